Context: an optimization exercise on an open-source flow, tuned for small area. The choices shown serve that exercise and are no tape-out recipe.
At most, simulation tests tie the RTL to the original design; equivalence was not proved.
Order is by start time. A run may have started before the one above it ended, and the first run may already hold edits.
Not every run is shown, and edits may drop behaviour that the tests do not exercise.
For runs 1 to 3 and 9, only the layout was checked, not whether the RTL still works.
The clock cells of runs 7 to 13 come from the design's own scripts or RTL, not from TritonCTS.
The clock input has no modelled driver; a real chip could not lean on it and would need a root buffer or a full tree.
Power and IR drop assume default switching activity.

==> design/flow/design.v <==
module cpu (
  input  logic     rst_n,
  input  logic     boot_mode,
  input  logic     clk,
  input  logic [23:0]  counter,
  output logic [7:0]   col,
  output logic [7:0]   row,
  input  logic [15:0]  dout,
  output logic [10:0]  pc_out
);
  logic [4:0] op;
  logic [2:0] sss;
  assign op  = dout[7:3];
  assign sss = dout[2:0];
  wire  [ 2:0] i = counter[15:13];
  logic        c_flag;
  logic [ 7:0] regs               [8];
  logic [11:0] pc;
  assign row = { regs[i][0], regs[i][1], regs[i][2], regs[i][3], regs[i][4],
                    regs[i][5], regs[i][6], regs[i][7] };
  assign col ={i!=0,i!=1,i!=2,i!=3,i!=4,i!=5,i!=6,i!=7};
  always_ff @(posedge clk or negedge rst_n) begin
    if (!rst_n) begin
      {regs[0], regs[1], regs[2], regs[3], regs[4], regs[5], regs[6], regs[7]} <= 8'd0;
      pc    <= 11'd0;
      c_flag  <= 1'b0;
      pc_out <= 11'd0;
    end else begin
      casez (op)
        5'b00zzz: regs[op[2:0]] <= regs[sss];
        5'b01000: begin
          regs[0] <= regs[0] + regs[sss];
          c_flag  <= ({1'b0, regs[0]} + {1'b0, regs[sss]}) > 9'h0FF ? 1'b1 : 1'b0;
        end
        5'b01001: regs[0] <= regs[0] | regs[sss];
        5'b01010: regs[0] <= regs[0] & regs[sss];
        5'b01011: regs[0] <= regs[0] ^ regs[sss];
        5'b01100: begin
          regs[sss] <= (regs[sss] + 1) & 8'hFF;
          c_flag  <= ((regs[sss] + 1) > 8'hFF) ? 1'b1 : 1'b0;
        end
        5'b01101: regs[sss] <= ~regs[sss];
        5'b01110: regs[sss] <= (regs[sss] >> 1) | ((regs[sss] << 7) & 8'b10000000);
        5'b01111: regs[sss] <= (regs[sss] << 1) | ((regs[sss] >> 7) & 8'b00000001);
        5'b1000z: begin
          pc <= (c_flag) ? (pc + 2) & 11'b111_1111_1111 : {op[0], sss};
          c_flag  <= 1'b0;
        end
        5'b1001z:
        pc <= {
          7'b0000000, op[0], sss
        };
        5'b1010z: regs[0] <= {4'b0000, op[0], sss};
        default: ;   
      endcase
      if (op[4:1] != 4'b1000 && op[4:1] != 4'b1001) begin
        pc <= (pc + 2) & 11'b111_1111_1111;
      end
      pc_out <= pc;
    end
  end
endmodule
==> design/flow/run.sh <==
#!/bin/bash
# synth_recipe.tcl (not shown) runs the flow's synth.tcl, then flattens the netlist and writes it again
# the make line also repeats each setting of config.mk as NAME=value (left out here)
make -C /OpenROAD-flow-scripts/flow DESIGN_CONFIG=/design/flow/config.mk WORK_HOME=/design/flow/orfs CLKGATE_MAP_FILE= SYNTH_SCRIPT=/design/flow/synth_recipe.tcl finish
==> design/flow/config.mk <==
export PLATFORM = sky130hd
export DESIGN_NAME = cpu
export DESIGN_NICKNAME = cpu
export VERILOG_FILES = /design/flow/design.v
export SDC_FILE = /design/flow/constraint.sdc
export NUM_CORES = 4
export LEC_CHECK = 0
export CAP_MARGIN = 20
export CORE_MARGIN = 2
export CORE_UTILIZATION = 40
export SLEW_MARGIN = 20
==> design/flow/constraint.sdc <==
create_clock -name core_clock -period 4.5 [get_ports {clk}]
set_input_delay 0.9000 -clock core_clock [delete_from_list [all_inputs] [get_ports {clk}]]
set_output_delay 0.9000 -clock core_clock [all_outputs]
set_load 0.01 [all_outputs]
==> results of run 1 <==
-- power groups by stage --
stage | sequential, mW | combinational, mW | clock, mW
4_1_cts | 1.22 | 1.27 | 0.772
5_1_grt | 1.26 | 1.41 | 0.803
2_1_floorplan | 1.17 | 0.829 | 0
3_5_place_dp | 1.24 | 1.26 | 0
3_3_place_gp | 1.22 | 1.23 | 0
6_report | 1.23 | 1.28 | 0.760
-- cells in the mapped netlist (16+ instances only) --
master,instances
dfrtp_1,87
o22ai_1,19
o31ai_1,19
nand2_1,74
nor3_1,16
a31oi_1,18
ha_1,19
nand3_1,16
mux2i_1,26
o21ai_0,29
nor2_1,68
inv_1,29
a21oi_1,52
clkbuf_1,35
mux2_2,21
-- sequential cells by signal (all words and copies together), names as in the netlist --
signal / cells
pc: 11
pc_out: 11
regs: 64
c_flag: 1
-- area by class of cell --
| cell class | count | area (um2) |
|---|---|---|
| Fill cell | 1388 | 7440 |
| Inverter | 37 | 144 |
| Clock buffer | 9 | 225 |
| Multi-Input combinational cell | 528 | 3500 |
| Sequential cell | 87 | 2180 |
| Clock inverter | 7 | 80.1 |
| Timing Repair Buffer | 95 | 846 |
| Tap cell | 184 | 230 |
-- worst max-delay path by stage --
stage                     start                     end  depth (start not counted)
finish              counter[14]                  row[2]                          9
floorplan               dout[1]      c_flag$_DFFE_PN0P_                         14
CTS                 counter[14]                  row[2]                          9
global placement        dout[0]  regs[0][6]$_DFFE_PN0P_                         16
detailed placement      dout[0]  regs[0][6]$_DFFE_PN0P_                         16
global route        counter[14]                  row[2]                          9
-- stage by stage --
stage | power [mW] | instances | cell area [um2] | hold slack (ns) | worst slack (ns)
after floorplan | 2.00 | 698 | 6040 | 0.350 | 0.796
after global placement | 2.46 | 931 | 6900 | 0.359 | 0.133
after detailed placement | 2.50 | 931 | 6900 | 0.366 | 0.134
after CTS | 3.26 | 947 | 7210 | 0.383 | 0.240
after global routing | 3.47 | 947 | 7210 | 0.405 | 0.141
final | 3.27 | 947 | 7210 | 0.387 | 0.185
-- routing by layer --
| metal | global-route usage (%) | routed length, um |
|---|---|---|
| met3 | 5.44 | 1690 |
| met2 | 39.1 | 8880 |
| met5 | 0 | 0 |
| met4 | 9.05 | 464 |
| met1 | 34.4 | 8610 |
-- cells by family (layout without fill, tap and decap cells) --
| family | count (synthesis) | after routing | share of synthesized area, % |
|---|---|---|---|
| AOI/OAI and AO/OA | 223 | 223 | 25.4 |
| xor gates and xnor gates | 13 | 13 | 1.89 |
| adders and majority gates | 20 | 20 | 4.27 |
| buffers and inverters | 83 | 148 | 5.97 |
| DFF | 87 | 87 | 36.1 |
| muxes | 50 | 50 | 9.35 |
| and+or+nand+nor | 222 | 222 | 17.1 |
-- critical path, delay by kind of cell --
| kind | cells | cell delay (ns) |
|---|---|---|
| buf+inv | 5 | 1.73 |
| simple gates | 2 | 0.49 |
| compound gates | 2 | 0.29 |
==> notes.md, run 1 <==
status timing/DRC/antenna clean; Synth area leaders dfrtp_1 36%, nand2_1 4.6%, a21oi_1 4.3%, mux2i_1 4.3%, nor2_1 4.2%; slew margin rel. 36.4%; reg2reg path depth 15; H-tree levels 3; Synth Instances 698; part of the cycle the worst path needs 95.9%; switching pwr 1.27 mW; post-synth design cell area 6040 um2; switching share of total power 38.8%; number of distinct library cells after synthesis 77; final hold violation count 0; WS Path Type input port to output port; Post-CTS Repair Setup Buffers 0; Routed WL per cell 20.7 um; Num CTS Buffers 9; I/O pins 70; Reg2Reg Launch Point regs[5][0]$_DFFE_PN0P_; crit start category input port; die width 127 um; Routed Antenna Nets 0; fmax 232 MHz; hold depth 0; Detail Placement HPWL 14.3 mm; largest net degree at the start of global routing 59; clock power share 23.3%; final net count 821; most frequent cells in the layout 87 x dfrtp_1, 74 x nand2_1, 68 x nor2_1, 54 x buf_4, 52 x a21oi_1; Seq/Total Area, Yosys 36.1%; clock skew 0.00600 ns; Synth Register Bits 87; CTS-repair resized insts 0; Setup violations, final 0; vias in the first global route 5790; Final Max Tran Viols 0; commonest non-fill, non-tap cell in the layout dfrtp_1; Min-Delay Path Class register to register; hold endpoint pc_out[0]$_DFF_PN0_; Leak 3.11 nW; die area 16100 um2; Inserted Diodes 0; cell taking the most area after synthesis dfrtp_1; area grow syn2layout 19.4%; # clock sinks 87; iteration-0 DRC count of the detailed router 490; first-pass GRT wire length 31.4 mm; power density over the cells 454 nW/um2; Tmin final 4.32 ns; layout cells sized above 1 15.9%; Async SR Flop Fraction 100%; Hold Buf Count CTS 0; Least-Margin Pin Slew 0.947 ns; TNS Setup 0 ns; GRT overflow 0; CP Max Fanout 9; Cell Chain, Critical Path clkdlybuf4s50_1 -> clkinv_1 -> buf_4 -> nand2_1 -> nor2_1 -> buf_4 -> a22oi_1 -> a31oi_1 -> clkdlybuf4s50_1; Post-Route WL 19.6 mm; hold path start pc[0]$_DFFE_PN0P_; Clock Latency Late Sink 0.36 ns; die height 127 um; Starting Density 41.2%; RSZ-0062 raised after global routing no; main flop type after synthesis dfrtp_1; Setup crit end kind output port; number of synthesized flops with an enable pin 0; reg2reg end regs[0][6]$_DFFE_PN0P_; final core area utilization 49.2%; max-capacitance violation count 0; CP required 3.60 ns; vias per cell 6.18; site row count 44; Vias 5854; Data arrival, critical path 3.42 ns; Worst path slowest cell clkdlybuf4s50_1; TritonCTS clock tree yes; Clock Tree Root clkbuf_16; VDD IR-drop max 0.238 mV; Max clock buf depth 2; cell-internal power 2.00 mW; max incr delay on CP 0.61 ns; Synth warnings 2; placer's final routability congestion estimate 0.920; total core area 14600 um2; Clock Pin Slew Worst Setup and Hold Paths 0.07 ns; Flop pwr share 37.6%; Post-Syn Area per Cell 8.65 um2; TritonRoute pass-1 iters 5; reg2reg setup slack 1.34 ns; Post-route DRC 0; initial antenna violation count 0; Yosys top cell area share 36.1%; GRT Resource Usage Total 25.1%; I/O Buffers 39; combinational fraction of design power 39.1%
==> run 2, diff against run 1 <==
==> design/flow/design.v (replaced) <==
module cpu_dec3 (
  input  logic [2:0] a,
  output logic [7:0] y
);
  always_comb
    for (int k = 0; k < 8; k++) y[k] = (a == k);
endmodule
module cpu_mux8 (
  input  logic [7:0] sel,
  input  logic [7:0] d,
  output logic       y
);
  assign y = |(sel & d);
endmodule
module cpu_wmux (
  input  logic       we,
  input  logic [7:0] w,
  input  logic [7:0] q,
  output logic [7:0] d
);
  assign d = we ? w : q;
endmodule
module cpu (
  input  logic        rst_n,
  input  logic        boot_mode,
  input  logic        clk,
  input  logic [23:0] counter,
  output logic [7:0]  col,
  output logic [7:0]  row,
  input  logic [15:0] dout,
  output logic [10:0] pc_out
);
  logic [4:0] op;
  logic [2:0] sss;
  assign op  = dout[7:3];
  assign sss = dout[2:0];
  wire [2:0] i = counter[15:13];
  logic [7:0] regs [8];
  logic       c_flag;
  logic       seq;
  logic [3:0] tgt;
  logic [7:0] isel;
  cpu_dec3 u_idec (.a(i), .y(isel));
  assign col = ~{isel[0], isel[1], isel[2], isel[3], isel[4], isel[5], isel[6], isel[7]};
  logic [7:0] ssel;
  cpu_dec3 u_sdec (.a(sss), .y(ssel));
  logic [7:0] rs;
  for (genvar b = 0; b < 8; b++) begin : g_bit
    logic [7:0] colb;
    for (genvar k = 0; k < 8; k++) begin : g_k
      assign colb[k] = regs[k][b];
    end
    cpu_mux8 u_rmux (.sel(ssel), .d(colb), .y(rs[b]));
    cpu_mux8 u_lmux (.sel(isel), .d(colb), .y(row[7-b]));
  end
  wire [10:0] pc = seq ? pc_out + 11'd2 : {7'd0, tgt};
  wire [7:0] r0 = regs[0];
  wire is_mov = (op[4:3] == 2'b00);
  wire is_add = (op == 5'b01000);
  wire is_or  = (op == 5'b01001);
  wire is_and = (op == 5'b01010);
  wire is_xor = (op == 5'b01011);
  wire is_inc = (op == 5'b01100);
  wire is_not = (op == 5'b01101);
  wire is_rr  = (op == 5'b01110);
  wire is_rl  = (op == 5'b01111);
  wire is_jnc = (op[4:1] == 4'b1000);
  wire is_jmp = (op[4:1] == 4'b1001);
  wire is_mvi = (op[4:1] == 4'b1010);
  wire [8:0] sum = {1'b0, rs} + (is_add ? {1'b0, r0} : 9'd0) + {8'd0, is_inc};
  logic [7:0] w;
  always_comb begin
    case (1'b1)
      is_add, is_inc: w = sum[7:0];
      is_or:  w = r0 | rs;
      is_and: w = r0 & rs;
      is_xor: w = r0 ^ rs;
      is_not: w = ~rs;
      is_rr:  w = {rs[0], rs[7:1]};
      is_rl:  w = {rs[6:0], rs[7]};
      is_mvi: w = {4'd0, op[0], sss};
      default: w = rs;
    endcase
  end
  wire wr_r0  = is_add | is_or | is_and | is_xor | is_mvi;
  wire wr_sss = op[4:2] == 3'b011;
  wire [2:0] wa = is_mov ? op[2:0] : wr_sss ? sss : 3'd0;
  wire we = is_mov | wr_r0 | wr_sss;
  logic [7:0] wsel;
  cpu_dec3 u_wdec (.a(wa), .y(wsel));
  logic [7:0] rnext [8];
  for (genvar k = 0; k < 8; k++) begin : g_w
    cpu_wmux u_wmux (.we(we & wsel[k]), .w(w), .q(regs[k]), .d(rnext[k]));
  end
  wire taken = is_jmp | (is_jnc & ~c_flag);
  always_ff @(posedge clk or negedge rst_n) begin
    if (!rst_n) begin
      for (int k = 0; k < 8; k++) regs[k] <= 8'd0;
      c_flag <= 1'b0;
      seq    <= 1'b0;
      tgt    <= 4'd0;
      pc_out <= 11'd0;
    end else begin
      for (int k = 0; k < 8; k++) regs[k] <= rnext[k];
      if (is_add | is_inc) c_flag <= sum[8];
      else if (is_jnc)     c_flag <= 1'b0;
      seq    <= ~taken;
      tgt    <= {op[0], sss};
      pc_out <= pc;
    end
  end
endmodule
--- a/design/flow/config.mk
+++ b/design/flow/config.mk
@@ -9,3 +9,4 @@
 export CORE_MARGIN = 2
 export CORE_UTILIZATION = 40
 export SLEW_MARGIN = 20
+export SYNTH_HIERARCHICAL = 1
==> run 2 against run 1 <==
Flip-flop and latch count shrank 6. Via count is 15% lower. Worst setup slack gained 0.0031 ns. Clock power grew 11%. Fmax about the same. Sequential power decreased by 9.8%. Core utilization down 0.51 points. Critical endpoint is now regs[3][6]$_DFF_PN0_. Largest power group is now sequential cells.
==> notes.md, run 2 <==
status timing/DRC/antenna clean; iteration-0 DRC count of the detailed router 508 (+3.7%); crit start category input port; Clock Pin Slew Worst Setup and Hold Paths 0.06 ns (about the same); area taken by multi-input logic gates 3550 um2 (+1.4%); Min-Delay Path Class register to register; max-capacitance violation count 0 (unchanged); final instance area 7050 um2 (-2.2%); Post-Route WL 17.1 mm (-13%); largest registers regs x64, pc_out x11, tgt x4; die height 126 um (-1.0%); Post-Syn Area per Cell 10.4 um2 (+20%); Storage cell area 2030 um2 (-6.9%); WS Path Type input port to register; VDD IR-drop max 0.204 mV (-14%); # fillers 1290 (-7.1%); hold endpoint pc_out[2]$_DFF_PN0_; power density over the cells 420 nW/um2 (-7.4%); Setup crit end kind register; max FFs per register 64 (unchanged); Routed WL per cell 20.5 um (-1.3%); I/O pins 70 (unchanged); commonest non-fill, non-tap cell in the layout dfrtp_1; placer's final routability congestion estimate 0.857 (-6.8%); Seq/Total Area, Yosys 34.3% (-1.8 points); Yosys top cell area share 34.3% (-1.8 points); post-synth design cell area 5910 um2 (-2.1%); hold path start tgt[2]$_DFF_PN0_; TritonCTS clock tree yes; layout cells sized above 1 25.5% (+9.6 points); H-tree levels 3 (unchanged); CP Max Fanout 8 (-1); RSZ-0062 raised after global routing no; Final WS setup 0.188 ns (+0.00315 ns); number of synthesized flops with an enable pin 0 (unchanged); Post-CTS Repair Setup Buffers 0 (unchanged); first-pass GRT wire length 27.0 mm (-14%); Cell Area, Placed 6690 um2 (-3.0%); most frequent cells after synthesis 81 x dfrtp_1, 65 x a22oi_1, 64 x mux2_4; Post-route DRC 0 (unchanged); TritonRoute pass-1 iters 5 (unchanged); fmax 232 MHz (about the same); slew margin rel. 42.3% (+5.9 points); vias in the first global route 4843 (-16%); reg2reg path depth 12 (-3); Vias 4987 (-15%); final net count 715 (-13%); TNS Setup 0 ns (unchanged); I/O Buffers 39 (unchanged); Synth Instances 568 (-19%); Async SR Flop Fraction 100% (unchanged); Synth Register Bits 81 (-6.9%); GRT Resource Usage Total 21.8% (-3.3 points); most flop-heavy register regs; Routed Antenna Nets 0 (unchanged); CP required 4.74 ns (+1.14 ns); Cells after DPL 818 (-12%); Data arrival, critical path 4.55 ns (+1.13 ns); hold depth 1 (+1); Clock Tree Root clkbuf_16; number of distinct library cells after synthesis 64 (-17%); die width 126 um (-1.0%); Overall Power 2.96 mW (-9.4%); reg2reg end regs[3][6]$_DFF_PN0_; Tmin final 4.31 ns (-0.00315 ns); most common cell in the netlist dfrtp_1; area grow syn2layout 19.3% (about the same); Inserted Diodes 0 (unchanged); Least-Margin Pin Slew 0.861 ns (-0.0860 ns); clock skew 0.00936 ns (+0.00336 ns); Final Max Tran Viols 0 (unchanged); final core area utilization 48.7% (-0.51 points); GRT overflow 0 (unchanged); Worst path slowest cell clkdlybuf4s50_1; Most common cell on crit path fa_1; Clock Latency Late Sink 0.35 ns (about the same); reg2reg setup slack 1.40 ns (+0.06 ns); # clock sinks 81 (-6.9%); Leak 3.09 nW (-0.83%); main flop type after synthesis dfrtp_1; total core area 14500 um2 (-1.1%); max incr delay on CP 0.60 ns (about the same); most frequent cells in the layout 81 x dfrtp_1, 64 x a22oi_1, 64 x mux2_4, 53 x buf_4, 38 x clkdlybuf4s50_1; vias per cell 5.97 (-3.4%); site row count 44 (unchanged); die area 15800 um2 (-2.0%); initial antenna violation count 0 (unchanged); Hold WS 0.477 ns (+0.0900 ns); Synth area leaders dfrtp_1 34%, mux2_4 16%, a22oi_1 8.3%, ha_1 5.1%, a21oi_1 3.2%; Detail Placement HPWL 12.1 mm (-15%); Max clock buf depth 2 (unchanged); final std cells w/o fill 835 (-12%); Synth warnings 11 (+9); Starting Density 40.8% (-0.41 points); final hold violation count 0 (unchanged); Reg2Reg Launch Point regs[0][0]$_DFF_PN0_; part of the cycle the worst path needs 95.8% (about the same); Post-Place Setup Slack -0.262 ns (-0.396 ns); Num CTS Buffers 9 (unchanged); Setup violations, final 0 (unchanged); cell taking the most area after synthesis dfrtp_1; Cell Chain, Critical Path clkdlybuf4s50_1 -> buf_4 -> and3b_2 -> a22oi_1 -> nand4_1 -> inv_1 -> fa_1 -> fa_1 -> nor2b_1 -> o31a_1 -> o21ai_1 -> nand2b_1 -> xor2_1 -> a22o_1 -> mux2_4; largest net degree at the start of global routing 82 (+39%)
-- run 2: cell types whose count changed in the layout (fill, tap and decap cells not counted), sizes merged, moves of 12 or more --
cell / delta
nand4: +17
nor2: -49
o22ai: -14
a22oi: +59
a221oi: -12
o21ai: -14
o31ai: -20
a31oi: -17
mux2i: -24
nand2: -45
mux2: +45
a21oi: -16
-- run 2: cell families after synthesis --
family	count (synthesis)	synth area share, %
multiplexers	68	17.0
AO/OA/AOI/OAI	161	18.5
adder cells (fa/ha/maj)	26	5.76
AND/OR/NAND/NOR	165	16.9
flip-flops	81	34.3
XOR/XNOR	12	1.78
buffers and inverters	55	5.80
-- run 2: modules after synthesis (local to each module, per instance) --
module / cells inside / area, um2
cpu: 392 / 4080
cpu_dec3: 8 / 65.1
cpu_mux8: 5 / 36.3
cpu_wmux: 9 / 131
-- run 2: worst max-delay path by stage --
stage                            to  cells past startpoint  startpoint
6_report       regs[3][6]$_DFF_PN0_                     15     dout[2]
3_5_place_dp   regs[2][4]$_DFF_PN0_                     13     dout[1]
5_1_grt        regs[7][6]$_DFF_PN0_                     14     dout[1]
4_1_cts        regs[5][4]$_DFF_PN0_                     13     dout[1]
2_1_floorplan  regs[0][6]$_DFF_PN0_                     13     dout[2]
3_3_place_gp   regs[5][1]$_DFF_PN0_                      9     dout[2]
-- run 2: final cells by class --
type	instances	area share, %
clock buffers	10	3.39
clock inverters	6	1.38
inverters	28	1.49
multi-input cells	432	50.4
flip-flops and latches	81	28.7
well taps	184	3.27
repair buffers	94	11.3
-- run 2: what timing repair did --
item	4_1_cts	5_1_grt
gates resized for setup	0	3
hold buffers	0	0
endpoints found under the setup margin	0	24
-- run 2: power by group --
part	internal (mW)	total, mW	switching (mW)
combinational	0.554	1.01	0.457
sequential	0.912	1.11	0.197
clock	0.510	0.843	0.333
total	1.98	2.96	0.987
-- run 2: worst max-delay path, delay by kind of cell --
family,cells,cell delay (ns)
simple gates,4,0.77
mux,1,0.30
fa+ha+maj,2,0.92
buf+inv,3,0.95
xor+xnor,1,0.08
compound gates,4,0.63
-- run 2: metal layers --
layer / share of wire [%] / wire, um / vias up / track usage (%)
met5: 0 / 0 / - / 0
met4: 3.4 / 581 / 0 / 9.80
met3: 5.2 / 883 / 36 / 3.08
met2: 46 / 7880 / 203 / 34.1
met1: 45 / 7760 / 2456 / 30.0
li1: - / - / 2292 / -
==> run 3, diff against run 2 <==
==> design/flow/design.v (replaced) <==
module cpu_a22o (input logic a1, a2, b1, b2, output logic x);
  assign x = (a1 & a2) | (b1 & b2);
endmodule
module cpu_a222oi (input logic a1, a2, b1, b2, c1, c2, output logic y);
  assign y = ~((a1 & a2) | (b1 & b2) | (c1 & c2));
endmodule
module cpu_a22oi (input logic a1, a2, b1, b2, output logic y);
  assign y = ~((a1 & a2) | (b1 & b2));
endmodule
module cpu_nand3 (input logic a, b, c, output logic y);
  assign y = ~(a & b & c);
endmodule
module cpu_a21o (input logic a1, a2, b1, output logic x);
  assign x = (a1 & a2) | b1;
endmodule
module cpu_a21oi (input logic a1, a2, b1, output logic y);
  assign y = ~((a1 & a2) | b1);
endmodule
module cpu_o21ai (input logic a1, a2, b1, output logic y);
  assign y = ~((a1 | a2) & b1);
endmodule
module cpu_xor2 (input logic a, b, output logic x);
  assign x = a ^ b;
endmodule
module cpu_ha (input logic a, b, output logic s, c);
  assign s = a ^ b;
  assign c = a & b;
endmodule
module cpu_xnor2 (input logic a, b, output logic y);
  assign y = ~(a ^ b);
endmodule
module cpu_nand2 (input logic a, b, output logic y);
  assign y = ~(a & b);
endmodule
module cpu_dec3 (
  input  logic [2:0] a,
  output logic [7:0] y
);
  always_comb
    for (int k = 0; k < 8; k++) y[k] = (a == k);
endmodule
module cpu_scan (
  input  logic [2:0] i,
  output logic [7:0] sel,
  output logic [7:0] col
);
  always_comb
    for (int k = 0; k < 8; k++) begin
      sel[k]     = (i == k);
      col[7 - k] = (i != k);
    end
endmodule
module cpu_mux8 (
  input  logic [7:0] sel,
  input  logic [7:0] d,
  output logic       y
);
  logic y0, y1, y2;
  cpu_a222oi u0 (.a1(sel[0]), .a2(d[0]), .b1(sel[1]), .b2(d[1]), .c1(sel[2]), .c2(d[2]), .y(y0));
  cpu_a222oi u1 (.a1(sel[3]), .a2(d[3]), .b1(sel[4]), .b2(d[4]), .c1(sel[5]), .c2(d[5]), .y(y1));
  cpu_a22oi  u2 (.a1(sel[6]), .a2(d[6]), .b1(sel[7]), .b2(d[7]), .y(y2));
  cpu_nand3  u3 (.a(y0), .b(y1), .c(y2), .y(y));
endmodule
module cpu_ctrl (
  input  logic [4:0] op,
  input  logic [3:0] imm,
  input  logic [7:0] ssel,
  input  logic       c_flag,
  input  logic       cout,
  output logic       l,       
  output logic       inv,     
  output logic       cin,     
  output logic       ar,      
  output logic       px,      
  output logic       ha,      
  output logic       rr,      
  output logic       rl,      
  output logic [3:0] im,      
  output logic [7:0] we,      
  output logic [7:0] wen,     
  output logic       c_next,
  output logic       seq_next
);
  wire is_mov = (op[4:3] == 2'b00);
  wire is_add = (op == 5'b01000);
  wire is_or  = (op == 5'b01001);
  wire is_and = (op == 5'b01010);
  wire is_xor = (op == 5'b01011);
  wire is_inc = (op == 5'b01100);
  wire is_not = (op == 5'b01101);
  wire is_jnc = (op[4:1] == 4'b1000);
  wire is_jmp = (op[4:1] == 4'b1001);
  wire is_mvi = (op[4:1] == 4'b1010);
  wire wr_r0  = (op[4:2] == 3'b010) | is_mvi;
  wire wr_sss = (op[4:2] == 3'b011);
  assign l   = (op[4:2] == 3'b010);
  assign inv = is_not;
  assign cin = is_inc;
  assign ar  = is_add | is_inc;
  assign px  = is_xor | is_not | is_mov | is_or;
  assign ha  = is_or | is_and;
  assign rr  = (op == 5'b01110);
  assign rl  = (op == 5'b01111);
  assign im  = is_mvi ? imm : 4'd0;
  always_comb
    for (int k = 0; k < 8; k++) begin
      we[k]  = (is_mov & (op[2:0] == k)) | (wr_sss & ssel[k]) | ((k == 0) & wr_r0);
      wen[k] = ~we[k];
    end
  assign c_next   = ar ? cout : (c_flag & ~is_jnc);
  assign seq_next = ~(is_jmp | (is_jnc & ~c_flag));
endmodule
module cpu_wsel (
  input  logic s, p, g, rsp, rsm, im,
  input  logic ar, px, ha, rr, rl,
  output logic w
);
  assign w = (s & ar) | (p & px) | (g & ha) | (rsp & rr) | (rsm & rl) | im;
endmodule
module cpu_alu_even (
  input  logic rs, r0, rsp, rsm, im, c,
  input  logic l, inv, ar, px, ha, rr, rl,
  output logic w, cn_out
);
  logic xa, p, g, s;
  cpu_a21o  u_xa (.a1(r0), .a2(l), .b1(inv), .x(xa));
  cpu_ha    u_pg (.a(rs), .b(xa), .s(p), .c(g));
  cpu_a21oi u_c  (.a1(p), .a2(c), .b1(g), .y(cn_out));
  cpu_xor2  u_s  (.a(p), .b(c), .x(s));
  cpu_wsel  u_w  (.s(s), .p(p), .g(g), .rsp(rsp), .rsm(rsm), .im(im),
                  .ar(ar), .px(px), .ha(ha), .rr(rr), .rl(rl), .w(w));
endmodule
module cpu_alu_odd (
  input  logic rs, r0, rsp, rsm, im, cn,
  input  logic l, inv, ar, px, ha, rr, rl,
  output logic w, c_out
);
  logic xa, pn, gn, s;
  cpu_a21o  u_xa (.a1(r0), .a2(l), .b1(inv), .x(xa));
  cpu_xnor2 u_p  (.a(rs), .b(xa), .y(pn));
  cpu_nand2 u_g  (.a(rs), .b(xa), .y(gn));
  cpu_o21ai u_c  (.a1(pn), .a2(cn), .b1(gn), .y(c_out));
  cpu_xor2  u_s  (.a(pn), .b(cn), .x(s));
  cpu_wsel  u_w  (.s(s), .p(~pn), .g(~gn), .rsp(rsp), .rsm(rsm), .im(im),
                  .ar(ar), .px(px), .ha(ha), .rr(rr), .rl(rl), .w(w));
endmodule
module cpu_pc (
  input  logic        seq,
  input  logic [3:0]  tgt,
  input  logic [10:0] q,
  output logic [10:0] pc
);
  logic [10:0] c;
  logic [10:0] inc;
  assign c[1] = 1'b1;
  assign c[2] = q[1];
  for (genvar b = 2; b < 10; b++) begin : g_inc
    cpu_ha u_ha (.a(q[b]), .b(c[b]), .s(inc[b]), .c(c[b+1]));
  end
  assign inc[10] = q[10] ^ c[10];
  assign inc[1]  = ~q[1];
  assign inc[0]  = q[0];
  assign pc = seq ? inc : {7'd0, tgt};
endmodule
module cpu (
  input  logic        rst_n,
  input  logic        boot_mode,
  input  logic        clk,
  input  logic [23:0] counter,
  output logic [7:0]  col,
  output logic [7:0]  row,
  input  logic [15:0] dout,
  output logic [10:0] pc_out
);
  logic [4:0] op;
  logic [2:0] sss;
  assign op  = dout[7:3];
  assign sss = dout[2:0];
  logic [7:0] regs [8];
  logic       c_flag;
  logic       seq;
  logic [3:0] tgt;
  logic [7:0] isel;
  cpu_scan u_scan (.i(counter[15:13]), .sel(isel), .col(col));
  logic [7:0] ssel;
  cpu_dec3 u_sdec (.a(sss), .y(ssel));
  logic [7:0] rs;
  for (genvar b = 0; b < 8; b++) begin : g_rd
    logic [7:0] colb;
    for (genvar k = 0; k < 8; k++) begin : g_k
      assign colb[k] = regs[k][b];
    end
    cpu_mux8 u_rmux (.sel(ssel), .d(colb), .y(rs[b]));
    cpu_mux8 u_lmux (.sel(isel), .d(colb), .y(row[7-b]));
  end
  logic       l, inv, cin, ar, px, ha, rr, rl;
  logic [3:0] im;
  logic [7:0] we, wen;
  logic       cout, c_next, seq_next;
  cpu_ctrl u_ctrl (.op(op), .imm(dout[3:0]), .ssel(ssel), .c_flag(c_flag), .cout(cout),
                   .l(l), .inv(inv), .cin(cin), .ar(ar), .px(px), .ha(ha), .rr(rr), .rl(rl),
                   .im(im), .we(we), .wen(wen), .c_next(c_next), .seq_next(seq_next));
  logic [7:0] w;
  logic [8:0] cc;    
  assign cc[0] = cin;
  for (genvar b = 0; b < 8; b++) begin : g_alu
    wire imb = (b < 4) ? im[b % 4] : 1'b0;
    if (b % 2 == 0) begin : g_even
      cpu_alu_even u (.rs(rs[b]), .r0(regs[0][b]), .rsp(rs[(b+1)%8]), .rsm(rs[(b+7)%8]),
                      .im(imb), .c(cc[b]), .l(l), .inv(inv), .ar(ar), .px(px), .ha(ha),
                      .rr(rr), .rl(rl), .w(w[b]), .cn_out(cc[b+1]));
    end else begin : g_odd
      cpu_alu_odd u (.rs(rs[b]), .r0(regs[0][b]), .rsp(rs[(b+1)%8]), .rsm(rs[(b+7)%8]),
                     .im(imb), .cn(cc[b]), .l(l), .inv(inv), .ar(ar), .px(px), .ha(ha),
                     .rr(rr), .rl(rl), .w(w[b]), .c_out(cc[b+1]));
    end
  end
  assign cout = cc[8];
  logic [7:0] rnext [8];
  for (genvar k = 0; k < 8; k++) begin : g_wr
    for (genvar b = 0; b < 8; b++) begin : g_b
      cpu_a22o u (.a1(w[b]), .a2(we[k]), .b1(regs[k][b]), .b2(wen[k]), .x(rnext[k][b]));
    end
  end
  logic [10:0] pc;
  cpu_pc u_pc (.seq(seq), .tgt(tgt), .q(pc_out), .pc(pc));
  always_ff @(posedge clk or negedge rst_n) begin
    if (!rst_n) begin
      for (int k = 0; k < 8; k++) regs[k] <= 8'd0;
      c_flag <= 1'b0;
      seq    <= 1'b0;
      tgt    <= 4'd0;
      pc_out <= 11'd0;
    end else begin
      for (int k = 0; k < 8; k++) regs[k] <= rnext[k];
      c_flag <= c_next;
      seq    <= seq_next;
      tgt    <= dout[3:0];
      pc_out <= pc;
    end
  end
endmodule
==> design/flow/flow/run.sh (new file) <==
#!/bin/bash
# Own layout flow: the standard synthesis, then every combinational cell
# set to its smallest drive strength, then the standard layout steps.
set -euo pipefail
bash standard.sh synth > synth.log 2>&1
res=orfs/results/$FLOW_PLATFORM/cpu/base
SYNTH_ODB=$res/1_synth.odb openroad -no_init -exit flow/downsize.tcl > downsize.log 2>&1
bash standard.sh finish > finish.log 2>&1
==> design/flow/flow/downsize.tcl (new file) <==
# Give every combinational cell of the synthesized netlist its smallest
# drive strength; the later repair steps size up what timing needs.
set odb $::env(SYNTH_ODB)
read_db $odb
set db [ord::get_db]
set block [ord::get_db_block]
set smallest [dict create]
foreach lib [$db getLibs] {
  foreach m [$lib getMasters] {
    set n [$m getName]
    if {![regexp {^(sky130_fd_sc_hd__[a-z0-9]+)_([0-9]+)$} $n -> base drive]} { continue }
    if {[regexp {lpflow|probe} $n]} { continue }
    set area [expr {[$m getWidth] * [$m getHeight]}]
    if {[dict exists $smallest $base]} {
      lassign [dict get $smallest $base] bm ba bd
      if {$area > $ba || ($area == $ba && $drive <= $bd)} { continue }
    }
    dict set smallest $base [list $m $area $drive]
  }
}
set n 0
foreach inst [$block getInsts] {
  set m [$inst getMaster]
  set name [$m getName]
  if {![regexp {^(sky130_fd_sc_hd__([a-z0-9]+))_([0-9]+)$} $name -> base short drive]} { continue }
  # registers keep their cells; buffers are handled by the flow
  if {[regexp {^(df|dl|sdf|edf|sed|buf|clk|conb|tap|fill|decap|dly)} $short]} { continue }
  if {![dict exists $smallest $base]} { continue }
  set nm [lindex [dict get $smallest $base] 0]
  if {[$nm getName] ne $name} {
    $inst swapMaster $nm
    incr n
  }
}
puts "downsized $n instances"
write_db $odb
==> design/flow/standard.sh (new file) <==
#!/bin/bash
# synth_recipe.tcl (not shown) runs the flow's synth.tcl, then flattens the netlist and writes it again
# the make line also repeats each setting of config.mk as NAME=value (left out here)
make -C /OpenROAD-flow-scripts/flow DESIGN_CONFIG=/design/flow/config.mk WORK_HOME=/design/flow/orfs CLKGATE_MAP_FILE= SYNTH_SCRIPT=/design/flow/synth_recipe.tcl "${@:-finish}"
--- a/design/flow/config.mk
+++ b/design/flow/config.mk
@@ -8,5 +8,6 @@
 export CAP_MARGIN = 20
 export CORE_MARGIN = 2
 export CORE_UTILIZATION = 40
+export GPL_TIMING_DRIVEN = 0
 export SLEW_MARGIN = 20
 export SYNTH_HIERARCHICAL = 1
removed: design/flow/run.sh
==> run 3 against run 2 <==
Still clean on timing, DRC and antenna. Cell count shrank 27%. Critical path type is now input port to output port. Via count shrank 23%. First-iteration DRC count shrank 42%. Non-clock buffer count shrank 39.
==> notes.md, run 3 <==
Setup violations, final 0 (unchanged); Cell Chain, Critical Path clkdlybuf4s50_1 -> buf_4 -> nor3b_1 -> a222oi_1 -> nand3_1 -> clkdlybuf4s50_1; area grow syn2layout 22.0%; H-tree levels 3 (unchanged); Worst Setup SP counter[14]; max FFs per register 64 (unchanged); max-capacitance violation count 0 (unchanged); iteration-0 DRC count of the detailed router 293 (-42%); total core area 10800 um2 (-25%); Cells after DPL 589 (-28%); largest registers regs x64, pc_out x11, tgt x4; Starting Density 40.8% (about the same); most flop-heavy register regs; Post-Place Setup Slack -1.21 ns (-0.953 ns); reg2reg setup slack 0.95 ns (-0.45 ns); Leak 2.47 nW (-20%); Post-Route WL 12.6 mm (-26%); final std cells w/o fill 608 (-27%); Post-Syn Area per Cell 10.9 um2 (+4.8%); first-pass GRT wire length 20.5 mm (-24%); Vias 3817 (-23%); most frequent cells in the layout 81 x dfrtp_1, 64 x a22o_1, 35 x clkdlybuf4s50_1, 32 x a22oi_1, 32 x a222oi_1; WS Path Type input port to output port; Routed WL per cell 20.7 um (+1.1%); crit start category input port; CP Max Fanout 10 (+2); Post-route DRC 0 (unchanged); I/O Buffers 39 (unchanged); final net count 518 (-28%); Inserted Diodes 0 (unchanged); Max clock buf depth 2 (unchanged); Reg2Reg Launch Point regs[0][0]$_DFF_PN0_; VDD IR-drop max 0.197 mV (-3.6%); die height 109 um (-13%); slew margin rel. 31.7% (-11 points); # fillers 965 (-25%); fmax 227 MHz (-2.1%); final hold violation count 0 (unchanged); clock skew 0.0122 ns (+0.00284 ns); status timing/DRC/antenna clean; vias per cell 6.28 (+5.1%); Data arrival, critical path 3.50 ns (-1.05 ns); TritonRoute pass-1 iters 5 (unchanged); Num CTS Buffers 9 (unchanged); TritonCTS clock tree yes; Routed Antenna Nets 0 (unchanged); Hold WS 0.487 ns (+0.00992 ns); reg2reg path depth 14 (+2); GRT Resource Usage Total 22.4% (+0.64 points); # clock sinks 81 (unchanged); Min-Delay Path Class register to register; vias in the first global route 3781 (-22%); site row count 38 (-14%); Clock Pin Slew Worst Setup and Hold Paths 0.09 ns (+0.03 ns); I/O pins 70 (unchanged); post-synth design cell area 4410 um2 (-25%); power density over the cells 383 nW/um2 (-8.9%); crit path to row[4]; Clock Tree Root clkbuf_8; commonest non-fill, non-tap cell in the layout dfrtp_1; Final WS setup 0.0954 ns (-0.0923 ns); Synth Instances 404 (-29%); Hold Buf Count CTS 0 (unchanged); Final Max Tran Viols 0 (unchanged); placer's final routability congestion estimate 0.831 (-3.1%); max incr delay on CP 0.84 ns (+0.24 ns); GRT overflow 0 (unchanged); die area 11900 um2 (-25%); Detail Placement HPWL 9.28 mm (-23%); part of the cycle the worst path needs 97.9% (+2.1 points); layout cells sized above 1 15.6% (-9.9 points); CP required 3.60 ns (-1.14 ns); reg2reg end regs[1][7]$_DFF_PN0_; Most common cell on crit path clkdlybuf4s50_1; initial antenna violation count 0 (unchanged); Setup crit end kind output port; Clock Latency Late Sink 0.36 ns (about the same); largest net degree at the start of global routing 46 (-44%); die width 109 um (-13%); final core area utilization 49.8% (+1.1 points); Synth warnings 13 (+2); Tmin final 4.40 ns (+0.0923 ns); Least-Margin Pin Slew 1.02 ns (+0.161 ns); Worst path slowest cell nor3b_1
## run 3: changes by cell type in the layout (fill, tap and decap cells not counted), moves of 28 or more
cell,delta
mux2_4,-64
a22oi_1,-32
buf_4,-45
inv_1,-28
a22o_1,+63
a222oi_1,+30
## run 3: cell type report
| type | count | area [um2] | share of cell area [%] |
|---|---|---|---|
| Buffer | 9 | 67.6 | 1.26 |
| Timing Repair Buffer | 46 | 453 | 8.43 |
| Multi-Input combinational cell | 306 | 2400 | 44.7 |
| Sequential cell | 81 | 2030 | 37.7 |
| Clock buffer | 9 | 124 | 2.31 |
| Clock inverter | 7 | 85.1 | 1.58 |
| Inverter | 10 | 37.5 | 0.698 |
| Tap cell | 140 | 175 | 3.26 |
## run 3: timing repair
item	CTS	global route
hold endpoints to repair	0	0
gates cloned	0	0
gates resized for setup	25	13
pin swaps	6	1
setup buffers	4	0
setup endpoints to repair	41	25
## run 3: power by group
group          total (mW)  switching, mW  internal (mW)
combinational       0.511          0.257          0.253
clock               0.580          0.311          0.269
sequential          0.967          0.109          0.859
total                2.06          0.677           1.38
## run 3: how the worst min path moves through the flow
stage                startpoint                   to  slack, ns  depth (start not counted)
2_1_floorplan  tgt[0]$_DFF_PN0_  pc_out[0]$_DFF_PN0_       0.46                          1
3_3_place_gp   tgt[0]$_DFF_PN0_  pc_out[0]$_DFF_PN0_       0.46                          1
3_5_place_dp   tgt[0]$_DFF_PN0_  pc_out[0]$_DFF_PN0_       0.47                          1
4_1_cts        tgt[0]$_DFF_PN0_  pc_out[0]$_DFF_PN0_       0.49                          1
5_1_grt        tgt[0]$_DFF_PN0_  pc_out[0]$_DFF_PN0_       0.50                          1
6_report       tgt[0]$_DFF_PN0_  pc_out[0]$_DFF_PN0_       0.49                          1
## run 3: critical path: cells and delay by family
family,cells,cell delay (ns)
and+or+nand+nor,2,1.01
AOI/OAI and AO/OA,1,0.28
buffers and inverters,3,1.31
## run 3: routing by layer
| layer | share of wire, % | GRT usage, % | wire length [um] |
|---|---|---|---|
| met1 | 47 | 32.4 | 5980 |
| met4 | 0.79 | 6.23 | 99 |
| met5 | 0 | 0 | 0 |
| met3 | 5.2 | 4.48 | 660 |
| met2 | 46 | 34.3 | 5850 |
## run 3: metrics by stage
stage / area, um2 / power [mW] / setup TNS, ns
detailed placement: 5020 / 1.47 / -37.02
floorplan: 4420 / 1.26 / 0
global route: 5370 / 2.17 / -0.0311
CTS: 5330 / 2.06 / 0
finish: 5370 / 2.06 / 0
global placement: 4980 / 1.45 / -65.01
==> run 4, diff against run 3 <==
==> design/flow/design.v (replaced) <==
module cpu_inv (input logic a, output wire y);
  assign y = ~a;
endmodule
module cpu_nand2 (input logic a, b, output wire y);
  assign y = ~(a & b);
endmodule
module cpu_nor2 (input logic a, b, output wire y);
  assign y = ~(a | b);
endmodule
module cpu_or2 (input wire a, b, output wire x);
  assign x = a | b;
endmodule
module cpu_nand3 (input logic a, b, c, output wire y);
  assign y = ~(a & b & c);
endmodule
module cpu_nor3 (input logic a, b, c, output wire y);
  assign y = ~(a | b | c);
endmodule
module cpu_and3 (input logic a, b, c, output wire x);
  assign x = a & b & c;
endmodule
module cpu_nor4 (input logic a, b, c, d, output wire y);
  assign y = ~(a | b | c | d);
endmodule
module cpu_xor2 (input logic a, b, output wire x);
  assign x = a ^ b;
endmodule
module cpu_xnor2 (input logic a, b, output wire y);
  assign y = ~(a ^ b);
endmodule
module cpu_ha (input logic a, b, output wire s, c);
  assign s = a ^ b;
  assign c = a & b;
endmodule
module cpu_a21o (input logic a1, a2, b1, output wire x);
  assign x = (a1 & a2) | b1;
endmodule
module cpu_a21oi (input logic a1, a2, b1, output wire y);
  assign y = ~((a1 & a2) | b1);
endmodule
module cpu_o21ai (input logic a1, a2, b1, output wire y);
  assign y = ~((a1 | a2) & b1);
endmodule
module cpu_a22o (input logic a1, a2, b1, b2, output wire x);
  assign x = (a1 & a2) | (b1 & b2);
endmodule
module cpu_a22oi (input logic a1, a2, b1, b2, output wire y);
  assign y = ~((a1 & a2) | (b1 & b2));
endmodule
module cpu_o22a (input logic a1, a2, b1, b2, output wire x);
  assign x = (a1 | a2) & (b1 | b2);
endmodule
module cpu_a221oi (input logic a1, a2, b1, b2, c1, output wire y);
  assign y = ~((a1 & a2) | (b1 & b2) | c1);
endmodule
module cpu_a222oi (input logic a1, a2, b1, b2, c1, c2, output wire y);
  assign y = ~((a1 & a2) | (b1 & b2) | (c1 & c2));
endmodule
module cpu_dec3 (
  input  logic [2:0] a,
  output wire [7:0] y
);
  wire [2:0] an;
  wire [3:0] hn;    
  for (genvar j = 0; j < 3; j++) begin : g_inv
    cpu_inv u (.a(a[j]), .y(an[j]));
  end
  cpu_nand2 u_h0 (.a(an[1]), .b(an[0]), .y(hn[0]));
  cpu_nand2 u_h1 (.a(an[1]), .b(a[0]),  .y(hn[1]));
  cpu_nand2 u_h2 (.a(a[1]),  .b(an[0]), .y(hn[2]));
  cpu_nand2 u_h3 (.a(a[1]),  .b(a[0]),  .y(hn[3]));
  for (genvar k = 0; k < 4; k++) begin : g_y
    cpu_nor2 u0 (.a(hn[k]), .b(a[2]),  .y(y[k]));
    cpu_nor2 u1 (.a(hn[k]), .b(an[2]), .y(y[k+4]));
  end
endmodule
module cpu_mux8 (
  input  logic [7:0] sel,
  input  logic [7:0] d,
  output wire       y
);
  wire y0, y1, y2;
  cpu_a222oi u0 (.a1(sel[0]), .a2(d[0]), .b1(sel[1]), .b2(d[1]), .c1(sel[2]), .c2(d[2]), .y(y0));
  cpu_a222oi u1 (.a1(sel[3]), .a2(d[3]), .b1(sel[4]), .b2(d[4]), .c1(sel[5]), .c2(d[5]), .y(y1));
  cpu_a22oi  u2 (.a1(sel[6]), .a2(d[6]), .b1(sel[7]), .b2(d[7]), .y(y2));
  cpu_nand3  u3 (.a(y0), .b(y1), .c(y2), .y(y));
endmodule
module cpu_ctrl (
  input  logic [4:0] op,
  input  logic [7:0] ssel,
  input  logic       c_flag,
  input  logic       cout,
  output wire       l,       
  output wire       inv,     
  output wire       ar,      
  output wire       px,      
  output wire       pxn,
  output wire       ha,      
  output wire       han,
  output wire       rr,      
  output wire       rl,      
  output wire       mvi,     
  output wire [7:0] we,      
  output wire [7:0] wen,     
  output wire       c_next,
  output wire       seq_next
);
  wire [4:0] on;
  for (genvar j = 0; j < 5; j++) begin : g_inv
    cpu_inv u (.a(op[j]), .y(on[j]));
  end
  cpu_nor2  u_l   (.a(on[3]), .b(op[2]), .y(l));                     
  cpu_and3  u_inv (.a(op[3]), .b(op[2]), .c(op[0]), .x(inv));        
  cpu_nor4  u_ar  (.a(op[4]), .b(on[3]), .c(op[1]), .d(op[0]), .y(ar));  
  wire pxa, pxb;
  cpu_a21oi u_pxa (.a1(op[1]), .a2(op[2]), .b1(on[0]), .y(pxa));     
  cpu_nor2  u_pxb (.a(op[4]), .b(op[3]), .y(pxb));                   
  cpu_a21o  u_px  (.a1(op[3]), .a2(pxa), .b1(pxb), .x(px));
  cpu_inv   u_pxn (.a(px), .y(pxn));
  wire x10;
  cpu_xor2  u_x10 (.a(op[1]), .b(op[0]), .x(x10));
  cpu_nand2 u_han (.a(l), .b(x10), .y(han));                         
  cpu_inv   u_ha  (.a(han), .y(ha));
  wire t111n;
  cpu_nand3 u_t   (.a(op[3]), .b(op[2]), .c(op[1]), .y(t111n));
  cpu_nor2  u_rr  (.a(t111n), .b(op[0]), .y(rr));                    
  cpu_nor2  u_rl  (.a(t111n), .b(on[0]), .y(rl));                    
  cpu_nor4  u_mvi (.a(on[4]), .b(op[3]), .c(on[2]), .d(op[1]), .y(mvi));  
  wire un, m0, m1, r0w, l0;
  wire [3:0] q;
  cpu_nor3 u_un (.a(op[4]), .b(on[3]), .c(on[2]), .y(un));            
  cpu_nor3 u_m0 (.a(op[4]), .b(op[3]), .c(op[2]), .y(m0));            
  cpu_nor3 u_m1 (.a(op[4]), .b(op[3]), .c(on[2]), .y(m1));            
  cpu_nor2 u_q0 (.a(op[1]), .b(op[0]), .y(q[0]));
  cpu_nor2 u_q1 (.a(op[1]), .b(on[0]), .y(q[1]));
  cpu_nor2 u_q2 (.a(on[1]), .b(op[0]), .y(q[2]));
  cpu_nor2 u_q3 (.a(on[1]), .b(on[0]), .y(q[3]));
  cpu_nor3 u_l0 (.a(op[4]), .b(on[3]), .c(op[2]), .y(l0));            
  cpu_or2    u_r0w (.a(l0), .b(mvi), .x(r0w));                       
  cpu_a221oi u_w0 (.a1(m0), .a2(q[0]), .b1(un), .b2(ssel[0]), .c1(r0w), .y(wen[0]));
  for (genvar k = 1; k < 4; k++) begin : g_we
    cpu_a22oi u (.a1(m0), .a2(q[k]), .b1(un), .b2(ssel[k]), .y(wen[k]));
  end
  for (genvar k = 4; k < 8; k++) begin : g_we1
    cpu_a22oi u (.a1(m1), .a2(q[k-4]), .b1(un), .b2(ssel[k]), .y(wen[k]));
  end
  for (genvar k = 0; k < 8; k++) begin : g_wen
    cpu_inv u (.a(wen[k]), .y(we[k]));
  end
  wire jn, jnc, cfn;
  cpu_nor3  u_j   (.a(on[4]), .b(op[3]), .c(op[2]), .y(jn));           
  cpu_nor4  u_jnc (.a(on[4]), .b(op[3]), .c(op[2]), .d(op[1]), .y(jnc));  
  cpu_inv   u_cfn (.a(c_flag), .y(cfn));
  cpu_o21ai u_seq (.a1(op[1]), .a2(cfn), .b1(jn), .y(seq_next));
  assign c_next = ar ? cout : (c_flag & ~jnc);
endmodule
module cpu_wsel_e (
  input  logic s, p, g, rsp, rsm, imm,
  input  logic ar, px, ha, rr, rl, mvi,
  output wire w
);
  wire y0, y1;
  cpu_a222oi u0 (.a1(s), .a2(ar), .b1(p), .b2(px), .c1(g), .c2(ha), .y(y0));
  cpu_a222oi u1 (.a1(rsp), .a2(rr), .b1(rsm), .b2(rl), .c1(imm), .c2(mvi), .y(y1));
  cpu_nand2  u2 (.a(y0), .b(y1), .y(w));
endmodule
module cpu_wsel_eh (
  input  wire s, p, g, rsp, rsm,
  input  wire ar, px, ha, rr, rl,
  output wire w
);
  wire y0, y1;
  cpu_a222oi u0 (.a1(s), .a2(ar), .b1(p), .b2(px), .c1(g), .c2(ha), .y(y0));
  cpu_a22oi  u1 (.a1(rsp), .a2(rr), .b1(rsm), .b2(rl), .y(y1));
  cpu_nand2  u2 (.a(y0), .b(y1), .y(w));
endmodule
module cpu_wsel_oh (
  input  wire s, pn, gn, rsp, rsm,
  input  wire ar, pxn, han, rr, rl,
  output wire w
);
  wire tn, y0;
  cpu_o22a   u0 (.a1(pn), .a2(pxn), .b1(gn), .b2(han), .x(tn));
  cpu_a222oi u1 (.a1(s), .a2(ar), .b1(rsp), .b2(rr), .c1(rsm), .c2(rl), .y(y0));
  cpu_nand2  u2 (.a(tn), .b(y0), .y(w));
endmodule
module cpu_wsel_o (
  input  logic s, pn, gn, rsp, rsm, imm,
  input  logic ar, pxn, han, rr, rl, mvi,
  output wire w
);
  wire tn, y0, y1;
  cpu_o22a   u0 (.a1(pn), .a2(pxn), .b1(gn), .b2(han), .x(tn));
  cpu_a222oi u1 (.a1(s), .a2(ar), .b1(rsp), .b2(rr), .c1(rsm), .c2(rl), .y(y0));
  cpu_nand2  u2 (.a(imm), .b(mvi), .y(y1));
  cpu_nand3  u3 (.a(tn), .b(y0), .c(y1), .y(w));
endmodule
module cpu_alu_e (
  input  logic rs, r0, rsp, rsm, imm, c,
  input  logic l, inv, ar, px, ha, rr, rl, mvi,
  output wire w, cn_out
);
  wire xa, p, g, s;
  cpu_a21o   u_xa (.a1(r0), .a2(l), .b1(inv), .x(xa));
  cpu_ha     u_pg (.a(rs), .b(xa), .s(p), .c(g));
  cpu_a21oi  u_c  (.a1(p), .a2(c), .b1(g), .y(cn_out));
  cpu_xor2   u_s  (.a(p), .b(c), .x(s));
  cpu_wsel_e u_w  (.s(s), .p(p), .g(g), .rsp(rsp), .rsm(rsm), .imm(imm),
                   .ar(ar), .px(px), .ha(ha), .rr(rr), .rl(rl), .mvi(mvi), .w(w));
endmodule
module cpu_alu_o (
  input  logic rs, r0, rsp, rsm, imm, cn,
  input  logic l, inv, ar, pxn, han, rr, rl, mvi,
  output wire w, c_out
);
  wire xa, pn, gn, s;
  cpu_a21o   u_xa (.a1(r0), .a2(l), .b1(inv), .x(xa));
  cpu_xnor2  u_p  (.a(rs), .b(xa), .y(pn));
  cpu_nand2  u_g  (.a(rs), .b(xa), .y(gn));
  cpu_o21ai  u_c  (.a1(pn), .a2(cn), .b1(gn), .y(c_out));
  cpu_xor2   u_s  (.a(pn), .b(cn), .x(s));
  cpu_wsel_o u_w  (.s(s), .pn(pn), .gn(gn), .rsp(rsp), .rsm(rsm), .imm(imm),
                   .ar(ar), .pxn(pxn), .han(han), .rr(rr), .rl(rl), .mvi(mvi), .w(w));
endmodule
module cpu_alu_eh (
  input  logic rs, r0, rsp, rsm, c,
  input  logic l, inv, ar, px, ha, rr, rl,
  output wire w, cn_out
);
  wire xa, p, g, s;
  cpu_a21o   u_xa (.a1(r0), .a2(l), .b1(inv), .x(xa));
  cpu_ha     u_pg (.a(rs), .b(xa), .s(p), .c(g));
  cpu_a21oi  u_c  (.a1(p), .a2(c), .b1(g), .y(cn_out));
  cpu_xor2   u_s  (.a(p), .b(c), .x(s));
  cpu_wsel_eh u_w  (.s(s), .p(p), .g(g), .rsp(rsp), .rsm(rsm),
                   .ar(ar), .px(px), .ha(ha), .rr(rr), .rl(rl), .w(w));
endmodule
module cpu_alu_oh (
  input  logic rs, r0, rsp, rsm, cn,
  input  logic l, inv, ar, pxn, han, rr, rl,
  output wire w, c_out
);
  wire xa, pn, gn, s;
  cpu_a21o   u_xa (.a1(r0), .a2(l), .b1(inv), .x(xa));
  cpu_xnor2  u_p  (.a(rs), .b(xa), .y(pn));
  cpu_nand2  u_g  (.a(rs), .b(xa), .y(gn));
  cpu_o21ai  u_c  (.a1(pn), .a2(cn), .b1(gn), .y(c_out));
  cpu_xor2   u_s  (.a(pn), .b(cn), .x(s));
  cpu_wsel_oh u_w  (.s(s), .pn(pn), .gn(gn), .rsp(rsp), .rsm(rsm),
                   .ar(ar), .pxn(pxn), .han(han), .rr(rr), .rl(rl), .w(w));
endmodule
module cpu_pc (
  input  logic        seq,
  input  logic [3:0]  tgt,
  input  logic [10:0] q,
  output wire [10:0] pc
);
  wire [10:0] c;
  wire [10:0] inc;
  assign c[2] = q[1];
  for (genvar b = 2; b < 10; b++) begin : g_inc
    cpu_ha u_ha (.a(q[b]), .b(c[b]), .s(inc[b]), .c(c[b+1]));
  end
  assign inc[10] = q[10] ^ c[10];
  assign inc[1]  = ~q[1];
  assign inc[0]  = q[0];
  assign pc = seq ? inc : {7'd0, tgt};
endmodule
module cpu (
  input  logic        rst_n,
  input  logic        boot_mode,
  input  logic        clk,
  input  logic [23:0] counter,
  output wire  [7:0]  col,
  output wire  [7:0]  row,
  input  logic [15:0] dout,
  output logic [10:0] pc_out
);
  logic [4:0] op;
  logic [2:0] sss;
  assign op  = dout[7:3];
  assign sss = dout[2:0];
  logic [7:0] regs [8];
  logic       c_flag;
  logic       seq;
  logic [3:0] tgt;
  wire [7:0] isel;
  cpu_dec3 u_idec (.a(counter[15:13]), .y(isel));
  for (genvar k = 0; k < 8; k++) begin : g_col
    cpu_inv u (.a(isel[k]), .y(col[7-k]));
  end
  wire [7:0] ssel;
  cpu_dec3 u_sdec (.a(sss), .y(ssel));
  wire [7:0] rs;
  for (genvar b = 0; b < 8; b++) begin : g_rd
    wire [7:0] colb;
    for (genvar k = 0; k < 8; k++) begin : g_k
      assign colb[k] = regs[k][b];
    end
    cpu_mux8 u_rmux (.sel(ssel), .d(colb), .y(rs[b]));
    cpu_mux8 u_lmux (.sel(isel), .d(colb), .y(row[7-b]));
  end
  logic       l, inv, ar, px, pxn, ha, han, rr, rl, mvi;
  wire [7:0] we, wen;
  logic       cout, c_next, seq_next;
  cpu_ctrl u_ctrl (.op(op), .ssel(ssel), .c_flag(c_flag), .cout(cout),
                   .l(l), .inv(inv), .ar(ar), .px(px), .pxn(pxn), .ha(ha), .han(han),
                   .rr(rr), .rl(rl), .mvi(mvi), .we(we), .wen(wen),
                   .c_next(c_next), .seq_next(seq_next));
  wire [7:0] w;
  wire [8:0] cc;
  assign cc[0] = op[2];
  for (genvar b = 0; b < 8; b++) begin : g_alu
    if (b % 2 == 0 && b < 4) begin : g_el
      cpu_alu_e u (.rs(rs[b]), .r0(regs[0][b]), .rsp(rs[(b+1)%8]), .rsm(rs[(b+7)%8]),
                   .imm(dout[b]), .c(cc[b]), .l(l), .inv(inv), .ar(ar), .px(px), .ha(ha),
                   .rr(rr), .rl(rl), .mvi(mvi), .w(w[b]), .cn_out(cc[b+1]));
    end else if (b % 2 == 0) begin : g_eh
      cpu_alu_eh u (.rs(rs[b]), .r0(regs[0][b]), .rsp(rs[(b+1)%8]), .rsm(rs[(b+7)%8]),
                    .c(cc[b]), .l(l), .inv(inv), .ar(ar), .px(px), .ha(ha),
                    .rr(rr), .rl(rl), .w(w[b]), .cn_out(cc[b+1]));
    end else if (b < 4) begin : g_ol
      cpu_alu_o u (.rs(rs[b]), .r0(regs[0][b]), .rsp(rs[(b+1)%8]), .rsm(rs[(b+7)%8]),
                   .imm(dout[b]), .cn(cc[b]), .l(l), .inv(inv), .ar(ar), .pxn(pxn), .han(han),
                   .rr(rr), .rl(rl), .mvi(mvi), .w(w[b]), .c_out(cc[b+1]));
    end else begin : g_oh
      cpu_alu_oh u (.rs(rs[b]), .r0(regs[0][b]), .rsp(rs[(b+1)%8]), .rsm(rs[(b+7)%8]),
                    .cn(cc[b]), .l(l), .inv(inv), .ar(ar), .pxn(pxn), .han(han),
                    .rr(rr), .rl(rl), .w(w[b]), .c_out(cc[b+1]));
    end
  end
  assign cout = cc[8];
  wire  [7:0] rnext [8];
  for (genvar k = 0; k < 8; k++) begin : g_wr
    for (genvar b = 0; b < 8; b++) begin : g_b
      cpu_a22o u (.a1(w[b]), .a2(we[k]), .b1(regs[k][b]), .b2(wen[k]), .x(rnext[k][b]));
    end
  end
  wire [10:0] pc;
  cpu_pc u_pc (.seq(seq), .tgt(tgt), .q(pc_out), .pc(pc));
  always_ff @(posedge clk or negedge rst_n) begin
    if (!rst_n) begin
      for (int k = 0; k < 8; k++) regs[k] <= 8'd0;
      c_flag <= 1'b0;
      seq    <= 1'b0;
      tgt    <= 4'd0;
      pc_out <= 11'd0;
    end else begin
      for (int k = 0; k < 8; k++) regs[k] <= rnext[k];
      c_flag <= c_next;
      seq    <= seq_next;
      tgt    <= dout[3:0];
      pc_out <= pc;
    end
  end
endmodule
==> design/flow/flow/run.sh (replaced) <==
#!/bin/bash
# Own layout flow: the standard synthesis, then every combinational cell
# set to its smallest drive strength, then the standard layout steps with
# plain buf_1 port buffers, synthesis buffers removed, and a clock tree of
# clkbuf_4 without dummy loads. Each tool's output goes to its own log here.
set -euo pipefail
bash standard.sh synth > synth.log 2>&1
res=orfs/results/$FLOW_PLATFORM/cpu/base
SYNTH_ODB=$res/1_synth.odb openroad -no_init -exit flow/downsize.tcl > downsize.log 2>&1
bash standard.sh finish REMOVE_ABC_BUFFERS=1 \
  "BUFFER_PORTS_ARGS=-buffer_cell sky130_fd_sc_hd__buf_1" \
  "CTS_ARGS=-sink_clustering_enable -repair_clock_nets -dont_use_dummy_load -buf_list sky130_fd_sc_hd__clkbuf_8" \
  > finish.log 2>&1
--- a/design/flow/config.mk
+++ b/design/flow/config.mk
@@ -7,7 +7,7 @@
 export LEC_CHECK = 0
 export CAP_MARGIN = 20
 export CORE_MARGIN = 2
-export CORE_UTILIZATION = 40
+export CORE_UTILIZATION = 60
 export GPL_TIMING_DRIVEN = 0
 export SLEW_MARGIN = 20
 export SYNTH_HIERARCHICAL = 1
==> run 4 against run 3 <==
Count of clock-buffer cells in the layout did not move. Core utilization is 19 points higher. Sequential share of layout area increased by 5.8 points. Cell count decreased by 15%. Largest cell class unchanged. Highest routed layer unchanged.
==> notes.md, run 4 <==
Hold Buf Count CTS 0 (unchanged); met2 Track Usage GR 43.7% (+9.5 points); commonest non-fill, non-tap cell in the layout dfrtp_1; max-capacitance violation count 0 (unchanged); Overall Power 1.92 mW (-6.8%); Post-Syn Area per Cell 10.9 um2 (+0.35%); final net count 491 (-5.2%); max FFs per register 64 (unchanged); die area 7650 um2 (-36%); WS Path Type input port to register; site row count 30 (-21%); # clock sinks 81 (unchanged); Post-route DRC 0 (unchanged); Vias 3814 (-0.079%); Clock Tree Root clkbuf_8; final std cells w/o fill 514 (-15%); most flop-heavy register regs; Worst Setup SP dout[1]; crit start category input port; met1 GRT Util 47.5% (+15 points); clock skew 0.0349 ns (+0.0227 ns); CP required 4.73 ns (+1.13 ns); VDD IR-drop max 0.216 mV (+9.4%); grt met3 use 7.49% (+3.0 points); Starting Density 61.9% (+21 points); post-synth design cell area 4180 um2 (-5.1%); first-pass GRT wire length 18.4 mm (-10%); Data arrival, critical path 4.49 ns (+0.99 ns); hold path start tgt[0]$_DFF_PN0_; reg2reg path depth 15 (+1); part of the cycle the worst path needs 94.6% (-3.3 points); most frequent cells in the layout 81 x dfrtp_1, 64 x a22o_1, 42 x a222oi_1, 35 x buf_1, 31 x inv_2; Tmin final 4.26 ns (-0.146 ns); vias in the first global route 3364 (-11%); Max clock buf depth 2 (unchanged); I/O Buffers 39 (unchanged); area grow syn2layout 11.4%; Clock Pin Slew Worst Setup and Hold Paths 0.08 ns (about the same); final hold violation count 0 (unchanged); Least-Margin Pin Slew 0.927 ns (-0.0957 ns); Routed WL per cell 22.9 um (+11%); hold depth 1 (unchanged); Leak 2.23 nW (-9.6%); largest registers regs x64, pc_out x11, tgt x4; Min-Delay Path Class register to register; Setup crit end kind register; CP Max Fanout 9 (-1); Routed Antenna Nets 0 (unchanged); Clock Latency Late Sink 0.36 ns (about the same); iteration-0 DRC count of the detailed router 584 (+99%); TritonCTS clock tree yes; hold endpoint pc_out[0]$_DFF_PN0_; initial antenna violation count 0 (unchanged); GRT overflow 0 (unchanged); die width 87.5 um (-20%); reg2reg setup slack 0.75 ns (-0.20 ns); largest net degree at the start of global routing 35 (-24%); die height 87.5 um (-20%); global route hottest layer met1; Synth Instances 382 (-5.4%); reg2reg end regs[7][7]$_DFF_PN0_; Detail Placement HPWL 8.46 mm (-8.8%); vias per cell 7.42 (+18%); total core area 6760 um2 (-37%); Reg2Reg Launch Point regs[3][0]$_DFF_PN0_; Synth warnings 9 (-4); Final Max Tran Viols 0 (unchanged); TritonRoute pass-1 iters 10 (+5); layout cells sized above 1 15.4% (-0.16 points); H-tree levels 3 (unchanged); Num CTS Buffers 9 (unchanged); Cells after DPL 502 (-15%); slew margin rel. 37.7% (+6.0 points); status timing/DRC/antenna clean; power density over the cells 412 nW/um2 (+7.6%); fmax 235 MHz (+3.4%); Post-Route WL 11.8 mm (-6.4%); I/O pins 70 (unchanged); placer's final routability congestion estimate 1.00 (+20%); Inserted Diodes 0 (unchanged); GRT Resource Usage Total 32.2% (+9.8 points); Setup violations, final 0 (unchanged)
run 4: area by class of cell:
cell class,count,area [um2]
inverters,31,116
well taps,80,100
repair buffers,44,219
clock buffers,9,124
multi-input cells,269,2070
fillers,517,2100
flip-flops and latches,81,2030
run 4: worst max-delay path, cell delays in order:
cell and delay, ns:
buf_2 0.14, nand2_1 0.12, nor2_2 0.11, a222oi_1 0.42, nand3_1 0.24, ha_1 0.41, a21oi_2 0.09, o21ai_2 0.19
a21oi_2 0.09, o21ai_1 0.24, a21oi_2 0.11, o21ai_1 0.23, a21oi_1 0.13, xor2_1 0.18, a222oi_1 0.37, nand2_2 0.08
buf_4 0.20, a22o_1 0.24
run 4: worst max path at each step:
| stage | endpoint | slack, ns | cells past startpoint |
|---|---|---|---|
| 3_3_place_gp | regs[7][7]$_DFF_PN0_ | -0.55 | 16 |
| 5_1_grt | regs[0][7]$_DFF_PN0_ | -0.004 | 18 |
| 3_5_place_dp | regs[4][7]$_DFF_PN0_ | -0.65 | 16 |
| 4_1_cts | regs[7][7]$_DFF_PN0_ | 0.05 | 17 |
| 6_report | regs[7][7]$_DFF_PN0_ | 0.24 | 18 |
| 2_1_floorplan | regs[0][7]$_DFF_PN0_ | 0.47 | 17 |
run 4: timing repair:
item / in CTS / in global routing
endpoints found under the setup margin: 16 / 16
setup buffers: 1 / 1
pin swaps: 3 / 4
gates resized for setup: 8 / 8
run 4: metrics by stage:
stage | hold slack, ns | area (um2) | setup TNS [ns] | utilization (%) | setup slack, ns
after floorplan | 0.456 | 4170 | 0 | - | 0.470
after global placement | 0.459 | 4420 | -48.75 | 65.4 | -0.553
after detailed placement | 0.466 | 4470 | -11.28 | 66.2 | -0.649
after CTS | 0.466 | 4620 | 0 | 68.4 | 0.0541
after global routing | 0.492 | 4660 | -0.00733 | 68.9 | -0.00411
final | 0.459 | 4660 | 0 | 68.9 | 0.242
run 4: routing by layer:
layer | part of all wire [%] | wire (um) | up-vias
met5 | 0 | 0 | -
met4 | 5.4 | 633 | 0
met3 | 11 | 1290 | 43
met2 | 41 | 4850 | 287
met1 | 43 | 5010 | 1818
li1 | - | - | 1666
run 4: report_power, final:
part	internal, mW	switching [mW]	total [mW]
clock	0.179	0.235	0.415
combinational	0.214	0.292	0.506
sequential	0.870	0.128	0.997
total	1.26	0.655	1.92
==> run 5, diff against run 4 <==
==> design/flow/flow/run.sh (replaced) <==
#!/bin/bash
# Own layout flow: the standard synthesis, then every combinational cell
# set to its smallest drive strength, then the standard layout steps with
# plain buf_1 port buffers, synthesis buffers removed, and a clock tree of
# clkbuf_4 without dummy loads; the hooks in post_place.tcl and post_cts.tcl
# size the reset port buffer and the busiest clock buffers. Each tool's output goes to its own log here.
set -euo pipefail
bash standard.sh synth > synth.log 2>&1
res=orfs/results/$FLOW_PLATFORM/cpu/base
SYNTH_ODB=$res/1_synth.odb openroad -no_init -exit flow/downsize.tcl > downsize.log 2>&1
bash standard.sh finish REMOVE_ABC_BUFFERS=1 \
  POST_GLOBAL_PLACE_TCL=$PWD/flow/post_place.tcl POST_CTS_TCL=$PWD/flow/post_cts.tcl \
  "BUFFER_PORTS_ARGS=-buffer_cell sky130_fd_sc_hd__buf_1" \
  "CTS_ARGS=-sink_clustering_enable -repair_clock_nets -dont_use_dummy_load -buf_list sky130_fd_sc_hd__clkbuf_4" \
  > finish.log 2>&1
==> design/flow/flow/post_cts.tcl (new file) <==
# After clock tree synthesis: a clkbuf_4 that drives more than 10 sinks
# becomes a clkbuf_8, so that every register clock pin sees a sharp edge.
set block [ord::get_db_block]
foreach inst [$block getInsts] {
  if {[[$inst getMaster] getName] ne "sky130_fd_sc_hd__clkbuf_4"} { continue }
  set out [[$inst findITerm X] getNet]
  set n [expr {[llength [$out getITerms]] - 1}]
  if {$n > 10} {
    puts "clock buffer [$inst getName] drives $n sinks -> clkbuf_8"
    replace_cell [$inst getName] sky130_fd_sc_hd__clkbuf_8
  }
}
==> design/flow/flow/post_place.tcl (new file) <==
# After global placement: the reset input drives every register, so give
# its port buffer the drive for that load instead of a tree of repair buffers.
set block [ord::get_db_block]
set net [[$block findBTerm rst_n] getNet]
foreach it [$net getITerms] {
  if {[$it isInputSignal]} {
    set inst [$it getInst]
    if {[string match "sky130_fd_sc_hd__buf_*" [[$inst getMaster] getName]]} {
      puts "rst_n port buffer [$inst getName] -> buf_4"
      replace_cell [$inst getName] sky130_fd_sc_hd__buf_4
    }
  }
}
==> run 5 against run 4 <==
Still clean on timing, DRC and antenna. Cell count decreased by 0.39%. Clock power decreased by 13%. Combinational power decreased by 0.8%. Fmax decreased by 2.8%. Register-to-register slack got worse by 0.14 ns. Worst setup slack got worse by 0.12 ns. Synthesized cell count unchanged. Critical path depth decreased by 1. Count of clock-buffer cells in the layout unchanged. Routed wire length decreased by 0.42%. Largest cell class unchanged. Highest routed layer unchanged.
==> notes.md, run 5 <==
status timing/DRC/antenna clean; largest net degree at the start of global routing 82 (+130%); Clock Pin Slew Worst Setup and Hold Paths 0.10 ns (+0.02 ns); area grow syn2layout 10.1%; VDD IR-drop max 0.207 mV (-4.2%); Inserted Diodes 0 (unchanged); GRT overflow 0 (unchanged); Cell Area, Placed 4430 um2 (-1.0%); Setup crit end kind register; initial antenna violation count 0 (unchanged); Most common cell on crit path a21oi_2; final net count 489 (-0.41%); vias in the first global route 3389 (+0.74%); part of the cycle the worst path needs 97.4% (+2.8 points); site row count 30 (unchanged); Flop pwr share 53.6% (+1.6 points); Leak 2.20 nW (-1.1%); Hold WS 0.337 ns (-0.122 ns); Post-route DRC 0 (unchanged); # clock sinks 81 (unchanged); Clock Latency Late Sink 0.44 ns (+0.08 ns); final core area utilization 68.1% (-0.81 points); Least-Margin Pin Slew 0.934 ns (+0.00669 ns); final hold violation count 0 (unchanged); clock power share 19.5% (-2.1 points); most flop-heavy register regs; TNS Setup 0 ns (unchanged); final instance area 4600 um2 (-1.2%); Min-Delay Path Class input port to asynchronous set/reset pin; Starting Density 61.9% (unchanged); CP Max Fanout 9 (unchanged); cell-internal power 1.21 mW (-4.2%); Synth Instances 382 (unchanged); iteration-0 DRC count of the detailed router 653 (+12%); first-pass GRT wire length 18.2 mm (-0.90%); die area 7650 um2 (unchanged); Routed Antenna Nets 0 (unchanged); vias per cell 7.42 (about the same); Post-Route WL 11.7 mm (-0.42%); largest registers regs x64, pc_out x11, tgt x4; Post-Syn Area per Cell 10.9 um2 (unchanged); die height 87.5 um (unchanged); switching share of total power 34.9% (+0.79 points); WS Path Type input port to register; most frequent cells in the layout 81 x dfrtp_1, 64 x a22o_1, 42 x a222oi_1, 35 x buf_1, 31 x inv_2; Detail Placement HPWL 8.29 mm (-2.1%); clock skew 0.0297 ns (-0.00522 ns); Final Max Tran Viols 0 (unchanged); max-capacitance violation count 0 (unchanged); I/O pins 70 (unchanged); switching pwr 650 uW (-0.79%); Tmin final 4.38 ns (+0.125 ns); commonest non-fill, non-tap cell in the layout dfrtp_1; fmax 228 MHz (-2.8%); post-synth design cell area 4180 um2 (unchanged); TritonRoute pass-1 iters 9 (-1); GRT Resource Usage Total 32.0% (-0.19 points); Data arrival, critical path 4.68 ns (+0.19 ns); CP required 4.80 ns (+0.07 ns); Routed WL per cell 22.9 um (about the same); slew margin rel. 37.8% (+0.068 points); total core area 6760 um2 (unchanged); layout cells sized above 1 15.0% (-0.39 points); I/O Buffers 39 (unchanged); combinational fraction of design power 27.0% (+0.6 points); TritonCTS clock tree yes; Cell Chain, Critical Path buf_2 -> inv_2 -> nor2_1 -> a222oi_1 -> nand3_1 -> ha_1 -> a21oi_1 -> o21ai_2 -> a21oi_2 -> o21ai_1 -> a21oi_2 -> o21ai_2 -> a21oi_2 -> xor2_1 -> a222oi_1 -> nand2_2 -> a22o_1; Synth warnings 9 (unchanged); max incr delay on CP 0.50 ns (+0.08 ns); Worst path slowest cell nor2_1; max FFs per register 64 (unchanged); power density over the cells 404 nW/um2 (-1.9%); crit start category input port; die width 87.5 um (unchanged); Vias 3800 (-0.37%); Setup violations, final 0 (unchanged)
run 5: cell types whose count changed in the layout (fill, tap and decap cells not counted), sizes merged:
cell / delta
buf: -4
clkbuf: +2
run 5: worst max-delay path: cells and delay by family:
| family | cells | cell delay, ns |
|---|---|---|
| simple gates | 3 | 1.01 |
| xor+xnor | 1 | 0.09 |
| buf+inv | 2 | 0.30 |
| compound gates | 10 | 2.07 |
| fa+ha+maj | 1 | 0.31 |
run 5: power groups by stage:
stage / Clock (mW) / Combinational [mW] / Sequential [mW]
final: 0.362 / 0.502 / 0.996
after global routing: 0.402 / 0.550 / 1.02
after detailed placement: 0 / 0.479 / 1.00
after global placement: 0 / 0.462 / 0.998
after floorplan: 0 / 0.319 / 0.978
run 5: layout make-up:
type / count / area, um2
sequential: 81 / 2030
timing repair buffer: 42 / 194
fill: 536 / 2160
tap: 80 / 100
clock buffer: 9 / 92.6
multi-input combinational: 269 / 2070
inverter: 31 / 116
run 5: per-stage QoR:
step | total power [mW] | worst slack [ns] | cells
6_report | 1.86 | 0.117 | 512
5_1_grt | 1.97 | -0.0165 | 512
3_5_place_dp | 1.48 | -0.643 | 500
3_3_place_gp | 1.46 | -0.553 | 500
2_1_floorplan | 1.30 | 0.470 | 381
run 5: final timing paths:
path                                      start              endpoint  slack (ns)  depth (start not counted)
min in group core_clock        tgt[3]$_DFF_PN0_   pc_out[3]$_DFF_PN0_        0.47                          1
setup / recovery                        dout[2]  regs[4][7]$_DFF_PN0_        0.12                         17
max in group asynchronous                 rst_n  regs[0][0]$_DFF_PN0_        3.55                          2
hold / removal                            rst_n      c_flag$_DFF_PN0_        0.34                          1
hold reg to reg                tgt[3]$_DFF_PN0_   pc_out[3]$_DFF_PN0_        0.47                          1
setup reg to reg           regs[3][0]$_DFF_PN0_  regs[4][7]$_DFF_PN0_        0.61                         14
run 5: routing by layer:
metal | global-route usage, % | wire [um] | vias up | share of wire, %
met2 | 44.4 | 4880 | 267 | 42
met3 | 7.58 | 1210 | 49 | 10
li1 | - | - | 1659 | -
met1 | 46.0 | 4990 | 1825 | 42
met5 | 0 | 0 | - | 0
met4 | 17.8 | 651 | 0 | 5.5
==> run 6, diff against run 5 <==
--- a/design/flow/design.v
+++ b/design/flow/design.v
@@ -7,6 +7,12 @@
 module cpu_nor2 (input logic a, b, output wire y);
   assign y = ~(a | b);
 endmodule
+module cpu_and2 (input wire a, b, output wire x);
+  assign x = a & b;
+endmodule
+module cpu_a2bb2o (input wire a1_n, a2_n, b1, b2, output wire x);
+  assign x = (~a1_n & ~a2_n) | (b1 & b2);
+endmodule
 module cpu_or2 (input wire a, b, output wire x);
   assign x = a | b;
 endmodule
@@ -117,10 +123,6 @@
   cpu_nor2  u_pxb (.a(op[4]), .b(op[3]), .y(pxb));                   
   cpu_a21o  u_px  (.a1(op[3]), .a2(pxa), .b1(pxb), .x(px));
   cpu_inv   u_pxn (.a(px), .y(pxn));
-  wire x10;
-  cpu_xor2  u_x10 (.a(op[1]), .b(op[0]), .x(x10));
-  cpu_nand2 u_han (.a(l), .b(x10), .y(han));                         
-  cpu_inv   u_ha  (.a(han), .y(ha));
   wire t111n;
   cpu_nand3 u_t   (.a(op[3]), .b(op[2]), .c(op[1]), .y(t111n));
   cpu_nor2  u_rr  (.a(t111n), .b(op[0]), .y(rr));                    
@@ -135,6 +137,8 @@
   cpu_nor2 u_q1 (.a(op[1]), .b(on[0]), .y(q[1]));
   cpu_nor2 u_q2 (.a(on[1]), .b(op[0]), .y(q[2]));
   cpu_nor2 u_q3 (.a(on[1]), .b(on[0]), .y(q[3]));
+  cpu_o21ai u_han (.a1(q[1]), .a2(q[2]), .b1(l), .y(han));          
+  cpu_inv   u_ha  (.a(han), .y(ha));
   cpu_nor3 u_l0 (.a(op[4]), .b(on[3]), .c(op[2]), .y(l0));            
   cpu_or2    u_r0w (.a(l0), .b(mvi), .x(r0w));                       
   cpu_a221oi u_w0 (.a1(m0), .a2(q[0]), .b1(un), .b2(ssel[0]), .c1(r0w), .y(wen[0]));
@@ -250,21 +254,27 @@
                    .ar(ar), .pxn(pxn), .han(han), .rr(rr), .rl(rl), .w(w));
 endmodule
 module cpu_pc (
-  input  logic        seq,
-  input  logic [3:0]  tgt,
-  input  logic [10:0] q,
+  input  wire        seq,
+  input  wire [3:0]  tgt,
+  input  wire [10:0] q,
   output wire [10:0] pc
 );
-  wire [10:0] c;
+  wire        seqn;
+  wire [10:0] c;      
   wire [10:0] inc;
+  cpu_inv u_sn (.a(seq), .y(seqn));
   assign c[2] = q[1];
   for (genvar b = 2; b < 10; b++) begin : g_inc
     cpu_ha u_ha (.a(q[b]), .b(c[b]), .s(inc[b]), .c(c[b+1]));
   end
-  assign inc[10] = q[10] ^ c[10];
-  assign inc[1]  = ~q[1];
-  assign inc[0]  = q[0];
-  assign pc = seq ? inc : {7'd0, tgt};
+  cpu_xor2 u_x10 (.a(q[10]), .b(c[10]), .x(inc[10]));
+  cpu_a22o   u_p0 (.a1(seq), .a2(q[0]), .b1(seqn), .b2(tgt[0]), .x(pc[0]));
+  cpu_a2bb2o u_p1 (.a1_n(seqn), .a2_n(q[1]), .b1(seqn), .b2(tgt[1]), .x(pc[1]));
+  cpu_a22o   u_p2 (.a1(seq), .a2(inc[2]), .b1(seqn), .b2(tgt[2]), .x(pc[2]));
+  cpu_a22o   u_p3 (.a1(seq), .a2(inc[3]), .b1(seqn), .b2(tgt[3]), .x(pc[3]));
+  for (genvar b = 4; b < 11; b++) begin : g_hi
+    cpu_and2 u (.a(seq), .b(inc[b]), .x(pc[b]));
+  end
 endmodule
 module cpu (
   input  logic        rst_n,
--- a/design/flow/flow/post_place.tcl
+++ b/design/flow/flow/post_place.tcl
@@ -6,8 +6,8 @@
   if {[$it isInputSignal]} {
     set inst [$it getInst]
     if {[string match "sky130_fd_sc_hd__buf_*" [[$inst getMaster] getName]]} {
-      puts "rst_n port buffer [$inst getName] -> buf_4"
-      replace_cell [$inst getName] sky130_fd_sc_hd__buf_4
+      puts "rst_n port buffer [$inst getName] -> buf_6"
+      replace_cell [$inst getName] sky130_fd_sc_hd__buf_6
     }
   }
 }
==> run 6 against run 5 <==
Largest power group unchanged. Design area shrank 0.68%. Clock power is 2% lower. Area after synthesis is 0.66% lower. Worst hold slack gained 0.11 ns. Combinational power fell by 1%. Global-route usage is 0.71 points higher. Still clean on timing, DRC and antenna. Fmax up 1.5%. Clock skew rose by 0.0015 ns. Via count rose by 0.13%.
==> notes.md, run 6 <==
Clock Pin Slew Worst Setup and Hold Paths 0.09 ns (about the same); Setup crit end kind register; final net count 488 (-0.20%); CP Max Fanout 9 (unchanged); hold depth 1; Min-Delay Path Class register to register; final std cells w/o fill 511 (-0.20%); # fillers 565 (+5.4%); Final WS setup 0.183 ns (+0.0665 ns); VDD IR-drop max 0.265 mV (+28%); power density over the cells 403 nW/um2 (-0.20%); Tmin final 4.32 ns (-0.0665 ns); Data arrival, critical path 4.60 ns (-0.08 ns); clock skew 0.0312 ns (+0.00154 ns); hold path start tgt[3]$_DFF_PN0_; die height 87.2 um (-0.31%); most flop-heavy register regs; Cells after DPL 499 (-0.20%); max FFs per register 64 (unchanged); Synth Instances 380 (-0.52%); Overall Power 1.84 mW (-0.88%); iteration-0 DRC count of the detailed router 565 (-13%); post-synth design cell area 4150 um2 (-0.66%); Least-Margin Pin Slew 0.901 ns (-0.0324 ns); area grow syn2layout 10.0% (about the same); Hold WS 0.445 ns (+0.108 ns); largest registers regs x64, pc_out x11, tgt x4; first-pass GRT wire length 18.5 mm (+1.6%); TritonRoute pass-1 iters 6 (-3); layout cells sized above 1 14.4% (-0.66 points); Detail Placement HPWL 8.40 mm (+1.3%); I/O pins 70 (unchanged); Routed WL per cell 23.0 um (+0.32%); Starting Density 61.5% (-0.41 points); TNS Setup 0 ns (unchanged); max-capacitance violation count 0 (unchanged); hold endpoint pc_out[3]$_DFF_PN0_; most frequent cells in the layout 81 x dfrtp_1, 67 x a22o_1, 42 x a222oi_1, 35 x buf_1, 31 x inv_2; final hold violation count 0 (unchanged); reg2reg path depth 14 (unchanged); Post-Syn Area per Cell 10.9 um2 (-0.14%); reg2reg end regs[4][7]$_DFF_PN0_; total core area 6760 um2 (unchanged); Vias 3805 (+0.13%); initial antenna violation count 0 (unchanged); final core area utilization 67.6% (-0.46 points); WS Path Type input port to register; status timing/DRC/antenna clean; commonest non-fill, non-tap cell in the layout dfrtp_1; # clock sinks 81 (unchanged); slew margin rel. 39.4% (+1.7 points); Cell Area, Placed 4410 um2 (-0.28%); Final Max Tran Viols 0 (unchanged); I/O Buffers 39 (unchanged); Post-route DRC 0 (unchanged); die width 87.2 um (-0.31%); Inserted Diodes 0 (unchanged); reg2reg setup slack 0.64 ns (+0.03 ns); Post-Route WL 11.7 mm (+0.13%); Clock Latency Late Sink 0.42 ns (-0.02 ns); Routed Antenna Nets 0 (unchanged); GRT overflow 0 (unchanged); vias per cell 7.45 (+0.33%); fmax 232 MHz (+1.5%); Leak 2.19 nW (-0.72%); GRT Resource Usage Total 32.7% (+0.71 points); vias in the first global route 3367 (-0.65%); die area 7600 um2 (-0.63%); Synth warnings 9 (unchanged); CP required 4.78 ns (-0.02 ns); final instance area 4570 um2 (-0.68%); site row count 30 (unchanged); crit start category input port; Setup violations, final 0 (unchanged); Reg2Reg Launch Point regs[3][0]$_DFF_PN0_; largest net degree at the start of global routing 82 (unchanged); TritonCTS clock tree yes; part of the cycle the worst path needs 95.9% (-1.5 points); Post-Place Setup Slack -0.702 ns (-0.0583 ns)
[run 6: power breakdown]
part	total [mW]	leakage [nW]	internal [mW]	switching, mW
Clock	0.353	0.0518	0.131	0.222
Combinational	0.495	1.05	0.206	0.289
Sequential	0.995	1.08	0.867	0.128
[run 6: worst max-delay path by stage]
| stage | from | to | cells past startpoint |
|---|---|---|---|
| global route | dout[1] | regs[4][7]$_DFF_PN0_ | 18 |
| global placement | dout[2] | regs[7][7]$_DFF_PN0_ | 16 |
| detailed placement | dout[2] | regs[4][7]$_DFF_PN0_ | 16 |
| floorplan | dout[1] | regs[0][7]$_DFF_PN0_ | 17 |
| finish | dout[1] | regs[4][7]$_DFF_PN0_ | 18 |
[run 6: critical path, stage by stage]
cell and delay, ns:
buf_2 0.16, inv_2 0.05, nand2_1 0.10, nor2_2 0.10, a222oi_1 0.46, nand3_1 0.25, ha_1 0.42, a21oi_2 0.09
o21ai_2 0.21, a21oi_2 0.10, o21ai_2 0.19, a21oi_2 0.09, o21ai_1 0.24, a21oi_2 0.11, xor2_1 0.17, a222oi_1 0.40
nand2_2 0.26, a22o_1 0.30
[run 6: metal layers]
metal	track usage, %	vias up	wire length, um
met3	7.87	48	1300
met4	19.4	0	639
met1	48.2	1824	4920
li1	-	1659	-
met5	0	-	0
met2	43.6	274	4890
[run 6: cell type report]
type	instances	area, um2	share of cell area (%)
multi-input combinational	268	2060	45.0
inverter	31	116	2.55
tap	80	100	2.19
timing repair buffer	42	178	3.89
clock buffer	9	92.6	2.03
sequential	81	2030	44.4
==> run 7, diff against run 6 <==
==> design/flow/flow/run.sh (replaced) <==
#!/bin/bash
# Own layout flow: the standard synthesis, then every combinational cell
# set to its smallest drive strength, then the standard layout steps with
# plain buf_1 port buffers, synthesis buffers removed, and a clock tree of
# clkbuf_4 without dummy loads. Hooks: post_place.tcl sizes the reset port
# buffer; clocktree.tcl rebalances the clock tree's leaves. Each tool's output goes to its own log here.
set -euo pipefail
bash standard.sh synth > synth.log 2>&1
res=orfs/results/$FLOW_PLATFORM/cpu/base
SYNTH_ODB=$res/1_synth.odb openroad -no_init -exit flow/downsize.tcl > downsize.log 2>&1
bash standard.sh finish REMOVE_ABC_BUFFERS=1 \
  POST_GLOBAL_PLACE_TCL=$PWD/flow/post_place.tcl POST_CTS_TCL=$PWD/flow/clocktree.tcl \
  "BUFFER_PORTS_ARGS=-buffer_cell sky130_fd_sc_hd__buf_1" \
  "CTS_ARGS=-sink_clustering_enable -repair_clock_nets -dont_use_dummy_load -buf_list sky130_fd_sc_hd__clkbuf_4" \
  > finish.log 2>&1
==> design/flow/flow/clocktree.tcl (new file) <==
# After clock tree synthesis: rebuild the clock tree in the same two-level
# shape (a root buffer and eight leaf buffers, all clkbuf_4), but with the
# registers split by position into eight groups of equal size, so that no
# leaf drives more than its share.
set block [ord::get_db_block]
set clknet [[$block findBTerm clk] getNet]
set sinks {}
set bufs {}
set todo [list $clknet]
while {[llength $todo] > 0} {
  set net [lindex $todo 0]
  set todo [lrange $todo 1 end]
  foreach it [$net getITerms] {
    if {[$it getIoType] ne "INPUT"} { continue }
    set inst [$it getInst]
    set m [[$inst getMaster] getName]
    if {[string match "sky130_fd_sc_hd__clkbuf_*" $m]} {
      lappend bufs $inst
      lappend todo [[$inst findITerm X] getNet]
    } else {
      lappend sinks $it
    }
  }
}
puts "clock tree: [llength $bufs] buffers, [llength $sinks] sinks"
set nets {}
foreach b $bufs { lappend nets [[$b findITerm X] getNet] }
foreach it $sinks { $it disconnect }
foreach b $bufs { odb::dbInst_destroy $b }
foreach n $nets { odb::dbNet_destroy $n }

proc loc {it} {
  set b [[$it getInst] getBBox]
  return [list [expr {([$b xMin] + [$b xMax]) / 2}] [expr {([$b yMin] + [$b yMax]) / 2}]]
}
proc split2 {items axis} {
  set s [lsort -integer -index $axis [lmap it $items {concat [loc $it] [list $it]}]]
  set h [expr {[llength $s] / 2}]
  return [list [lmap e [lrange $s 0 [expr {$h - 1}]] {lindex $e 2}] [lmap e [lrange $s $h end] {lindex $e 2}]]
}
set groups {}
foreach a [split2 $sinks 0] {
  foreach b [split2 $a 1] {
    foreach c [split2 $b 0] { lappend groups $c }
  }
}
set master [[ord::get_db] findMaster sky130_fd_sc_hd__clkbuf_4]
set root [odb::dbInst_create $block $master clkbuf_root]
set rootnet [odb::dbNet_create $block clknet_root]
$rootnet setSigType CLOCK
[$root findITerm A] connect $clknet
[$root findITerm X] connect $rootnet
set n 0
set rx 0; set ry 0
foreach g $groups {
  set sx 0; set sy 0
  foreach it $g { lassign [loc $it] x y; incr sx $x; incr sy $y }
  set cx [expr {$sx / [llength $g]}]
  set cy [expr {$sy / [llength $g]}]
  incr rx $cx; incr ry $cy
  set inst [odb::dbInst_create $block $master clkbuf_leaf_$n]
  $inst setLocation $cx $cy
  $inst setPlacementStatus PLACED
  set net [odb::dbNet_create $block clknet_leaf_$n]
  $net setSigType CLOCK
  [$inst findITerm A] connect $rootnet
  [$inst findITerm X] connect $net
  foreach it $g { $it connect $net }
  puts "clock leaf $n: [llength $g] sinks at $cx $cy"
  incr n
}
$root setLocation [expr {$rx / $n}] [expr {$ry / $n}]
$root setPlacementStatus PLACED
detailed_placement
check_placement -verbose
estimate_parasitics -placement
report_clock_skew
removed: design/flow/flow/post_cts.tcl
==> run 7 against run 6 <==
Still clean. Routed wire length down 0.44%. Worst setup slack worse by 0.023 ns. Fmax down 0.53%. Area after synthesis unchanged. First-iteration DRC count up 10%. Cell count unchanged. Combinational power about the same. Worst hold slack better by 0.028 ns. Core utilization down 0.37 points. Register-to-register slack worse by 0.06 ns. Largest cell class unchanged. Highest routed layer unchanged.
==> notes.md, run 7 <==
status timing/DRC/antenna clean; Reg2Reg Launch Point regs[3][0]$_DFF_PN0_; final net count 488 (unchanged); post-synth design cell area 4150 um2 (unchanged); Clock Latency Late Sink 0.43 ns (about the same); most frequent cells in the layout 81 x dfrtp_1, 67 x a22o_1, 42 x a222oi_1, 35 x buf_1, 31 x inv_2; Most common cell on crit path a21oi_2; Vias 3753 (-1.4%); max-capacitance violation count 0 (unchanged); hold path start tgt[3]$_DFF_PN0_; Synth Instances 380 (unchanged); GRT Resource Usage Total 31.9% (-0.79 points); I/O pins 70 (unchanged); crit start category input port; Worst Setup SP dout[1]; I/O Buffers 39 (unchanged); Post-Route WL 11.7 mm (-0.44%); largest registers regs x64, pc_out x11, tgt x4; Starting Density 61.5% (unchanged); layout cells sized above 1 14.4% (unchanged); Min-Delay Path Class register to register; vias in the first global route 3384 (+0.50%); Detail Placement HPWL 8.40 mm (unchanged); grt met3 use 7.39% (-0.47 points); clock skew 0.0132 ns (-0.0181 ns); Post-route DRC 0 (unchanged); # clock sinks 81 (unchanged); Clock Pin Slew Worst Setup and Hold Paths 0.11 ns (+0.02 ns); max incr delay on CP 0.48 ns (+0.02 ns); area grow syn2layout 9.43%; part of the cycle the worst path needs 96.4% (+0.51 points); cell family with most CP delay compound AO/OA/AOI/OAI gates; iteration-0 DRC count of the detailed router 623 (+10%); Post-Syn Area per Cell 10.9 um2 (unchanged); Final Max Tran Viols 0 (unchanged); Cell Area, Placed 4410 um2 (unchanged); Setup crit end kind register; fmax 230 MHz (-0.53%); CP Buf/Inv Count 2 (unchanged); final core area utilization 67.3% (-0.37 points); die area 7600 um2 (unchanged); largest net degree at the start of global routing 82 (unchanged); most flop-heavy register regs; TritonRoute pass-1 iters 10 (+4); max FFs per register 64 (unchanged); final hold violation count 0 (unchanged); CP Max Fanout 9 (unchanged); Tmin final 4.34 ns (+0.0230 ns); slew margin rel. 40.5% (+1.1 points); power density over the cells 395 nW/um2 (-2.1%); initial antenna violation count 0 (unchanged); total core area 6760 um2 (unchanged); Data arrival, critical path 4.67 ns (+0.07 ns); met2 Track Usage GR 44.1% (+0.56 points); site row count 30 (unchanged); Worst path slowest cell a222oi_1; Routed Antenna Nets 0 (unchanged); Overall Power 1.80 mW (-2.6%); Synth warnings 9 (unchanged); Least-Margin Pin Slew 0.893 ns (-0.00862 ns); Inserted Diodes 0 (unchanged); vias per cell 7.34 (-1.4%); die height 87.2 um (unchanged); VDD IR-drop max 0.232 mV (-13%); CP required 4.83 ns (+0.05 ns); Routed WL per cell 22.9 um (-0.44%); Leak 2.18 nW (-0.47%); GRT overflow 0 (unchanged); global route hottest layer met1; reg2reg setup slack 0.58 ns (-0.06 ns); Setup violations, final 0 (unchanged); die width 87.2 um (unchanged); commonest non-fill, non-tap cell in the layout dfrtp_1; met1 GRT Util 47.0% (-1.2 points); WS Path Type input port to register; RSZ-0062 raised after global routing no; final instance area 4540 um2 (-0.55%); first-pass GRT wire length 18.5 mm (+0.15%); Cell Chain, Critical Path buf_2 -> inv_2 -> nand2_1 -> nor2_2 -> a222oi_1 -> nand3_1 -> ha_1 -> a21oi_2 -> o21ai_2 -> a21oi_2 -> o21ai_2 -> a21oi_2 -> o21ai_1 -> a21oi_2 -> xor2_1 -> a222oi_1 -> nand2_2 -> a22o_1
==> run 7: worst paths after layout <==
check                           cells past startpoint                    to
worst max-delay path                               18  regs[4][7]$_DFF_PN0_
worst min-delay path                                1   pc_out[3]$_DFF_PN0_
worst max register to register                     14  regs[4][7]$_DFF_PN0_
worst min register to register                      1   pc_out[3]$_DFF_PN0_
max in group asynchronous                           1  regs[1][5]$_DFF_PN0_
min in group asynchronous                           1      c_flag$_DFF_PN0_
==> run 7: worst reg2reg max path, delay by kind of cell, from the launching register on <==
kind / cells / cell delay [ns]
flops: 1 / 0.43
fa+ha+maj: 1 / 0.43
simple gates: 2 / 0.55
xor+xnor: 1 / 0.17
compound gates: 10 / 2.25
==> run 7: metal layers <==
layer | vias up | share of wire (%)
met5 | - | 0
met4 | 0 | 5.5
met3 | 44 | 10
met2 | 234 | 43
met1 | 1818 | 42
li1 | 1657 | -
==> run 7: final cells by class <==
class | instances | area, um2
multi-input cells | 268 | 2060
well taps | 80 | 100
fillers | 565 | 2210
inverters | 31 | 116
repair buffers | 42 | 178
flip-flops and latches | 81 | 2030
plain buffers | 9 | 67.6
==> run 7: stage by stage <==
step	cells	worst slack, ns	setup TNS (ns)	hold WS, ns
final	511	0.160	0	0.473
after global routing	511	0.0218	0	0.505
after detailed placement	499	-0.702	-12.84	0.451
after global placement	499	-0.685	-56.18	0.439
after floorplan	380	0.470	0	0.433
==> run 7: power breakdown <==
| part | leakage, nW | internal, mW | switching, mW |
|---|---|---|---|
| Combinational | 1.05 | 0.207 | 0.288 |
| Sequential | 1.08 | 0.867 | 0.129 |
| Clock | 0.0414 | 0.0929 | 0.212 |
| Total | 2.18 | 1.17 | 0.629 |
==> run 8, diff against run 7 <==
--- a/design/flow/config.mk
+++ b/design/flow/config.mk
@@ -7,7 +7,7 @@
 export LEC_CHECK = 0
 export CAP_MARGIN = 20
 export CORE_MARGIN = 2
-export CORE_UTILIZATION = 60
+export CORE_UTILIZATION = 65
 export GPL_TIMING_DRIVEN = 0
 export SLEW_MARGIN = 20
 export SYNTH_HIERARCHICAL = 1
==> run 8 against run 7 <==
Clock skew rose by 0.0070 ns. Sequential power about the same. Routed wire length shrank 0.68%. Area after synthesis unchanged. Combinational power about the same. Global-route usage is 2.0 points higher. Worst setup slack better by 0.012 ns. Worst hold slack worse by 0.015 ns. Core utilization grew 5.0 points. Power grew 0.23%. Highest routed layer unchanged.
==> notes.md, run 8 <==
status timing/DRC/antenna clean; I/O pins 70 (unchanged); fmax 231 MHz (+0.28%); Setup violations, final 0 (unchanged); # clock sinks 81 (unchanged); Leak 2.18 nW (about the same); final instance area 4540 um2 (-0.17%); crit start category input port; Tmin final 4.33 ns (-0.0121 ns); Post-Syn Area per Cell 10.9 um2 (unchanged); max-capacitance violation count 0 (unchanged); WS Path Type input port to register; Clock Latency Late Sink 0.46 ns (+0.03 ns); Min-Delay Path Class input port to asynchronous set/reset pin; die width 83.9 um (-3.7%); CP required 4.84 ns (about the same); Synth warnings 9 (unchanged); max FFs per register 64 (unchanged); layout cells sized above 1 14.1% (-0.26 points); reg2reg setup slack 0.64 ns (+0.06 ns); Starting Density 66.2% (+4.7 points); total length of routed met2 wires 4.84 mm (-2.7%); Synth Instances 380 (unchanged); Reg2Reg Launch Point regs[3][0]$_DFF_PN0_; Routed Antenna Nets 0 (unchanged); largest registers regs x64, pc_out x11, tgt x4; Inserted Diodes 0 (unchanged); Vias 3805 (+1.4%); TNS Setup 0 ns (unchanged); Final WS setup 0.172 ns (+0.0121 ns); vias in the first global route 3579 (+5.8%); site row count 29 (-3.3%); GRT Resource Usage Total 33.9% (+2.0 points); Post-Route WL 11.6 mm (-0.68%); Setup crit end kind register; GRT overflow 0 (unchanged); Post-route DRC 0 (unchanged); Least-Margin Pin Slew 0.909 ns (+0.0163 ns); Final Max Tran Viols 0 (unchanged); total core area 6280 um2 (-7.1%); vias per cell 7.48 (+1.8%); Detail Placement HPWL 8.17 mm (-2.8%); I/O Buffers 39 (unchanged); reg2reg path depth 13 (-1); power density over the cells 397 nW/um2 (+0.39%); Data arrival, critical path 4.66 ns (about the same); first-pass GRT wire length 19.0 mm (+2.3%); VDD IR-drop max 0.272 mV (+18%); Routed WL per cell 22.8 um (-0.29%); WL met1 4.71 mm (-3.2%); initial antenna violation count 0 (unchanged); clock skew 0.0202 ns (+0.00704 ns); die height 83.9 um (-3.7%); RSZ-0062 raised after global routing no; Highest Signal Layer met4; WL met3 1.41 mm (+17%); Cell Area, Placed 4410 um2 (about the same); final net count 489 (+0.20%); Post-Place Setup Slack -0.694 ns (+0.00756 ns); most flop-heavy register regs; Hold WS 0.458 ns (-0.0152 ns); CP Max Fanout 9 (unchanged); largest net degree at the start of global routing 82 (unchanged); Clock Pin Slew Worst Setup and Hold Paths 0.11 ns (about the same); post-synth design cell area 4150 um2 (unchanged); most frequent cells in the layout 81 x dfrtp_1, 67 x a22o_1, 42 x a222oi_1, 35 x buf_1, 31 x inv_2; Overall Power 1.80 mW (+0.23%); slew margin rel. 39.4% (-1.1 points); TritonRoute pass-1 iters 11 (+1); commonest non-fill, non-tap cell in the layout dfrtp_1; reg2reg end regs[1][6]$_DFF_PN0_; iteration-0 DRC count of the detailed router 560 (-10%); part of the cycle the worst path needs 96.2% (-0.27 points); final hold violation count 0 (unchanged); die area 7040 um2 (-7.3%); area grow syn2layout 9.25%
==> run 8: worst max-delay path, stage by stage <==
cell and delay (ns):
clkbuf_2 0.16, inv_2 0.05, nand2_1 0.12, nor2_1 0.16
a222oi_1 0.43, nand3_1 0.24, ha_1 0.39, a21oi_1 0.23
o21ai_1 0.14, a21oi_1 0.23, o21ai_1 0.16, a21oi_2 0.21
o21ai_2 0.11, xor2_1 0.17, a222oi_1 0.42, nand2_2 0.26
a22o_1 0.29
==> run 8: per-stage QoR <==
stage,util (%),cells
floorplan,-,380
global placement,70.0,496
detailed placement,70.3,497
global route,72.3,509
finish,72.3,509
==> run 8: routing by layer <==
layer | vias to the layer above | track usage [%]
li1 | 1660 | -
met1 | 1810 | 49.1
met2 | 280 | 47.6
met3 | 55 | 9.00
met4 | 0 | 16.0
met5 | - | 0
==> run 8: worst max-delay path by stage <==
stage | startpoint | to | slack, ns | depth (start not counted)
6_report | dout[0] | regs[1][6]$_DFF_PN0_ | 0.17 | 17
5_1_grt | dout[0] | regs[5][7]$_DFF_PN0_ | 0.03 | 18
3_5_place_dp | dout[2] | regs[5][7]$_DFF_PN0_ | -0.69 | 16
3_3_place_gp | dout[2] | regs[7][7]$_DFF_PN0_ | -0.65 | 16
2_1_floorplan | dout[1] | regs[0][7]$_DFF_PN0_ | 0.47 | 17
==> run 8: cell type report <==
type / instances / area, um2
multi-input combinational: 268 / 2050
sequential: 81 / 2030
fill: 456 / 1740
timing repair buffer: 43 / 183
inverter: 31 / 116
tap: 77 / 96.3
buffer: 9 / 67.6
==> run 8: power breakdown <==
part           switching [mW]  leakage (nW)  internal (mW)  total [mW]
combinational           0.287          1.06          0.206       0.493
clock                   0.220        0.0414         0.0927       0.312
sequential              0.127          1.08          0.867       0.994
==> run 9, diff against run 8 <==
--- a/design/flow/design.v
+++ b/design/flow/design.v
@@ -80,6 +80,23 @@
     cpu_nor2 u1 (.a(hn[k]), .b(an[2]), .y(y[k+4]));
   end
 endmodule
+module cpu_dec3a (
+  input  wire [2:0] a,
+  output wire [7:0] y
+);
+  wire [2:0] an;
+  for (genvar j = 0; j < 3; j++) begin : g_inv
+    cpu_inv u (.a(a[j]), .y(an[j]));
+  end
+  cpu_and3 u0 (.a(an[2]), .b(an[1]), .c(an[0]), .x(y[0]));
+  cpu_and3 u1 (.a(an[2]), .b(an[1]), .c(a[0]),  .x(y[1]));
+  cpu_and3 u2 (.a(an[2]), .b(a[1]),  .c(an[0]), .x(y[2]));
+  cpu_and3 u3 (.a(an[2]), .b(a[1]),  .c(a[0]),  .x(y[3]));
+  cpu_and3 u4 (.a(a[2]),  .b(an[1]), .c(an[0]), .x(y[4]));
+  cpu_and3 u5 (.a(a[2]),  .b(an[1]), .c(a[0]),  .x(y[5]));
+  cpu_and3 u6 (.a(a[2]),  .b(a[1]),  .c(an[0]), .x(y[6]));
+  cpu_and3 u7 (.a(a[2]),  .b(a[1]),  .c(a[0]),  .x(y[7]));
+endmodule
 module cpu_mux8 (
   input  logic [7:0] sel,
   input  logic [7:0] d,
@@ -300,7 +317,7 @@
     cpu_inv u (.a(isel[k]), .y(col[7-k]));
   end
   wire [7:0] ssel;
-  cpu_dec3 u_sdec (.a(sss), .y(ssel));
+  cpu_dec3a u_sdec (.a(sss), .y(ssel));
   wire [7:0] rs;
   for (genvar b = 0; b < 8; b++) begin : g_rd
     wire [7:0] colb;
--- a/design/flow/config.mk
+++ b/design/flow/config.mk
@@ -7,7 +7,7 @@
 export LEC_CHECK = 0
 export CAP_MARGIN = 20
 export CORE_MARGIN = 2
-export CORE_UTILIZATION = 65
+export CORE_UTILIZATION = 60
 export GPL_TIMING_DRIVEN = 0
 export SLEW_MARGIN = 20
 export SYNTH_HIERARCHICAL = 1
==> run 9 against run 8 <==
Still clean on timing, DRC and antenna. Combinational power about the same. Worst hold slack better by 0.0061 ns. Global-route usage down 2.5 points. Flip-flop and latch count unchanged. Clock power about the same. Critical path depth up 1. Fmax down 1.0%. Cell count down 0.59%. Routed wire length up 2.2%. Via count down 1.4%. Synthesized cell count down 1.1%. Sequential share of layout area up 0.086 points. Largest power group unchanged.
==> notes.md, run 9 <==
Synth warnings 9 (unchanged); # fillers 550 (+21%); Setup violations, final 0 (unchanged); Least-Margin Pin Slew 1.09 ns (+0.182 ns); area grow syn2layout 8.91%; max FFs per register 64 (unchanged); status timing/DRC/antenna clean; vias per cell 7.42 (-0.78%); largest registers regs x64, pc_out x11, tgt x4; first-pass GRT wire length 18.2 mm (-3.9%); Routed WL per cell 23.5 um (+2.8%); TNS Setup 0 ns (unchanged); iteration-0 DRC count of the detailed router 511 (-8.8%); Routed Antenna Nets 0 (unchanged); TritonRoute pass-1 iters 10 (-1); CP Max Fanout 9 (unchanged); clock skew 0.0200 ns (-0.000242 ns); die width 87.2 um (+3.9%); slew margin rel. 27.3% (-12 points); Vias 3753 (-1.4%); most flop-heavy register regs; Synth Instances 376 (-1.1%); commonest non-fill, non-tap cell in the layout dfrtp_1; Clock Latency Late Sink 0.46 ns (about the same); final core area utilization 67.0% (-5.3 points); Leak 2.19 nW (+0.60%); Setup crit end kind register; final net count 483 (-1.2%); WS Path Type input port to register; post-synth design cell area 4160 um2 (+0.12%); I/O Buffers 39 (unchanged); max incr delay on CP 0.48 ns (+0.05 ns); Detail Placement HPWL 8.28 mm (+1.4%); GRT Resource Usage Total 31.4% (-2.5 points); VDD IR-drop max 0.250 mV (-8.1%); largest net degree at the start of global routing 82 (unchanged); GRT overflow 0 (unchanged); Inserted Diodes 0 (unchanged); total core area 6760 um2 (+7.6%); site row count 30 (+3.4%); Most common cell on crit path a21oi_2; power density over the cells 396 nW/um2 (about the same); Final Max Tran Viols 0 (unchanged); die height 87.2 um (+3.9%); crit start category input port; vias in the first global route 3269 (-8.7%); Post-Place Setup Slack -0.722 ns (-0.0277 ns); Starting Density 61.5% (-4.6 points); Worst path slowest cell a222oi_1; Min-Delay Path Class register to register; Tmin final 4.37 ns (+0.0446 ns); Overall Power 1.79 mW (-0.26%); Data arrival, critical path 4.71 ns (+0.05 ns); fmax 229 MHz (-1.0%); I/O pins 70 (unchanged); Clock Pin Slew Worst Setup and Hold Paths 0.10 ns (about the same); # clock sinks 81 (unchanged); Post-route DRC 0 (unchanged); Post-Syn Area per Cell 11.1 um2 (+1.2%); final hold violation count 0 (unchanged); max-capacitance violation count 0 (unchanged); layout cells sized above 1 12.9% (-1.2 points); initial antenna violation count 0 (unchanged); Final WS setup 0.128 ns (-0.0446 ns); die area 7610 um2 (+8.1%); Cell Chain, Critical Path buf_2 -> inv_2 -> and3_1 -> a222oi_1 -> nand3_1 -> ha_1 -> a21oi_2 -> o21ai_2 -> a21oi_2 -> o21ai_1 -> a21oi_2 -> o21ai_1 -> a21oi_2 -> xor2_1 -> a222oi_1 -> nand2_2 -> buf_4 -> a22o_1; part of the cycle the worst path needs 97.2% (+0.99 points); final std cells w/o fill 506 (-0.59%); Cells after DPL 495 (-0.40%); CP required 4.84 ns (about the same); most frequent cells in the layout 81 x dfrtp_1, 67 x a22o_1, 42 x a222oi_1, 35 x buf_1, 31 x inv_2; Post-Route WL 11.9 mm (+2.2%)
[run 9: cell count changes in the layout (fill, tap and decap cells not counted)]
cell,before,now
buf_2,4,3
and3_1,1,9
a21oi_1,3,1
nand2_1,19,15
a21oi_2,2,4
nor2_1,18,16
nor2_2,6,0
clkbuf_2,1,0
[run 9: worst max-delay path: cells and delay by family]
kind                     cells  cell delay (ns)
AND/OR/NAND/NOR              3             0.60
buffers and inverters        3             0.43
AO/OA/AOI/OAI               10             2.19
adder cells (fa/ha/maj)      1             0.42
XOR/XNOR                     1             0.17
[run 9: cell type report]
class	count	area (um2)	area share (%)
plain buffers	9	67.6	1.49
inverters	31	116	2.57
multi-input cells	264	2040	45.2
flip-flops and latches	81	2030	44.8
well taps	80	100	2.21
repair buffers	41	173	3.81
[run 9: per-layer routing]
metal  vias to the layer above  track usage (%)  routed length (um)
met3                        29             5.12                1200
met2                       242             43.9                4990
li1                       1660                -                   -
met4                         0             12.7                 527
met5                         -                0                   0
met1                      1822             48.6                5150
[run 9: stage by stage]
step	hold WS [ns]	cell area, um2
after floorplan	0.433	4160
after global placement	0.440	4400
after detailed placement	0.444	4420
after global routing	0.495	4530
final	0.464	4530
[run 9: final timing paths]
| path | start | end | slack, ns | cells past startpoint |
|---|---|---|---|---|
| max in group asynchronous | rst_n | regs[7][4]$_DFF_PN0_ | 3.52 | 1 |
| hold reg to reg | tgt[1]$_DFF_PN0_ | pc_out[1]$_DFF_PN0_ | 0.46 | 1 |
| setup reg to reg | regs[3][0]$_DFF_PN0_ | regs[1][7]$_DFF_PN0_ | 0.72 | 15 |
| setup / recovery | dout[2] | regs[1][7]$_DFF_PN0_ | 0.13 | 18 |
| hold / removal | tgt[1]$_DFF_PN0_ | pc_out[1]$_DFF_PN0_ | 0.46 | 1 |
| min in group asynchronous | rst_n | regs[2][5]$_DFF_PN0_ | 0.47 | 1 |
[run 9: power breakdown]
part	internal, mW	switching (mW)	leakage [nW]	total, mW
clock network	0.0926	0.219	0.0414	0.311
registers	0.867	0.123	1.08	0.990
logic	0.206	0.288	1.07	0.493
==> run 10, diff against run 9 <==
--- a/design/flow/design.v
+++ b/design/flow/design.v
@@ -62,24 +62,6 @@
 module cpu_a222oi (input logic a1, a2, b1, b2, c1, c2, output wire y);
   assign y = ~((a1 & a2) | (b1 & b2) | (c1 & c2));
 endmodule
-module cpu_dec3 (
-  input  logic [2:0] a,
-  output wire [7:0] y
-);
-  wire [2:0] an;
-  wire [3:0] hn;    
-  for (genvar j = 0; j < 3; j++) begin : g_inv
-    cpu_inv u (.a(a[j]), .y(an[j]));
-  end
-  cpu_nand2 u_h0 (.a(an[1]), .b(an[0]), .y(hn[0]));
-  cpu_nand2 u_h1 (.a(an[1]), .b(a[0]),  .y(hn[1]));
-  cpu_nand2 u_h2 (.a(a[1]),  .b(an[0]), .y(hn[2]));
-  cpu_nand2 u_h3 (.a(a[1]),  .b(a[0]),  .y(hn[3]));
-  for (genvar k = 0; k < 4; k++) begin : g_y
-    cpu_nor2 u0 (.a(hn[k]), .b(a[2]),  .y(y[k]));
-    cpu_nor2 u1 (.a(hn[k]), .b(an[2]), .y(y[k+4]));
-  end
-endmodule
 module cpu_dec3a (
   input  wire [2:0] a,
   output wire [7:0] y
@@ -97,6 +79,27 @@
   cpu_and3 u6 (.a(a[2]),  .b(a[1]),  .c(an[0]), .x(y[6]));
   cpu_and3 u7 (.a(a[2]),  .b(a[1]),  .c(a[0]),  .x(y[7]));
 endmodule
+module cpu_scan (
+  input  wire [2:0] i,
+  output wire [7:0] sel,
+  output wire [7:0] col
+);
+  wire [2:0] in;
+  for (genvar j = 0; j < 3; j++) begin : g_inv
+    cpu_inv u (.a(i[j]), .y(in[j]));
+  end
+  cpu_nand3 u0 (.a(in[2]), .b(in[1]), .c(in[0]), .y(col[7]));
+  cpu_nand3 u1 (.a(in[2]), .b(in[1]), .c(i[0]),  .y(col[6]));
+  cpu_nand3 u2 (.a(in[2]), .b(i[1]),  .c(in[0]), .y(col[5]));
+  cpu_nand3 u3 (.a(in[2]), .b(i[1]),  .c(i[0]),  .y(col[4]));
+  cpu_nand3 u4 (.a(i[2]),  .b(in[1]), .c(in[0]), .y(col[3]));
+  cpu_nand3 u5 (.a(i[2]),  .b(in[1]), .c(i[0]),  .y(col[2]));
+  cpu_nand3 u6 (.a(i[2]),  .b(i[1]),  .c(in[0]), .y(col[1]));
+  cpu_nand3 u7 (.a(i[2]),  .b(i[1]),  .c(i[0]),  .y(col[0]));
+  for (genvar k = 0; k < 8; k++) begin : g_sel
+    cpu_inv u (.a(col[7-k]), .y(sel[k]));
+  end
+endmodule
 module cpu_mux8 (
   input  logic [7:0] sel,
   input  logic [7:0] d,
@@ -216,6 +219,20 @@
   cpu_nand2  u2 (.a(imm), .b(mvi), .y(y1));
   cpu_nand3  u3 (.a(tn), .b(y0), .c(y1), .y(w));
 endmodule
+module cpu_alu_e0 (
+  input  logic rs, r0, rsp, rsm, imm, c,
+  input  logic l, inv, ar, px, ha, rr, rl, mvi,
+  output wire w, cn_out
+);
+  wire xa, p, g, s, t;
+  cpu_a21o   u_xa (.a1(r0), .a2(l), .b1(inv), .x(xa));
+  cpu_or2    u_t  (.a(xa), .b(c), .x(t));
+  cpu_ha     u_pg (.a(rs), .b(xa), .s(p), .c(g));
+  cpu_nand2  u_c  (.a(rs), .b(t), .y(cn_out));
+  cpu_xor2   u_s  (.a(p), .b(c), .x(s));
+  cpu_wsel_e u_w  (.s(s), .p(p), .g(g), .rsp(rsp), .rsm(rsm), .imm(imm),
+                   .ar(ar), .px(px), .ha(ha), .rr(rr), .rl(rl), .mvi(mvi), .w(w));
+endmodule
 module cpu_alu_e (
   input  logic rs, r0, rsp, rsm, imm, c,
   input  logic l, inv, ar, px, ha, rr, rl, mvi,
@@ -312,10 +329,7 @@
   logic       seq;
   logic [3:0] tgt;
   wire [7:0] isel;
-  cpu_dec3 u_idec (.a(counter[15:13]), .y(isel));
-  for (genvar k = 0; k < 8; k++) begin : g_col
-    cpu_inv u (.a(isel[k]), .y(col[7-k]));
-  end
+  cpu_scan u_scan (.i(counter[15:13]), .sel(isel), .col(col));
   wire [7:0] ssel;
   cpu_dec3a u_sdec (.a(sss), .y(ssel));
   wire [7:0] rs;
@@ -338,7 +352,11 @@
   wire [8:0] cc;
   assign cc[0] = op[2];
   for (genvar b = 0; b < 8; b++) begin : g_alu
-    if (b % 2 == 0 && b < 4) begin : g_el
+    if (b == 0) begin : g_e0
+      cpu_alu_e0 u (.rs(rs[b]), .r0(regs[0][b]), .rsp(rs[(b+1)%8]), .rsm(rs[(b+7)%8]),
+                    .imm(dout[b]), .c(cc[b]), .l(l), .inv(inv), .ar(ar), .px(px), .ha(ha),
+                    .rr(rr), .rl(rl), .mvi(mvi), .w(w[b]), .cn_out(cc[b+1]));
+    end else if (b % 2 == 0 && b < 4) begin : g_el
       cpu_alu_e u (.rs(rs[b]), .r0(regs[0][b]), .rsp(rs[(b+1)%8]), .rsm(rs[(b+7)%8]),
                    .imm(dout[b]), .c(cc[b]), .l(l), .inv(inv), .ar(ar), .px(px), .ha(ha),
                    .rr(rr), .rl(rl), .mvi(mvi), .w(w[b]), .cn_out(cc[b+1]));
==> run 10 against run 9 <==
Still clean on timing, DRC and antenna. Worst hold slack better by 0.0062 ns. Critical path depth down 2. Via count down 0.32%. Clock skew down 0.0051 ns. Die area unchanged. Largest power group unchanged. Highest routed layer unchanged.
==> notes.md, run 10 <==
Post-Route WL 12.0 mm (+1.2%); VDD IR-drop max 0.236 mV (-5.6%); Setup crit end kind register; Final Max Tran Viols 0 (unchanged); reg2reg path depth 13 (-2); Synth warnings 9 (unchanged); vias per cell 7.45 (+0.47%); CP Max Fanout 9 (unchanged); initial antenna violation count 0 (unchanged); total core area 6760 um2 (unchanged); clock skew 0.0148 ns (-0.00514 ns); Synth Instances 373 (-0.80%); power density over the cells 396 nW/um2 (-0.16%); max-capacitance violation count 0 (unchanged); cell family with most CP delay compound AO/OA/AOI/OAI gates; I/O Buffers 39 (unchanged); hold path start tgt[2]$_DFF_PN0_; die height 87.2 um (unchanged); RSZ-0062 raised after global routing no; commonest non-fill, non-tap cell in the layout dfrtp_1; largest registers regs x64, pc_out x11, tgt x4; iteration-0 DRC count of the detailed router 603 (+18%); largest net degree at the start of global routing 82 (unchanged); max FFs per register 64 (unchanged); die width 87.2 um (unchanged); TritonRoute pass-1 iters 8 (-2); Worst path slowest cell a222oi_1; post-synth design cell area 4160 um2 (unchanged); final hold violation count 0 (unchanged); area grow syn2layout 8.46%; reg2reg setup slack 0.82 ns (+0.10 ns); hold depth 1 (unchanged); Vias 3741 (-0.32%); Data arrival, critical path 4.59 ns (-0.12 ns); Least-Margin Pin Slew 0.964 ns (-0.127 ns); reg2reg end regs[7][7]$_DFF_PN0_; WS Path Type input port to register; status timing/DRC/antenna clean; # clock sinks 81 (unchanged); most flop-heavy register regs; Setup violations, final 0 (unchanged); slew margin rel. 35.7% (+8.4 points); CP Buf/Inv Count 2 (-1); GRT Resource Usage Total 32.7% (+1.3 points); GRT overflow 0 (unchanged); die area 7610 um2 (unchanged); max incr delay on CP 0.50 ns (+0.02 ns); Cell Chain, Critical Path clkbuf_2 -> inv_2 -> and3_1 -> a222oi_1 -> nand3_2 -> xnor2_2 -> o21ai_1 -> a21oi_1 -> o21ai_1 -> a21oi_1 -> o21ai_1 -> a21oi_1 -> xor2_1 -> a222oi_1 -> nand2_2 -> a22o_1; Leak 2.22 nW (+1.3%); final instance area 4510 um2 (-0.41%); crit start category input port; layout cells sized above 1 12.1% (-0.83 points); CP required 4.83 ns (about the same); Crit. path cell count 16 (-2); Tmin final 4.26 ns (-0.115 ns); Post-route DRC 0 (unchanged); I/O pins 70 (unchanged); most frequent cells in the layout 81 x dfrtp_1, 67 x a22o_1, 42 x a222oi_1, 35 x buf_1, 31 x inv_2; Routed Antenna Nets 0 (unchanged); hold endpoint pc_out[2]$_DFF_PN0_; Clock Pin Slew Worst Setup and Hold Paths 0.10 ns (about the same); Detail Placement HPWL 8.41 mm (+1.5%); Post-Place Setup Slack -0.479 ns (+0.243 ns); Routed WL per cell 23.9 um (+2.0%); Cell Area, Placed 4420 um2 (unchanged); site row count 30 (unchanged); first-pass GRT wire length 19.1 mm (+4.8%); vias in the first global route 3510 (+7.4%); Min-Delay Path Class register to register; part of the cycle the worst path needs 94.6% (-2.5 points); Clock Latency Late Sink 0.45 ns (about the same); Post-Syn Area per Cell 11.1 um2 (+0.80%); Final WS setup 0.242 ns (+0.115 ns); Reg2Reg Launch Point regs[3][1]$_DFF_PN0_; Starting Density 61.5% (unchanged); Inserted Diodes 0 (unchanged); final net count 479 (-0.83%); fmax 235 MHz (+2.7%)
-- run 10: per-stage QoR --
step,instances,util [%],total power [mW],TNS (ns),hold slack (ns)
2_1_floorplan,373,-,1.29,0,0.433
3_3_place_gp,492,65.2,1.45,-46.42,0.437
3_5_place_dp,492,65.4,1.46,-6.59,0.448
5_1_grt,502,66.7,1.89,0,0.500
6_report,502,66.7,1.78,0,0.470
-- run 10: how the worst max path moves through the flow --
stage | start | to | slack, ns
final | dout[2] | regs[7][7]$_DFF_PN0_ | 0.24
after global routing | dout[2] | regs[6][7]$_DFF_PN0_ | 0.03
after detailed placement | dout[2] | regs[7][7]$_DFF_PN0_ | -0.48
after global placement | rst_n | regs[6][1]$_DFF_PN0_ | -0.51
after floorplan | dout[0] | regs[0][7]$_DFF_PN0_ | 0.64
-- run 10: layout make-up --
cell class / instances / area (um2)
buffer: 9 / 67.6
fill: 555 / 2250
inverter: 31 / 116
multi-input combinational: 261 / 2040
sequential: 81 / 2030
tap: 80 / 100
timing repair buffer: 40 / 163
-- run 10: power by group --
group / total [mW] / switching (mW) / internal [mW]
Sequential: 0.991 / 0.125 / 0.866
Combinational: 0.481 / 0.280 / 0.201
Clock: 0.312 / 0.219 / 0.0928
Total: 1.78 / 0.625 / 1.16
-- run 10: metal layers --
metal  vias up  part of all wire [%]  wire [um]  global-route usage [%]
met5         -                     0          0                       0
met4         0                   4.2        506                    12.4
met3        36                    11       1350                    6.54
met2       266                    42       5090                    46.4
met1      1789                    42       5070                    49.4
li1       1650                     -          -                       -
==> run 11, diff against run 10 <==
--- a/design/flow/flow/run.sh
+++ b/design/flow/flow/run.sh
@@ -3,7 +3,7 @@
 # set to its smallest drive strength, then the standard layout steps with
 # plain buf_1 port buffers, synthesis buffers removed, and a clock tree of
 # clkbuf_4 without dummy loads. Hooks: post_place.tcl sizes the reset port
-# buffer; clocktree.tcl rebalances the clock tree's leaves. Each tool's output goes to its own log here.
+# buffer; clocktree.tcl rebuilds the clock tree as four clkbuf_8 leaves. Each tool's output goes to its own log here.
 set -euo pipefail
 bash standard.sh synth > synth.log 2>&1
 res=orfs/results/$FLOW_PLATFORM/cpu/base
--- a/design/flow/flow/clocktree.tcl
+++ b/design/flow/flow/clocktree.tcl
@@ -1,7 +1,6 @@
-# After clock tree synthesis: rebuild the clock tree in the same two-level
-# shape (a root buffer and eight leaf buffers, all clkbuf_4), but with the
-# registers split by position into eight groups of equal size, so that no
-# leaf drives more than its share.
+# After clock tree synthesis: rebuild the clock tree as one level of four
+# clkbuf_8, each driving a quarter of the registers (split by position), fed
+# from the clock port.
 set block [ord::get_db_block]
 set clknet [[$block findBTerm clk] getNet]
 set sinks {}
@@ -39,38 +38,27 @@
   return [list [lmap e [lrange $s 0 [expr {$h - 1}]] {lindex $e 2}] [lmap e [lrange $s $h end] {lindex $e 2}]]
 }
 set groups {}
-foreach a [split2 $sinks 0] {
-  foreach b [split2 $a 1] {
-    foreach c [split2 $b 0] { lappend groups $c }
-  }
+foreach half [split2 $sinks 0] {
+  foreach q [split2 $half 1] { lappend groups $q }
 }
-set master [[ord::get_db] findMaster sky130_fd_sc_hd__clkbuf_4]
-set root [odb::dbInst_create $block $master clkbuf_root]
-set rootnet [odb::dbNet_create $block clknet_root]
-$rootnet setSigType CLOCK
-[$root findITerm A] connect $clknet
-[$root findITerm X] connect $rootnet
+set master [[ord::get_db] findMaster sky130_fd_sc_hd__clkbuf_8]
 set n 0
-set rx 0; set ry 0
 foreach g $groups {
   set sx 0; set sy 0
   foreach it $g { lassign [loc $it] x y; incr sx $x; incr sy $y }
   set cx [expr {$sx / [llength $g]}]
   set cy [expr {$sy / [llength $g]}]
-  incr rx $cx; incr ry $cy
   set inst [odb::dbInst_create $block $master clkbuf_leaf_$n]
   $inst setLocation $cx $cy
   $inst setPlacementStatus PLACED
   set net [odb::dbNet_create $block clknet_leaf_$n]
   $net setSigType CLOCK
-  [$inst findITerm A] connect $rootnet
+  [$inst findITerm A] connect $clknet
   [$inst findITerm X] connect $net
   foreach it $g { $it connect $net }
   puts "clock leaf $n: [llength $g] sinks at $cx $cy"
   incr n
 }
-$root setLocation [expr {$rx / $n}] [expr {$ry / $n}]
-$root setPlacementStatus PLACED
 detailed_placement
 check_placement -verbose
 estimate_parasitics -placement
==> run 11 against run 10 <==
Flip-flop and latch count stayed put. Cell count is 0.80% lower. Clock skew is 0.0044 ns lower. Design area is 1.0% higher. Sequential share of layout area is 0.46 points lower. Worst hold slack better by 0.0016 ns. Sequential power hardly changed. Synthesized cell count stayed put. Global-route usage is 0.20 points higher. Largest cell class unchanged. Largest power group unchanged.
==> notes.md, run 11 <==
status timing/DRC/antenna clean; iteration-0 DRC count of the detailed router 586 (-2.8%); clock skew 0.0104 ns (-0.00443 ns); Final Max Tran Viols 0 (unchanged); final core area utilization 67.4% (+0.69 points); GRT Resource Usage Total 32.9% (+0.20 points); met1 GRT Util 50.1% (+0.69 points); area taken by multi-input logic gates 2090 um2 (+2.5%); part of the cycle the worst path needs 97.3% (+2.6 points); Data arrival, critical path 4.45 ns (-0.14 ns); Routed WL per cell 24.3 um (+1.7%); Synth warnings 9 (unchanged); I/O Buffers 39 (unchanged); Final WS setup 0.123 ns (-0.119 ns); max-capacitance violation count 0 (unchanged); die width 87.2 um (unchanged); Post-Route WL 12.1 mm (+0.91%); fmax 228 MHz (-2.7%); most frequent cells in the layout 81 x dfrtp_1, 67 x a22o_1, 42 x a222oi_1, 35 x buf_1, 31 x inv_2; I/O pins 70 (unchanged); # fillers 550 (-0.90%); initial antenna violation count 0 (unchanged); Synth Instances 373 (unchanged); site row count 30 (unchanged); CP required 4.57 ns (-0.26 ns); largest net degree at the start of global routing 82 (unchanged); grt met3 use 5.21% (-1.3 points); Storage cell area 2030 um2 (unchanged); CP Max Fanout 9 (unchanged); die area 7610 um2 (unchanged); Setup violations, final 0 (unchanged); Tmin final 4.38 ns (+0.119 ns); Detail Placement HPWL 8.41 mm (unchanged); Vias 3765 (+0.64%); WS Path Type input port to register; slew margin rel. 36.7% (+0.96 points); max FFs per register 64 (unchanged); commonest non-fill, non-tap cell in the layout dfrtp_1; layout cells sized above 1 13.2% (+1.1 points); VDD IR-drop max 0.305 mV (+29%); crit start category input port; final hold violation count 0 (unchanged); Clock Latency Late Sink 0.17 ns (-0.28 ns); most flop-heavy register regs; Cell Area, Placed 4420 um2 (unchanged); Inserted Diodes 0 (unchanged); Min-Delay Path Class register to register; largest registers regs x64, pc_out x11, tgt x4; TritonRoute pass-1 iters 9 (+1); # clock sinks 81 (unchanged); GRT overflow 0 (unchanged); total core area 6760 um2 (unchanged); Routed Antenna Nets 0 (unchanged); final net count 475 (-0.84%); met2 Track Usage GR 46.1% (-0.34 points); vias in the first global route 3453 (-1.6%); die height 87.2 um (unchanged); vias per cell 7.56 (+1.4%); first-pass GRT wire length 18.9 mm (-1.2%); area grow syn2layout 9.57%; Clock Pin Slew Worst Setup and Hold Paths 0.12 ns (+0.02 ns); Post-Syn Area per Cell 11.1 um2 (unchanged); Post-Place Setup Slack -0.479 ns (unchanged); Starting Density 61.5% (unchanged); Leak 2.23 nW (+0.31%); Setup crit end kind register; Post-route DRC 0 (unchanged); final instance area 4560 um2 (+1.0%); Least-Margin Pin Slew 0.950 ns (-0.0144 ns); global route hottest layer met1; power density over the cells 385 nW/um2 (-2.6%); Hold WS 0.472 ns (+0.00161 ns); post-synth design cell area 4160 um2 (unchanged)
-- run 11: cell types whose count changed in the layout (fill, tap and decap cells not counted), sizes merged --
cell / before / now
clkbuf: 13 / 8
buf: 36 / 37
-- run 11: final cells by class --
type / instances / share of cell area, %
multi-input cells: 261 / 45.8
repair buffers: 41 / 3.74
well taps: 80 / 2.20
inverters: 31 / 2.55
plain buffers: 4 / 1.21
flip-flops and latches: 81 / 44.5
-- run 11: critical path, cell delays in order --
cell,delay [ns]
clkbuf_2,0.19
inv_2,0.06
and3_1,0.28
a222oi_1,0.51
nand3_2,0.26
xnor2_4,0.21
o21ai_2,0.19
a21oi_2,0.10
o21ai_2,0.21
a21oi_2,0.10
o21ai_2,0.19
a21oi_2,0.09
xor2_1,0.16
a222oi_1,0.39
nand2_2,0.27
a22o_1,0.31
-- run 11: metal layers --
layer / vias up / wire, um
met5: - / 0
met3: 38 / 1260
met1: 1814 / 5180
li1: 1647 / -
met2: 266 / 5160
met4: 0 / 518
-- run 11: final timing paths --
kind	start	cells past startpoint	endpoint	slack, ns
max reg2reg	regs[3][1]$_DFF_PN0_	13	regs[7][7]$_DFF_PN0_	0.97
max in group asynchronous	rst_n	1	pc_out[9]$_DFF_PN0_	3.24
min	tgt[2]$_DFF_PN0_	1	pc_out[2]$_DFF_PN0_	0.47
max	dout[2]	16	regs[7][7]$_DFF_PN0_	0.12
min in group asynchronous	rst_n	1	c_flag$_DFF_PN0_	0.73
min reg2reg	tgt[2]$_DFF_PN0_	1	pc_out[2]$_DFF_PN0_	0.47
-- run 11: per-stage QoR --
stage	std cells	setup TNS (ns)	total power [mW]
2_1_floorplan	373	0	1.29
3_3_place_gp	492	-46.42	1.45
3_5_place_dp	492	-6.59	1.46
5_1_grt	498	-0.0110	1.85
6_report	498	0	1.76
-- run 11: power by group --
part / internal (mW) / switching (mW)
sequential: 0.866 / 0.125
combinational: 0.210 / 0.293
clock: 0.0835 / 0.178
total: 1.16 / 0.596
==> run 12, diff against run 11 <==
--- a/design/flow/design.v
+++ b/design/flow/design.v
@@ -62,22 +62,23 @@
 module cpu_a222oi (input logic a1, a2, b1, b2, c1, c2, output wire y);
   assign y = ~((a1 & a2) | (b1 & b2) | (c1 & c2));
 endmodule
-module cpu_dec3a (
+module cpu_dec3 (
   input  wire [2:0] a,
   output wire [7:0] y
 );
   wire [2:0] an;
+  wire [3:0] hn;    
   for (genvar j = 0; j < 3; j++) begin : g_inv
     cpu_inv u (.a(a[j]), .y(an[j]));
   end
-  cpu_and3 u0 (.a(an[2]), .b(an[1]), .c(an[0]), .x(y[0]));
-  cpu_and3 u1 (.a(an[2]), .b(an[1]), .c(a[0]),  .x(y[1]));
-  cpu_and3 u2 (.a(an[2]), .b(a[1]),  .c(an[0]), .x(y[2]));
-  cpu_and3 u3 (.a(an[2]), .b(a[1]),  .c(a[0]),  .x(y[3]));
-  cpu_and3 u4 (.a(a[2]),  .b(an[1]), .c(an[0]), .x(y[4]));
-  cpu_and3 u5 (.a(a[2]),  .b(an[1]), .c(a[0]),  .x(y[5]));
-  cpu_and3 u6 (.a(a[2]),  .b(a[1]),  .c(an[0]), .x(y[6]));
-  cpu_and3 u7 (.a(a[2]),  .b(a[1]),  .c(a[0]),  .x(y[7]));
+  cpu_nand2 u_h0 (.a(an[1]), .b(an[0]), .y(hn[0]));
+  cpu_nand2 u_h1 (.a(an[1]), .b(a[0]),  .y(hn[1]));
+  cpu_nand2 u_h2 (.a(a[1]),  .b(an[0]), .y(hn[2]));
+  cpu_nand2 u_h3 (.a(a[1]),  .b(a[0]),  .y(hn[3]));
+  for (genvar k = 0; k < 4; k++) begin : g_y
+    cpu_nor2 u0 (.a(hn[k]), .b(a[2]),  .y(y[k]));
+    cpu_nor2 u1 (.a(hn[k]), .b(an[2]), .y(y[k+4]));
+  end
 endmodule
 module cpu_scan (
   input  wire [2:0] i,
@@ -331,7 +332,7 @@
   wire [7:0] isel;
   cpu_scan u_scan (.i(counter[15:13]), .sel(isel), .col(col));
   wire [7:0] ssel;
-  cpu_dec3a u_sdec (.a(sss), .y(ssel));
+  cpu_dec3 u_sdec (.a(sss), .y(ssel));
   wire [7:0] rs;
   for (genvar b = 0; b < 8; b++) begin : g_rd
     wire [7:0] colb;
--- a/design/flow/flow/run.sh
+++ b/design/flow/flow/run.sh
@@ -3,7 +3,7 @@
 # set to its smallest drive strength, then the standard layout steps with
 # plain buf_1 port buffers, synthesis buffers removed, and a clock tree of
 # clkbuf_4 without dummy loads. Hooks: post_place.tcl sizes the reset port
-# buffer; clocktree.tcl rebuilds the clock tree as four clkbuf_8 leaves. Each tool's output goes to its own log here.
+# buffer; clocktree.tcl rebalances the clock tree's leaves. Each tool's output goes to its own log here.
 set -euo pipefail
 bash standard.sh synth > synth.log 2>&1
 res=orfs/results/$FLOW_PLATFORM/cpu/base
--- a/design/flow/flow/clocktree.tcl
+++ b/design/flow/flow/clocktree.tcl
@@ -1,6 +1,7 @@
-# After clock tree synthesis: rebuild the clock tree as one level of four
-# clkbuf_8, each driving a quarter of the registers (split by position), fed
-# from the clock port.
+# After clock tree synthesis: rebuild the clock tree in the same two-level
+# shape (a root buffer and eight leaf buffers, all clkbuf_4), but with the
+# registers split by position into eight groups of equal size, so that no
+# leaf drives more than its share.
 set block [ord::get_db_block]
 set clknet [[$block findBTerm clk] getNet]
 set sinks {}
@@ -38,27 +39,38 @@
   return [list [lmap e [lrange $s 0 [expr {$h - 1}]] {lindex $e 2}] [lmap e [lrange $s $h end] {lindex $e 2}]]
 }
 set groups {}
-foreach half [split2 $sinks 0] {
-  foreach q [split2 $half 1] { lappend groups $q }
+foreach a [split2 $sinks 0] {
+  foreach b [split2 $a 1] {
+    foreach c [split2 $b 0] { lappend groups $c }
+  }
 }
-set master [[ord::get_db] findMaster sky130_fd_sc_hd__clkbuf_8]
+set master [[ord::get_db] findMaster sky130_fd_sc_hd__clkbuf_4]
+set root [odb::dbInst_create $block $master clkbuf_root]
+set rootnet [odb::dbNet_create $block clknet_root]
+$rootnet setSigType CLOCK
+[$root findITerm A] connect $clknet
+[$root findITerm X] connect $rootnet
 set n 0
+set rx 0; set ry 0
 foreach g $groups {
   set sx 0; set sy 0
   foreach it $g { lassign [loc $it] x y; incr sx $x; incr sy $y }
   set cx [expr {$sx / [llength $g]}]
   set cy [expr {$sy / [llength $g]}]
+  incr rx $cx; incr ry $cy
   set inst [odb::dbInst_create $block $master clkbuf_leaf_$n]
   $inst setLocation $cx $cy
   $inst setPlacementStatus PLACED
   set net [odb::dbNet_create $block clknet_leaf_$n]
   $net setSigType CLOCK
-  [$inst findITerm A] connect $clknet
+  [$inst findITerm A] connect $rootnet
   [$inst findITerm X] connect $net
   foreach it $g { $it connect $net }
   puts "clock leaf $n: [llength $g] sinks at $cx $cy"
   incr n
 }
+$root setLocation [expr {$rx / $n}] [expr {$ry / $n}]
+$root setPlacementStatus PLACED
 detailed_placement
 check_placement -verbose
 estimate_parasitics -placement
==> run 12 against run 11 <==
Power rose by 1.4%. Die area fell by 0.11%. Via count rose by 0.42%. Sequential share of layout area rose by 0.53 points. Synthesized cell count rose by 1.1%. Flip-flop and latch count did not move. Critical endpoint is now regs[1][7]$_DFF_PN0_. Highest routed layer unchanged. Clock power rose by 16%. Core utilization fell by 0.80 points.
==> notes.md, run 12 <==
status timing/DRC/antenna clean; Clock Pin Slew Worst Setup and Hold Paths 0.10 ns (-0.02 ns); Data arrival, critical path 4.68 ns (+0.23 ns); CP Max Fanout 9 (unchanged); final hold violation count 0 (unchanged); power density over the cells 395 nW/um2 (+2.6%); Inserted Diodes 0 (unchanged); fmax 229 MHz (+0.28%); initial antenna violation count 0 (unchanged); Setup violations, final 0 (unchanged); Reg2Reg Launch Point regs[3][1]$_DFF_PN0_; vias per cell 7.49 (-0.97%); commonest non-fill, non-tap cell in the layout dfrtp_1; hold endpoint pc_out[3]$_DFF_PN0_; iteration-0 DRC count of the detailed router 482 (-18%); VDD IR-drop max 0.269 mV (-12%); Least-Margin Pin Slew 1.12 ns (+0.170 ns); first-pass GRT wire length 18.6 mm (-1.6%); Detail Placement HPWL 8.33 mm (-0.91%); Clock Latency Late Sink 0.43 ns (+0.26 ns); GRT Resource Usage Total 32.3% (-0.59 points); vias in the first global route 3446 (-0.20%); Worst Setup SP dout[1]; # fillers 570 (+3.6%); site row count 30 (unchanged); Setup crit end kind register; Synth warnings 9 (unchanged); clock skew 0.0189 ns (+0.00854 ns); part of the cycle the worst path needs 97.0% (-0.27 points); die height 87.2 um (about the same); final net count 482 (+1.5%); Leak 2.19 nW (-1.6%); Routed Antenna Nets 0 (unchanged); reg2reg setup slack 0.71 ns (-0.26 ns); Post-route DRC 0 (unchanged); most flop-heavy register regs; crit start category input port; total core area 6760 um2 (unchanged); GRT overflow 0 (unchanged); hold path start tgt[3]$_DFF_PN0_; area grow syn2layout 8.41%; largest registers regs x64, pc_out x11, tgt x4; Starting Density 61.5% (-0.074 points); CP required 4.82 ns (+0.25 ns); Synth Instances 377 (+1.1%); reg2reg end regs[1][7]$_DFF_PN0_; most frequent cells in the layout 81 x dfrtp_1, 67 x a22o_1, 42 x a222oi_1, 37 x buf_1, 31 x inv_2; max-capacitance violation count 0 (unchanged); Post-Place Setup Slack -0.429 ns (+0.0501 ns); max FFs per register 64 (unchanged); slew margin rel. 25.4% (-11 points); post-synth design cell area 4150 um2 (-0.12%); die width 87.2 um (about the same); hold depth 1 (unchanged); Final Max Tran Viols 0 (unchanged); Min-Delay Path Class register to register; I/O pins 70 (unchanged); RSZ-0062 raised after global routing no; Post-Route WL 11.9 mm (-1.7%); WS Path Type input port to register; Vias 3781 (+0.42%); TritonRoute pass-1 iters 8 (-1); reg2reg path depth 13 (unchanged); Overall Power 1.78 mW (+1.4%); Final WS setup 0.136 ns (+0.0122 ns); # clock sinks 81 (unchanged); Post-Syn Area per Cell 11.0 um2 (-1.2%); largest net degree at the start of global routing 82 (unchanged); I/O Buffers 39 (unchanged); Routed WL per cell 23.6 um (-3.1%); Tmin final 4.36 ns (-0.0122 ns); layout cells sized above 1 11.8% (-1.4 points); die area 7600 um2 (-0.11%)
-- run 12: area by class of cell --
class | instances | area (um2) | area share (%)
multi-input combinational | 265 | 2040 | 45.2
sequential | 81 | 2030 | 45.0
inverter | 31 | 116 | 2.58
timing repair buffer | 39 | 155 | 3.45
buffer | 9 | 67.6 | 1.50
tap | 80 | 100 | 2.22
-- run 12: per-stage QoR --
step	std cells	hold WS [ns]	setup TNS (ns)	utilization (%)	instance area [um2]
after floorplan	377	0.433	0	-	4150
after detailed placement	496	0.453	-5.69	65.3	4410
after global routing	505	0.503	0	66.6	4500
final	505	0.476	0	66.6	4500
after global placement	496	0.438	-46.11	65.1	4400
-- run 12: critical path, cell delays in order --
cell      delay (ns)
buf_1           0.23
inv_2           0.06
nand2_1         0.09
nor2_1          0.14
a222oi_1        0.54
nand3_2         0.25
xnor2_2         0.21
o21ai_1         0.19
a21oi_1         0.13
o21ai_1         0.23
a21oi_1         0.13
o21ai_1         0.24
a21oi_1         0.14
xor2_1          0.18
a222oi_1        0.41
nand2_2         0.28
a22o_1          0.31
-- run 12: metal layers --
metal	up-vias	global-route usage, %	wire length (um)
met5	-	0	0
met4	0	11.6	461
met3	27	7.77	1350
met2	278	45.7	5080
met1	1822	48.6	5020
li1	1654	-	-
-- run 12: power breakdown --
group / internal [mW] / switching (mW)
logic: 0.201 / 0.285
registers: 0.866 / 0.122
clock network: 0.0930 / 0.211
total: 1.16 / 0.619
-- run 12: worst max-delay path by stage --
| stage | endpoint | slack, ns | cells past startpoint |
|---|---|---|---|
| 5_1_grt | regs[0][7]$_DFF_PN0_ | 0.0006 | 17 |
| 6_report | regs[1][7]$_DFF_PN0_ | 0.14 | 17 |
| 2_1_floorplan | regs[0][7]$_DFF_PN0_ | 0.73 | 16 |
| 3_5_place_dp | regs[1][7]$_DFF_PN0_ | -0.43 | 16 |
| 3_3_place_gp | regs[6][1]$_DFF_PN0_ | -0.51 | 1 |
==> run 13, diff against run 12 <==
--- a/design/flow/config.mk
+++ b/design/flow/config.mk
@@ -9,5 +9,6 @@
 export CORE_MARGIN = 2
 export CORE_UTILIZATION = 60
 export GPL_TIMING_DRIVEN = 0
+export PLACE_DENSITY = 0.7
 export SLEW_MARGIN = 20
 export SYNTH_HIERARCHICAL = 1
==> run 13 against run 12 <==
Fmax unchanged. Via count is the same. Register-to-register slack is essentially flat. Flip-flop and latch count is the same. Clock power about the same. Die area did not move. Worst hold slack is the same. Sequential power about the same. Critical endpoint unchanged. Largest power group unchanged. Highest routed layer unchanged.
==> notes.md, run 13 <==
die area 7600 um2 (unchanged); total core area 6760 um2 (unchanged); max-capacitance violation count 0 (unchanged); Clock Latency Late Sink 0.43 ns (about the same); GRT overflow 0 (unchanged); max FFs per register 64 (unchanged); part of the cycle the worst path needs 97.0% (unchanged); most flop-heavy register regs; largest registers regs x64, pc_out x11, tgt x4; Synth warnings 9 (unchanged); Vias 3781 (unchanged); I/O Buffers 39 (unchanged); I/O pins 70 (unchanged); VDD IR-drop max 0.269 mV (unchanged); Final Max Tran Viols 0 (unchanged); Final WS setup 0.136 ns (unchanged); Leak 2.19 nW (unchanged); Data arrival, critical path 4.68 ns (about the same); Inserted Diodes 0 (unchanged); Setup crit end kind register; final core area utilization 66.6% (unchanged); fmax 229 MHz (unchanged); Setup violations, final 0 (unchanged); crit start category input port; initial antenna violation count 0 (unchanged); vias per cell 7.49 (unchanged); commonest non-fill, non-tap cell in the layout dfrtp_1; RSZ-0062 raised after global routing no; status timing/DRC/antenna clean; layout cells sized above 1 11.8% (unchanged); Post-Route WL 11.9 mm (unchanged); Detail Placement HPWL 8.33 mm (unchanged); Post-route DRC 0 (unchanged); max incr delay on CP 0.54 ns (about the same); Routed WL per cell 23.6 um (unchanged); cell family with most CP delay compound AO/OA/AOI/OAI gates; Post-Syn Area per Cell 11.0 um2 (unchanged); Crit. path cell count 17 (unchanged); area taken by multi-input logic gates 2040 um2 (unchanged); die height 87.2 um (unchanged); CP Buf/Inv Count 2 (unchanged); vias in the first global route 3446 (unchanged); hold path start tgt[3]$_DFF_PN0_; Flop pwr share 55.5% (about the same); final hold violation count 0 (unchanged); # fillers 570 (unchanged); iteration-0 DRC count of the detailed router 482 (unchanged); TritonRoute pass-1 iters 8 (unchanged); clock power share 17.1% (about the same); CP required 4.82 ns (about the same); crit path to regs[1][7]$_DFF_PN0_; Synth Instances 377 (unchanged); clock skew 0.0189 ns (unchanged); most frequent cells in the layout 81 x dfrtp_1, 67 x a22o_1, 42 x a222oi_1, 37 x buf_1, 31 x inv_2; WS Path Type input port to register; Min-Delay Path Class register to register; largest net degree at the start of global routing 82 (unchanged); Starting Density 61.5% (unchanged); slew margin rel. 25.4% (unchanged); cell-internal power 1.16 mW (unchanged); area grow syn2layout 8.41% (unchanged); Tmin final 4.36 ns (unchanged); # clock sinks 81 (unchanged); switching share of total power 34.8% (unchanged); Storage cell area 2030 um2 (unchanged); reg2reg path depth 13 (unchanged); Post-Place Setup Slack -0.429 ns (unchanged); GRT Resource Usage Total 32.3% (unchanged); Least-Margin Pin Slew 1.12 ns (unchanged); reg2reg end regs[1][7]$_DFF_PN0_; first-pass GRT wire length 18.6 mm (unchanged); Worst Setup SP dout[1]; CP Max Fanout 9 (unchanged); switching pwr 619 uW (unchanged); reg2reg setup slack 0.71 ns (about the same); Reg2Reg Launch Point regs[3][1]$_DFF_PN0_; Hold WS 0.476 ns (unchanged); power density over the cells 395 nW/um2 (unchanged); die width 87.2 um (unchanged); post-synth design cell area 4150 um2 (unchanged); Worst path slowest cell a222oi_1; Clock Pin Slew Worst Setup and Hold Paths 0.10 ns (about the same); final std cells w/o fill 505 (unchanged); combinational fraction of design power 27.4% (about the same); site row count 30 (unchanged); Routed Antenna Nets 0 (unchanged); Cell Chain, Critical Path buf_1 -> inv_2 -> nand2_1 -> nor2_1 -> a222oi_1 -> nand3_2 -> xnor2_2 -> o21ai_1 -> a21oi_1 -> o21ai_1 -> a21oi_1 -> o21ai_1 -> a21oi_1 -> xor2_1 -> a222oi_1 -> nand2_2 -> a22o_1; final net count 482 (unchanged); Cells after DPL 496 (unchanged)
[run 13: metrics by stage]
stage	cell area, um2	setup TNS (ns)	total power, mW
6_report	4500	0	1.78
5_1_grt	4500	0	1.88
3_5_place_dp	4410	-5.69	1.46
3_3_place_gp	4400	-46.11	1.45
2_1_floorplan	4150	0	1.29
[run 13: worst min path at each step]
stage / endpoint / cells past startpoint / slack, ns
3_5_place_dp: pc_out[3]$_DFF_PN0_ / 1 / 0.45
5_1_grt: pc_out[1]$_DFF_PN0_ / 1 / 0.50
6_report: pc_out[3]$_DFF_PN0_ / 1 / 0.48
2_1_floorplan: pc_out[1]$_DFF_PN0_ / 1 / 0.43
3_3_place_gp: pc_out[1]$_DFF_PN0_ / 1 / 0.44
[run 13: area by class of cell]
cell class	instances	area share (%)
Timing Repair Buffer	39	3.45
Sequential cell	81	45.0
Inverter	31	2.58
Buffer	9	1.50
Tap cell	80	2.22
Multi-Input combinational cell	265	45.2
[run 13: metal layers]
| metal | vias up | wire [um] | track usage, % |
|---|---|---|---|
| li1 | 1654 | - | - |
| met1 | 1822 | 5020 | 48.6 |
| met2 | 278 | 5080 | 45.7 |
| met3 | 27 | 1350 | 7.77 |
| met4 | 0 | 461 | 11.6 |
| met5 | - | 0 | 0 |
[run 13: power by group through the flow]
stage	Combinational, mW	Clock (mW)	Sequential, mW
after global routing	0.535	0.344	1.00
after floorplan	0.313	0	0.973
final	0.487	0.304	0.988
after detailed placement	0.470	0	0.993
after global placement	0.454	0	0.992

## port drivers added, routing unchanged
In the flow no input, the clock included, has a driving cell. The finished layouts below were timed again as built, in two steps. Step 1 assumes that a clkbuf_16 drives the clock port and a buf_2 every other input. Step 2 times the ports against the registers' clock, not the clock port: input delays grow and output delays shrink by t, the midpoint of the rising clock arrivals with the driver on. a / b / c = ideal / step 1 / step 2; a / b = the first two.
run	shift t [ns]	setup WS [ns]	clock arrival spread, ns
run 1	0.395	0.185 / 0.162 / 0.099	0.007 / 0.006
run 2	0.392	0.188 / 0.208 / -0.184	0.009 / 0.009
run 3	0.387	0.095 / 0.073 / -0.167	0.012 / 0.013
run 4	0.367	0.242 / 0.249 / -0.119	0.035 / 0.035
run 5	0.448	0.117 / 0.118 / -0.330	0.030 / 0.030
run 6	0.431	0.183 / 0.190 / -0.241	0.031 / 0.032
run 7	0.454	0.160 / 0.166 / -0.288	0.013 / 0.013
run 8	0.478	0.172 / 0.179 / -0.299	0.020 / 0.020
run 9	0.481	0.128 / 0.135 / -0.346	0.020 / 0.020
run 10	0.474	0.242 / 0.248 / -0.226	0.014 / 0.014
run 11	0.230	0.123 / 0.163 / -0.067	0.012 / 0.011
run 12	0.452	0.136 / 0.138 / -0.313	0.019 / 0.019
run 13	0.452	0.136 / 0.138 / -0.313	0.019 / 0.019
With both steps, setup timing fails in 12 of these runs, where it was met with ideal ports. The setup slack of run 9, which loses most, moves by +0.007 ns with the drivers and by -0.474 ns with both steps.
